This is an optimization exercise on Yosys and OpenROAD, whose aim is a short achievable clock period and few clock cycles, not a production implementation.
Only simulation tests tie the RTL to the original design; equivalence was not proved.
Runs are listed by start time; runs that overlapped did not see each other's results, and the first one shown may already differ from the original design.
The series may have gaps, and a smaller design here may also do less where the tests do not look.
Power and IR drop assume default switching activity.

<file path="flow/config.mk">
export PLATFORM = sky130hd
export DESIGN_NAME = cpu
export DESIGN_NICKNAME = cpu
export VERILOG_FILES = /design/flow/design.v
export SDC_FILE = /design/flow/constraint.sdc
export NUM_CORES = 4
export LEC_CHECK = 0
export CAP_MARGIN = 20
export CORE_MARGIN = 2
export CORE_UTILIZATION = 40
export SLEW_MARGIN = 20
</file>
<file path="flow/constraint.sdc">
create_clock -name core_clock -period 6.0 [get_ports {clock}]
set_input_delay 1.2000 -clock core_clock [delete_from_list [all_inputs] [get_ports {clock}]]
set_output_delay 1.2000 -clock core_clock [all_outputs]
set_load 0.01 [all_outputs]
</file>
<file path="flow/design.v">
`timescale 1ns / 10ps
module cpu(clock, reset, imem_addr, imem_rdata, dmem_addr, dmem_we, dmem_wdata, dmem_rdata);
	input clock;
	input reset;
	output[11:0] imem_addr;
	input[15:0] imem_rdata;
	output[10:0] dmem_addr;
	output dmem_we;
	output[15:0] dmem_wdata;
	input[15:0] dmem_rdata;
	wire[17:0] brbus;
	wire[15:0] inst;
	wire[2:0] ex_dest, mem_dest, wb_dest;
	wire[19:0] wbbus;
	wire[55:0] idbus;
	wire[39:0] exbus;
	wire[39:0] membus;
	fetch_module fetch(.clock(clock), .reset(reset), .brbus(brbus), .inst(inst),
		.imem_addr(imem_addr), .imem_rdata(imem_rdata));
	decode_module decode(.clock(clock), .reset(reset), .inst(inst),
		.ex_dest(ex_dest), .mem_dest(mem_dest), .wb_dest(wb_dest),
		.wbbus(wbbus), .brbus(brbus), .idbus(idbus));
	alu_module alu(.clock(clock), .reset(reset),
		.idbus(idbus), .exbus(exbus), .ex_dest(ex_dest));
	mem_module mem(.clock(clock), .reset(reset),
		.exbus(exbus), .membus(membus), .mem_dest(mem_dest),
		.dmem_addr(dmem_addr), .dmem_we(dmem_we), .dmem_wdata(dmem_wdata), .dmem_rdata(dmem_rdata));
	wb_module wb(.clock(clock), .reset(reset),
		.membus(membus), .wbbus(wbbus), .wb_dest(wb_dest));
endmodule
`timescale 1ns / 10ps
module fetch_module(clock, reset, brbus, inst, imem_addr, imem_rdata);
	input clock;
	input reset;
	input[17:0]brbus;
	output[15:0]inst;
	output[11:0]imem_addr;
	input[15:0]imem_rdata;
	reg[15:0] pc;
	wire brbus_valid;
	wire brbus_taken;
	wire[15:0] brbus_offset;
	assign brbus_valid = brbus[17];
	assign brbus_taken = brbus[16];
	assign brbus_offset = brbus[15:0];
	wire [11:0] addr;
	wire [15:0] next_pc;
	assign addr = pc[11:0];
	assign next_pc = pc + (brbus_taken?brbus_offset:16'b10);
	assign imem_addr = addr;
	assign inst = imem_rdata;
	always @(posedge clock) begin
		if (reset) begin
			pc <= 16'b0;
		end else begin 
			if (brbus_valid) begin
				pc <= next_pc;
			end
		end
	end
endmodule
`timescale 1ns / 10ps
module decode_module(clock, reset, inst, ex_dest, mem_dest, wb_dest, wbbus, brbus, idbus);
	input clock;
	input reset;
	input[15:0]inst;
	input[2:0]ex_dest, mem_dest, wb_dest;
	input[19:0]wbbus;
	output[55:0]idbus;
	output[17:0]brbus;
	reg[15:0] ir;
	wire wbbus_valid;
	wire[2:0] wbbus_dest;
	wire[15:0] wbbus_value;
	wire idbus_valid;
	wire[3:0] idbus_op;
	wire[2:0] idbus_dest;
	wire[15:0] idbus_value1;
	wire[15:0] idbus_value2;
	wire[15:0] idbus_stvalue;
	wire brbus_valid;
	wire brbus_taken;
	wire[15:0] brbus_offset;
	assign wbbus_valid = wbbus[19];
	assign wbbus_dest = wbbus[18:16];
	assign wbbus_value = wbbus[15:0];
	wire rout1_ez;
	wire rout1_lz;
	wire rout1_lez;
	wire raw;
	wire use_imm;
	wire is_branch;
	wire is_store;
	wire [3:0] op;
	wire [2:0] cond;
	wire invalid_inst;
	wire invalid_branch;
	wire [2:0] rs1;
	wire [2:0] rs2;
	wire [15:0] rout1;
	wire [15:0] rout2;
	assign raw = rs1!=3'b0 & (wb_dest==rs1 | ex_dest==rs1 | mem_dest==rs1) |
		rs2!=3'b0 & (wb_dest==rs2 | ex_dest==rs2 | mem_dest==rs2) ;
	assign use_imm = ir[15] && (ir[14] || ir[13] || ir[12]) ;
	assign op = raw?4'b0:ir[15:12];
	assign invalid_branch = is_branch & (cond[2] | cond[1] & cond[0]); 
	assign invalid_inst = ir[15:12]==4'b0
		|| (op[3] & op[2] & (op[1:0]!=2'b0))
		|| invalid_branch
		|| (~op[3] & (ir[2:0]!=3'b0))
		|| ((op==4'b1000) & (ir[2:0]!=3'b0));
	assign idbus_valid = (~op[3]&(op[2]|op[1]|op[0]))
		|(op[3]&~op[2]&~op[1])
		|(~op[2]&op[1]&~op[0]);
	assign is_branch = op==4'b1100;
	assign is_store = ir[15:12]==4'b1011;
	assign rs1 = ir[8:6];
	assign rs2 = is_store?ir[11:9]:use_imm?0:ir[5:3];
	regfile regs(.clock(clock), .raddr1(rs1), .rout1(rout1), 
		.raddr2(rs2), .rout2(rout2), 
		.wen(wbbus_valid), .waddr(wbbus_dest), .win(wbbus_value));
	assign idbus_op = op;
	assign idbus_dest = (raw|is_store|is_branch)?3'b0:ir[11:9];
	assign idbus_value1 = rout1;
	assign idbus_value2 = use_imm?{{10{ir[5]}},ir[5:0]}:rout2;
	assign idbus_stvalue = rout2;
	assign rout1_ez = rout1==16'b0;
	assign rout1_lz = rout1[15];
	assign rout1_lez = rout1_ez | rout1_lz;
	assign cond = ir[11:9];
	assign brbus_valid = ~raw & ~invalid_inst;
	assign brbus_taken = is_branch & (cond==3'b0 & rout1_ez |
		cond==3'b1 & ~rout1_lez |
		cond==3'b10 & rout1_lez);
	assign brbus_offset = {{9{ir[5]}},ir[5:0],1'b0};
	always @(posedge clock) begin
		if (reset) begin
			ir <= 16'b0;
		end else begin
			if (!raw) begin
				ir <= inst;
			end
		end
	end
	assign brbus[17] = brbus_valid;
	assign brbus[16] = brbus_taken;
	assign brbus[15:0] = brbus_offset;
	assign idbus[55] = idbus_valid;
	assign idbus[54:51] = idbus_op;
	assign idbus[50:48] = idbus_dest;
	assign idbus[47:32] = idbus_value1;
	assign idbus[31:16] = idbus_value2;
	assign idbus[15:0] = idbus_stvalue;
endmodule
`timescale 1ns / 10ps
module alu_module(clock, reset, idbus, exbus, ex_dest);
	input clock;
	input reset;
	input[55:0]idbus;
	output[39:0]exbus;
	output[2:0]ex_dest;
	wire idbus_valid;
	wire[3:0] idbus_op;
	wire[2:0] idbus_dest;
	wire[15:0] idbus_value1;
	wire[15:0] idbus_value2;
	wire[15:0] idbus_stvalue;
	wire exbus_valid;
	wire[3:0] exbus_op;
	wire[2:0] exbus_dest;
	wire[15:0] exbus_exresult;
	wire[15:0] exbus_stvalue;
	assign idbus_valid = idbus[55];
	assign idbus_op = idbus[54:51];
	assign idbus_dest = idbus[50:48];
	assign idbus_value1 = idbus[47:32];
	assign idbus_value2 = idbus[31:16];
	assign idbus_stvalue = idbus[15:0];
	reg valid;
	reg [3:0] op;
	reg [2:0] dest;
	reg [15:0] value1;
	reg [15:0] value2;
	reg [15:0] stvalue;
	wire [15:0] add_result;
	wire [15:0] sub_result;
	wire [15:0] and_result;
	wire [15:0] or_result;
	wire [15:0] not_result;
	wire [15:0] sl_result;
	wire [15:0] sr_result;
	wire [15:0] sru_result;
	assign exbus_valid = valid;
	assign exbus_op = op;
	assign exbus_dest = dest;
	assign ex_dest = dest;
	assign exbus_exresult = (op==4'b1|op==4'b1001|op[3:1]==3'b101)?add_result:
				(op==4'b10)?sub_result:
				(op==4'b11)?and_result: 
				(op==4'b100)?or_result:
				(op==4'b101)?not_result:
				(op==4'b110)?sl_result:
				(op==4'b0111)?sr_result:
				sru_result; 
	assign exbus_stvalue = stvalue;
	assign add_result = value1+value2;
	assign sub_result = value1+~value2+1;
	assign and_result = value1&value2;
	assign or_result = value1|value2;
	assign not_result = ~value1;
	assign sl_result = value1<<value2;
	assign sr_result = value1>>>value2;
	assign sru_result = value1>>value2;
	always @(posedge clock) begin
		if (reset) begin
			op <= 4'b0;
			dest <= 3'b0;
			value1 <= 16'b0;
			value2 <= 16'b0;
		end else begin
			valid <= idbus_valid;
			op <= idbus_op;
			dest <= idbus_dest;
			value1 <= idbus_value1;
			value2 <= idbus_value2;				
			stvalue <= idbus_stvalue;
		end
	end
	assign exbus[39] = exbus_valid;
	assign exbus[38:35] = exbus_op;
	assign exbus[34:32] = exbus_dest;
	assign exbus[31:16] = exbus_exresult;
	assign exbus[15:0] = exbus_stvalue;
endmodule
`timescale 1ns / 10ps
module mem_module(clock, reset, exbus, membus, mem_dest, dmem_addr, dmem_we, dmem_wdata, dmem_rdata);
	input clock;
	input reset;
	input[39:0]exbus;
	output[39:0]membus;
	output[2:0]mem_dest;
	output[10:0]dmem_addr;
	output dmem_we;
	output[15:0]dmem_wdata;
	input[15:0]dmem_rdata;
	wire exbus_valid;
	wire[3:0] exbus_op;
	wire[2:0] exbus_dest;
	wire[15:0] exbus_exresult;
	wire[15:0] exbus_stvalue;
	wire membus_valid;
	wire[3:0] membus_op;
	wire[2:0] membus_dest;
	wire[15:0] membus_exresult;
	wire[15:0] membus_memresult;
	assign exbus_valid = exbus[39];
	assign exbus_op = exbus[38:35];
	assign exbus_dest = exbus[34:32];
	assign exbus_exresult = exbus[31:16];
	assign exbus_stvalue = exbus[15:0];
	reg valid;
	reg [3:0] op;
	reg [2:0] dest;
	reg [15:0] exresult;
	reg [15:0] stvalue;
	wire [11:0] addr;
	assign dmem_addr = addr[11:1];
	assign dmem_we = op==4'b1011;
	assign dmem_wdata = stvalue;
	assign membus_memresult = dmem_rdata;
	assign addr = {exresult[10:0],1'b0};
	assign membus_valid = valid;
	assign membus_op = op;
	assign membus_dest = dest;
	assign mem_dest = dest;
	assign membus_exresult = exresult;
	always @(posedge clock) begin
		if (reset) begin
			valid <= 1'b0;
			op <= 4'b0;
			dest <= 3'b0;
		end else begin
			valid <= exbus_valid;
			op <= exbus_op;
			dest <= exbus_dest;
			exresult <= exbus_exresult;
			stvalue <= exbus_stvalue;
		end
	end
	assign membus[39] = membus_valid;
	assign membus[38:35] = membus_op;
	assign membus[34:32] = membus_dest;
	assign membus[31:16] = membus_exresult;
	assign membus[15:0] = membus_memresult;
endmodule
`timescale 1ns / 10ps
module wb_module(clock, reset, membus, wbbus, wb_dest);
	input clock;
	input reset;
	input[39:0]membus;
	output[19:0]wbbus;
	output[2:0]wb_dest;
	wire membus_valid;
	wire[3:0] membus_op;
	wire[2:0] membus_dest;
	wire[15:0] membus_exresult;
	wire[15:0] membus_memresult;
	wire wbbus_valid;
	wire[2:0] wbbus_dest;
	wire[15:0] wbbus_value;
	assign membus_valid = membus[39];
	assign membus_op = membus[38:35];
	assign membus_dest = membus[34:32];
	assign membus_exresult = membus[31:16];
	assign membus_memresult = membus[15:0];
	reg valid;
	reg [2:0] dest;
	reg [3:0] op;
	reg [15:0] exresult;
	reg [15:0] memresult;
	wire is_loadstore;
	assign is_loadstore = op[3] & op[1];
	assign wbbus_valid = valid;
	assign wbbus_dest = dest;
	assign wb_dest = dest;
	assign wbbus_value = is_loadstore?memresult:exresult;  
	always @(posedge clock) begin
		if (reset) begin
			dest <= 3'b0;
		end else begin
			valid <= membus_valid;
			dest <= membus_dest;
			op <= membus_op;
			exresult <= membus_exresult;
			memresult <= membus_memresult;
		end
	end
	assign wbbus[19] = wbbus_valid;
	assign wbbus[18:16] = wbbus_dest;
	assign wbbus[15:0] = wbbus_value;
endmodule
`timescale 1ns / 10ps
module regfile(clock, raddr1, rout1, raddr2, rout2, wen, waddr, win);
	input clock;
	input wen;
	input[15:0]win;
	input[2:0]raddr1, raddr2;
	input[2:0]waddr;
	output[15:0]rout1, rout2;
	reg[15:0] regs[7:0];
	assign rout1 = regs[raddr1];
	assign rout2 = regs[raddr2];
	always @(posedge clock)
	begin
		regs[0] <= 16'b0;
		if (wen)
		begin
			if (waddr != 0)regs[waddr] <= win;
		end
	end
endmodule
</file>
<file path="flow/run.sh">
#!/bin/bash
# synth_recipe.tcl (not shown) runs the flow's synth.tcl, then flattens the netlist and writes it again
# the make line also repeats each setting of config.mk as NAME=value (left out here)
make -C /OpenROAD-flow-scripts/flow DESIGN_CONFIG=/design/flow/config.mk WORK_HOME=/design/flow/orfs CLKGATE_MAP_FILE= SYNTH_SCRIPT=/design/flow/synth_recipe.tcl finish
</file>
==> flow_summary.ini, run 1 <==
[clock_tree]
clk_transition_reported_paths_ns = 0.06
holdBufCountCts = 0
post-cts-setup-buffer-count = 0
worst_skew_pair.late_latency_ns = 0.56
clock_tree.root_cell = sky130_fd_sc_hd__clkbuf_16
tritoncts = done
max_h_tree_level = 1
cts_max_path_buffers = 3
cts_made_buffers = 30
tritoncts_num_sinks = 292
cts-resized-gates = 0

[place]
place.detailed.hpwl_um = 30400
globalplace.congestion = 0.905
place.port_buffers = 72
postPlaceCellArea_um2 = 16900

[drt]
number_of_nets_with_antenna_violations_after_detailed_routing = 0
remaining_drc_errors = 0
routed_wire_length_per_instance_um = 21.1
drt-initial-drc-count = 1199
via_per_inst = 5.73
first_pass_iters = 5
final_routed_wirelength_um = 43800
vias = 11900

[power]
power.ir.vdd_worst_mv = 0.249
p_leak_nw = 6.57
pwr_density_cell_nw_per_um2 = 473

[finish]
post_route_cells_drive_above_1_share_pct = 9.79
finish.instance_area_um2 = 17900
finish.utilization_pct = 46.4
antenna_fix_cells = 0
num-fill-cells = 3521
multi_input_area_um2 = 7190
final_common_cell = sky130_fd_sc_hd__edfxtp_1
final_nets = 1623
mostFrequentLayoutCells = 196 x sky130_fd_sc_hd__edfxtp_1, 148 x sky130_fd_sc_hd__nand2_1, 130 x sky130_fd_sc_hd__a21oi_1, 122 x sky130_fd_sc_hd__nor2_1, 93 x sky130_fd_sc_hd__dfxtp_1
syn_to_final_growth_pct = 14.3
regArea_um2 = 7810

[worst_setup_path]
critical_path_maximum_fanout = 16
classification_of_the_worst_setup_path = register to register
critPathLaunchType = register
regToRegSetupSlack_ns = 0.61
timing.critical_path.to_type = register
worstPathRequired_ns = 6.44
timing.critical_path.arrival_ns = 5.83

[timing]
setup-violations-final = 0
grt_setup_unrepaired = false
final_min_period_over_clock_period_pct = 89.8
relSlewSlack_pct = 31.2
worst-slew-pin-transition_ns = 1.03
final-hold-violation-count = 0
final_max_slew_viol_count = 0
final_worst_path_period_need_ns = 5.39
fin_skew_ns = 0.0141
timing.setup.tns_ns = 0
fmax_mhz = 186

[die]
die_h_um = 202
die-area_um2 = 40800
fp.coreArea_um2 = 38600
num_io_pins = 74
core.rowCount = 72
initial_util_pct = 40.6
die_w_um = 202

[synth]
synth.ff_latch_count = 292
synth_instances = 1493
yosys.area.top_type = sky130_fd_sc_hd__edfxtp_1
synth_ff_type = sky130_fd_sc_hd__edfxtp_1
fraction_of_registers_with_async_set_reset_pct = 0
post_synth_instance_area_um2 = 15700
count_of_flip_flops_with_a_built_in_enable_after_synthesis = 196
synth_area_leaders = sky130_fd_sc_hd__edfxtp_1 38%, sky130_fd_sc_hd__dfxtp_1 12%, sky130_fd_sc_hd__mux2i_1 4.7%
synth_warn = 6
syn_area_per_cell_um2 = 10.5
synthDominantCellAreaShare_pct = 37.5
synth.lib_cells_used.distinct = 76
ys_seq_area_share_pct = 49.8

[hold_path]
min-delay-path-class = register to register

[global_routing]
grt_pass1_wl_um = 67700
maximum_number_of_pins_on_one_net_before_global_route_repair = 65
first_global_vias = 11600
globalRouteOverflowTotal = 0
antenna_found_initial = 1
groute.usage.overall_pct = 21.3

[flow_run]
max_cap_violations = 0

[outcome]
status = no timing/DRC/antenna violations
[routing by layer]
metal	GRT usage (%)	share of wire, %	vias to the layer above
met1	28.9	43	5793
met2	33.6	46	448
met3	3.77	6.4	86
met4	9.32	4.4	2
met5	0	0.030	-
li1	-	-	5547
[sequential cells by signal, summed over array words and instances, names as in the netlist, 2 cells and up, named ones only]
name and count:
decode.ir 16, fetch.pc 11, alu.value1 16, alu.value2 16
alu.dest 3, alu.op 4, alu.stvalue 16, wb.memresult 16
wb.op 2, wb.dest 3, mem.exresult 16, decode.regs.regs 128
mem.stvalue 16, mem.dest 3, wb.exresult 16, mem.op 4
[worst paths after layout]
kind,from,cells past startpoint,to
hold / removal,mem.exresult[11],0,wb.exresult[11]
setup reg to reg,register,18,fetch.pc[11]
hold reg to reg,mem.exresult[11],0,wb.exresult[11]
setup / recovery,register,18,fetch.pc[11]
[final cells by class]
cell class / instances / area share (%)
sequential: 292 / 43.6
multi-input combinational: 1033 / 40.1
timing repair buffer: 104 / 5.40
clock buffer: 44 / 5.17
tap: 518 / 3.62
inverter: 68 / 1.44
clock inverter: 12 / 0.670
[Yosys cell counts, types with 29 or more instances]
master	n
sky130_fd_sc_hd__a21oi_1	130
sky130_fd_sc_hd__nand2_1	148
sky130_fd_sc_hd__mux4_2	31
sky130_fd_sc_hd__a211oi_1	40
sky130_fd_sc_hd__inv_1	67
sky130_fd_sc_hd__edfxtp_1	196
sky130_fd_sc_hd__clkbuf_1	77
sky130_fd_sc_hd__nor2_1	122
sky130_fd_sc_hd__and2_1	34
sky130_fd_sc_hd__o22ai_1	29
sky130_fd_sc_hd__ha_1	57
sky130_fd_sc_hd__mux2i_1	73
sky130_fd_sc_hd__o21ai_0	52
sky130_fd_sc_hd__dfxtp_1	96
[worst max-delay path, cell delays in order (launching register included)]
cell and delay, ns:
sky130_fd_sc_hd__dfxtp_1 0.61, sky130_fd_sc_hd__nand2b_1 0.65, sky130_fd_sc_hd__o22ai_1 0.18, sky130_fd_sc_hd__a21oi_1 0.28, sky130_fd_sc_hd__nand4_1 0.18, sky130_fd_sc_hd__o41a_1 0.44, sky130_fd_sc_hd__o22a_1 0.30, sky130_fd_sc_hd__nor4b_4 0.39
sky130_fd_sc_hd__nand2_1 0.15, sky130_fd_sc_hd__fa_1 0.42, sky130_fd_sc_hd__nor2b_1 0.16, sky130_fd_sc_hd__o21ai_0 0.12, sky130_fd_sc_hd__a21boi_0 0.25, sky130_fd_sc_hd__o21ai_0 0.15, sky130_fd_sc_hd__a21oi_1 0.20, sky130_fd_sc_hd__o211ai_1 0.13
sky130_fd_sc_hd__and3b_1 0.17, sky130_fd_sc_hd__mux2i_1 0.14, sky130_fd_sc_hd__mux2_1 0.34
[through the flow]
stage          hold slack [ns]  std cells  total power, mW  setup slack, ns
2_1_floorplan            0.386       1509             5.41             1.47
3_3_place_gp             0.388       2015             6.48            0.785
3_5_place_dp             0.397       2015             6.52            0.682
4_1_cts                  0.412       2071             8.46            0.660
5_1_grt                  0.422       2071             8.96            0.319
6_report                 0.415       2071             8.47            0.614
[kinds of logic (layout without fill, tap and decap cells)]
logic type | count (synthesis) | in the layout | share of synthesized area (%)
buffers and inverters | 184 | 228 | 5.00
xor gates and xnor gates | 25 | 25 | 1.40
DFF | 292 | 292 | 49.8
AOI/OAI and AO/OA | 385 | 385 | 15.8
muxes | 123 | 123 | 10.5
other | 1 | 17 | 0.0239
and+or+nand+nor | 423 | 423 | 12.6
adders and majority gates | 60 | 60 | 4.93
[power breakdown]
group / switching [mW] / internal (mW) / leakage, nW
sequential: 0.399 / 2.63 / 2.64
clock: 0.761 / 1.15 / 0.513
combinational: 2.15 / 1.38 / 3.42
Testbench counts, summed over its fixed seeds: cycles 97,032.
==> inputs of run 2 (changes only) <==
==> flow/design.v (replaced) <==
`timescale 1ns / 10ps
module cpu(clock, reset, imem_addr, imem_rdata, dmem_addr, dmem_we, dmem_wdata, dmem_rdata);
	input clock;
	input reset;
	output[11:0] imem_addr;
	input[15:0] imem_rdata;
	output[10:0] dmem_addr;
	output dmem_we;
	output[15:0] dmem_wdata;
	input[15:0] dmem_rdata;
	reg [10:0] pc;           
	reg        s2_hold;      
	reg        s2_add, s2_sub, s2_and, s2_or, s2_not, s2_shl, s2_shr;
	reg        s2_ld, s2_st, s2_br;
	reg [1:0]  s2_cond;
	reg [2:0]  s2_rd;        
	reg        s2_fwd;       
	reg [15:0] s2_a, s2_b, s2_sd;
	reg [5:0]  s2_imm;
	reg        s3_ld, s3_st;
	reg [2:0]  s3_rd;        
	reg [15:0] s3_res, s3_sd;
	reg [15:0] rf [1:7];
	wire [15:0] inst = imem_rdata;
	wire [3:0] op  = inst[15:12];
	wire [2:0] f_rd  = inst[11:9];
	wire [2:0] f_rs1 = inst[8:6];
	wire [2:0] f_rs2 = inst[5:3];
	wire rr     = (op >= 4'd1) && (op <= 4'd8);       
	wire d_addi = op == 4'd9;
	wire d_ld   = op == 4'd10;
	wire d_st   = op == 4'd11;
	wire d_br   = op == 4'd12;
	wire d_inv  = (op == 4'd0) || (op >= 4'd13) || (d_br && (f_rd[2] || (f_rd[1] && f_rd[0])))
		|| (rr && (inst[2:0] != 3'b0));
	wire d_wr   = rr || d_addi || d_ld;             
	wire use1   = (op >= 4'd1) && (op <= 4'd12);
	wire use2   = rr && (op != 4'd5);
	wire use3   = d_st;
	wire [15:0] imm = {{10{inst[5]}}, inst[5:0]};
	wire s2_ldw = s2_ld && (s2_rd != 3'd0);
	wire stall = s2_ldw && ((use1 && f_rs1 == s2_rd) || (use2 && f_rs2 == s2_rd) || (use3 && f_rd == s2_rd));
	wire [15:0] sum  = s2_a + s2_b;
	wire [15:0] diff = s2_a - s2_b;
	wire        big  = |s2_b[15:4];
	wire [15:0] shl  = big ? 16'd0 : (s2_a << s2_b[3:0]);
	wire [15:0] shr  = big ? 16'd0 : (s2_a >> s2_b[3:0]);
	wire [15:0] alu =
		({16{s2_add}} & sum) |
		({16{s2_sub}} & diff) |
		({16{s2_and}} & (s2_a & s2_b)) |
		({16{s2_or}}  & (s2_a | s2_b)) |
		({16{s2_not}} & ~s2_a) |
		({16{s2_shl}} & shl) |
		({16{s2_shr}} & shr);
	wire a_zero = s2_a == 16'd0;
	wire taken = s2_br && (s2_cond == 2'd0 ? a_zero :
	                       s2_cond == 2'd1 ? (~s2_a[15] & ~a_zero) :
	                                         (s2_a[15] | a_zero));
	wire [10:0] pc_inc = pc + 11'd1;
	wire [10:0] pc_br  = pc + {{5{s2_imm[5]}}, s2_imm};
	wire [10:0] pc_next = (stall || s2_hold) ? pc : (taken ? pc_br : pc_inc);
	wire [15:0] wb = s3_ld ? dmem_rdata : s3_res;
	assign dmem_addr  = s3_res[10:0];
	assign dmem_we    = s3_st;
	assign dmem_wdata = s3_sd;
	assign imem_addr  = {pc, 1'b0};
	reg [15:0] v1, v2, v3;
	always @* begin
		if (f_rs1 == 3'd0) v1 = 16'd0;
		else if (s2_fwd && f_rs1 == s2_rd) v1 = alu;
		else if (f_rs1 == s3_rd) v1 = wb;
		else v1 = rf[f_rs1];
	end
	always @* begin
		if (f_rs2 == 3'd0) v2 = 16'd0;
		else if (s2_fwd && f_rs2 == s2_rd) v2 = alu;
		else if (f_rs2 == s3_rd) v2 = wb;
		else v2 = rf[f_rs2];
	end
	always @* begin
		if (f_rd == 3'd0) v3 = 16'd0;
		else if (s2_fwd && f_rd == s2_rd) v3 = alu;
		else if (f_rd == s3_rd) v3 = wb;
		else v3 = rf[f_rd];
	end
	always @(posedge clock) begin
		if (reset) begin
			pc <= 11'd0;
			s2_hold <= 1'b1;
			s2_add <= 1'b0; s2_sub <= 1'b0; s2_and <= 1'b0; s2_or <= 1'b0;
			s2_not <= 1'b0; s2_shl <= 1'b0; s2_shr <= 1'b0;
			s2_ld <= 1'b0; s2_st <= 1'b0; s2_br <= 1'b0;
			s2_rd <= 3'd0; s2_fwd <= 1'b0;
			s3_ld <= 1'b0; s3_st <= 1'b0; s3_rd <= 3'd0;
		end else begin
			pc <= pc_next;
			if (stall) begin
				s2_hold <= 1'b0;
				s2_add <= 1'b0; s2_sub <= 1'b0; s2_and <= 1'b0; s2_or <= 1'b0;
				s2_not <= 1'b0; s2_shl <= 1'b0; s2_shr <= 1'b0;
				s2_ld <= 1'b0; s2_st <= 1'b0; s2_br <= 1'b0;
				s2_rd <= 3'd0; s2_fwd <= 1'b0;
			end else begin
				s2_hold <= d_inv;
				s2_add <= op == 4'd1 || d_addi || d_ld || d_st;
				s2_sub <= op == 4'd2;
				s2_and <= op == 4'd3;
				s2_or  <= op == 4'd4;
				s2_not <= op == 4'd5;
				s2_shl <= op == 4'd6;
				s2_shr <= op == 4'd7 || op == 4'd8;
				s2_ld  <= d_ld;
				s2_st  <= d_st;
				s2_br  <= d_br;
				s2_rd  <= d_wr ? f_rd : 3'd0;
				s2_fwd <= d_wr && !d_ld && f_rd != 3'd0;
			end
			s3_ld <= s2_ld;
			s3_st <= s2_st;
			s3_rd <= s2_rd;
			if (s3_rd != 3'd0)
				rf[s3_rd] <= wb;
		end
		s2_cond <= inst[10:9];
		s2_imm  <= inst[5:0];
		s2_a  <= v1;
		s2_b  <= (rr ? v2 : imm);
		s2_sd <= v3;
		s3_res <= alu;
		s3_sd  <= s2_sd;
	end
endmodule
==> run 2 against run 1 <==
  * Clock power decreased by about 20%
  * Maximum frequency increased by 36%
  * First-iteration DRC count decreased by 11%
  * Register-to-register slack improved by 1.4 ns
  * Highest routed layer is now met4
  * Largest cell class is now multi-input combinational cells
  * Worst setup slack improved by 1.4 ns
  * Critical path depth decreased by 9
  * Flip-flop and latch count decreased by 61
  * Final cell count decreased by 5.6%
  * Non-clock buffer count decreased by 7
  * Synthesized area decreased by 6.5%
==> flow_summary.ini, run 2 <==
[synth]
synth_instances = 1458
synth_ff_type = sky130_fd_sc_hd__dfxtp_1
synth.lib_cells_used.distinct = 82
yosys.area.top_type = sky130_fd_sc_hd__edfxtp_1
synth_warn = 1
fraction_of_registers_with_async_set_reset_pct = 0
syn_area_per_cell_um2 = 10.1
synth_common_cells = 140 x sky130_fd_sc_hd__nor2_1, 119 x sky130_fd_sc_hd__dfxtp_1, 114 x sky130_fd_sc_hd__a21oi_1
yosysMostFrequentCell = sky130_fd_sc_hd__nor2_1
post_synth_instance_area_um2 = 14700
synth_area_leaders = sky130_fd_sc_hd__edfxtp_1 23%, sky130_fd_sc_hd__dfxtp_1 16%, sky130_fd_sc_hd__mux4_2 9.4%
synth.ff_latch_count = 231
synthDominantCellAreaShare_pct = 22.9
ys_seq_area_share_pct = 39.2
count_of_flip_flops_with_a_built_in_enable_after_synthesis = 112

[die]
die_w_um = 195
die_h_um = 195
num_io_pins = 74
core.rowCount = 70
die-area_um2 = 38200
fp.coreArea_um2 = 36300
initial_util_pct = 40.3

[worst_setup_path]
worstRegToRegCells = 9
critPathLaunchType = register
regToRegEndpoint = s2_a[7]
timing.critical_path.to_type = register
worstPathRequired_ns = 6.38
timing.critical_path.arrival_ns = 4.32
critical_path_maximum_fanout = 39
regToRegSetupSlack_ns = 2.05
r2r-start = s2_b[2]
classification_of_the_worst_setup_path = register to register

[drt]
vias = 11700
drt-initial-drc-count = 1062
remaining_drc_errors = 0
final_routed_wirelength_um = 44500
routed_wire_length_per_instance_um = 22.8
number_of_nets_with_antenna_violations_after_detailed_routing = 0
via_per_inst = 5.98
first_pass_iters = 5

[finish]
syn_to_final_growth_pct = 12.0
finish.instance_area_um2 = 16400
num-fill-cells = 3346
antenna_fix_cells = 0
mostFrequentLayoutCells = 140 x sky130_fd_sc_hd__nor2_1, 118 x sky130_fd_sc_hd__dfxtp_1, 114 x sky130_fd_sc_hd__a21oi_1, 112 x sky130_fd_sc_hd__edfxtp_1, 78 x sky130_fd_sc_hd__mux2i_1
max_ffs_per_register = 112
post_route_cells_drive_above_1_share_pct = 12.5
final_common_cell = sky130_fd_sc_hd__nor2_1
final_nets = 1562
registers.top_by_ff_count = rf
finish.utilization_pct = 45.2
post_layout_nonfiller_instances = 1955

[clock_tree]
cts_max_path_buffers = 3
clock_tree.root_cell = sky130_fd_sc_hd__clkbuf_16
max_h_tree_level = 1
tritoncts = done
worst_skew_pair.late_latency_ns = 0.53
clk_transition_reported_paths_ns = 0.06
post-cts-setup-buffer-count = 0
cts_made_buffers = 26
tritoncts_num_sinks = 231
holdBufCountCts = 0
cts-resized-gates = 0

[power]
seqPwrFrac_pct = 40.5
pwr_density_cell_nw_per_um2 = 288
power.total_mw = 4.73
power.net_switching_mw = 1.54
p_leak_nw = 6.20
pwr-share-clk_pct = 32.4
share_of_total_power_consumed_by_net_switching_pct = 32.6
power.ir.vdd_worst_mv = 0.199
comb_power_share_pct = 27.1
cell_internal_pwr_mw = 3.18

[timing]
final_max_slew_viol_count = 0
final_worst_path_period_need_ns = 3.95
layout_setup_ws_ns = 2.05
fmax_mhz = 253
fin_skew_ns = 0.00890
setup-violations-final = 0
final_min_period_over_clock_period_pct = 65.8
relSlewSlack_pct = 28.4
worst-slew-pin-transition_ns = 1.07
timing.setup.tns_ns = 0
final-hold-violation-count = 0
hold-worst-slack_ns = 0.320
grt_setup_unrepaired = false

[global_routing]
antenna_found_initial = 0
maximum_number_of_pins_on_one_net_before_global_route_repair = 51
first_global_vias = 11400
grt_pass1_wl_um = 68200
globalRouteOverflowTotal = 0
groute.usage.overall_pct = 23.0

[hold_path]
worst_hold_startpoint = s2_sd[4]
min-delay-path-class = register to register
holdPathStages = 0
hold_end = s3_sd[4]

[place]
postPlaceCellArea_um2 = 15600
place.detailed.hpwl_um = 31800
place.port_buffers = 72
dpl_worst_slack_ns = 1.96
placed_cells = 1907
globalplace.congestion = 0.946

[flow_run]
max_cap_violations = 0

[outcome]
status = no timing/DRC/antenna violations
## run 2: changes by cell type after synthesis, sizes merged, moves of 21 or more
cell / change
a211oi: +32
a31oi: -21
dfxtp: +23
edfxtp: -84
mux4: +31
nand2: -75
## run 2: kinds of logic after synthesis
group	count (synthesis)	synth area share, %
mux	167	17.0
xor+xnor	40	2.39
other cells	1	0.0256
buf+inv	184	5.61
simple gates	357	11.5
fa+ha+maj	62	5.43
compound gates	416	18.9
flops	231	39.2
## run 2: power groups by stage
stage | Combinational (mW) | Sequential, mW | Clock, mW
after global placement | 1.25 | 1.94 | 0
after global routing | 1.39 | 1.92 | 1.63
after detailed placement | 1.25 | 1.94 | 0
after CTS | 1.26 | 1.91 | 1.57
after floorplan | 0.929 | 1.88 | 0
final | 1.28 | 1.91 | 1.53
## run 2: area by class of cell
cell class	instances	area (µm²)	area share, %
Clock buffer	32	704	4.29
Inverter	68	255	1.55
Clock inverter	16	133	0.808
Timing Repair Buffer	97	878	5.35
Multi-Input combinational cell	1043	8110	49.4
Sequential cell	231	5750	35.0
Tap cell	468	586	3.57
## run 2: worst max path at each step
stage,start,end,slack [ns]
after floorplan,s2_a[11],pc[10],2.79
after global placement,imem_rdata[10],s2_sd[7],2.04
after detailed placement,imem_rdata[10],s2_sd[10],1.96
after CTS,s2_b[2],s2_a[7],2.13
after global routing,s2_b[2],s2_sd[10],1.78
final,s2_b[2],s2_a[7],2.05
## run 2: layer usage
layer	up-vias	GRT usage, %	share of wire [%]
met4	0	7.24	2.8
li1	5514	-	-
met2	456	38.3	47
met1	5631	30.9	43
met3	81	3.28	6.4
met5	-	0	0
## run 2: critical path, cell delays in order, from the launching register on
cell	delay (ns)
sky130_fd_sc_hd__dfxtp_1	0.31
sky130_fd_sc_hd__buf_4	0.35
sky130_fd_sc_hd__clkinv_1	0.59
sky130_fd_sc_hd__ha_1	0.66
sky130_fd_sc_hd__o21ai_0	0.13
sky130_fd_sc_hd__o21bai_1	0.26
sky130_fd_sc_hd__o21ai_0	0.24
sky130_fd_sc_hd__a221o_1	0.40
sky130_fd_sc_hd__a221oi_1	0.66
sky130_fd_sc_hd__o22ai_1	0.19
Testbench counts for the RTL of run 2, summed over its fixed seeds: cycles 60,430.
==> inputs of run 3 (changes only) <==
--- a/flow/config.mk
+++ b/flow/config.mk
@@ -5,7 +5,9 @@
 export SDC_FILE = /design/flow/constraint.sdc
 export NUM_CORES = 4
 export LEC_CHECK = 0
+export ABC_CLOCK_PERIOD_IN_PS = 2000
 export CAP_MARGIN = 20
 export CORE_MARGIN = 2
 export CORE_UTILIZATION = 40
+export SETUP_SLACK_MARGIN = 4
 export SLEW_MARGIN = 20
==> run 3 against run 2 <==
  * Combinational power grew 58%
  * Still clean
  * Largest cell class unchanged
  * Critical path depth grew 6
  * Clock skew grew 0.0073 ns
  * Clock-buffer cell count grew 5
  * Flip-flop and latch count is the same
  * Largest power group is now combinational cells
  * Final cell count grew 8.6%
  * Synthesized cell count is the same
  * Non-clock buffer count grew 169
==> flow_summary.ini, run 3 <==
[outcome]
status = no timing/DRC/antenna violations

[synth]
synthDominantCellAreaShare_pct = 22.9
ys_seq_area_share_pct = 39.2
synth_common_cells = 140 x sky130_fd_sc_hd__nor2_1, 119 x sky130_fd_sc_hd__dfxtp_1, 114 x sky130_fd_sc_hd__a21oi_1
synth.lib_cells_used.distinct = 82
syn_area_per_cell_um2 = 10.1
count_of_flip_flops_with_a_built_in_enable_after_synthesis = 112
synth_instances = 1458
synth_warn = 1
fraction_of_registers_with_async_set_reset_pct = 0
synth.ff_latch_count = 231
yosysMostFrequentCell = sky130_fd_sc_hd__nor2_1
yosys.area.top_type = sky130_fd_sc_hd__edfxtp_1
post_synth_instance_area_um2 = 14700
synth_ff_type = sky130_fd_sc_hd__dfxtp_1
synth_area_leaders = sky130_fd_sc_hd__edfxtp_1 23%, sky130_fd_sc_hd__dfxtp_1 16%, sky130_fd_sc_hd__mux4_2 9.4%

[timing]
layout_setup_ws_ns = 2.74
relSlewSlack_pct = 29.5
fmax_mhz = 307
final-hold-violation-count = 0
final_min_period_over_clock_period_pct = 54.3
setup-violations-final = 0
final_max_slew_viol_count = 0
hold-worst-slack_ns = 0.327
final_worst_path_period_need_ns = 3.26
worst-slew-pin-transition_ns = 1.06
fin_skew_ns = 0.0162
timing.setup.tns_ns = 0
grt_setup_unrepaired = true

[place]
postPlaceCellArea_um2 = 16000
place.detailed.hpwl_um = 31600
place.port_buffers = 72
dpl_worst_slack_ns = 2.08
globalplace.congestion = 0.923
placed_cells = 1900

[finish]
finish.instance_area_um2 = 20500
registers.top_by_ff_count = rf
mostFrequentLayoutCells = 125 x sky130_fd_sc_hd__nor2_1, 121 x sky130_fd_sc_hd__buf_4, 112 x sky130_fd_sc_hd__edfxtp_1, 89 x sky130_fd_sc_hd__a21oi_1, 72 x sky130_fd_sc_hd__mux2i_1
num-fill-cells = 2916
finish.utilization_pct = 56.4
max_ffs_per_register = 112
final_nets = 1732
final_common_cell = sky130_fd_sc_hd__nor2_1
antenna_fix_cells = 0
post_layout_nonfiller_instances = 2123
post_route_cells_drive_above_1_share_pct = 40.9
syn_to_final_growth_pct = 39.8

[power]
p_leak_nw = 7.80
power.total_mw = 5.44
power.ir.vdd_worst_mv = 0.169
pwr_density_cell_nw_per_um2 = 266

[clock_tree]
tritoncts_num_sinks = 231
clock_tree.root_cell = sky130_fd_sc_hd__clkbuf_16
clk_transition_reported_paths_ns = 0.07
worst_skew_pair.late_latency_ns = 0.54
cts_max_path_buffers = 3
tritoncts = done
max_h_tree_level = 1
cts_made_buffers = 25

[drt]
remaining_drc_errors = 0
vias = 13200
routed_wire_length_per_instance_um = 25.0
number_of_nets_with_antenna_violations_after_detailed_routing = 0
drt-initial-drc-count = 1214
via_per_inst = 6.20
first_pass_iters = 6
final_routed_wirelength_um = 53100

[worst_setup_path]
critPathLaunchType = register
timing.critical_path.arrival_ns = 3.70
critical_path_maximum_fanout = 7
classification_of_the_worst_setup_path = register to register
worstPathRequired_ns = 6.44
timing.critical_path.to_type = register

[die]
num_io_pins = 74
die_h_um = 195
die_w_um = 195
initial_util_pct = 40.3
core.rowCount = 70
fp.coreArea_um2 = 36300
die-area_um2 = 38200

[global_routing]
grt_pass1_wl_um = 79700
antenna_found_initial = 0
maximum_number_of_pins_on_one_net_before_global_route_repair = 51
globalRouteOverflowTotal = 0
groute.usage.overall_pct = 27.2
first_global_vias = 13000

[hold_path]
min-delay-path-class = register to register

[flow_run]
max_cap_violations = 0
-- run 3: cell counts after synthesis --
No cell type changed its count.
-- run 3: critical path, stage by stage, from the launching register on --
cell and delay [ns]:
sky130_fd_sc_hd__dfxtp_2 0.40, sky130_fd_sc_hd__nor4_4 0.29, sky130_fd_sc_hd__and4_4 0.29, sky130_fd_sc_hd__nor4b_4 0.05, sky130_fd_sc_hd__o31a_1 0.34, sky130_fd_sc_hd__nand2b_1 0.11, sky130_fd_sc_hd__ha_2 0.19, sky130_fd_sc_hd__inv_2 0.04
sky130_fd_sc_hd__fa_2 0.34, sky130_fd_sc_hd__nand2b_4 0.16, sky130_fd_sc_hd__o2bb2ai_4 0.14, sky130_fd_sc_hd__a21oi_2 0.16, sky130_fd_sc_hd__a31oi_1 0.11, sky130_fd_sc_hd__xnor2_1 0.22, sky130_fd_sc_hd__a21oi_1 0.09, sky130_fd_sc_hd__a31o_2 0.21
-- run 3: metal layers --
metal / track usage [%] / wire length, µm / share of wire [%] / vias to the layer above
li1: - / - / - / 5854
met1: 34.8 / 20800 / 39 / 6480
met2: 46.7 / 25900 / 49 / 660
met3: 3.18 / 3830 / 7.2 / 164
met4: 11.1 / 2490 / 4.7 / 0
met5: 0 / 0 / 0 / -
-- run 3: path summary, 6_finish.rpt --
path | startpoint | to | slack [ns] | cells after the start
worst max-delay path | s2_a[0] | pc[10] | 2.74 | 15
worst max register to register | s2_a[0] | pc[10] | 2.74 | 15
worst min-delay path | s2_sd[5] | s3_sd[5] | 0.33 | 0
worst min register to register | s2_sd[5] | s3_sd[5] | 0.33 | 0
-- run 3: power breakdown --
group | internal, mW | total, mW | leakage [nW] | switching, mW
combinational | 0.941 | 2.02 | 5.36 | 1.08
sequential | 1.80 | 1.91 | 2.04 | 0.110
clock | 0.864 | 1.51 | 0.400 | 0.647
total | 3.60 | 5.44 | 7.80 | 1.84
-- run 3: timing repair --
action	in CTS	in global routing
resized for setup	585	80
hold endpoints to repair	0	0
setup buffers	120	42
cloned	15	1
pin swaps	90	37
hold buffers	0	0
setup endpoints to repair	241	145
-- run 3: cell type report --
class,instances,area [µm²],area share (%)
multi-input combinational,1045,9890,48.2
clock buffer,37,747,3.65
sequential,231,5860,28.6
timing repair buffer,266,3080,15.0
tap,468,586,2.86
inverter,68,284,1.39
clock inverter,8,53.8,0.263
-- run 3: cells by family after synthesis --
group                      count (synthesis)  synth area share (%)
buffers and inverters                    184                  5.61
other                                      1                0.0256
and+or+nand+nor                          357                  11.5
muxes                                    167                  17.0
DFF                                      231                  39.2
adders and majority gates                 62                  5.43
AOI/OAI and AO/OA                        416                  18.9
xor gates and xnor gates                  40                  2.39
==> inputs of run 4 (changes only) <==
--- a/flow/design.v
+++ b/flow/design.v
@@ -19,6 +19,7 @@
 	reg [5:0]  s2_imm;
 	reg        s3_ld, s3_st;
 	reg [2:0]  s3_rd;        
+	reg        s3_w;         
 	reg [15:0] s3_res, s3_sd;
 	reg [15:0] rf [1:7];
 	wire [15:0] inst = imem_rdata;
@@ -45,19 +46,24 @@
 	wire        big  = |s2_b[15:4];
 	wire [15:0] shl  = big ? 16'd0 : (s2_a << s2_b[3:0]);
 	wire [15:0] shr  = big ? 16'd0 : (s2_a >> s2_b[3:0]);
-	wire [15:0] alu =
-		({16{s2_add}} & sum) |
-		({16{s2_sub}} & diff) |
+	wire [15:0] oth =
 		({16{s2_and}} & (s2_a & s2_b)) |
 		({16{s2_or}}  & (s2_a | s2_b)) |
 		({16{s2_not}} & ~s2_a) |
 		({16{s2_shl}} & shl) |
 		({16{s2_shr}} & shr);
+	wire [15:0] alu = ({16{s2_add}} & sum) | ({16{s2_sub}} & diff) | oth;
 	wire a_zero = s2_a == 16'd0;
 	wire taken = s2_br && (s2_cond == 2'd0 ? a_zero :
 	                       s2_cond == 2'd1 ? (~s2_a[15] & ~a_zero) :
 	                                         (s2_a[15] | a_zero));
-	wire [10:0] pc_inc = pc + 11'd1;
+	reg [10:0] pc_inc;
+	integer k;
+	always @* begin
+		pc_inc[0] = ~pc[0];
+		for (k = 1; k < 11; k = k + 1)
+			pc_inc[k] = pc[k] ^ (&(pc | ~((11'd1 << k) - 11'd1)));
+	end
 	wire [10:0] pc_br  = pc + {{5{s2_imm[5]}}, s2_imm};
 	wire [10:0] pc_next = (stall || s2_hold) ? pc : (taken ? pc_br : pc_inc);
 	wire [15:0] wb = s3_ld ? dmem_rdata : s3_res;
@@ -65,25 +71,35 @@
 	assign dmem_we    = s3_st;
 	assign dmem_wdata = s3_sd;
 	assign imem_addr  = {pc, 1'b0};
-	reg [15:0] v1, v2, v3;
-	always @* begin
-		if (f_rs1 == 3'd0) v1 = 16'd0;
-		else if (s2_fwd && f_rs1 == s2_rd) v1 = alu;
-		else if (f_rs1 == s3_rd) v1 = wb;
-		else v1 = rf[f_rs1];
-	end
-	always @* begin
-		if (f_rs2 == 3'd0) v2 = 16'd0;
-		else if (s2_fwd && f_rs2 == s2_rd) v2 = alu;
-		else if (f_rs2 == s3_rd) v2 = wb;
-		else v2 = rf[f_rs2];
-	end
-	always @* begin
-		if (f_rd == 3'd0) v3 = 16'd0;
-		else if (s2_fwd && f_rd == s2_rd) v3 = alu;
-		else if (f_rd == s3_rd) v3 = wb;
-		else v3 = rf[f_rd];
-	end
+	wire [15:0] rf_r1 = f_rs1 == 3'd0 ? 16'd0 : rf[f_rs1];
+	wire [15:0] rf_r2 = f_rs2 == 3'd0 ? 16'd0 : rf[f_rs2];
+	wire [15:0] rf_r3 = f_rd  == 3'd0 ? 16'd0 : rf[f_rd];
+	wire h2_1 = s2_fwd && f_rs1 == s2_rd;
+	wire h2_2 = s2_fwd && f_rs2 == s2_rd && rr;
+	wire h2_3 = s2_fwd && f_rd  == s2_rd;
+	wire h3_1 = s3_w && f_rs1 == s3_rd;
+	wire h3_2 = s3_w && f_rs2 == s3_rd && rr;
+	wire h3_3 = s3_w && f_rd  == s3_rd;
+	wire s2_oth = ~s2_add & ~s2_sub;
+	wire [15:0] v1 =
+		({16{h2_1 & s2_add}} & sum) |
+		({16{h2_1 & s2_sub}} & diff) |
+		({16{h2_1 & s2_oth}} & oth) |
+		({16{~h2_1 & h3_1}} & wb) |
+		({16{~h2_1 & ~h3_1}} & rf_r1);
+	wire [15:0] v2 =
+		({16{h2_2 & s2_add}} & sum) |
+		({16{h2_2 & s2_sub}} & diff) |
+		({16{h2_2 & s2_oth}} & oth) |
+		({16{~h2_2 & h3_2}} & wb) |
+		({16{~h2_2 & ~h3_2 & rr}} & rf_r2) |
+		({16{~rr}} & imm);
+	wire [15:0] v3 =
+		({16{h2_3 & s2_add}} & sum) |
+		({16{h2_3 & s2_sub}} & diff) |
+		({16{h2_3 & s2_oth}} & oth) |
+		({16{~h2_3 & h3_3}} & wb) |
+		({16{~h2_3 & ~h3_3}} & rf_r3);
 	always @(posedge clock) begin
 		if (reset) begin
 			pc <= 11'd0;
@@ -92,7 +108,7 @@
 			s2_not <= 1'b0; s2_shl <= 1'b0; s2_shr <= 1'b0;
 			s2_ld <= 1'b0; s2_st <= 1'b0; s2_br <= 1'b0;
 			s2_rd <= 3'd0; s2_fwd <= 1'b0;
-			s3_ld <= 1'b0; s3_st <= 1'b0; s3_rd <= 3'd0;
+			s3_ld <= 1'b0; s3_st <= 1'b0; s3_rd <= 3'd0; s3_w <= 1'b0;
 		end else begin
 			pc <= pc_next;
 			if (stall) begin
@@ -119,13 +135,14 @@
 			s3_ld <= s2_ld;
 			s3_st <= s2_st;
 			s3_rd <= s2_rd;
-			if (s3_rd != 3'd0)
+			s3_w  <= s2_rd != 3'd0;
+			if (s3_w)
 				rf[s3_rd] <= wb;
 		end
 		s2_cond <= inst[10:9];
 		s2_imm  <= inst[5:0];
 		s2_a  <= v1;
-		s2_b  <= (rr ? v2 : imm);
+		s2_b  <= v2;
 		s2_sd <= v3;
 		s3_res <= alu;
 		s3_sd  <= s2_sd;
==> run 4 against run 3 <==
  * Wire length is 12% higher
  * Still clean on timing, DRC and antenna
  * Clock-buffer cell count is 9 lower
  * Design area is 6.5% higher
  * Die area is 3.7% higher
  * Combinational power hardly changed
  * Register-to-register slack better by 0.57 ns
  * Flip-flop and latch count is 1 higher
==> flow_summary.ini, run 4 <==
[outcome]
status = no timing/DRC/antenna violations

[finish]
final_nets = 1835
finish.instance_area_um2 = 21800
final_common_cell = sky130_fd_sc_hd__buf_4
mostFrequentLayoutCells = 157 x sky130_fd_sc_hd__buf_4, 112 x sky130_fd_sc_hd__edfxtp_1, 109 x sky130_fd_sc_hd__nand2_1, 78 x sky130_fd_sc_hd__buf_6, 68 x sky130_fd_sc_hd__nor2_1
max_ffs_per_register = 112
antenna_fix_cells = 0
num-fill-cells = 3011
registers.top_by_ff_count = rf
syn_to_final_growth_pct = 43.5
post_route_cells_drive_above_1_share_pct = 46.6

[drt]
routed_wire_length_per_instance_um = 26.3
first_pass_iters = 7
final_routed_wirelength_um = 59600
vias = 14400
via_per_inst = 6.36
number_of_nets_with_antenna_violations_after_detailed_routing = 0
remaining_drc_errors = 0
drt-initial-drc-count = 1598

[worst_setup_path]
critPathLaunchType = register
worstPathRequired_ns = 6.42
cp_slowest_stage_delay_ns = 0.38
cpLargestDelayFamily = compound AO/OA/AOI/OAI gates
crit_buf_inv = 2
timing.critical_path.slowest_stage_cell = sky130_fd_sc_hd__fa_2
timing.critical_path.arrival_ns = 3.11
classification_of_the_worst_setup_path = register to register
critical_path_maximum_fanout = 3
cp_cell_instances = buf_12 > ha_4 > fa_2 > a211oi_4 > nor2_2 > o41ai_4 > buf_4 > o31ai_2 > mux2i_2 > nand2_1 > a221o_1
timing.critical_path.to_type = register

[synth]
ys_seq_area_share_pct = 37.9
yosys.area.top_type = sky130_fd_sc_hd__edfxtp_1
syn_area_per_cell_um2 = 10.1
synthDominantCellAreaShare_pct = 22.1
fraction_of_registers_with_async_set_reset_pct = 0
synth_common_cells = 120 x sky130_fd_sc_hd__dfxtp_1, 117 x sky130_fd_sc_hd__nand2_1, 112 x sky130_fd_sc_hd__edfxtp_1
synth.lib_cells_used.distinct = 85
post_synth_instance_area_um2 = 15200
synth_instances = 1511
synth.ff_latch_count = 232
synth_warn = 1
yosysMostFrequentCell = sky130_fd_sc_hd__dfxtp_1
count_of_flip_flops_with_a_built_in_enable_after_synthesis = 112
synth_ff_type = sky130_fd_sc_hd__dfxtp_1
synth_area_leaders = sky130_fd_sc_hd__edfxtp_1 22%, sky130_fd_sc_hd__dfxtp_1 16%, sky130_fd_sc_hd__mux4_2 8.7%

[clock_tree]
cts_max_path_buffers = 3
cts_made_buffers = 26
max_h_tree_level = 1
clock_tree.root_cell = sky130_fd_sc_hd__clkbuf_16
holdBufCountCts = 0
worst_skew_pair.late_latency_ns = 0.55
tritoncts = done
clk_transition_reported_paths_ns = 0.06
tritoncts_num_sinks = 232

[timing]
final-hold-violation-count = 0
fmax_mhz = 372
relSlewSlack_pct = 42.6
worst-slew-pin-transition_ns = 0.860
fin_skew_ns = 0.0277
final_min_period_over_clock_period_pct = 44.9
setup-violations-final = 0
final_max_slew_viol_count = 0
final_worst_path_period_need_ns = 2.69
grt_setup_unrepaired = true
timing.setup.tns_ns = 0

[global_routing]
grt_pass1_wl_um = 87800
globalRouteOverflowTotal = 0
antenna_found_initial = 0
first_global_vias = 14100
maximum_number_of_pins_on_one_net_before_global_route_repair = 32
groute.usage.overall_pct = 29.5

[place]
place.port_buffers = 72
place.detailed.hpwl_um = 37100
globalplace.congestion = 0.980
postPlaceCellArea_um2 = 16400

[die]
num_io_pins = 74
initial_util_pct = 40.5
die_h_um = 199
die_w_um = 199
core.rowCount = 71
die-area_um2 = 39600
fp.coreArea_um2 = 37600

[hold_path]
min-delay-path-class = register to register

[power]
p_leak_nw = 8.09
power.ir.vdd_worst_mv = 0.204
pwr_density_cell_nw_per_um2 = 256

[flow_run]
max_cap_violations = 0
## run 4: cell types whose count changed in the layout (fill, tap and decap cells not counted), sizes merged, moves of 16 or more
cell and change:
buf +48, a222oi +17, nand3 +16, a21oi -37, mux2 +18, nand2 +45, o21ai +26, a211oi -47
nor2 -46, o221ai +34, mux2i -17
## run 4: logic make-up (layout without fill, tap and decap cells)
group                    after synthesis  count (layout)  share of synthesized area (%)
other                                  1               1                         0.0247
flip-flops                           232             232                           37.9
XOR/XNOR                              45              45                           2.59
AO/OA/AOI/OAI                        431             433                           20.3
buffers and inverters                192             433                           5.49
adder cells (fa/ha/maj)               67              67                           5.64
AND/OR/NAND/NOR                      378             379                           11.9
multiplexers                         165             165                           16.1
## run 4: power breakdown
part | switching, mW | leakage (nW) | total, mW | internal (mW)
Clock | 0.690 | 0.442 | 1.69 | 1.00
Sequential | 0.111 | 2.05 | 1.88 | 1.77
Combinational | 1.10 | 5.60 | 2.02 | 0.920
## run 4: what timing repair did
item | in CTS | in global routing
setup endpoints to repair | 256 | 154
pin swaps | 128 | 62
resized for setup | 684 | 105
buffers inserted | 183 | 30
cloned | 16 | 0
## run 4: area by class of cell
type	instances	area [µm²]	share of cell area, %
repair buffers	310	3360	15.4
clock inverters	20	225	1.03
multi-input cells	1090	10700	48.9
flip-flops and latches	232	5910	27.1
repair inverters	1	8.76	0.0401
inverters	74	329	1.51
clock buffers	28	679	3.11
well taps	511	639	2.93
## run 4: metrics by stage
step	instances	total power, mW	util [%]	setup WS (ns)	hold slack (ns)
floorplan	1511	2.78	-	3.10	0.310
global placement	1989	3.16	43.7	2.01	0.359
detailed placement	1989	3.16	43.7	1.89	0.347
CTS	2236	5.39	56.1	3.33	0.362
global route	2266	5.77	58.1	3.19	0.354
finish	2266	5.59	58.1	3.31	0.354
## run 4: per-layer routing
layer  global-route usage (%)  up-vias  part of all wire (%)
met5                        0        -                     0
met3                     4.80      232                   7.7
li1                         -     6258                     -
met2                     49.3      826                    48
met1                     36.9     7086                    39
met4                     14.9        0                   5.9
## run 4: path summary, 6_finish.rpt
path	start	end	slack [ns]	depth (start not counted)
hold reg to reg	s2_sd[13]	s3_sd[13]	0.35	0
setup reg to reg	s2_b[0]	s2_b[14]	3.31	11
setup / recovery	s2_b[0]	s2_b[14]	3.31	11
hold / removal	s2_sd[13]	s3_sd[13]	0.35	0
## run 4: worst reg2reg max path: cells and delay by family, from the launching register on
kind            cells  cell delay, ns
mux                 1            0.23
flops               1            0.35
fa+ha+maj           2            0.54
buf+inv             2            0.31
compound gates      4            0.95
simple gates        2            0.20
Testbench counts for the RTL of run 4, summed over its fixed seeds: cycles 60,430.
==> inputs of run 5 (changes only) <==
==> flow/design.v (replaced) <==
`timescale 1ns / 10ps
module cpu(clock, reset, imem_addr, imem_rdata, dmem_addr, dmem_we, dmem_wdata, dmem_rdata);
	input clock;
	input reset;
	output[11:0] imem_addr;
	input[15:0] imem_rdata;
	output[10:0] dmem_addr;
	output dmem_we;
	output[15:0] dmem_wdata;
	input[15:0] dmem_rdata;
	reg [10:0] pc;           
	reg        s2_hold;      
	reg        s2_add, s2_sub, s2_and, s2_or, s2_not, s2_shl, s2_shr;
	reg        s2_ld, s2_st, s2_br;
	reg [1:0]  s2_cond;
	reg [2:0]  s2_rd;        
	reg        s2_bf;        
	reg        s2_fsd;       
	reg [15:0] s2_a, s2_b, s2_sd;
	reg [5:0]  s2_imm;
	reg        s3_ld, s3_st;
	reg [7:1]  s3_ao;        
	reg [7:1]  s3_lo;        
	reg        s3_isum, s3_idiff, s3_ioth;  
	reg [15:0] s3_sum, s3_diff, s3_oth, s3_sd;
	reg [15:0] rf [1:7];
	wire [15:0] inst = imem_rdata;
	wire [3:0] op  = inst[15:12];
	wire [2:0] f_rd  = inst[11:9];
	wire [2:0] f_rs1 = inst[8:6];
	wire [2:0] f_rs2 = inst[5:3];
	wire rr     = (op >= 4'd1) && (op <= 4'd8);       
	wire d_addi = op == 4'd9;
	wire d_ld   = op == 4'd10;
	wire d_st   = op == 4'd11;
	wire d_br   = op == 4'd12;
	wire d_inv  = (op == 4'd0) || (op >= 4'd13) || (d_br && (f_rd[2] || (f_rd[1] && f_rd[0])))
		|| (rr && (inst[2:0] != 3'b0));
	wire d_wr   = rr || d_addi || d_ld;             
	wire use1   = (op >= 4'd1) && (op <= 4'd11);    
	wire use2   = rr && (op != 4'd5);               
	wire [15:0] imm = {{10{inst[5]}}, inst[5:0]};
	wire s2_wr = s2_rd != 3'd0;
	wire hit1 = s2_wr && f_rs1 == s2_rd;
	wire hit2 = s2_wr && f_rs2 == s2_rd;
	wire hit3 = s2_wr && f_rd  == s2_rd;
	wire stall = (hit1 && (use1 || (d_br && s2_ld))) || (hit2 && use2);
	wire [15:0] s3_res = ({16{s3_isum}} & s3_sum) | ({16{s3_idiff}} & s3_diff) |
	                     ({16{s3_ioth}} & s3_oth);
	wire [15:0] wb = s3_ld ? dmem_rdata : s3_res;
	assign dmem_addr  = s3_sum[10:0];
	assign dmem_we    = s3_st;
	assign dmem_wdata = s3_sd;
	assign imem_addr  = {pc, 1'b0};
	wire [15:0] sum  = s2_a + s2_b;
	wire [15:0] diff = s2_a - s2_b;
	wire        big  = |s2_b[15:4];
	wire [15:0] shl  = big ? 16'd0 : (s2_a << s2_b[3:0]);
	wire [15:0] shr  = big ? 16'd0 : (s2_a >> s2_b[3:0]);
	wire [15:0] oth =
		({16{s2_and}} & (s2_a & s2_b)) |
		({16{s2_or}}  & (s2_a | s2_b)) |
		({16{s2_not}} & ~s2_a) |
		({16{s2_shl}} & shl) |
		({16{s2_shr}} & shr);
	wire z_a    = s2_a == 16'd0;
	wire z_sum  = s3_sum == 16'd0;
	wire z_diff = s3_diff == 16'd0;
	wire z_oth  = s3_oth == 16'd0;
	wire a_zero = s2_bf ? ((s3_isum & z_sum) | (s3_idiff & z_diff) | (s3_ioth & z_oth)) : z_a;
	wire a_neg  = s2_bf ? s3_res[15] : s2_a[15];
	wire taken = s2_br && (s2_cond == 2'd0 ? a_zero :
	                       s2_cond == 2'd1 ? (~a_neg & ~a_zero) :
	                                         (a_neg | a_zero));
	reg [10:0] pc_inc;
	integer k;
	always @* begin
		pc_inc[0] = ~pc[0];
		for (k = 1; k < 11; k = k + 1)
			pc_inc[k] = pc[k] ^ (&(pc | ~((11'd1 << k) - 11'd1)));
	end
	wire [10:0] pc_br  = pc + {{5{s2_imm[5]}}, s2_imm};
	wire [10:0] pc_next = taken ? pc_br : (stall || s2_hold) ? pc : pc_inc;
	wire [15:0] rv [0:7];
	assign rv[0] = 16'd0;
	genvar g;
	generate for (g = 1; g < 8; g = g + 1) begin : rvg
		assign rv[g] = s3_ao[g] ? s3_res : rf[g];
	end endgenerate
	wire [7:0] lo = {s3_lo, 1'b0};
	wire [15:0] v1 = lo[f_rs1] ? dmem_rdata : rv[f_rs1];
	wire [15:0] v2 = lo[f_rs2] ? dmem_rdata : rv[f_rs2];
	wire [15:0] v3 = lo[f_rd]  ? dmem_rdata : rv[f_rd];
	always @(posedge clock) begin
		if (reset) begin
			pc <= 11'd0;
			s2_hold <= 1'b1;
			s2_add <= 1'b0; s2_sub <= 1'b0; s2_and <= 1'b0; s2_or <= 1'b0;
			s2_not <= 1'b0; s2_shl <= 1'b0; s2_shr <= 1'b0;
			s2_ld <= 1'b0; s2_st <= 1'b0; s2_br <= 1'b0;
			s2_rd <= 3'd0; s2_bf <= 1'b0; s2_fsd <= 1'b0;
			s3_ld <= 1'b0; s3_st <= 1'b0; s3_ao <= 7'd0; s3_lo <= 7'd0;
			s3_isum <= 1'b0; s3_idiff <= 1'b0; s3_ioth <= 1'b0;
		end else begin
			pc <= pc_next;
			if (stall) begin
				s2_hold <= 1'b0;
				s2_add <= 1'b0; s2_sub <= 1'b0; s2_and <= 1'b0; s2_or <= 1'b0;
				s2_not <= 1'b0; s2_shl <= 1'b0; s2_shr <= 1'b0;
				s2_ld <= 1'b0; s2_st <= 1'b0; s2_br <= 1'b0;
				s2_rd <= 3'd0; s2_bf <= 1'b0; s2_fsd <= 1'b0;
			end else begin
				s2_hold <= d_inv;
				s2_add <= op == 4'd1 || d_addi || d_ld || d_st;
				s2_sub <= op == 4'd2;
				s2_and <= op == 4'd3;
				s2_or  <= op == 4'd4;
				s2_not <= op == 4'd5;
				s2_shl <= op == 4'd6;
				s2_shr <= op == 4'd7 || op == 4'd8;
				s2_ld  <= d_ld;
				s2_st  <= d_st;
				s2_br  <= d_br && !d_inv;
				s2_rd  <= d_wr ? f_rd : 3'd0;
				s2_bf  <= hit1;
				s2_fsd <= hit3;
			end
			s3_ld <= s2_ld;
			s3_st <= s2_st;
			s3_ao <= s2_ld ? 7'd0 : (8'd1 << s2_rd) >> 1;
			s3_lo <= s2_ld ? (8'd1 << s2_rd) >> 1 : 7'd0;
			s3_isum  <= s2_add;
			s3_idiff <= s2_sub;
			s3_ioth  <= ~s2_add & ~s2_sub;
			for (k = 1; k < 8; k = k + 1)
				if (s3_ao[k] || s3_lo[k])
					rf[k] <= wb;
		end
		s2_cond <= inst[10:9];
		s2_imm  <= inst[5:0];
		s2_a  <= v1;
		s2_b  <= rr ? v2 : imm;
		s2_sd <= v3;
		s3_sum  <= sum;
		s3_diff <= diff;
		s3_oth  <= oth;
		s3_sd   <= s2_fsd ? wb : s2_sd;
	end
endmodule
==> run 5 against run 4 <==
  * Still clean on timing, DRC and antenna
  * Clock power up 28%
  * Clock-buffer cell count up 16
  * Via count up 18%
  * Sequential share of layout area up 1.2 points
  * Die area up 10%
  * Hold slack better by 0.051 ns
  * Wire length up 18%
  * Synthesized area up 10%
  * Non-clock buffer count up 38
  * Combinational power down 9.9%
  * Final cell count up 17%
  * First-iteration DRC count up 45%
==> flow_summary.ini, run 5 <==
[die]
die_h_um = 209
fp.coreArea_um2 = 41700
die_w_um = 209
initial_util_pct = 40.3
core.rowCount = 75
die-area_um2 = 43600
num_io_pins = 74

[synth]
synth_warn = 2
synth.ff_latch_count = 277
syn_area_per_cell_um2 = 9.05
post_synth_instance_area_um2 = 16800
count_of_flip_flops_with_a_built_in_enable_after_synthesis = 112
yosysMostFrequentCell = sky130_fd_sc_hd__nor2_1
synth_ff_type = sky130_fd_sc_hd__dfxtp_1
synth_common_cells = 196 x sky130_fd_sc_hd__nor2_1, 165 x sky130_fd_sc_hd__dfxtp_1, 161 x sky130_fd_sc_hd__nand2_1
synth_instances = 1855
yosys.area.top_type = sky130_fd_sc_hd__edfxtp_1
synth_area_leaders = sky130_fd_sc_hd__edfxtp_1 20%, sky130_fd_sc_hd__dfxtp_1 20%, sky130_fd_sc_hd__mux2i_1 5.1%
synthDominantCellAreaShare_pct = 20.0
ys_seq_area_share_pct = 39.7
fraction_of_registers_with_async_set_reset_pct = 0
synth.lib_cells_used.distinct = 80

[global_routing]
maximum_number_of_pins_on_one_net_before_global_route_repair = 50
groute.usage.overall_pct = 30.4
grt_pass1_wl_um = 101000
first_global_vias = 16200
globalRouteOverflowTotal = 0
antenna_found_initial = 1

[drt]
number_of_nets_with_antenna_violations_after_detailed_routing = 0
vias = 16900
via_per_inst = 6.37
remaining_drc_errors = 0
drt-initial-drc-count = 2313
routed_wire_length_per_instance_um = 26.5
first_pass_iters = 8
final_routed_wirelength_um = 70600

[timing]
final_min_period_over_clock_period_pct = 43.5
hold-worst-slack_ns = 0.405
fin_skew_ns = 0.0164
final-hold-violation-count = 0
fmax_mhz = 384
worst-slew-pin-transition_ns = 0.850
final_max_slew_viol_count = 0
grt_setup_unrepaired = true
setup-violations-final = 0
timing.setup.tns_ns = 0
relSlewSlack_pct = 43.3
final_worst_path_period_need_ns = 2.61

[worst_setup_path]
timing.critical_path.slowest_stage_cell = sky130_fd_sc_hd__mux4_2
cp_cell_instances = buf_12 > buf_12 > mux2_4 > mux4_2 > o21ba_4 > o21ai_2 > a31oi_1 > a211oi_1 > nor2_1
timing.critical_path.arrival_ns = 3.13
worstPathRequired_ns = 6.53
critPathLaunchType = input port
startpoint = imem_rdata[4]
classification_of_the_worst_setup_path = input port to register
crit_top_cell = sky130_fd_sc_hd__buf_12
r2r-start = s2_b[0]
cp_slowest_stage_delay_ns = 0.60
crit_buf_inv = 2
cpLargestDelayFamily = multiplexers
critical_path_maximum_fanout = 7
timing.critical_path.to_type = register

[finish]
multi_input_area_um2 = 11300
mostFrequentLayoutCells = 167 x sky130_fd_sc_hd__buf_4, 164 x sky130_fd_sc_hd__nor2_1, 140 x sky130_fd_sc_hd__nand2_1, 112 x sky130_fd_sc_hd__edfxtp_1, 110 x sky130_fd_sc_hd__dfxtp_1
post_layout_nonfiller_instances = 2660
num-fill-cells = 3446
max_ffs_per_register = 112
final_common_cell = sky130_fd_sc_hd__buf_4
regArea_um2 = 6820
finish.instance_area_um2 = 24100
registers.top_by_ff_count = rf
syn_to_final_growth_pct = 43.6
final_nets = 2194
post_route_cells_drive_above_1_share_pct = 39.5

[place]
placed_cells = 2359
postPlaceCellArea_um2 = 18200
globalplace.congestion = 0.997
place.detailed.hpwl_um = 42500
place.port_buffers = 72

[clock_tree]
clk_transition_reported_paths_ns = 0.06
clock_tree.root_cell = sky130_fd_sc_hd__clkbuf_16
tritoncts = done
max_h_tree_level = 1
tritoncts_num_sinks = 277
worst_skew_pair.late_latency_ns = 0.60
cts_max_path_buffers = 3
cts_made_buffers = 31
holdBufCountCts = 0

[flow_run]
max_cap_violations = 0

[hold_path]
min-delay-path-class = register to register
worst_hold_startpoint = s2_sub

[power]
pwr_density_cell_nw_per_um2 = 262
power.total_mw = 6.31
power.ir.vdd_worst_mv = 0.255
p_leak_nw = 9.32

[outcome]
status = no timing/DRC/antenna violations
-- run 5: cell types whose count changed in the layout (fill, tap and decap cells not counted), moves of 17 or more --
cell                       change
sky130_fd_sc_hd__mux4_2       -31
sky130_fd_sc_hd__a22o_1       +27
sky130_fd_sc_hd__dfxtp_1      +52
sky130_fd_sc_hd__mux2_2       -22
sky130_fd_sc_hd__o21ai_1      +23
sky130_fd_sc_hd__o221ai_2     -24
sky130_fd_sc_hd__a21oi_1      +31
sky130_fd_sc_hd__nor2_1       +96
sky130_fd_sc_hd__nand2_1      +31
sky130_fd_sc_hd__o21ai_2      +25
sky130_fd_sc_hd__a21oi_2      +17
-- run 5: final cells by class --
| type | instances | area share [%] |
|---|---|---|
| Inverter | 83 | 1.55 |
| Antenna cell | 1 | 0.0104 |
| Timing Repair inverter | 1 | 0.0311 |
| Multi-Input combinational cell | 1353 | 46.7 |
| Clock buffer | 44 | 3.75 |
| Timing Repair Buffer | 348 | 15.8 |
| Clock inverter | 14 | 1.06 |
| Tap cell | 539 | 2.80 |
| Sequential cell | 277 | 28.3 |
-- run 5: metal layers --
layer,wire (µm),global-route usage (%)
met5,0,0
met4,4690,17.0
met3,7130,6.94
met2,31700,48.0
met1,27000,38.5
-- run 5: cells by family after synthesis --
kind of cell / synth area share (%)
compound gates: 22.7
xor+xnor: 2.45
flops: 39.7
mux: 11.0
other cells: 0.0223
buf+inv: 5.77
simple gates: 13.3
fa+ha+maj: 4.98
-- run 5: per-stage QoR --
stage / utilization, % / setup WS [ns]
2_1_floorplan: - / 3.07
3_3_place_gp: 43.6 / 1.74
3_5_place_dp: 43.6 / 1.62
4_1_cts: 53.6 / 3.46
5_1_grt: 57.9 / 3.36
6_report: 57.9 / 3.39
-- run 5: path summary, 6_finish.rpt --
| path | slack [ns] | endpoint | cells after the start |
|---|---|---|---|
| max | 3.39 | s2_b[14] | 9 |
| min | 0.40 | s3_ioth | 1 |
| max reg2reg | 3.53 | s3_diff[14] | 10 |
| min reg2reg | 0.40 | s3_ioth | 1 |
-- run 5: where the power goes --
| group | internal, mW | total (mW) | switching [mW] |
|---|---|---|---|
| Combinational | 0.870 | 1.82 | 0.950 |
| Clock | 1.35 | 2.16 | 0.814 |
| Sequential | 2.15 | 2.33 | 0.186 |
-- run 5: worst register-to-register path, stage by stage (launching register included) --
cell and delay [ns]:
sky130_fd_sc_hd__dfxtp_4 0.37, sky130_fd_sc_hd__buf_6 0.13, sky130_fd_sc_hd__ha_4 0.15, sky130_fd_sc_hd__fa_2 0.39, sky130_fd_sc_hd__o21bai_4 0.18, sky130_fd_sc_hd__a211oi_4 0.10
sky130_fd_sc_hd__or4b_4 0.58, sky130_fd_sc_hd__nand3_4 0.11, sky130_fd_sc_hd__a31oi_4 0.10, sky130_fd_sc_hd__o21bai_1 0.16, sky130_fd_sc_hd__xnor2_1 0.13
-- run 5: what timing repair did --
item / in CTS / in global routing
buffers inserted: 148 / 75
gates resized for setup: 632 / 277
cloned: 15 / 4
endpoints found under the setup margin: 389 / 289
pin swaps: 114 / 133
Testbench counts for the RTL of run 5, summed over its fixed seeds: cycles 64,218.
==> inputs of run 6 (changes only) <==
==> flow/design.v (replaced) <==
`timescale 1ns / 10ps
module cpu(clock, reset, imem_addr, imem_rdata, dmem_addr, dmem_we, dmem_wdata, dmem_rdata);
	input clock;
	input reset;
	output[11:0] imem_addr;
	input[15:0] imem_rdata;
	output[10:0] dmem_addr;
	output dmem_we;
	output[15:0] dmem_wdata;
	input[15:0] dmem_rdata;
	reg [10:0] pc;           
	reg [15:0] ir;
	reg        ir_v;         
	reg        e_add, e_sub, e_and, e_or, e_not, e_shl, e_shr;
	reg        e_ld, e_st, e_br;
	reg [1:0]  e_cond;
	reg [2:0]  e_rd;         
	reg        e_fwd;        
	reg [15:0] e_a, e_b, e_sd;
	reg [5:0]  e_imm;
	reg        e_pred;       
	reg        e_late;       
	reg [10:0] e_base;       
	reg        m_ld, m_st;
	reg [7:1]  m_ao;         
	reg [7:1]  m_lo;         
	reg        m_isum, m_idiff, m_ioth;
	reg [15:0] m_sum, m_diff, m_oth, m_sd;
	reg [15:0] rf [1:7];
	integer k;
	wire [3:0] op  = ir[15:12];
	wire [2:0] f_rd  = ir[11:9];
	wire [2:0] f_rs1 = ir[8:6];
	wire [2:0] f_rs2 = ir[5:3];
	wire rr     = ir_v && (op >= 4'd1) && (op <= 4'd8);       
	wire d_addi = ir_v && op == 4'd9;
	wire d_ld   = ir_v && op == 4'd10;
	wire d_st   = ir_v && op == 4'd11;
	wire d_brop = op == 4'd12;
	wire d_inv  = ir_v && ((op == 4'd0) || (op >= 4'd13) || (d_brop && (f_rd[2] || (f_rd[1] && f_rd[0])))
		|| (((op >= 4'd1) && (op <= 4'd8)) && (ir[2:0] != 3'b0)));
	wire d_br   = ir_v && d_brop && !d_inv;
	wire d_wr   = rr || d_addi || d_ld;             
	wire use1   = ir_v && (op >= 4'd1) && (op <= 4'd12);
	wire use2   = rr && (op != 4'd5);
	wire use3   = d_st;
	wire [15:0] imm = {{10{ir[5]}}, ir[5:0]};
	wire d_pred = d_br && (ir[5] || (f_rs1 == 3'd0 && ir[10:9] != 2'd1));
	wire e_ldw = e_ld && (e_rd != 3'd0);
	wire stall = e_ldw && ((use1 && f_rs1 == e_rd) || (use2 && f_rs2 == e_rd) || (use3 && f_rd == e_rd));
	wire [15:0] sum  = e_a + e_b;
	wire [15:0] diff = e_a - e_b;
	wire        big  = |e_b[15:4];
	wire [15:0] shl  = big ? 16'd0 : (e_a << e_b[3:0]);
	wire [15:0] shr  = big ? 16'd0 : (e_a >> e_b[3:0]);
	wire [15:0] oth =
		({16{e_and}} & (e_a & e_b)) |
		({16{e_or}}  & (e_a | e_b)) |
		({16{e_not}} & ~e_a) |
		({16{e_shl}} & shl) |
		({16{e_shr}} & shr);
	wire a_zero = e_a == 16'd0;
	wire taken = e_br && (e_cond == 2'd0 ? a_zero :
	                      e_cond == 2'd1 ? (~e_a[15] & ~a_zero) :
	                                       (e_a[15] | a_zero));
	wire [10:0] e_tgt  = e_base + {{5{e_imm[5]}}, e_imm};
	reg [10:0] e_fall;
	always @* begin
		e_fall[0] = ~e_base[0];
		for (k = 1; k < 11; k = k + 1)
			e_fall[k] = e_base[k] ^ (&(e_base | ~((11'd1 << k) - 11'd1)));
	end
	wire [10:0] e_next = taken ? e_tgt : e_fall;
	wire redirect = e_br && (e_late || (taken != e_pred));
	wire squash   = redirect && !e_late;
	reg [10:0] pc_inc;
	always @* begin
		pc_inc[0] = ~pc[0];
		for (k = 1; k < 11; k = k + 1)
			pc_inc[k] = pc[k] ^ (&(pc | ~((11'd1 << k) - 11'd1)));
	end
	wire [10:0] d_tgt = pc + {{5{ir[5]}}, ir[5:0]};
	wire [10:0] pc_next = redirect ? e_next :
	                      (stall || d_inv) ? pc :
	                      d_pred ? d_tgt : pc_inc;
	wire [15:0] m_res = ({16{m_isum}} & m_sum) | ({16{m_idiff}} & m_diff) |
	                    ({16{m_ioth}} & m_oth);
	wire [15:0] wb = m_ld ? dmem_rdata : m_res;
	assign dmem_addr  = m_sum[10:0];
	assign dmem_we    = m_st;
	assign dmem_wdata = m_sd;
	assign imem_addr  = {pc, 1'b0};
	wire [15:0] rv [0:7];
	assign rv[0] = 16'd0;
	genvar g;
	generate for (g = 1; g < 8; g = g + 1) begin : rvg
		assign rv[g] = m_ao[g] ? m_res : rf[g];
	end endgenerate
	wire [7:0] lo = {m_lo, 1'b0};
	wire h2_1 = e_fwd && f_rs1 == e_rd;
	wire h2_2 = e_fwd && f_rs2 == e_rd;
	wire h2_3 = e_fwd && f_rd  == e_rd;
	wire e_oth = ~e_add & ~e_sub;
	wire [15:0] v1 =
		({16{h2_1 & e_add}} & sum) |
		({16{h2_1 & e_sub}} & diff) |
		({16{h2_1 & e_oth}} & oth) |
		({16{~h2_1 & lo[f_rs1]}} & dmem_rdata) |
		({16{~h2_1 & ~lo[f_rs1]}} & rv[f_rs1]);
	wire [15:0] v2 =
		({16{rr & h2_2 & e_add}} & sum) |
		({16{rr & h2_2 & e_sub}} & diff) |
		({16{rr & h2_2 & e_oth}} & oth) |
		({16{rr & ~h2_2 & lo[f_rs2]}} & dmem_rdata) |
		({16{rr & ~h2_2 & ~lo[f_rs2]}} & rv[f_rs2]) |
		({16{~rr}} & imm);
	wire [15:0] v3 =
		({16{h2_3 & e_add}} & sum) |
		({16{h2_3 & e_sub}} & diff) |
		({16{h2_3 & e_oth}} & oth) |
		({16{~h2_3 & lo[f_rd]}} & dmem_rdata) |
		({16{~h2_3 & ~lo[f_rd]}} & rv[f_rd]);
	always @(posedge clock) begin
		if (reset) begin
			pc <= 11'd0;
			ir <= 16'h0000;      
			ir_v <= 1'b1;
			e_add <= 1'b0; e_sub <= 1'b0; e_and <= 1'b0; e_or <= 1'b0;
			e_not <= 1'b0; e_shl <= 1'b0; e_shr <= 1'b0;
			e_ld <= 1'b0; e_st <= 1'b0; e_br <= 1'b0;
			e_rd <= 3'd0; e_fwd <= 1'b0;
			m_ld <= 1'b0; m_st <= 1'b0; m_ao <= 7'd0; m_lo <= 7'd0;
			m_isum <= 1'b0; m_idiff <= 1'b0; m_ioth <= 1'b0;
		end else begin
			pc <= pc_next;
			if (!stall) begin
				ir <= imem_rdata;
				ir_v <= !squash;
			end
			if (stall) begin
				e_add <= 1'b0; e_sub <= 1'b0; e_and <= 1'b0; e_or <= 1'b0;
				e_not <= 1'b0; e_shl <= 1'b0; e_shr <= 1'b0;
				e_ld <= 1'b0; e_st <= 1'b0; e_br <= 1'b0;
				e_rd <= 3'd0; e_fwd <= 1'b0;
			end else begin
				e_add <= (ir_v && op == 4'd1) || d_addi || d_ld || d_st;
				e_sub <= ir_v && op == 4'd2;
				e_and <= ir_v && op == 4'd3;
				e_or  <= ir_v && op == 4'd4;
				e_not <= ir_v && op == 4'd5;
				e_shl <= ir_v && op == 4'd6;
				e_shr <= ir_v && (op == 4'd7 || op == 4'd8);
				e_ld  <= d_ld;
				e_st  <= d_st;
				e_br  <= d_br;
				e_rd  <= d_wr ? f_rd : 3'd0;
				e_fwd <= d_wr && !d_ld && f_rd != 3'd0;
			end
			m_ld <= e_ld;
			m_st <= e_st;
			m_ao <= e_ld ? 7'd0 : (8'd1 << e_rd) >> 1;
			m_lo <= e_ld ? (8'd1 << e_rd) >> 1 : 7'd0;
			m_isum  <= e_add;
			m_idiff <= e_sub;
			m_ioth  <= ~e_add & ~e_sub;
			for (k = 1; k < 8; k = k + 1)
				if (m_ao[k] || m_lo[k])
					rf[k] <= wb;
		end
		e_cond <= ir[10:9];
		e_imm  <= ir[5:0];
		e_pred <= d_pred;
		e_late <= redirect;
		e_base <= redirect ? e_next : pc;
		e_a  <= v1;
		e_b  <= v2;
		e_sd <= v3;
		m_sum  <= sum;
		m_diff <= diff;
		m_oth  <= oth;
		m_sd   <= e_sd;
	end
endmodule
==> run 6 against run 5 <==
  * Clock-buffer cell count increased by 5
  * Non-clock buffer count increased by 43
  * Clock power rose by 8%
  * Design area rose by 16%
  * Still clean on timing, DRC and antenna
  * Largest power group is now combinational cells
  * Hold slack got worse by 0.075 ns
  * Final cell count grew 13%
  * Power increased by 19%
  * Clock skew up 0.0061 ns
==> flow_summary.ini, run 6 <==
[finish]
multi_input_area_um2 = 13900
num-fill-cells = 3949
post_route_cells_drive_above_1_share_pct = 41.2
mostFrequentLayoutCells = 212 x sky130_fd_sc_hd__buf_4, 196 x sky130_fd_sc_hd__nor2_1, 155 x sky130_fd_sc_hd__nand2_1, 113 x sky130_fd_sc_hd__dfxtp_1, 112 x sky130_fd_sc_hd__edfxtp_1
syn_to_final_growth_pct = 43.6
final_nets = 2486
post_layout_nonfiller_instances = 3015
registers.top_by_ff_count = rf
max_ffs_per_register = 112
antenna_fix_cells = 0
regArea_um2 = 7460
final_common_cell = sky130_fd_sc_hd__buf_4

[clock_tree]
holdBufCountCts = 0
tritoncts_num_sinks = 305
tritoncts = done
cts_max_path_buffers = 3
clock_tree.root_cell = sky130_fd_sc_hd__clkbuf_16
worst_skew_pair.late_latency_ns = 0.56
clk_transition_reported_paths_ns = 0.06
cts_made_buffers = 36
max_h_tree_level = 2

[die]
die-area_um2 = 50300
core.rowCount = 80
fp.coreArea_um2 = 47800
die_w_um = 224
num_io_pins = 74
die_h_um = 224
initial_util_pct = 40.6

[power]
power.net_switching_mw = 2.53
p_leak_nw = 10.8
power.total_mw = 7.49
comb_power_share_pct = 35.1
seqPwrFrac_pct = 33.6
pwr_density_cell_nw_per_um2 = 269
share_of_total_power_consumed_by_net_switching_pct = 33.8
pwr-share-clk_pct = 31.2
cell_internal_pwr_mw = 4.96
power.ir.vdd_worst_mv = 0.212

[drt]
number_of_nets_with_antenna_violations_after_detailed_routing = 0
via_per_inst = 6.50
vias = 19600
routed_wire_length_per_instance_um = 27.8
drt-initial-drc-count = 2623
final_routed_wirelength_um = 83800
first_pass_iters = 7
remaining_drc_errors = 0

[worst_setup_path]
classification_of_the_worst_setup_path = register to register
critical_path_maximum_fanout = 6
worstRegToRegCells = 9
timing.critical_path.to_type = register
regToRegSetupSlack_ns = 3.33
worstPathRequired_ns = 6.43
r2r-start = e_b[0]
timing.critical_path.arrival_ns = 3.10
critPathLaunchType = register
regToRegEndpoint = e_a[12]

[hold_path]
holdPathStages = 0
worst_hold_startpoint = e_sd[6]
hold_end = m_sd[6]
min-delay-path-class = register to register

[synth]
synth_area_leaders = sky130_fd_sc_hd__dfxtp_1 20%, sky130_fd_sc_hd__edfxtp_1 17%, sky130_fd_sc_hd__mux4_2 6.4%
syn_area_per_cell_um2 = 9.20
fraction_of_registers_with_async_set_reset_pct = 0
synth_ff_type = sky130_fd_sc_hd__dfxtp_1
synth_common_cells = 229 x sky130_fd_sc_hd__nor2_1, 193 x sky130_fd_sc_hd__dfxtp_1, 173 x sky130_fd_sc_hd__nand2_1
count_of_flip_flops_with_a_built_in_enable_after_synthesis = 112
ys_seq_area_share_pct = 37.2
synth.lib_cells_used.distinct = 82
yosys.area.top_type = sky130_fd_sc_hd__dfxtp_1
synth.ff_latch_count = 305
synthDominantCellAreaShare_pct = 19.9
post_synth_instance_area_um2 = 19400
yosysMostFrequentCell = sky130_fd_sc_hd__nor2_1
synth_warn = 2
synth_instances = 2111

[global_routing]
global_route.usage.met3_pct = 6.48
maximum_number_of_pins_on_one_net_before_global_route_repair = 48
globalRouteOverflowTotal = 0
groute.usage.overall_pct = 31.9
grt_pass1_wl_um = 120000
first_global_vias = 18500
grt-busiest-layer = met2
grt_use_met1_pct = 41.1
groute.layer.met2.usage_pct = 50.5
antenna_found_initial = 3

[timing]
setup-violations-final = 0
final-hold-violation-count = 0
final_worst_path_period_need_ns = 2.67
grt_setup_unrepaired = true
final_min_period_over_clock_period_pct = 44.5
timing.setup.tns_ns = 0
worst-slew-pin-transition_ns = 1.11
fmax_mhz = 374
final_max_slew_viol_count = 0
fin_skew_ns = 0.0225
relSlewSlack_pct = 26.0

[place]
place.detailed.hpwl_um = 51600
placed_cells = 2656
place.port_buffers = 72
globalplace.congestion = 0.950

[outcome]
status = no timing/DRC/antenna violations

[flow_run]
max_cap_violations = 0
run 6: critical path, stage by stage (launching register included):
cell                       delay (ns)
sky130_fd_sc_hd__dfxtp_4         0.38
sky130_fd_sc_hd__buf_12          0.15
sky130_fd_sc_hd__ha_4            0.17
sky130_fd_sc_hd__a21oi_4         0.15
sky130_fd_sc_hd__nand4b_1        0.17
sky130_fd_sc_hd__a32oi_2         0.19
sky130_fd_sc_hd__a211o_4         0.39
sky130_fd_sc_hd__a31o_4          0.28
sky130_fd_sc_hd__a221o_1         0.33
sky130_fd_sc_hd__a211o_1         0.31
run 6: power by group through the flow:
stage	combinational, mW	clock [mW]	sequential [mW]
5_1_grt	2.73	2.44	2.53
6_report	2.63	2.34	2.52
3_5_place_dp	1.57	0	2.58
3_3_place_gp	1.57	0	2.57
4_1_cts	2.23	2.35	2.51
2_1_floorplan	1.19	0	2.45
run 6: per-stage QoR:
stage               util, %  cell area, µm²  worst slack (ns)  hold slack [ns]
floorplan                 -           20100              3.38            0.310
global placement       43.6           20800              2.56            0.315
detailed placement     43.6           20900              2.47            0.314
CTS                    54.8           26200              3.39            0.330
global route           58.3           27900              3.33            0.332
finish                 58.3           27900              3.33            0.329
run 6: routing by layer:
layer | routed length (µm) | vias up
li1 | - | 8479
met1 | 31800 | 9489
met2 | 37800 | 1296
met3 | 8780 | 334
met4 | 5480 | 2
met5 | 8 | -
run 6: repair_timing:
action,in CTS,in global routing
cloned,21,0
endpoints found under the setup margin,404,249
gates resized for setup,669,245
pin swaps,121,116
setup buffers,202,70
run 6: logic make-up (layout without fill, tap and decap cells):
group | count (synthesis) | count (layout) | share of synthesized area [%]
other | 1 | 1 | 0.0193
XOR/XNOR | 52 | 52 | 2.35
adder cells (fa/ha/maj) | 80 | 80 | 5.27
AND/OR/NAND/NOR | 608 | 610 | 14.2
buffers and inverters | 278 | 562 | 5.77
multiplexers | 173 | 173 | 12.6
flip-flops | 305 | 305 | 37.2
AO/OA/AOI/OAI | 614 | 617 | 22.5
run 6: final cells by class:
cell class                 instances  share of cell area, %
tap                              615                   2.76
clock buffer                      49                   3.85
timing repair buffer             391                   14.4
multi-input combinational       1533                   50.0
inverter                         103                   1.60
sequential                       305                   26.8
timing repair inverter             2                 0.0583
clock inverter                    17                  0.668
run 6: worst max path at each step:
stage                       from      end  slack, ns
final                     e_b[0]  e_a[12]       3.33
after global routing      e_b[0]  e_a[12]       3.33
after CTS                 e_b[0]  e_b[12]       3.39
after detailed placement  e_b[0]  e_b[12]       2.47
after global placement    e_b[0]  e_a[12]       2.56
after floorplan           e_b[1]  e_b[12]       3.38
Testbench counts for the RTL of run 6, summed over its fixed seeds: cycles 61,497.
==> inputs of run 7 (changes only) <==
==> flow/design.v (replaced) <==
`timescale 1ns / 10ps
module cpu(clock, reset, imem_addr, imem_rdata, dmem_addr, dmem_we, dmem_wdata, dmem_rdata);
	input clock;
	input reset;
	output[11:0] imem_addr;
	input[15:0] imem_rdata;
	output[10:0] dmem_addr;
	output dmem_we;
	output[15:0] dmem_wdata;
	input[15:0] dmem_rdata;
	integer k;
	reg [10:0] pc;           
	reg [15:0] ir;
	reg        ir_v;         
	reg        x_add, x_sub, x_and, x_or, x_not, x_shl, x_shr;
	reg        x_ld, x_st, x_br;
	reg [1:0]  x_cond;
	reg [5:0]  x_imm;
	reg [2:0]  x_rd;         
	reg        x_alu;        
	reg        x_sh;         
	reg        x_ldw;        
	reg [7:0]  x_alo, x_blo, x_ahi, x_bhi;
	reg        x_fa1, x_fb1;  
	reg        x_fa2, x_fb2;  
	reg [15:0] x_sd;
	reg        x_sf1, x_sf2;  
	reg        x_pred;
	reg [10:0] x_base;       
	reg        x_kill;       
	reg        y_add, y_sub, y_and, y_or, y_not, y_shl, y_shr;
	reg        y_ld, y_st, y_br;
	reg        y_c0, y_c1, y_c2;  
	reg        y_zlo;        
	reg [5:0]  y_imm;
	reg [2:0]  y_rd;
	reg [7:1]  y_wo;         
	reg        y_alu, y_sh, y_ldw;
	reg [7:0]  y_lo;         
	reg        y_c, y_bc;    
	reg [7:0]  y_alo, y_blo, y_ahi, y_bhi;
	reg [10:0] y_addr;
	reg [15:0] y_sd;
	reg        y_pred;
	reg        y_late;       
	reg [10:0] y_base;
	reg [7:1]  w_wo;
	reg [15:0] w_val;
	reg [15:0] rf [1:7];
	wire [3:0] op  = ir[15:12];
	wire [2:0] f_rd  = ir[11:9];
	wire [2:0] f_rs1 = ir[8:6];
	wire [2:0] f_rs2 = ir[5:3];
	wire rr     = ir_v && (op >= 4'd1) && (op <= 4'd8);       
	wire d_addi = ir_v && op == 4'd9;
	wire d_ld   = ir_v && op == 4'd10;
	wire d_st   = ir_v && op == 4'd11;
	wire d_brop = op == 4'd12;
	wire d_inv  = ir_v && ((op == 4'd0) || (op >= 4'd13) || (d_brop && (f_rd[2] || (f_rd[1] && f_rd[0])))
		|| (((op >= 4'd1) && (op <= 4'd8)) && (ir[2:0] != 3'b0)));
	wire d_br   = ir_v && d_brop && !d_inv;
	wire d_sh   = ir_v && (op >= 4'd6) && (op <= 4'd8);
	wire d_wr   = rr || d_addi || d_ld;             
	wire use1   = ir_v && (op >= 4'd1) && (op <= 4'd12);
	wire use2   = rr && (op != 4'd5);
	wire [15:0] imm = {{10{ir[5]}}, ir[5:0]};
	wire d_pred = d_br && (ir[5] || (f_rs1 == 3'd0 && ir[10:9] != 2'd1));
	wire x_w = x_rd != 3'd0 && !x_kill;
	wire y_w = y_rd != 3'd0;
	wire p1_1 = x_w && f_rs1 == x_rd;
	wire p1_2 = x_w && f_rs2 == x_rd;
	wire p1_3 = x_w && f_rd  == x_rd;
	wire p2_1 = !p1_1 && y_w && f_rs1 == y_rd;
	wire p2_2 = !p1_2 && y_w && f_rs2 == y_rd;
	wire p2_3 = !p1_3 && y_w && f_rd  == y_rd;
	wire stall = (use1 && p1_1 && (x_sh || x_ldw || d_ld || d_st)) ||
	             (use2 && p1_2 && (x_sh || x_ldw));
	wire [8:0] sum_lo  = {1'b0, x_alo} + {1'b0, x_blo};
	wire [8:0] diff_lo = {1'b0, x_alo} + {1'b0, ~x_blo} + 9'd1;
	wire [7:0] log_lo  = ({8{x_and}} & (x_alo & x_blo)) |
	                     ({8{x_or}}  & (x_alo | x_blo)) |
	                     ({8{x_not}} & ~x_alo);
	wire [7:0] res_lo  = ({8{x_add}} & sum_lo[7:0]) | ({8{x_sub}} & diff_lo[7:0]) | log_lo;
	wire [2:0] ah0 = x_ahi[2:0] + x_bhi[2:0];
	wire [2:0] ah1 = {ah0[2] ^ (ah0[1] & ah0[0]), ah0[1] ^ ah0[0], ~ah0[0]};
	wire [2:0] addr_hi = sum_lo[8] ? ah1 : ah0;
	wire [15:0] ya = {y_ahi, y_alo};
	wire [15:0] yb = {y_bhi, y_blo};
	wire [7:0] sum_hi  = y_ahi + y_bhi + {7'b0, y_c};
	wire [7:0] diff_hi = y_ahi + ~y_bhi + {7'b0, y_bc};
	wire [7:0] log_hi  = ({8{y_and}} & (y_ahi & y_bhi)) |
	                     ({8{y_or}}  & (y_ahi | y_bhi)) |
	                     ({8{y_not}} & ~y_ahi);
	wire [7:0] res_hi  = ({8{y_add}} & sum_hi) | ({8{y_sub}} & diff_hi) | log_hi;
	wire        big = |y_bhi | |y_blo[7:4];
	wire [15:0] shl = big ? 16'd0 : (ya << y_blo[3:0]);
	wire [15:0] shr = big ? 16'd0 : (ya >> y_blo[3:0]);
	wire [15:0] shres = ({16{y_shl}} & shl) | ({16{y_shr}} & shr);
	wire [15:0] wb = ({16{y_alu}} & {res_hi, y_lo}) | ({16{y_sh}} & shres) |
	                 ({16{y_ldw}} & dmem_rdata);
	wire a_zero = y_zlo && y_ahi == 8'd0;
	wire a_neg  = y_ahi[7];
	wire tk1 = y_br && (y_c0 || y_c2);                       
	wire tk0 = y_br && ((y_c1 && !a_neg) || (y_c2 && a_neg));  
	wire [10:0] y_tgt = y_base + {{5{y_imm[5]}}, y_imm};
	reg [10:0] y_fall;
	always @* begin
		y_fall[0] = ~y_base[0];
		for (k = 1; k < 11; k = k + 1)
			y_fall[k] = y_base[k] ^ (&(y_base | ~((11'd1 << k) - 11'd1)));
	end
	wire [10:0] nx1 = tk1 ? y_tgt : y_fall;
	wire [10:0] nx0 = tk0 ? y_tgt : y_fall;
	wire rd1 = y_br && (y_late || (tk1 != y_pred));
	wire rd0 = y_br && (y_late || (tk0 != y_pred));
	wire redirect = a_zero ? rd1 : rd0;
	wire squash   = redirect && !y_late;
	assign dmem_addr  = y_addr;
	assign dmem_we    = y_st;
	assign dmem_wdata = y_sd;
	reg [10:0] pc_inc;
	always @* begin
		pc_inc[0] = ~pc[0];
		for (k = 1; k < 11; k = k + 1)
			pc_inc[k] = pc[k] ^ (&(pc | ~((11'd1 << k) - 11'd1)));
	end
	wire [10:0] d_tgt = pc + {{5{ir[5]}}, ir[5:0]};
	wire [10:0] pc_norm = (stall || d_inv) ? pc : d_pred ? d_tgt : pc_inc;
	wire [10:0] pc_next = a_zero ? (rd1 ? nx1 : pc_norm) : (rd0 ? nx0 : pc_norm);
	assign imem_addr = {pc, 1'b0};
	wire [15:0] rv [0:7];
	assign rv[0] = 16'd0;
	genvar g;
	generate for (g = 1; g < 8; g = g + 1) begin : rvg
		assign rv[g] = w_wo[g] ? w_val : rf[g];
	end endgenerate
	wire [15:0] r1 = rv[f_rs1];
	wire [15:0] r2 = rv[f_rs2];
	wire [15:0] r3 = rv[f_rd];
	wire y_alu_lo = y_alu;       
	wire [7:0] a_lo =
		({8{p1_1 & x_add}} & sum_lo[7:0]) | ({8{p1_1 & x_sub}} & diff_lo[7:0]) |
		({8{p1_1 & (x_and | x_or | x_not)}} & log_lo) |
		({8{p2_1 & y_alu_lo}} & y_lo) | ({8{p2_1 & y_sh}} & shres[7:0]) |
		({8{p2_1 & y_ldw}} & dmem_rdata[7:0]) |
		({8{~p1_1 & ~p2_1}} & r1[7:0]);
	wire [7:0] b_lo =
		({8{rr & p1_2 & x_add}} & sum_lo[7:0]) | ({8{rr & p1_2 & x_sub}} & diff_lo[7:0]) |
		({8{rr & p1_2 & (x_and | x_or | x_not)}} & log_lo) |
		({8{rr & p2_2 & y_alu_lo}} & y_lo) | ({8{rr & p2_2 & y_sh}} & shres[7:0]) |
		({8{rr & p2_2 & y_ldw}} & dmem_rdata[7:0]) |
		({8{rr & ~p1_2 & ~p2_2}} & r2[7:0]) |
		({8{~rr}} & imm[7:0]);
	wire [2:0] y_hi3 = ({3{y_alu}} & res_hi[2:0]) | ({3{y_sh}} & shres[10:8]) |
	                   ({3{y_ldw}} & dmem_rdata[10:8]);
	wire [7:0] a_hi = {r1[15:11], p2_1 ? y_hi3 : r1[10:8]};
	wire [7:0] b_hi = rr ? r2[15:8] : imm[15:8];
	wire y_log = y_and | y_or | y_not;
	always @(posedge clock) begin
		if (reset) begin
			pc <= 11'd0;
			ir <= 16'h0000;      
			ir_v <= 1'b1;
			x_add <= 1'b0; x_sub <= 1'b0; x_and <= 1'b0; x_or <= 1'b0;
			x_not <= 1'b0; x_shl <= 1'b0; x_shr <= 1'b0;
			x_ld <= 1'b0; x_st <= 1'b0; x_br <= 1'b0;
			x_rd <= 3'd0; x_alu <= 1'b0; x_sh <= 1'b0; x_ldw <= 1'b0; x_kill <= 1'b0;
			y_add <= 1'b0; y_sub <= 1'b0; y_and <= 1'b0; y_or <= 1'b0;
			y_not <= 1'b0; y_shl <= 1'b0; y_shr <= 1'b0;
			y_ld <= 1'b0; y_st <= 1'b0; y_br <= 1'b0;
			y_rd <= 3'd0; y_wo <= 7'd0; y_alu <= 1'b0; y_sh <= 1'b0; y_ldw <= 1'b0;
			w_wo <= 7'd0;
		end else begin
			pc <= pc_next;
			if (squash) begin
				ir_v <= 1'b0;
			end else if (!stall) begin
				ir <= imem_rdata;
				ir_v <= 1'b1;
			end
			x_kill <= squash;
			if (stall) begin
				x_add <= 1'b0; x_sub <= 1'b0; x_and <= 1'b0; x_or <= 1'b0;
				x_not <= 1'b0; x_shl <= 1'b0; x_shr <= 1'b0;
				x_ld <= 1'b0; x_st <= 1'b0; x_br <= 1'b0;
				x_rd <= 3'd0; x_alu <= 1'b0; x_sh <= 1'b0; x_ldw <= 1'b0;
			end else begin
				x_add <= (ir_v && op == 4'd1) || d_addi || d_ld || d_st;
				x_sub <= ir_v && op == 4'd2;
				x_and <= ir_v && op == 4'd3;
				x_or  <= ir_v && op == 4'd4;
				x_not <= ir_v && op == 4'd5;
				x_shl <= ir_v && op == 4'd6;
				x_shr <= ir_v && (op == 4'd7 || op == 4'd8);
				x_ld  <= d_ld;
				x_st  <= d_st;
				x_br  <= d_br;
				x_rd  <= d_wr ? f_rd : 3'd0;
				x_alu <= d_wr && !d_ld && !d_sh && f_rd != 3'd0;
				x_sh  <= d_sh && f_rd != 3'd0;
				x_ldw <= d_ld && f_rd != 3'd0;
			end
			y_add <= x_add; y_sub <= x_sub; y_and <= x_and; y_or <= x_or;
			y_not <= x_not; y_shl <= x_shl; y_shr <= x_shr;
			y_ld <= x_ld && !x_kill; y_st <= x_st && !x_kill; y_br <= x_br && !x_kill;
			y_rd <= x_kill ? 3'd0 : x_rd;
			y_wo <= x_kill ? 7'd0 : (8'd1 << x_rd) >> 1;
			y_alu <= x_alu && !x_kill; y_sh <= x_sh && !x_kill; y_ldw <= x_ldw && !x_kill;
			w_wo <= y_wo;
			for (k = 1; k < 8; k = k + 1)
				if (w_wo[k])
					rf[k] <= w_val;
		end
		x_cond <= ir[10:9];
		x_imm  <= ir[5:0];
		x_alo  <= a_lo;
		x_blo  <= b_lo;
		x_ahi  <= a_hi;
		x_bhi  <= b_hi;
		x_fa1  <= p1_1;
		x_fb1  <= rr && p1_2;
		x_sd   <= r3;
		x_sf1  <= p1_3;
		x_sf2  <= p2_3;
		x_fa2  <= p2_1;
		x_fb2  <= rr && p2_2;
		x_pred <= d_pred;
		x_base <= pc;
		y_c0   <= x_cond == 2'd0;
		y_c1   <= x_cond == 2'd1;
		y_c2   <= x_cond[1];
		y_zlo  <= x_alo == 8'd0;
		y_imm  <= x_imm;
		y_lo   <= res_lo;
		y_c    <= sum_lo[8];
		y_bc   <= diff_lo[8];
		y_alo  <= x_alo;
		y_blo  <= x_blo;
		y_ahi  <= ({8{x_fa1 & y_add}} & sum_hi) | ({8{x_fa1 & y_sub}} & diff_hi) |
		          ({8{x_fa1 & y_log}} & log_hi) | ({8{x_fa2}} & w_val[15:8]) |
		          ({8{~x_fa1 & ~x_fa2}} & x_ahi);
		y_bhi  <= ({8{x_fb1 & y_add}} & sum_hi) | ({8{x_fb1 & y_sub}} & diff_hi) |
		          ({8{x_fb1 & y_log}} & log_hi) | ({8{x_fb2}} & w_val[15:8]) |
		          ({8{~x_fb1 & ~x_fb2}} & x_bhi);
		y_addr <= {addr_hi, sum_lo[7:0]};
		y_sd   <= x_sf1 ? wb : x_sf2 ? w_val : x_sd;
		y_pred <= x_pred;
		y_late <= redirect;
		y_base <= a_zero ? (rd1 ? nx1 : x_base) : (rd0 ? nx0 : x_base);
		w_val  <= wb;
	end
endmodule
==> run 7 against run 6 <==
  * Flip-flop and latch count rose by 62
  * Synthesized area up 5.5%
  * Final cell count is 0.46% lower
  * First-iteration DRC count down 3.3%
  * Critical path depth grew 2
  * Die area is 5.4% higher
  * Sequential power rose by about 20%
  * Clock-buffer cell count grew 6
  * Design area is 1.4% lower
  * Wire length is 12% lower
  * Synthesized cell count down 0.99%
  * Critical path type unchanged
==> flow_summary.ini, run 7 <==
[outcome]
status = no timing/DRC/antenna violations

[timing]
final_max_slew_viol_count = 0
hold-worst-slack_ns = 0.327
setup-violations-final = 0
relSlewSlack_pct = 43.5
final_worst_path_period_need_ns = 2.43
final_min_period_over_clock_period_pct = 40.5
fin_skew_ns = 0.0172
timing.setup.tns_ns = 0
final-hold-violation-count = 0
grt_setup_unrepaired = true
fmax_mhz = 411
worst-slew-pin-transition_ns = 0.847

[place]
globalplace.congestion = 0.919
place.detailed.hpwl_um = 44100
postPlaceCellArea_um2 = 22000
place.port_buffers = 72

[synth]
xor_xnor_share_of_the_synthesized_area_pct = 2.27
syn_area_per_cell_um2 = 9.80
compound_gate_portion_of_the_synthesized_area_pct = 18.3
synth_instances = 2090
yosys.area.top_type = sky130_fd_sc_hd__dfxtp_1
synth_common_cells = 255 x sky130_fd_sc_hd__dfxtp_1, 169 x sky130_fd_sc_hd__nor2_1, 163 x sky130_fd_sc_hd__nand2_1
combinational_family_with_the_most_area_after_synthesis = compound AO/OA/AOI/OAI gates
proportion_of_synthesized_area_in_mux_cells_pct = 14.8
count_of_flip_flops_with_a_built_in_enable_after_synthesis = 112
post_synth_and_or_nand_nor_area_fraction_pct = 11.9
synthAdderAreaFrac_pct = 5.70
post_synth_instance_area_um2 = 20500
synth_area_leaders = sky130_fd_sc_hd__dfxtp_1 25%, sky130_fd_sc_hd__edfxtp_1 16%, sky130_fd_sc_hd__mux4_2 5.2%
fraction_of_registers_with_async_set_reset_pct = 0
synth.lib_cells_used.distinct = 89
synth.ff_latch_count = 367
synth_ff_type = sky130_fd_sc_hd__dfxtp_1
ys_seq_area_share_pct = 41.3
synthDominantCellAreaShare_pct = 24.9
yosysMostFrequentCell = sky130_fd_sc_hd__dfxtp_1
synth_warn = 2

[die]
initial_util_pct = 40.7
die_w_um = 230
die-area_um2 = 53100
fp.coreArea_um2 = 50400
core.rowCount = 82
die_h_um = 230
num_io_pins = 74

[drt]
final_routed_wirelength_um = 74100
number_of_nets_with_antenna_violations_after_detailed_routing = 0
first_pass_iters = 10
drt-initial-drc-count = 2536
vias = 18300
via_per_inst = 6.10
routed_wire_length_per_instance_um = 24.7
remaining_drc_errors = 0

[clock_tree]
tritoncts_num_sinks = 367
worst_skew_pair.late_latency_ns = 0.57
tritoncts = done
cts_max_path_buffers = 3
clk_transition_reported_paths_ns = 0.07
cts_made_buffers = 40
max_h_tree_level = 2
clock_tree.root_cell = sky130_fd_sc_hd__clkbuf_16

[finish]
finish.utilization_pct = 54.6
mostFrequentLayoutCells = 165 x sky130_fd_sc_hd__dfxtp_1, 151 x sky130_fd_sc_hd__nor2_1, 150 x sky130_fd_sc_hd__nand2_1, 148 x sky130_fd_sc_hd__buf_4
syn_to_final_growth_pct = 34.2
final_common_cell = sky130_fd_sc_hd__dfxtp_1
post_route_cells_drive_above_1_share_pct = 35.9
num-fill-cells = 4138
regArea_um2 = 8690
final_nets = 2423
finish.instance_area_um2 = 27500
max_ffs_per_register = 112
antenna_fix_cells = 0
registers.top_by_ff_count = rf
multi_input_area_um2 = 12500

[global_routing]
first_global_vias = 17700
grt_pass1_wl_um = 110000
globalRouteOverflowTotal = 0
maximum_number_of_pins_on_one_net_before_global_route_repair = 61
antenna_found_initial = 0
groute.usage.overall_pct = 26.8

[flow_run]
max_cap_violations = 0

[power]
p_leak_nw = 10.7
pwr_density_cell_nw_per_um2 = 268
power.total_mw = 7.36
power.ir.vdd_worst_mv = 0.163

[worst_setup_path]
classification_of_the_worst_setup_path = register to register
critPathLaunchType = register
timing.critical_path.to_type = register
critical_path_maximum_fanout = 2
worstPathRequired_ns = 6.47
timing.critical_path.arrival_ns = 2.90

[hold_path]
min-delay-path-class = register to register
==> run 7: changes by cell type after synthesis, sizes merged, moves of 11 or more <==
cell	before	now
dfxtp	193	255
clkbuf	129	94
mux2	28	84
a211o	22	5
a22oi	16	40
a222oi	33	9
nor2	229	169
inv	101	135
a21o	31	15
nor2b	23	34
==> run 7: layout make-up <==
class | instances | share of cell area [%]
timing repair inverter | 2 | 0.0546
multi-input combinational | 1436 | 45.6
timing repair buffer | 316 | 13.0
clock buffer | 55 | 4.14
inverter | 138 | 1.99
clock inverter | 15 | 0.578
tap | 672 | 3.06
sequential | 367 | 31.6
==> run 7: cells by family after synthesis <==
family,after synthesis
other cells,1
buf+inv,288
flops,367
xor+xnor,53
fa+ha+maj,88
mux,225
simple gates,523
compound gates,545
==> run 7: final timing paths <==
check	from	to	slack [ns]	cells past startpoint
hold / removal	x_imm[2]	y_imm[2]	0.33	0
setup reg to reg	y_base[0]	pc[10]	3.57	11
setup / recovery	y_base[0]	pc[10]	3.57	11
hold reg to reg	x_imm[2]	y_imm[2]	0.33	0
==> run 7: layer usage <==
layer	wire [µm]	global-route usage, %
met1	30200	35.6
met2	34000	42.8
met3	6680	5.03
met4	3240	11.4
met5	0	0
==> run 7: through the flow <==
step | std cells | worst slack [ns]
6_report | 3001 | 3.57
5_1_grt | 3001 | 3.48
4_1_cts | 2951 | 3.61
3_5_place_dp | 2713 | 2.42
3_3_place_gp | 2713 | 2.48
2_1_floorplan | 2090 | 2.59
==> run 7: critical path, stage by stage, from the launching register on <==
cell and delay, ns:
sky130_fd_sc_hd__dfxtp_2 0.34, sky130_fd_sc_hd__ha_4 0.17, sky130_fd_sc_hd__inv_2 0.06, sky130_fd_sc_hd__fa_2 0.23, sky130_fd_sc_hd__nor2b_4 0.06, sky130_fd_sc_hd__o31ai_4 0.27, sky130_fd_sc_hd__a21oi_4 0.12, sky130_fd_sc_hd__a2111oi_4 0.46
sky130_fd_sc_hd__buf_4 0.19, sky130_fd_sc_hd__nand3b_1 0.08, sky130_fd_sc_hd__o2111a_1 0.15, sky130_fd_sc_hd__o32ai_1 0.22
==> run 7: report_power, final <==
group | switching [mW] | internal [mW] | leakage, nW | total (mW)
combinational | 0.972 | 0.889 | 6.81 | 1.86
clock | 1.03 | 1.45 | 0.635 | 2.48
sequential | 0.227 | 2.79 | 3.24 | 3.02
==> run 7: repair_timing <==
item	CTS	global route
buffers inserted	148	46
endpoints found under the hold margin	0	0
gates resized for setup	533	166
pin swaps	98	89
setup endpoints to repair	318	212
hold buffers	0	0
cloned	20	4
Testbench counts for the RTL of run 7, summed over its fixed seeds: cycles 63,595.
==> inputs of run 8 (changes only) <==
--- a/flow/design.v
+++ b/flow/design.v
@@ -27,6 +27,7 @@
 	reg        x_sf1, x_sf2;  
 	reg        x_pred;
 	reg [10:0] x_base;       
+	reg [10:0] x_tgt;        
 	reg        x_kill;       
 	reg        y_add, y_sub, y_and, y_or, y_not, y_shl, y_shr;
 	reg        y_ld, y_st, y_br;
@@ -44,6 +45,7 @@
 	reg        y_pred;
 	reg        y_late;       
 	reg [10:0] y_base;
+	reg [10:0] y_tgt;        
 	reg [7:1]  w_wo;
 	reg [15:0] w_val;
 	reg [15:0] rf [1:7];
@@ -102,13 +104,16 @@
 	wire a_neg  = y_ahi[7];
 	wire tk1 = y_br && (y_c0 || y_c2);                       
 	wire tk0 = y_br && ((y_c1 && !a_neg) || (y_c2 && a_neg));  
-	wire [10:0] y_tgt = y_base + {{5{y_imm[5]}}, y_imm};
 	reg [10:0] y_fall;
 	always @* begin
 		y_fall[0] = ~y_base[0];
 		for (k = 1; k < 11; k = k + 1)
 			y_fall[k] = y_base[k] ^ (&(y_base | ~((11'd1 << k) - 11'd1)));
 	end
+	wire [10:0] x_off = {{5{x_imm[5]}}, x_imm};
+	wire [10:0] lt_t;
+	ks_add11 lt_u(.a(y_tgt), .b(x_off), .s(lt_t));
+	wire [10:0] lt_f = y_fall + x_off;
 	wire [10:0] nx1 = tk1 ? y_tgt : y_fall;
 	wire [10:0] nx0 = tk0 ? y_tgt : y_fall;
 	wire rd1 = y_br && (y_late || (tk1 != y_pred));
@@ -172,12 +177,12 @@
 			w_wo <= 7'd0;
 		end else begin
 			pc <= pc_next;
-			if (squash) begin
+			if (!stall)
+				ir <= imem_rdata;
+			if (squash)
 				ir_v <= 1'b0;
-			end else if (!stall) begin
-				ir <= imem_rdata;
+			else if (!stall)
 				ir_v <= 1'b1;
-			end
 			x_kill <= squash;
 			if (stall) begin
 				x_add <= 1'b0; x_sub <= 1'b0; x_and <= 1'b0; x_or <= 1'b0;
@@ -226,6 +231,7 @@
 		x_fb2  <= rr && p2_2;
 		x_pred <= d_pred;
 		x_base <= pc;
+		x_tgt  <= d_tgt;
 		y_c0   <= x_cond == 2'd0;
 		y_c1   <= x_cond == 2'd1;
 		y_c2   <= x_cond[1];
@@ -243,10 +249,55 @@
 		          ({8{x_fb1 & y_log}} & log_hi) | ({8{x_fb2}} & w_val[15:8]) |
 		          ({8{~x_fb1 & ~x_fb2}} & x_bhi);
 		y_addr <= {addr_hi, sum_lo[7:0]};
-		y_sd   <= x_sf1 ? wb : x_sf2 ? w_val : x_sd;
+		y_sd[15:8] <= ({8{x_sf1 & y_alu & y_add}} & sum_hi) | ({8{x_sf1 & y_alu & y_sub}} & diff_hi) |
+		              ({8{x_sf1 & y_alu & y_log}} & log_hi) | ({8{x_sf1 & y_sh}} & shres[15:8]) |
+		              ({8{x_sf1 & y_ldw}} & dmem_rdata[15:8]) | ({8{x_sf2}} & w_val[15:8]) |
+		              ({8{~x_sf1 & ~x_sf2}} & x_sd[15:8]);
+		y_sd[7:0]  <= ({8{x_sf1 & y_alu}} & y_lo) | ({8{x_sf1 & y_sh}} & shres[7:0]) |
+		              ({8{x_sf1 & y_ldw}} & dmem_rdata[7:0]) | ({8{x_sf2}} & w_val[7:0]) |
+		              ({8{~x_sf1 & ~x_sf2}} & x_sd[7:0]);
 		y_pred <= x_pred;
 		y_late <= redirect;
 		y_base <= a_zero ? (rd1 ? nx1 : x_base) : (rd0 ? nx0 : x_base);
+		y_tgt  <= a_zero ? (rd1 ? (tk1 ? lt_t : lt_f) : x_tgt) : (rd0 ? (tk0 ? lt_t : lt_f) : x_tgt);
 		w_val  <= wb;
 	end
 endmodule
+module ks_add11(a, b, s);
+	input [10:0] a, b;
+	output [10:0] s;
+	wire [10:0] p = a ^ b;
+	wire [10:0] g0 = a & b;
+	wire [10:0] t0 = a | b;
+	wire [10:0] g1, t1, g2, t2, g3, t3, g4;
+	genvar i;
+	generate for (i = 0; i < 11; i = i + 1) begin : pre
+		if (i >= 1) begin : l1
+			assign g1[i] = g0[i] | (t0[i] & g0[i-1]);
+			assign t1[i] = t0[i] & t0[i-1];
+		end else begin : l1c
+			assign g1[i] = g0[i];
+			assign t1[i] = t0[i];
+		end
+		if (i >= 2) begin : l2
+			assign g2[i] = g1[i] | (t1[i] & g1[i-2]);
+			assign t2[i] = t1[i] & t1[i-2];
+		end else begin : l2c
+			assign g2[i] = g1[i];
+			assign t2[i] = t1[i];
+		end
+		if (i >= 4) begin : l3
+			assign g3[i] = g2[i] | (t2[i] & g2[i-4]);
+			assign t3[i] = t2[i] & t2[i-4];
+		end else begin : l3c
+			assign g3[i] = g2[i];
+			assign t3[i] = t2[i];
+		end
+		if (i >= 8) begin : l4
+			assign g4[i] = g3[i] | (t3[i] & g3[i-8]);
+		end else begin : l4c
+			assign g4[i] = g3[i];
+		end
+	end endgenerate
+	assign s = p ^ {g4[9:0], 1'b0};
+endmodule
==> run 8 against run 7 <==
  * Flip-flop and latch count is 16 higher
  * Global-route usage about the same
  * Critical endpoint is now y_sd[14]
  * Largest power group unchanged
  * Die area grew 4.9%
  * Critical path type unchanged
  * Still clean
  * Largest cell class unchanged
==> flow_summary.ini, run 8 <==
[outcome]
status = no timing/DRC/antenna violations

[place]
place.port_buffers = 72
dpl_worst_slack_ns = 2.78
place.detailed.hpwl_um = 48600
placed_cells = 2914
postPlaceCellArea_um2 = 23100
globalplace.congestion = 0.892

[worst_setup_path]
worstPathRequired_ns = 6.52
critical_path_maximum_fanout = 4
regToRegSetupSlack_ns = 3.50
worstRegToRegCells = 10
cpLargestDelayFamily = compound AO/OA/AOI/OAI gates
cp_cell_instances = fa_2 > inv_2 > fa_2 > nand2b_4 > a21oi_4 > o21ai_1 > nor3b_2 > o32a_1 > o211ai_1 > a21o_1
critPathLaunchType = register
cp_slowest_stage_delay_ns = 0.38
classification_of_the_worst_setup_path = register to register
r2r-start = y_ahi[0]
startpoint = y_ahi[0]
crit_top_cell = sky130_fd_sc_hd__fa_2
timing.critical_path.to_type = register
timing.critical_path.slowest_stage_cell = sky130_fd_sc_hd__fa_2
regToRegEndpoint = y_sd[14]
timing.critical_path.arrival_ns = 3.02
crit_buf_inv = 1

[clock_tree]
tritoncts_num_sinks = 383
clock_tree.root_cell = sky130_fd_sc_hd__clkbuf_16
cts_made_buffers = 45
holdBufCountCts = 0
cts_max_path_buffers = 3
tritoncts = done
max_h_tree_level = 2
worst_skew_pair.late_latency_ns = 0.59
clk_transition_reported_paths_ns = 0.06

[flow_run]
max_cap_violations = 0

[timing]
fin_skew_ns = 0.0277
grt_setup_unrepaired = true
final-hold-violation-count = 0
final_min_period_over_clock_period_pct = 41.6
setup-violations-final = 0
timing.setup.tns_ns = 0
worst-slew-pin-transition_ns = 1.16
layout_setup_ws_ns = 3.50
final_worst_path_period_need_ns = 2.50
final_max_slew_viol_count = 0
fmax_mhz = 400
relSlewSlack_pct = 21.5

[finish]
max_ffs_per_register = 112
mostFrequentLayoutCells = 190 x sky130_fd_sc_hd__dfxtp_1, 178 x sky130_fd_sc_hd__buf_4, 176 x sky130_fd_sc_hd__nand2_1, 152 x sky130_fd_sc_hd__nor2_1, 130 x sky130_fd_sc_hd__inv_1
finish.instance_area_um2 = 29300
post_route_cells_drive_above_1_share_pct = 36.1
final_nets = 2660
multi_input_area_um2 = 13500
num-fill-cells = 4497
final_common_cell = sky130_fd_sc_hd__dfxtp_1
regArea_um2 = 9000
post_layout_nonfiller_instances = 3251
registers.top_by_ff_count = rf
syn_to_final_growth_pct = 36.3
finish.utilization_pct = 54.8

[drt]
routed_wire_length_per_instance_um = 23.9
via_per_inst = 5.97
drt-initial-drc-count = 2104
number_of_nets_with_antenna_violations_after_detailed_routing = 0
first_pass_iters = 6
remaining_drc_errors = 0
vias = 19400
final_routed_wirelength_um = 77700

[synth]
synth_ff_type = sky130_fd_sc_hd__dfxtp_1
synth.lib_cells_used.distinct = 82
yosys.area.top_type = sky130_fd_sc_hd__dfxtp_1
post_synth_instance_area_um2 = 21500
yosysMostFrequentCell = sky130_fd_sc_hd__dfxtp_1
synth_warn = 2
synth.ff_latch_count = 383
fraction_of_registers_with_async_set_reset_pct = 0
syn_area_per_cell_um2 = 9.48
count_of_flip_flops_with_a_built_in_enable_after_synthesis = 112
synth_area_leaders = sky130_fd_sc_hd__dfxtp_1 25%, sky130_fd_sc_hd__edfxtp_1 16%, sky130_fd_sc_hd__ha_1 5.7%
synth_instances = 2271
synthDominantCellAreaShare_pct = 25.2
ys_seq_area_share_pct = 40.8
synth_common_cells = 271 x sky130_fd_sc_hd__dfxtp_1, 200 x sky130_fd_sc_hd__nand2_1, 166 x sky130_fd_sc_hd__nor2_1

[global_routing]
maximum_number_of_pins_on_one_net_before_global_route_repair = 55
grt_pass1_wl_um = 116000
first_global_vias = 19000
globalRouteOverflowTotal = 0
antenna_found_initial = 3
groute.usage.overall_pct = 26.8

[hold_path]
min-delay-path-class = register to register
hold_end = y_pred
worst_hold_startpoint = x_pred
holdPathStages = 0

[power]
pwr_density_cell_nw_per_um2 = 276
power.ir.vdd_worst_mv = 0.170
p_leak_nw = 11.6

[die]
die-area_um2 = 55700
die_w_um = 236
die_h_um = 236
core.rowCount = 85
num_io_pins = 74
fp.coreArea_um2 = 53500
initial_util_pct = 40.2
[run 8: cell types whose count changed after synthesis, sizes merged, moves of 17 or more]
cell	delta
a22oi	+21
o22ai	+26
inv	+17
ha	+19
a21o	+19
a22o	+17
a221oi	-21
nand2	+37
o21ai	+37
[run 8: cell families (layout without fill, tap and decap cells)]
group	count (synthesis)	count (layout)	synth area share, %
muxes	205	205	12.4
adders and majority gates	108	108	6.63
and+or+nand+nor	556	559	11.8
xor gates and xnor gates	64	64	2.60
DFF	383	383	40.8
AOI/OAI and AO/OA	640	640	20.0
buffers and inverters	314	594	5.75
other	1	2	0.0174
[run 8: how the worst max path moves through the flow]
stage               endpoint  slack (ns)  cells past startpoint
floorplan              pc[3]        2.51                      4
global placement    rf[2][8]        2.81                      4
detailed placement  rf[6][8]        2.78                      4
CTS                 y_sd[14]        3.56                     10
global route        y_sd[14]        3.46                     11
finish              y_sd[14]        3.50                     10
[run 8: power breakdown]
| part | leakage, nW | total, mW | internal (mW) | switching, mW |
|---|---|---|---|---|
| Combinational | 7.42 | 1.99 | 0.937 | 1.05 |
| Clock | 0.807 | 2.99 | 1.83 | 1.16 |
| Sequential | 3.37 | 3.11 | 2.90 | 0.217 |
[run 8: metal layers]
metal	vias to the layer above	global-route usage [%]	share of wire (%)	wire length, µm
met3	226	6.17	8.6	6680
met4	2	11.7	4.7	3680
met2	913	42.7	46	35600
met1	9516	34.8	41	31700
met5	-	0	0.015	12
li1	8762	-	-	-
[run 8: what timing repair did]
item / 4_1_cts / 5_1_grt
endpoints found under the setup margin: 334 / 197
pin swaps: 112 / 103
setup buffers: 184 / 54
resized for setup: 559 / 217
gates cloned: 14 / 1
[run 8: stage by stage]
stage / hold WS (ns) / power, mW
6_report: 0.327 / 8.10
5_1_grt: 0.329 / 8.39
4_1_cts: 0.328 / 7.90
3_5_place_dp: 0.314 / 4.60
3_3_place_gp: 0.315 / 4.57
2_1_floorplan: 0.310 / 4.14
[run 8: cell type report]
class / instances / share of cell area [%]
diodes: 1 / 0.00853
clock buffers: 60 / 4.56
clock inverters: 23 / 1.02
inverters: 159 / 2.16
multi-input cells: 1577 / 46.0
flip-flops and latches: 383 / 30.7
well taps: 696 / 2.97
repair buffers: 351 / 12.6
repair inverters: 1 / 0.0256
Testbench counts for the RTL of run 8, summed over its fixed seeds: cycles 63,595.
==> inputs of run 9 (changes only) <==
--- a/flow/design.v
+++ b/flow/design.v
@@ -113,7 +113,7 @@
 	wire [10:0] x_off = {{5{x_imm[5]}}, x_imm};
 	wire [10:0] lt_t;
 	ks_add11 lt_u(.a(y_tgt), .b(x_off), .s(lt_t));
-	wire [10:0] lt_f = y_fall + x_off;
+	wire [10:0] lt_f = y_base + x_off + 11'd1;
 	wire [10:0] nx1 = tk1 ? y_tgt : y_fall;
 	wire [10:0] nx0 = tk0 ? y_tgt : y_fall;
 	wire rd1 = y_br && (y_late || (tk1 != y_pred));
==> run 9 against run 8 <==
  * Highest routed layer unchanged
  * Largest cell class unchanged
  * Sequential power about the same
  * Global-route usage up 0.64 points
  * Clock power down 2%
  * Critical endpoint is now pc[9]
  * Largest power group unchanged
  * Design area up 0.15%
  * Via count up 2.4%
==> flow_summary.ini, run 9 <==
[global_routing]
maximum_number_of_pins_on_one_net_before_global_route_repair = 49
first_global_vias = 19000
globalRouteOverflowTotal = 0
groute.usage.overall_pct = 27.5
grt_pass1_wl_um = 118000
antenna_found_initial = 4

[flow_run]
max_cap_violations = 0

[clock_tree]
max_h_tree_level = 2
cts_made_buffers = 44
tritoncts_num_sinks = 383
clk_transition_reported_paths_ns = 0.06
worst_skew_pair.late_latency_ns = 0.60
clock_tree.root_cell = sky130_fd_sc_hd__clkbuf_16
tritoncts = done
cts_max_path_buffers = 3

[synth]
synth_common_cells = 271 x sky130_fd_sc_hd__dfxtp_1, 222 x sky130_fd_sc_hd__nand2_1, 157 x sky130_fd_sc_hd__nor2_1
post_synth_instance_area_um2 = 21600
yosys.area.top_type = sky130_fd_sc_hd__dfxtp_1
ys_seq_area_share_pct = 40.6
synth_warn = 2
synth.lib_cells_used.distinct = 85
yosysMostFrequentCell = sky130_fd_sc_hd__dfxtp_1
synth_ff_type = sky130_fd_sc_hd__dfxtp_1
synth_instances = 2293
synth_area_leaders = sky130_fd_sc_hd__dfxtp_1 25%, sky130_fd_sc_hd__edfxtp_1 16%, sky130_fd_sc_hd__ha_1 5.7%
syn_area_per_cell_um2 = 9.44
count_of_flip_flops_with_a_built_in_enable_after_synthesis = 112
synthDominantCellAreaShare_pct = 25.1
fraction_of_registers_with_async_set_reset_pct = 0
synth.ff_latch_count = 383

[worst_setup_path]
classification_of_the_worst_setup_path = register to register
timing.critical_path.to_type = register
critical_path_maximum_fanout = 7
worstPathRequired_ns = 6.46
timing.critical_path.arrival_ns = 2.88
critPathLaunchType = register

[drt]
routed_wire_length_per_instance_um = 24.9
number_of_nets_with_antenna_violations_after_detailed_routing = 0
first_pass_iters = 7
via_per_inst = 6.13
met3WireLength_um = 7200
final_routed_wirelength_um = 80800
route.top_layer_used = met5
m1WireLength_um = 32700
drt-initial-drc-count = 2263
vias = 19900
wl_met2_um = 36800
remaining_drc_errors = 0

[power]
seqPwrFrac_pct = 38.1
pwr_density_cell_nw_per_um2 = 280
comb_power_share_pct = 26.3
p_leak_nw = 11.5
power.net_switching_mw = 2.56
share_of_total_power_consumed_by_net_switching_pct = 31.2
power.ir.vdd_worst_mv = 0.195
cell_internal_pwr_mw = 5.66
pwr-share-clk_pct = 35.6

[die]
fp.coreArea_um2 = 53700
core.rowCount = 85
die_h_um = 237
initial_util_pct = 40.3
num_io_pins = 74
die_w_um = 237
die-area_um2 = 56000

[timing]
hold-worst-slack_ns = 0.353
setup-violations-final = 0
final-hold-violation-count = 0
timing.setup.tns_ns = 0
fmax_mhz = 413
relSlewSlack_pct = 49.0
final_worst_path_period_need_ns = 2.42
grt_setup_unrepaired = true
final_max_slew_viol_count = 0
fin_skew_ns = 0.0391
worst-slew-pin-transition_ns = 0.764
final_min_period_over_clock_period_pct = 40.4

[finish]
registers.top_by_ff_count = rf
final_nets = 2650
mostFrequentLayoutCells = 192 x sky130_fd_sc_hd__dfxtp_1, 182 x sky130_fd_sc_hd__nand2_1, 146 x sky130_fd_sc_hd__buf_4, 139 x sky130_fd_sc_hd__nor2_1, 126 x sky130_fd_sc_hd__inv_1
final_common_cell = sky130_fd_sc_hd__dfxtp_1
post_route_cells_drive_above_1_share_pct = 37.3
finish.instance_area_um2 = 29400
finish.utilization_pct = 54.7
max_ffs_per_register = 112
syn_to_final_growth_pct = 35.7

[hold_path]
min-delay-path-class = register to register

[place]
place.detailed.hpwl_um = 50000
postPlaceCellArea_um2 = 23100
globalplace.congestion = 0.951
place.port_buffers = 72

[outcome]
status = no timing/DRC/antenna violations
run 9: changes by cell type after synthesis, sizes merged, moves of 10 or more:
cell    before  now
a21o        34   21
a21oi      137  149
a221oi      28   39
mux2        75   85
mux2i       89   69
nand2      200  222
nor4         8   19
o21ai      137  118
o22ai       48   35
xor2        21   32
run 9: repair_timing:
item	in CTS	in global routing
hold buffers	0	0
setup buffers	156	45
resized for setup	647	210
setup endpoints to repair	327	227
pin swaps	121	103
gates cloned	16	5
run 9: cells by family after synthesis:
group | count (synthesis) | synth area share, %
buffers and inverters | 314 | 5.69
AO/OA/AOI/OAI | 618 | 19.3
AND/OR/NAND/NOR | 606 | 13.0
other | 1 | 0.0173
XOR/XNOR | 66 | 2.67
multiplexers | 197 | 12.1
adder cells (fa/ha/maj) | 108 | 6.59
flip-flops | 383 | 40.6
run 9: worst paths after layout:
path / depth (start not counted) / start / slack [ns] / endpoint
setup / recovery: 11 / ir[13] / 3.58 / pc[9]
hold / removal: 0 / x_pred / 0.35 / y_pred
setup reg to reg: 11 / ir[13] / 3.58 / pc[9]
hold reg to reg: 0 / x_pred / 0.35 / y_pred
run 9: power by group through the flow:
stage	clock network, mW	registers, mW	logic (mW)
floorplan	0	3.08	1.11
global placement	0	3.18	1.48
detailed placement	0	3.19	1.50
CTS	2.96	3.12	1.96
global route	3.07	3.15	2.29
finish	2.93	3.13	2.17
run 9: metrics by stage:
| stage | total power [mW] | cells | setup slack [ns] |
|---|---|---|---|
| after floorplan | 4.19 | 2293 | 2.60 |
| after global placement | 4.66 | 2936 | 2.44 |
| after detailed placement | 4.69 | 2936 | 2.40 |
| after CTS | 8.04 | 3190 | 3.60 |
| after global routing | 8.51 | 3241 | 3.49 |
| final | 8.23 | 3242 | 3.58 |
run 9: area by class of cell:
cell class / count / area (µm²)
fill: 4440 / 24300
multi-input combinational: 1600 / 13700
sequential: 383 / 9010
timing repair buffer: 320 / 3530
clock buffer: 58 / 1330
tap: 696 / 871
inverter: 159 / 658
clock inverter: 24 / 268
antenna: 2 / 5.00
run 9: critical path: stages (launching register included):
cell and delay (ns):
sky130_fd_sc_hd__dfxtp_4 0.35, sky130_fd_sc_hd__buf_4 0.15, sky130_fd_sc_hd__buf_4 0.14, sky130_fd_sc_hd__nor3_1 0.38, sky130_fd_sc_hd__a21boi_0 0.38, sky130_fd_sc_hd__o21a_2 0.26, sky130_fd_sc_hd__buf_4 0.13, sky130_fd_sc_hd__nor3_4 0.04
sky130_fd_sc_hd__buf_12 0.13, sky130_fd_sc_hd__a31oi_1 0.17, sky130_fd_sc_hd__a21o_1 0.11, sky130_fd_sc_hd__a31oi_1 0.08
run 9: layer usage:
layer / vias to the layer above / track usage, %
li1: 8825 / -
met4: 4 / 13.3
met1: 9672 / 36.2
met5: - / 0
met2: 1132 / 43.6
met3: 253 / 4.93
Testbench counts for the RTL of run 9, summed over its fixed seeds: cycles 63,595.
==> inputs of run 10 (changes only) <==
--- a/flow/design.v
+++ b/flow/design.v
@@ -49,6 +49,7 @@
 	reg [7:1]  w_wo;
 	reg [15:0] w_val;
 	reg [15:0] rf [1:7];
+	reg [7:1]  zf;           
 	wire [3:0] op  = ir[15:12];
 	wire [2:0] f_rd  = ir[11:9];
 	wire [2:0] f_rs1 = ir[8:6];
@@ -66,7 +67,6 @@
 	wire use1   = ir_v && (op >= 4'd1) && (op <= 4'd12);
 	wire use2   = rr && (op != 4'd5);
 	wire [15:0] imm = {{10{ir[5]}}, ir[5:0]};
-	wire d_pred = d_br && (ir[5] || (f_rs1 == 3'd0 && ir[10:9] != 2'd1));
 	wire x_w = x_rd != 3'd0 && !x_kill;
 	wire y_w = y_rd != 3'd0;
 	wire p1_1 = x_w && f_rs1 == x_rd;
@@ -75,6 +75,23 @@
 	wire p2_1 = !p1_1 && y_w && f_rs1 == y_rd;
 	wire p2_2 = !p1_2 && y_w && f_rs2 == y_rd;
 	wire p2_3 = !p1_3 && y_w && f_rd  == y_rd;
+	wire [7:0] zfv = {zf, 1'b1};
+	wire [7:0] sgv;
+	assign sgv[0] = 1'b0;
+	genvar gz;
+	generate for (gz = 1; gz < 8; gz = gz + 1) begin : sgg
+		assign sgv[gz] = rf[gz][15];
+	end endgenerate
+	wire [7:0] w_wo8 = {w_wo, 1'b0};
+	wire x_lz = (x_alo ^ x_blo) == {x_alo[6:0] | x_blo[6:0], 1'b0};
+	wire d_z = zfv[f_rs1];
+	wire d_n = sgv[f_rs1];
+	wire d_guess = p1_1 && x_alu && x_add;
+	wire d_known = !p1_1 && !p2_1 && !w_wo8[f_rs1];
+	wire d_tk = ir[10:9] == 2'd0 ? d_z : ir[10:9] == 2'd1 ? (!d_n && !d_z) : (d_n || d_z);
+	wire pred1 = d_br && (d_guess ? ir[10:9] != 2'd1 : d_known ? d_tk : ir[5]);
+	wire pred0 = d_br && (d_guess ? ir[10:9] == 2'd1 : d_known ? d_tk : ir[5]);
+	wire d_pred = x_lz ? pred1 : pred0;
 	wire stall = (use1 && p1_1 && (x_sh || x_ldw || d_ld || d_st)) ||
 	             (use2 && p1_2 && (x_sh || x_ldw));
 	wire [8:0] sum_lo  = {1'b0, x_alo} + {1'b0, x_blo};
@@ -130,7 +147,10 @@
 			pc_inc[k] = pc[k] ^ (&(pc | ~((11'd1 << k) - 11'd1)));
 	end
 	wire [10:0] d_tgt = pc + {{5{ir[5]}}, ir[5:0]};
-	wire [10:0] pc_norm = (stall || d_inv) ? pc : d_pred ? d_tgt : pc_inc;
+	wire [10:0] pc_hold = (stall || d_inv) ? pc : pc_inc;
+	wire [10:0] norm1 = (pred1 && !stall) ? d_tgt : pc_hold;
+	wire [10:0] norm0 = (pred0 && !stall) ? d_tgt : pc_hold;
+	wire [10:0] pc_norm = x_lz ? norm1 : norm0;
 	wire [10:0] pc_next = a_zero ? (rd1 ? nx1 : pc_norm) : (rd0 ? nx0 : pc_norm);
 	assign imem_addr = {pc, 1'b0};
 	wire [15:0] rv [0:7];
@@ -213,8 +233,10 @@
 			y_alu <= x_alu && !x_kill; y_sh <= x_sh && !x_kill; y_ldw <= x_ldw && !x_kill;
 			w_wo <= y_wo;
 			for (k = 1; k < 8; k = k + 1)
-				if (w_wo[k])
+				if (w_wo[k]) begin
 					rf[k] <= w_val;
+					zf[k] <= w_val == 16'd0;
+				end
 		end
 		x_cond <= ir[10:9];
 		x_imm  <= ir[5:0];
==> run 10 against run 9 <==
  * First-iteration DRC count fell by 6.2%
  * Clock-buffer cell count did not move
  * Power fell by 1.7%
  * Design area rose by 0.31%
  * Flip-flop and latch count rose by 7
  * Largest power group unchanged
  * Combinational power rose by 3%
  * Worst setup slack got worse by 0.24 ns
  * Global-route usage fell by 0.32 points
  * Largest cell class unchanged
  * Wire length fell by 1.6%
  * Clock skew fell by 0.012 ns
  * Clock power fell by 7.8%
  * Core utilization rose by 0.17 points
==> flow_summary.ini, run 10 <==
[die]
fp.coreArea_um2 = 53700
num_io_pins = 74
die-area_um2 = 56100
die_h_um = 237
initial_util_pct = 40.4
core.rowCount = 85
die_w_um = 237

[global_routing]
maximum_number_of_pins_on_one_net_before_global_route_repair = 85
antenna_found_initial = 3
groute.usage.overall_pct = 27.1
grt_pass1_wl_um = 116000
first_global_vias = 18700
globalRouteOverflowTotal = 0

[timing]
fmax_mhz = 375
final_max_slew_viol_count = 0
final-hold-violation-count = 0
fin_skew_ns = 0.0267
grt_setup_unrepaired = true
setup-violations-final = 0
final_worst_path_period_need_ns = 2.67
layout_setup_ws_ns = 3.33
relSlewSlack_pct = 46.8
timing.setup.tns_ns = 0
final_min_period_over_clock_period_pct = 44.4
worst-slew-pin-transition_ns = 0.796

[finish]
final_nets = 2642
registers.top_by_ff_count = rf
final_common_cell = sky130_fd_sc_hd__dfxtp_1
antenna_fix_cells = 0
mostFrequentLayoutCells = 197 x sky130_fd_sc_hd__dfxtp_1, 160 x sky130_fd_sc_hd__nand2_1, 159 x sky130_fd_sc_hd__nor2_1, 157 x sky130_fd_sc_hd__buf_4, 128 x sky130_fd_sc_hd__inv_1
syn_to_final_growth_pct = 35.9
post_layout_nonfiller_instances = 3234
max_ffs_per_register = 112
post_route_cells_drive_above_1_share_pct = 35.9

[worst_setup_path]
timing.critical_path.arrival_ns = 3.15
critical_path_maximum_fanout = 13
worstPathRequired_ns = 6.48
classification_of_the_worst_setup_path = register to register
critPathLaunchType = register
regToRegSetupSlack_ns = 3.33
timing.critical_path.slowest_stage_cell = sky130_fd_sc_hd__a2111oi_0
cp_cell_instances = buf_6 > buf_4 > a2111oi_0 > nand4_1 > a21oi_1 > nor4b_4 > buf_12 > nor3_1 > a211o_1
timing.critical_path.to_type = register
cp_slowest_stage_delay_ns = 0.52

[drt]
routed_wire_length_per_instance_um = 24.6
number_of_nets_with_antenna_violations_after_detailed_routing = 0
drt-initial-drc-count = 2122
remaining_drc_errors = 0
final_routed_wirelength_um = 79500
via_per_inst = 5.99
vias = 19400
first_pass_iters = 6

[synth]
yosys.area.top_type = sky130_fd_sc_hd__dfxtp_1
post_synth_instance_area_um2 = 21700
syn_area_per_cell_um2 = 9.63
fraction_of_registers_with_async_set_reset_pct = 0
synthDominantCellAreaShare_pct = 25.0
yosysMostFrequentCell = sky130_fd_sc_hd__dfxtp_1
synth.ff_latch_count = 390
synth_warn = 2
synth.lib_cells_used.distinct = 78
count_of_flip_flops_with_a_built_in_enable_after_synthesis = 119
synth_area_leaders = sky130_fd_sc_hd__dfxtp_1 25%, sky130_fd_sc_hd__edfxtp_1 16%, sky130_fd_sc_hd__ha_1 5.5%
synth_ff_type = sky130_fd_sc_hd__dfxtp_1
synth_common_cells = 271 x sky130_fd_sc_hd__dfxtp_1, 193 x sky130_fd_sc_hd__nand2_1, 177 x sky130_fd_sc_hd__nor2_1
ys_seq_area_share_pct = 41.5
synth_instances = 2252

[power]
p_leak_nw = 11.8
pwr_density_cell_nw_per_um2 = 274
power.ir.vdd_worst_mv = 0.191
power.total_mw = 8.09

[clock_tree]
tritoncts = done
holdBufCountCts = 0
cts_max_path_buffers = 3
worst_skew_pair.late_latency_ns = 0.60
max_h_tree_level = 2
cts_made_buffers = 44
tritoncts_num_sinks = 390
clock_tree.root_cell = sky130_fd_sc_hd__clkbuf_16
clk_transition_reported_paths_ns = 0.06

[outcome]
status = no timing/DRC/antenna violations

[place]
dpl_worst_slack_ns = 2.27
place.detailed.hpwl_um = 49600
placed_cells = 2890
place.port_buffers = 72
globalplace.congestion = 0.911

[hold_path]
min-delay-path-class = register to register

[flow_run]
max_cap_violations = 0
## run 10: layout make-up
cell class                 count  area, µm²
multi-input combinational   1538      13300
timing repair buffer         364       3910
sequential                   390       9200
inverter                     164        689
fill                        4535      24200
clock buffer                  58       1240
timing repair inverter         1       7.51
clock inverter                23        210
tap                          696        871
## run 10: power breakdown
part / internal [mW] / switching, mW / total (mW)
Combinational: 1.04 / 1.19 / 2.23
Sequential: 2.96 / 0.201 / 3.16
Clock: 1.53 / 1.17 / 2.70
Total: 5.52 / 2.56 / 8.09
## run 10: critical path: cells and delay by family, from the launching register on
kind | cells | cell delay (ns)
compound gates | 3 | 1.00
simple gates | 3 | 0.72
buf+inv | 3 | 0.48
flops | 1 | 0.35
## run 10: final timing paths
path                              from  endpoint  cells after the start
worst max-delay path            ir[13]     pc[7]                      9
worst min-delay path            x_pred    y_pred                      0
worst max register to register  ir[13]     pc[7]                      9
worst min register to register  x_pred    y_pred                      0
## run 10: through the flow
stage	cell area, µm²	util [%]	hold WS (ns)
global placement	23200	43.2	0.317
detailed placement	23200	43.2	0.312
CTS	28200	52.5	0.331
global route	29500	54.9	0.344
finish	29500	54.9	0.329
floorplan	22200	-	0.310
## run 10: cells by family (layout without fill, tap and decap cells)
kind of cell | count (synthesis) | count (layout) | share of synthesized area [%]
buffers and inverters | 324 | 610 | 5.83
and+or+nand+nor | 577 | 577 | 12.2
DFF | 390 | 390 | 41.5
xor gates and xnor gates | 80 | 80 | 3.23
AOI/OAI and AO/OA | 557 | 557 | 17.9
muxes | 218 | 218 | 13.0
other | 1 | 1 | 0.0173
adders and majority gates | 105 | 105 | 6.41
## run 10: what timing repair did
item,4_1_cts,5_1_grt
resized for setup,614,180
setup endpoints to repair,306,222
pin swaps,145,106
setup buffers,198,50
gates cloned,12,3
## run 10: metal layers
layer  routed length, µm  global-route usage (%)
met5                  25                       0
met4                3210                    9.92
met3                6530                    5.15
met2               37100                    44.2
met1               32700                    35.9
Testbench counts for the RTL of run 10, summed over its fixed seeds: cycles 61,784.
==> inputs of run 11 (changes only) <==
--- a/flow/design.v
+++ b/flow/design.v
@@ -54,18 +54,23 @@
 	wire [2:0] f_rd  = ir[11:9];
 	wire [2:0] f_rs1 = ir[8:6];
 	wire [2:0] f_rs2 = ir[5:3];
-	wire rr     = ir_v && (op >= 4'd1) && (op <= 4'd8);       
-	wire d_addi = ir_v && op == 4'd9;
-	wire d_ld   = ir_v && op == 4'd10;
-	wire d_st   = ir_v && op == 4'd11;
-	wire d_brop = op == 4'd12;
-	wire d_inv  = ir_v && ((op == 4'd0) || (op >= 4'd13) || (d_brop && (f_rd[2] || (f_rd[1] && f_rd[0])))
-		|| (((op >= 4'd1) && (op <= 4'd8)) && (ir[2:0] != 3'b0)));
-	wire d_br   = ir_v && d_brop && !d_inv;
-	wire d_sh   = ir_v && (op >= 4'd6) && (op <= 4'd8);
+	wire [3:0] f_op = imem_rdata[15:12];
+	wire f_rr  = (f_op >= 4'd1) && (f_op <= 4'd8);
+	wire f_inv = (f_op == 4'd0) || (f_op >= 4'd13) ||
+		(f_op == 4'd12 && (imem_rdata[11] || (imem_rdata[10] && imem_rdata[9]))) ||
+		(f_rr && (imem_rdata[2:0] != 3'b0));
+	reg pd_rr, pd_addi, pd_ld, pd_st, pd_br, pd_inv, pd_sh, pd_use1, pd_use2;
+	reg pd_add, pd_sub, pd_and, pd_or, pd_not, pd_shl, pd_shr;
+	wire rr     = ir_v && pd_rr;           
+	wire d_addi = ir_v && pd_addi;
+	wire d_ld   = ir_v && pd_ld;
+	wire d_st   = ir_v && pd_st;
+	wire d_inv  = ir_v && pd_inv;
+	wire d_br   = ir_v && pd_br;
+	wire d_sh   = ir_v && pd_sh;
 	wire d_wr   = rr || d_addi || d_ld;             
-	wire use1   = ir_v && (op >= 4'd1) && (op <= 4'd12);
-	wire use2   = rr && (op != 4'd5);
+	wire use1   = ir_v && pd_use1;
+	wire use2   = ir_v && pd_use2;
 	wire [15:0] imm = {{10{ir[5]}}, ir[5:0]};
 	wire x_w = x_rd != 3'd0 && !x_kill;
 	wire y_w = y_rd != 3'd0;
@@ -185,6 +190,10 @@
 		if (reset) begin
 			pc <= 11'd0;
 			ir <= 16'h0000;      
+			pd_rr <= 1'b0; pd_addi <= 1'b0; pd_ld <= 1'b0; pd_st <= 1'b0; pd_br <= 1'b0;
+			pd_inv <= 1'b1; pd_sh <= 1'b0; pd_use1 <= 1'b0; pd_use2 <= 1'b0;
+			pd_add <= 1'b0; pd_sub <= 1'b0; pd_and <= 1'b0; pd_or <= 1'b0;
+			pd_not <= 1'b0; pd_shl <= 1'b0; pd_shr <= 1'b0;
 			ir_v <= 1'b1;
 			x_add <= 1'b0; x_sub <= 1'b0; x_and <= 1'b0; x_or <= 1'b0;
 			x_not <= 1'b0; x_shl <= 1'b0; x_shr <= 1'b0;
@@ -197,8 +206,25 @@
 			w_wo <= 7'd0;
 		end else begin
 			pc <= pc_next;
-			if (!stall)
+			if (!stall) begin
 				ir <= imem_rdata;
+				pd_rr   <= f_rr;
+				pd_addi <= f_op == 4'd9;
+				pd_ld   <= f_op == 4'd10;
+				pd_st   <= f_op == 4'd11;
+				pd_br   <= f_op == 4'd12 && !f_inv;
+				pd_inv  <= f_inv;
+				pd_sh   <= (f_op >= 4'd6) && (f_op <= 4'd8);
+				pd_use1 <= (f_op >= 4'd1) && (f_op <= 4'd12);
+				pd_use2 <= f_rr && (f_op != 4'd5);
+				pd_add  <= f_op == 4'd1 || f_op == 4'd9 || f_op == 4'd10 || f_op == 4'd11;
+				pd_sub  <= f_op == 4'd2;
+				pd_and  <= f_op == 4'd3;
+				pd_or   <= f_op == 4'd4;
+				pd_not  <= f_op == 4'd5;
+				pd_shl  <= f_op == 4'd6;
+				pd_shr  <= f_op == 4'd7 || f_op == 4'd8;
+			end
 			if (squash)
 				ir_v <= 1'b0;
 			else if (!stall)
@@ -210,13 +236,13 @@
 				x_ld <= 1'b0; x_st <= 1'b0; x_br <= 1'b0;
 				x_rd <= 3'd0; x_alu <= 1'b0; x_sh <= 1'b0; x_ldw <= 1'b0;
 			end else begin
-				x_add <= (ir_v && op == 4'd1) || d_addi || d_ld || d_st;
-				x_sub <= ir_v && op == 4'd2;
-				x_and <= ir_v && op == 4'd3;
-				x_or  <= ir_v && op == 4'd4;
-				x_not <= ir_v && op == 4'd5;
-				x_shl <= ir_v && op == 4'd6;
-				x_shr <= ir_v && (op == 4'd7 || op == 4'd8);
+				x_add <= ir_v && pd_add;
+				x_sub <= ir_v && pd_sub;
+				x_and <= ir_v && pd_and;
+				x_or  <= ir_v && pd_or;
+				x_not <= ir_v && pd_not;
+				x_shl <= ir_v && pd_shl;
+				x_shr <= ir_v && pd_shr;
 				x_ld  <= d_ld;
 				x_st  <= d_st;
 				x_br  <= d_br;
==> run 11 against run 10 <==
  * Largest cell class unchanged
  * Largest power group unchanged
  * Core utilization increased by 0.32 points
  * Global-route usage grew 0.53 points
  * Die area grew 2.2%
  * Non-clock buffer count fell by 4
  * Via count up 2.4%
  * Power down 4.7%
  * Synthesized area is 2.3% higher
  * Still clean
  * Combinational power decreased by 21%
  * Clock-buffer cell count grew 12
  * Highest routed layer is now met4
==> flow_summary.ini, run 11 <==
[clock_tree]
holdBufCountCts = 0
cts_max_path_buffers = 3
tritoncts_num_sinks = 402
clock_tree.root_cell = sky130_fd_sc_hd__clkbuf_16
cts_made_buffers = 45
worst_skew_pair.late_latency_ns = 0.60
max_h_tree_level = 2
clk_transition_reported_paths_ns = 0.06
tritoncts = done

[synth]
synth_instances = 2299
fraction_of_registers_with_async_set_reset_pct = 0
yosys.area.top_type = sky130_fd_sc_hd__dfxtp_1
ys_seq_area_share_pct = 41.7
count_of_flip_flops_with_a_built_in_enable_after_synthesis = 119
synth_ff_type = sky130_fd_sc_hd__dfxtp_1
synth_warn = 2
syn_area_per_cell_um2 = 9.64
synthDominantCellAreaShare_pct = 25.6
synth_common_cells = 283 x sky130_fd_sc_hd__dfxtp_1, 199 x sky130_fd_sc_hd__nand2_1, 157 x sky130_fd_sc_hd__inv_1, 157 x sky130_fd_sc_hd__nor2_1, 133 x sky130_fd_sc_hd__a21oi_1
synth.lib_cells_used.distinct = 81
yosysMostFrequentCell = sky130_fd_sc_hd__dfxtp_1
synth_area_leaders = sky130_fd_sc_hd__dfxtp_1 26%, sky130_fd_sc_hd__edfxtp_1 16%, sky130_fd_sc_hd__ha_1 5.4%
synth.ff_latch_count = 402
post_synth_instance_area_um2 = 22200

[timing]
relSlewSlack_pct = 23.1
worst-slew-pin-transition_ns = 1.15
final-hold-violation-count = 0
timing.setup.tns_ns = 0
layout_setup_ws_ns = 3.42
grt_setup_unrepaired = true
final_worst_path_period_need_ns = 2.58
setup-violations-final = 0
final_max_slew_viol_count = 0
fin_skew_ns = 0.0246
final_min_period_over_clock_period_pct = 43.0
fmax_mhz = 387

[worst_setup_path]
worstPathRequired_ns = 6.52
timing.critical_path.arrival_ns = 3.10
classification_of_the_worst_setup_path = register to register
critPathLaunchType = register
timing.critical_path.to_type = register
critical_path_maximum_fanout = 8

[drt]
vias = 19800
routed_wire_length_per_instance_um = 24.3
via_per_inst = 5.95
met3WireLength_um = 6440
remaining_drc_errors = 0
first_pass_iters = 8
wl_met2_um = 37200
drt-initial-drc-count = 2254
number_of_nets_with_antenna_violations_after_detailed_routing = 0
final_routed_wirelength_um = 81000
route.top_layer_used = met4
m1WireLength_um = 33300

[power]
pwr_density_cell_nw_per_um2 = 254
pwr-share-clk_pct = 36.0
p_leak_nw = 11.9
seqPwrFrac_pct = 41.1
power.net_switching_mw = 2.28
power.ir.vdd_worst_mv = 0.219
share_of_total_power_consumed_by_net_switching_pct = 29.6
cell_internal_pwr_mw = 5.43
comb_power_share_pct = 22.9

[die]
die_h_um = 239
die-area_um2 = 57300
core.rowCount = 86
die_w_um = 239
initial_util_pct = 40.3
num_io_pins = 74
fp.coreArea_um2 = 55000

[place]
place.detailed.hpwl_um = 50900
postPlaceCellArea_um2 = 23800
place.port_buffers = 72
globalplace.congestion = 0.947
dpl_worst_slack_ns = 2.18

[finish]
syn_to_final_growth_pct = 36.9
multi_input_area_um2 = 14000
num-fill-cells = 4613
final_nets = 2688
post_route_cells_drive_above_1_share_pct = 38.4
final_common_cell = sky130_fd_sc_hd__dfxtp_1
max_ffs_per_register = 112
finish.utilization_pct = 55.2
finish.instance_area_um2 = 30300
registers.top_by_ff_count = rf
mostFrequentLayoutCells = 193 x sky130_fd_sc_hd__dfxtp_1, 183 x sky130_fd_sc_hd__buf_4, 182 x sky130_fd_sc_hd__nand2_1, 136 x sky130_fd_sc_hd__nor2_1
regArea_um2 = 9480
antenna_fix_cells = 0

[global_routing]
grt_pass1_wl_um = 120000
first_global_vias = 19200
antenna_found_initial = 1
maximum_number_of_pins_on_one_net_before_global_route_repair = 61
groute.usage.overall_pct = 27.7
globalRouteOverflowTotal = 0

[flow_run]
max_cap_violations = 0

[outcome]
status = no timing/DRC/antenna violations

[hold_path]
min-delay-path-class = register to register
run 11: changes by cell type after synthesis, moves of 11 or more:
cell / previous run / this run
sky130_fd_sc_hd__mux2i_1: 100 / 69
sky130_fd_sc_hd__a221oi_1: 41 / 57
sky130_fd_sc_hd__xor2_1: 42 / 30
sky130_fd_sc_hd__a221o_1: 27 / 10
sky130_fd_sc_hd__xnor2_1: 38 / 49
sky130_fd_sc_hd__nor2_1: 177 / 157
sky130_fd_sc_hd__o22ai_1: 49 / 35
sky130_fd_sc_hd__a21oi_1: 104 / 133
sky130_fd_sc_hd__mux2_2: 71 / 92
sky130_fd_sc_hd__nor3_1: 42 / 31
sky130_fd_sc_hd__dfxtp_1: 271 / 283
run 11: worst max-delay path: stages (launching register included):
cell	delay (ns)
sky130_fd_sc_hd__dfxtp_4	0.39
sky130_fd_sc_hd__inv_4	0.05
sky130_fd_sc_hd__ha_4	0.27
sky130_fd_sc_hd__xnor2_4	0.15
sky130_fd_sc_hd__nor4_4	0.31
sky130_fd_sc_hd__a21oi_1	0.12
sky130_fd_sc_hd__o21ba_4	0.25
sky130_fd_sc_hd__or4_4	0.64
sky130_fd_sc_hd__nor2_8	0.16
sky130_fd_sc_hd__a311o_1	0.18
run 11: power by group through the flow:
stage                     Combinational [mW]  Sequential [mW]  Clock [mW]
after detailed placement                1.21             3.25           0
after floorplan                        0.905             3.14           0
after global placement                  1.20             3.24           0
final                                   1.76             3.16        2.78
after global routing                    1.87             3.18        2.92
after CTS                               1.55             3.15        2.81
run 11: area by class of cell:
cell class	instances	area share, %
Clock buffer	70	4.63
Clock inverter	12	0.235
Inverter	163	2.25
Multi-Input combinational cell	1573	46.1
Sequential cell	402	31.3
Tap cell	748	3.08
Timing Repair Buffer	360	12.3
Timing Repair inverter	4	0.157
run 11: cells by family (layout without fill, tap and decap cells):
kind of cell             Yosys count  after routing  synth area share [%]
flip-flops                       402            402                  41.7
other                              1              1                0.0169
buffers and inverters            324            609                  5.79
adder cells (fa/ha/maj)          105            105                  6.27
XOR/XNOR                          79             79                  3.12
AND/OR/NAND/NOR                  580            580                  12.2
multiplexers                     207            207                  12.5
AO/OA/AOI/OAI                    601            601                  18.4
run 11: path summary, 6_finish.rpt:
path                                from     end  slack [ns]  depth (start not counted)
worst min register to register    x_pred  y_pred        0.33                          0
worst min-delay path              x_pred  y_pred        0.33                          0
worst max register to register  x_alo[3]   pc[9]        3.42                          9
worst max-delay path            x_alo[3]   pc[9]        3.42                          9
run 11: timing repair:
action,4_1_cts,5_1_grt
pin swaps,146,111
resized for setup,643,206
cloned,11,0
buffers inserted,191,66
endpoints found under the setup margin,354,213
run 11: metal layers:
metal	GRT usage [%]	up-vias
met4	12.9	0
met3	4.69	256
met5	0	-
met2	44.7	1028
li1	-	8904
met1	36.2	9650
run 11: stage by stage:
step                hold WS [ns]  std cells  total power, mW
detailed placement         0.313       2982             4.46
floorplan                  0.310       2299             4.05
global route               0.345       3332             7.97
CTS                        0.327       3266             7.50
finish                     0.329       3332             7.70
global placement           0.316       2982             4.44
Testbench counts for the RTL of run 11, summed over its fixed seeds: cycles 61,784.
==> inputs of run 12 (changes only) <==
--- a/flow/design.v
+++ b/flow/design.v
@@ -97,8 +97,18 @@
 	wire pred1 = d_br && (d_guess ? ir[10:9] != 2'd1 : d_known ? d_tk : ir[5]);
 	wire pred0 = d_br && (d_guess ? ir[10:9] == 2'd1 : d_known ? d_tk : ir[5]);
 	wire d_pred = x_lz ? pred1 : pred0;
-	wire stall = (use1 && p1_1 && (x_sh || x_ldw || d_ld || d_st)) ||
-	             (use2 && p1_2 && (x_sh || x_ldw));
+	reg stall_r;
+	wire stall = stall_r;
+	wire d_wsh = d_sh && f_rd != 3'd0;           
+	wire d_wld = d_ld && f_rd != 3'd0;           
+	wire d_wany = d_wr && f_rd != 3'd0;
+	wire f_mem  = f_op == 4'd10 || f_op == 4'd11;
+	wire f_u1   = (f_op >= 4'd1) && (f_op <= 4'd12);
+	wire f_u2   = f_rr && (f_op != 4'd5);
+	wire f_h1   = imem_rdata[8:6] == f_rd;
+	wire f_h2   = imem_rdata[5:3] == f_rd;
+	wire stall_next = (f_u1 && f_h1 && (d_wsh || d_wld || (f_mem && d_wany))) ||
+	                  (f_u2 && f_h2 && (d_wsh || d_wld));
 	wire [8:0] sum_lo  = {1'b0, x_alo} + {1'b0, x_blo};
 	wire [8:0] diff_lo = {1'b0, x_alo} + {1'b0, ~x_blo} + 9'd1;
 	wire [7:0] log_lo  = ({8{x_and}} & (x_alo & x_blo)) |
@@ -190,6 +200,7 @@
 		if (reset) begin
 			pc <= 11'd0;
 			ir <= 16'h0000;      
+			stall_r <= 1'b0;
 			pd_rr <= 1'b0; pd_addi <= 1'b0; pd_ld <= 1'b0; pd_st <= 1'b0; pd_br <= 1'b0;
 			pd_inv <= 1'b1; pd_sh <= 1'b0; pd_use1 <= 1'b0; pd_use2 <= 1'b0;
 			pd_add <= 1'b0; pd_sub <= 1'b0; pd_and <= 1'b0; pd_or <= 1'b0;
@@ -230,6 +241,7 @@
 			else if (!stall)
 				ir_v <= 1'b1;
 			x_kill <= squash;
+			stall_r <= !stall && !squash && stall_next;
 			if (stall) begin
 				x_add <= 1'b0; x_sub <= 1'b0; x_and <= 1'b0; x_or <= 1'b0;
 				x_not <= 1'b0; x_shl <= 1'b0; x_shr <= 1'b0;
==> run 12 against run 11 <==
  * Via count shrank 0.14%
  * Still clean
  * Design area fell by 2.0%
  * Synthesized cell count up 0.22%
  * First-iteration DRC count is 4.7% higher
  * Die area rose by 0.72%
  * Clock skew about the same
  * Clock-buffer cell count shrank 6
  * Clock power up 4%
  * Core utilization fell by 1.2 points
  * Power rose by 0.63%
==> flow_summary.ini, run 12 <==
[power]
power.ir.vdd_worst_mv = 0.191
pwr_density_cell_nw_per_um2 = 261
seqPwrFrac_pct = 40.7
p_leak_nw = 11.8
power.net_switching_mw = 2.24
pwr-share-clk_pct = 37.4
cell_internal_pwr_mw = 5.52
share_of_total_power_consumed_by_net_switching_pct = 28.8
comb_power_share_pct = 21.9

[drt]
vias = 19800
via_per_inst = 6.00
final_routed_wirelength_um = 79700
number_of_nets_with_antenna_violations_after_detailed_routing = 0
remaining_drc_errors = 0
routed_wire_length_per_instance_um = 24.1
first_pass_iters = 6
drt-initial-drc-count = 2359

[worst_setup_path]
timing.critical_path.to_type = register
critical_path_maximum_fanout = 5
worstPathRequired_ns = 6.52
timing.critical_path.arrival_ns = 3.18
critPathLaunchType = register
classification_of_the_worst_setup_path = register to register

[synth]
yosysMostFrequentCell = sky130_fd_sc_hd__dfxtp_1
count_of_flip_flops_with_a_built_in_enable_after_synthesis = 119
synth_area_leaders = sky130_fd_sc_hd__dfxtp_1 25%, sky130_fd_sc_hd__edfxtp_1 16%, sky130_fd_sc_hd__ha_1 5.5%
synth_warn = 2
syn_area_per_cell_um2 = 9.69
synth_common_cells = 282 x sky130_fd_sc_hd__dfxtp_1, 175 x sky130_fd_sc_hd__nand2_1, 166 x sky130_fd_sc_hd__nor2_1
fraction_of_registers_with_async_set_reset_pct = 0
ys_seq_area_share_pct = 41.3
synth.ff_latch_count = 401
synth_instances = 2304
synth.lib_cells_used.distinct = 86
post_synth_instance_area_um2 = 22300
yosys.area.top_type = sky130_fd_sc_hd__dfxtp_1
synth_ff_type = sky130_fd_sc_hd__dfxtp_1
synthDominantCellAreaShare_pct = 25.3

[flow_run]
max_cap_violations = 0

[die]
num_io_pins = 74
die_h_um = 240
fp.coreArea_um2 = 55100
die_w_um = 240
core.rowCount = 86
die-area_um2 = 57700
initial_util_pct = 40.5

[global_routing]
groute.usage.overall_pct = 26.5
maximum_number_of_pins_on_one_net_before_global_route_repair = 120
first_global_vias = 18700
globalRouteOverflowTotal = 0
grt_pass1_wl_um = 116000
antenna_found_initial = 2

[finish]
max_ffs_per_register = 112
registers.top_by_ff_count = rf
mostFrequentLayoutCells = 200 x sky130_fd_sc_hd__dfxtp_1, 158 x sky130_fd_sc_hd__nand2_1, 152 x sky130_fd_sc_hd__nor2_1, 152 x sky130_fd_sc_hd__buf_4, 136 x sky130_fd_sc_hd__inv_1
syn_to_final_growth_pct = 33.2
final_nets = 2662
post_route_cells_drive_above_1_share_pct = 34.3
final_common_cell = sky130_fd_sc_hd__dfxtp_1
num-fill-cells = 4768
antenna_fix_cells = 0
post_layout_nonfiller_instances = 3302

[clock_tree]
worst_skew_pair.late_latency_ns = 0.59
max_h_tree_level = 2
tritoncts_num_sinks = 401
holdBufCountCts = 0
clk_transition_reported_paths_ns = 0.06
clock_tree.root_cell = sky130_fd_sc_hd__clkbuf_16
cts_max_path_buffers = 3
tritoncts = done
cts_made_buffers = 45

[outcome]
status = no timing/DRC/antenna violations

[timing]
fmax_mhz = 376
final_max_slew_viol_count = 0
setup-violations-final = 0
fin_skew_ns = 0.0250
timing.setup.tns_ns = 0
grt_setup_unrepaired = true
final_min_period_over_clock_period_pct = 44.3
relSlewSlack_pct = 27.9
worst-slew-pin-transition_ns = 1.08
final-hold-violation-count = 0
final_worst_path_period_need_ns = 2.66

[place]
place.detailed.hpwl_um = 49900
place.port_buffers = 72
globalplace.congestion = 0.881
placed_cells = 2985

[hold_path]
min-delay-path-class = register to register
## run 12: kinds of logic after synthesis
| logic type | Yosys count | synth area share [%] |
|---|---|---|
| and+or+nand+nor | 551 | 11.6 |
| other | 1 | 0.0168 |
| adders and majority gates | 108 | 6.39 |
| buffers and inverters | 337 | 5.83 |
| DFF | 401 | 41.3 |
| muxes | 221 | 12.9 |
| xor gates and xnor gates | 79 | 3.10 |
| AOI/OAI and AO/OA | 606 | 18.9 |
## run 12: repair_timing
item	CTS	global route
buffers inserted	180	43
resized for setup	540	182
pin swaps	126	110
setup endpoints to repair	223	175
cloned	9	4
## run 12: stage by stage
step	hold slack (ns)	area [µm²]	total power, mW	util, %	worst slack, ns
global placement	0.354	24000	4.41	43.6	2.63
global route	0.359	29700	8.00	54.0	3.29
detailed placement	0.343	24000	4.43	43.6	2.58
finish	0.358	29700	7.75	54.0	3.34
CTS	0.357	28500	7.60	51.7	3.40
floorplan	0.310	23100	4.03	-	3.57
## run 12: worst max-delay path: stages (launching register included)
cell and delay (ns):
sky130_fd_sc_hd__dfxtp_4 0.37, sky130_fd_sc_hd__or4_4 0.60, sky130_fd_sc_hd__o32a_1 0.40, sky130_fd_sc_hd__a21oi_2 0.19, sky130_fd_sc_hd__o31ai_4 0.08, sky130_fd_sc_hd__buf_4 0.16, sky130_fd_sc_hd__buf_6 0.13, sky130_fd_sc_hd__or3_1 0.33
sky130_fd_sc_hd__mux2_2 0.26, sky130_fd_sc_hd__nand4b_1 0.09
## run 12: power groups by stage
| stage | Sequential (mW) | Clock [mW] | Combinational, mW |
|---|---|---|---|
| floorplan | 3.13 | 0 | 0.900 |
| global placement | 3.21 | 0 | 1.20 |
| detailed placement | 3.22 | 0 | 1.21 |
| CTS | 3.14 | 2.92 | 1.53 |
| global route | 3.17 | 3.03 | 1.80 |
| finish | 3.16 | 2.90 | 1.70 |
## run 12: final timing paths
check,start,to,slack [ns],depth (start not counted)
max,y_ahi[0],y_tgt[10],3.34,9
min,x_pred,y_pred,0.36,0
max reg2reg,y_ahi[0],y_tgt[10],3.34,9
min reg2reg,x_pred,y_pred,0.36,0
## run 12: layer usage
metal	part of all wire (%)	GRT usage (%)
met5	0.029	0
met4	4.5	12.3
met3	8.9	4.40
met2	44	40.1
met1	43	36.9
## run 12: cell type report
type                            count  area [µm²]  share of cell area [%]
Timing Repair inverter              1        7.51                  0.0252
Clock inverter                     17         249                   0.837
Clock buffer                       64        1270                    4.27
Sequential cell                   401        9440                    31.7
Multi-Input combinational cell   1567       13600                    45.6
Tap cell                          748         936                    3.15
Inverter                          173         726                    2.44
Timing Repair Buffer              331        3540                    11.9
Testbench counts for the RTL of run 12, summed over its fixed seeds: cycles 61,784.
==> inputs of run 13 (changes only) <==
==> flow/design.v: back to that of run 9 <==
--- a/flow/config.mk
+++ b/flow/config.mk
@@ -9,5 +9,5 @@
 export CAP_MARGIN = 20
 export CORE_MARGIN = 2
 export CORE_UTILIZATION = 40
-export SETUP_SLACK_MARGIN = 4
+export SETUP_SLACK_MARGIN = 3.5
 export SLEW_MARGIN = 20
==> run 13 against run 12 <==
  * Still clean
  * Design area fell by 15%
  * Register-to-register slack improved by 0.18 ns
  * Sequential share of layout area rose by 3.3 points
  * Critical endpoint is now x_blo[2]
  * Largest cell class unchanged
  * Highest routed layer is now met4
==> flow_summary.ini, run 13 <==
[synth]
synthDominantCellAreaShare_pct = 25.1
count_of_flip_flops_with_a_built_in_enable_after_synthesis = 112
yosys.area.top_type = sky130_fd_sc_hd__dfxtp_1
ys_seq_area_share_pct = 40.6
synth_common_cells = 271 x sky130_fd_sc_hd__dfxtp_1, 222 x sky130_fd_sc_hd__nand2_1, 157 x sky130_fd_sc_hd__nor2_1
yosysMostFrequentCell = sky130_fd_sc_hd__dfxtp_1
syn_area_per_cell_um2 = 9.44
combinational_family_with_the_most_area_after_synthesis = compound AO/OA/AOI/OAI gates
synthAdderAreaFrac_pct = 6.59
proportion_of_synthesized_area_in_mux_cells_pct = 12.1
synth.lib_cells_used.distinct = 85
synth.ff_latch_count = 383
synth_ff_type = sky130_fd_sc_hd__dfxtp_1
synth_instances = 2293
xor_xnor_share_of_the_synthesized_area_pct = 2.67
fraction_of_registers_with_async_set_reset_pct = 0
post_synth_and_or_nand_nor_area_fraction_pct = 13.0
compound_gate_portion_of_the_synthesized_area_pct = 19.3
post_synth_instance_area_um2 = 21600
synth_warn = 2
synth_area_leaders = sky130_fd_sc_hd__dfxtp_1 25%, sky130_fd_sc_hd__edfxtp_1 16%, sky130_fd_sc_hd__ha_1 5.7%

[drt]
via_per_inst = 6.02
drt-initial-drc-count = 2308
remaining_drc_errors = 0
final_routed_wirelength_um = 71800
number_of_nets_with_antenna_violations_after_detailed_routing = 0
routed_wire_length_per_instance_um = 23.4
vias = 18500
first_pass_iters = 9

[global_routing]
first_global_vias = 17400
groute.layer.met2.usage_pct = 38.1
groute.usage.overall_pct = 25.0
globalRouteOverflowTotal = 0
global_route.usage.met3_pct = 4.46
maximum_number_of_pins_on_one_net_before_global_route_repair = 68
grt_use_met1_pct = 35.5
grt_pass1_wl_um = 108000
grt-busiest-layer = met2
antenna_found_initial = 0

[finish]
final_nets = 2477
post_route_cells_drive_above_1_share_pct = 18.8
final_common_cell = sky130_fd_sc_hd__dfxtp_1
syn_to_final_growth_pct = 17.3
finish.instance_area_um2 = 25400
num-fill-cells = 4959
post_layout_nonfiller_instances = 3067
max_ffs_per_register = 112
registers.top_by_ff_count = rf
mostFrequentLayoutCells = 222 x sky130_fd_sc_hd__dfxtp_1, 218 x sky130_fd_sc_hd__nand2_1, 151 x sky130_fd_sc_hd__nor2_1, 147 x sky130_fd_sc_hd__inv_1, 139 x sky130_fd_sc_hd__a21oi_1

[place]
place.port_buffers = 72
placed_cells = 2935
dpl_worst_slack_ns = 2.43
globalplace.congestion = 0.969
postPlaceCellArea_um2 = 22800
place.detailed.hpwl_um = 50000

[hold_path]
min-delay-path-class = register to register
worst_hold_startpoint = x_pred
hold_end = y_pred
holdPathStages = 0

[timing]
layout_setup_ws_ns = 3.52
timing.setup.tns_ns = 0
relSlewSlack_pct = 31.1
final-hold-violation-count = 0
fin_skew_ns = 0.0197
grt_setup_unrepaired = true
final_min_period_over_clock_period_pct = 41.3
worst-slew-pin-transition_ns = 1.03
setup-violations-final = 0
final_max_slew_viol_count = 0
fmax_mhz = 403
final_worst_path_period_need_ns = 2.48

[power]
pwr-share-clk_pct = 36.9
pwr_density_cell_nw_per_um2 = 298
power.ir.vdd_worst_mv = 0.212
share_of_total_power_consumed_by_net_switching_pct = 30.6
power.total_mw = 7.55
cell_internal_pwr_mw = 5.24
seqPwrFrac_pct = 41.3
power.net_switching_mw = 2.31
p_leak_nw = 9.98
comb_power_share_pct = 21.8

[clock_tree]
tritoncts = done
cts_max_path_buffers = 3
max_h_tree_level = 2
worst_skew_pair.late_latency_ns = 0.59
holdBufCountCts = 0
clk_transition_reported_paths_ns = 0.06
cts_made_buffers = 44
clock_tree.root_cell = sky130_fd_sc_hd__clkbuf_16
tritoncts_num_sinks = 383

[worst_setup_path]
worstRegToRegCells = 9
worstPathRequired_ns = 6.43
timing.critical_path.arrival_ns = 2.91
regToRegSetupSlack_ns = 3.52
critPathLaunchType = register
classification_of_the_worst_setup_path = register to register
regToRegEndpoint = x_blo[2]
r2r-start = x_alo[0]
critical_path_maximum_fanout = 4
timing.critical_path.to_type = register

[die]
die_h_um = 237
die-area_um2 = 56000
initial_util_pct = 40.3
num_io_pins = 74
die_w_um = 237
core.rowCount = 85
fp.coreArea_um2 = 53700

[flow_run]
max_cap_violations = 0

[outcome]
status = no timing/DRC/antenna violations
run 13: routing by layer:
metal	part of all wire, %	wire, µm
met5	0	0
met4	3.8	2700
met2	44	31400
met3	8.7	6240
met1	44	31400
run 13: power by group through the flow:
| stage | sequential (mW) | combinational (mW) | clock, mW |
|---|---|---|---|
| final | 3.12 | 1.65 | 2.79 |
| after floorplan | 3.07 | 1.04 | 0 |
| after global placement | 3.17 | 1.44 | 0 |
| after detailed placement | 3.18 | 1.46 | 0 |
| after global routing | 3.15 | 1.78 | 2.94 |
| after CTS | 3.12 | 1.53 | 2.83 |
run 13: critical path, cell delays in order, from the launching register on:
cell and delay (ns):
sky130_fd_sc_hd__dfxtp_2 0.34, sky130_fd_sc_hd__inv_2 0.10, sky130_fd_sc_hd__ha_4 0.15, sky130_fd_sc_hd__inv_1 0.05, sky130_fd_sc_hd__fa_2 0.42, sky130_fd_sc_hd__a221oi_1 0.29
sky130_fd_sc_hd__o21ai_1 0.23, sky130_fd_sc_hd__and3_1 0.24, sky130_fd_sc_hd__a221oi_1 0.31, sky130_fd_sc_hd__o21ai_1 0.20
run 13: repair_timing:
action	4_1_cts	5_1_grt
gates resized for setup	171	95
cloned	2	0
buffers inserted	22	26
pin swaps	13	22
endpoints found under the setup margin	222	104
hold endpoints to repair	0	0
run 13: how the worst max path moves through the flow:
stage                     startpoint       end  slack, ns
after global placement        ir[13]     x_ldw       2.55
final                       x_alo[0]  x_blo[2]       3.52
after global routing           ir[4]  x_blo[6]       3.44
after detailed placement      ir[13]     x_and       2.43
after floorplan                reset     x_alu       2.60
after CTS                   y_ahi[4]  y_ahi[7]       3.48
run 13: area by class of cell:
cell class / count / area [µm²] / area share (%)
repair buffers: 149 / 1360 / 5.37
clock inverters: 18 / 235 / 0.927
inverters: 159 / 611 / 2.41
well taps: 696 / 871 / 3.43
diodes: 1 / 2.50 / 0.00986
multi-input cells: 1598 / 12100 / 47.8
flip-flops and latches: 383 / 8900 / 35.1
clock buffers: 63 / 1260 / 4.97
run 13: cell families after synthesis:
group / after synthesis
AO/OA/AOI/OAI: 618
XOR/XNOR: 66
adder cells (fa/ha/maj): 108
buffers and inverters: 314
flip-flops: 383
multiplexers: 197
other: 1
AND/OR/NAND/NOR: 606
run 13: metrics by stage:
step	hold slack (ns)	util (%)
after floorplan	0.310	-
after global routing	0.339	47.3
after global placement	0.317	42.5
after CTS	0.328	46.3
final	0.328	47.3
after detailed placement	0.315	42.5
Testbench counts for the RTL of run 13, summed over its fixed seeds: cycles 63,595.
==> inputs of run 14 (changes only) <==
--- a/flow/design.v
+++ b/flow/design.v
@@ -53,18 +53,23 @@
 	wire [2:0] f_rd  = ir[11:9];
 	wire [2:0] f_rs1 = ir[8:6];
 	wire [2:0] f_rs2 = ir[5:3];
-	wire rr     = ir_v && (op >= 4'd1) && (op <= 4'd8);       
-	wire d_addi = ir_v && op == 4'd9;
-	wire d_ld   = ir_v && op == 4'd10;
-	wire d_st   = ir_v && op == 4'd11;
-	wire d_brop = op == 4'd12;
-	wire d_inv  = ir_v && ((op == 4'd0) || (op >= 4'd13) || (d_brop && (f_rd[2] || (f_rd[1] && f_rd[0])))
-		|| (((op >= 4'd1) && (op <= 4'd8)) && (ir[2:0] != 3'b0)));
-	wire d_br   = ir_v && d_brop && !d_inv;
-	wire d_sh   = ir_v && (op >= 4'd6) && (op <= 4'd8);
+	wire [3:0] f_op = imem_rdata[15:12];
+	wire f_rr  = (f_op >= 4'd1) && (f_op <= 4'd8);
+	wire f_inv = (f_op == 4'd0) || (f_op >= 4'd13) ||
+		(f_op == 4'd12 && (imem_rdata[11] || (imem_rdata[10] && imem_rdata[9]))) ||
+		(f_rr && (imem_rdata[2:0] != 3'b0));
+	reg pd_rr, pd_addi, pd_ld, pd_st, pd_br, pd_inv, pd_sh, pd_use1, pd_use2;
+	reg pd_add, pd_sub, pd_and, pd_or, pd_not, pd_shl, pd_shr;
+	wire rr     = ir_v && pd_rr;           
+	wire d_addi = ir_v && pd_addi;
+	wire d_ld   = ir_v && pd_ld;
+	wire d_st   = ir_v && pd_st;
+	wire d_inv  = ir_v && pd_inv;
+	wire d_br   = ir_v && pd_br;
+	wire d_sh   = ir_v && pd_sh;
 	wire d_wr   = rr || d_addi || d_ld;             
-	wire use1   = ir_v && (op >= 4'd1) && (op <= 4'd12);
-	wire use2   = rr && (op != 4'd5);
+	wire use1   = ir_v && pd_use1;
+	wire use2   = ir_v && pd_use2;
 	wire [15:0] imm = {{10{ir[5]}}, ir[5:0]};
 	wire d_pred = d_br && (ir[5] || (f_rs1 == 3'd0 && ir[10:9] != 2'd1));
 	wire x_w = x_rd != 3'd0 && !x_kill;
@@ -75,8 +80,18 @@
 	wire p2_1 = !p1_1 && y_w && f_rs1 == y_rd;
 	wire p2_2 = !p1_2 && y_w && f_rs2 == y_rd;
 	wire p2_3 = !p1_3 && y_w && f_rd  == y_rd;
-	wire stall = (use1 && p1_1 && (x_sh || x_ldw || d_ld || d_st)) ||
-	             (use2 && p1_2 && (x_sh || x_ldw));
+	reg stall_r;
+	wire stall = stall_r;
+	wire d_wsh = d_sh && f_rd != 3'd0;           
+	wire d_wld = d_ld && f_rd != 3'd0;           
+	wire d_wany = d_wr && f_rd != 3'd0;
+	wire f_mem  = f_op == 4'd10 || f_op == 4'd11;
+	wire f_u1   = (f_op >= 4'd1) && (f_op <= 4'd12);
+	wire f_u2   = f_rr && (f_op != 4'd5);
+	wire f_h1   = imem_rdata[8:6] == f_rd;
+	wire f_h2   = imem_rdata[5:3] == f_rd;
+	wire stall_next = (f_u1 && f_h1 && (d_wsh || d_wld || (f_mem && d_wany))) ||
+	                  (f_u2 && f_h2 && (d_wsh || d_wld));
 	wire [8:0] sum_lo  = {1'b0, x_alo} + {1'b0, x_blo};
 	wire [8:0] diff_lo = {1'b0, x_alo} + {1'b0, ~x_blo} + 9'd1;
 	wire [7:0] log_lo  = ({8{x_and}} & (x_alo & x_blo)) |
@@ -165,6 +180,11 @@
 		if (reset) begin
 			pc <= 11'd0;
 			ir <= 16'h0000;      
+			pd_rr <= 1'b0; pd_addi <= 1'b0; pd_ld <= 1'b0; pd_st <= 1'b0; pd_br <= 1'b0;
+			pd_inv <= 1'b1; pd_sh <= 1'b0; pd_use1 <= 1'b0; pd_use2 <= 1'b0;
+			pd_add <= 1'b0; pd_sub <= 1'b0; pd_and <= 1'b0; pd_or <= 1'b0;
+			pd_not <= 1'b0; pd_shl <= 1'b0; pd_shr <= 1'b0;
+			stall_r <= 1'b0;
 			ir_v <= 1'b1;
 			x_add <= 1'b0; x_sub <= 1'b0; x_and <= 1'b0; x_or <= 1'b0;
 			x_not <= 1'b0; x_shl <= 1'b0; x_shr <= 1'b0;
@@ -177,26 +197,44 @@
 			w_wo <= 7'd0;
 		end else begin
 			pc <= pc_next;
-			if (!stall)
+			if (!stall) begin
 				ir <= imem_rdata;
+				pd_rr   <= f_rr;
+				pd_addi <= f_op == 4'd9;
+				pd_ld   <= f_op == 4'd10;
+				pd_st   <= f_op == 4'd11;
+				pd_br   <= f_op == 4'd12 && !f_inv;
+				pd_inv  <= f_inv;
+				pd_sh   <= (f_op >= 4'd6) && (f_op <= 4'd8);
+				pd_use1 <= (f_op >= 4'd1) && (f_op <= 4'd12);
+				pd_use2 <= f_rr && (f_op != 4'd5);
+				pd_add  <= f_op == 4'd1 || f_op == 4'd9 || f_op == 4'd10 || f_op == 4'd11;
+				pd_sub  <= f_op == 4'd2;
+				pd_and  <= f_op == 4'd3;
+				pd_or   <= f_op == 4'd4;
+				pd_not  <= f_op == 4'd5;
+				pd_shl  <= f_op == 4'd6;
+				pd_shr  <= f_op == 4'd7 || f_op == 4'd8;
+			end
 			if (squash)
 				ir_v <= 1'b0;
 			else if (!stall)
 				ir_v <= 1'b1;
 			x_kill <= squash;
+			stall_r <= !stall && !squash && stall_next;
 			if (stall) begin
 				x_add <= 1'b0; x_sub <= 1'b0; x_and <= 1'b0; x_or <= 1'b0;
 				x_not <= 1'b0; x_shl <= 1'b0; x_shr <= 1'b0;
 				x_ld <= 1'b0; x_st <= 1'b0; x_br <= 1'b0;
 				x_rd <= 3'd0; x_alu <= 1'b0; x_sh <= 1'b0; x_ldw <= 1'b0;
 			end else begin
-				x_add <= (ir_v && op == 4'd1) || d_addi || d_ld || d_st;
-				x_sub <= ir_v && op == 4'd2;
-				x_and <= ir_v && op == 4'd3;
-				x_or  <= ir_v && op == 4'd4;
-				x_not <= ir_v && op == 4'd5;
-				x_shl <= ir_v && op == 4'd6;
-				x_shr <= ir_v && (op == 4'd7 || op == 4'd8);
+				x_add <= ir_v && pd_add;
+				x_sub <= ir_v && pd_sub;
+				x_and <= ir_v && pd_and;
+				x_or  <= ir_v && pd_or;
+				x_not <= ir_v && pd_not;
+				x_shl <= ir_v && pd_shl;
+				x_shr <= ir_v && pd_shr;
 				x_ld  <= d_ld;
 				x_st  <= d_st;
 				x_br  <= d_br;
--- a/flow/config.mk
+++ b/flow/config.mk
@@ -9,5 +9,5 @@
 export CAP_MARGIN = 20
 export CORE_MARGIN = 2
 export CORE_UTILIZATION = 40
-export SETUP_SLACK_MARGIN = 3.5
+export SETUP_SLACK_MARGIN = 4
 export SLEW_MARGIN = 20
==> run 14 against run 13 <==
  * Clock power fell by 4%
  * Global-route usage up 1.1 points
  * Final cell count grew 3.9%
  * Flip-flop and latch count up 11
  * Synthesized area up 1.5%
  * Die area rose by 1.5%
  * Still clean
  * Worst setup slack better by 0.016 ns
==> flow_summary.ini, run 14 <==
[outcome]
status = no timing/DRC/antenna violations

[clock_tree]
cts_made_buffers = 44
cts_max_path_buffers = 3
worst_skew_pair.late_latency_ns = 0.58
clock_tree.root_cell = sky130_fd_sc_hd__clkbuf_16
tritoncts = done
max_h_tree_level = 2
clk_transition_reported_paths_ns = 0.07
tritoncts_num_sinks = 394
holdBufCountCts = 0

[global_routing]
antenna_found_initial = 3
globalRouteOverflowTotal = 0
grt_pass1_wl_um = 114000
maximum_number_of_pins_on_one_net_before_global_route_repair = 121
groute.usage.overall_pct = 26.1
first_global_vias = 18100

[finish]
syn_to_final_growth_pct = 29.3
final_common_cell = sky130_fd_sc_hd__dfxtp_1
post_route_cells_drive_above_1_share_pct = 31.7
mostFrequentLayoutCells = 201 x sky130_fd_sc_hd__dfxtp_1, 160 x sky130_fd_sc_hd__nand2_1, 142 x sky130_fd_sc_hd__inv_1, 136 x sky130_fd_sc_hd__buf_4, 135 x sky130_fd_sc_hd__nor2_1
finish.utilization_pct = 52.6
final_nets = 2592
max_ffs_per_register = 112
finish.instance_area_um2 = 28400
registers.top_by_ff_count = rf

[die]
fp.coreArea_um2 = 54000
initial_util_pct = 40.7
die_w_um = 238
die-area_um2 = 56800
die_h_um = 238
num_io_pins = 74
core.rowCount = 85

[worst_setup_path]
worstRegToRegCells = 9
r2r-start = y_ahi[0]
critical_path_maximum_fanout = 4
timing.critical_path.to_type = register
timing.critical_path.arrival_ns = 2.89
startpoint = y_ahi[0]
worstPathRequired_ns = 6.43
classification_of_the_worst_setup_path = register to register
critPathLaunchType = register

[hold_path]
holdPathStages = 0
min-delay-path-class = register to register
worst_hold_startpoint = x_pred

[timing]
final-hold-violation-count = 0
final_worst_path_period_need_ns = 2.46
setup-violations-final = 0
grt_setup_unrepaired = true
final_min_period_over_clock_period_pct = 41.1
worst-slew-pin-transition_ns = 0.675
fmax_mhz = 406
fin_skew_ns = 0.0281
hold-worst-slack_ns = 0.342
timing.setup.tns_ns = 0
relSlewSlack_pct = 54.9
final_max_slew_viol_count = 0

[drt]
first_pass_iters = 8
via_per_inst = 6.06
routed_wire_length_per_instance_um = 24.3
remaining_drc_errors = 0
vias = 19300
number_of_nets_with_antenna_violations_after_detailed_routing = 0
drt-initial-drc-count = 2196
final_routed_wirelength_um = 77500

[synth]
ys_seq_area_share_pct = 41.0
synth_common_cells = 282 x sky130_fd_sc_hd__dfxtp_1, 182 x sky130_fd_sc_hd__nand2_1, 159 x sky130_fd_sc_hd__inv_1
synth_area_leaders = sky130_fd_sc_hd__dfxtp_1 26%, sky130_fd_sc_hd__edfxtp_1 15%, sky130_fd_sc_hd__ha_1 5.5%
synth_instances = 2275
yosys.area.top_type = sky130_fd_sc_hd__dfxtp_1
syn_area_per_cell_um2 = 9.66
synth_warn = 2
synth.ff_latch_count = 394
synth_ff_type = sky130_fd_sc_hd__dfxtp_1
yosysMostFrequentCell = sky130_fd_sc_hd__dfxtp_1
synthDominantCellAreaShare_pct = 25.7
count_of_flip_flops_with_a_built_in_enable_after_synthesis = 112
fraction_of_registers_with_async_set_reset_pct = 0
post_synth_instance_area_um2 = 22000
synth.lib_cells_used.distinct = 81

[place]
postPlaceCellArea_um2 = 23600
place.port_buffers = 72
place.detailed.hpwl_um = 49900
globalplace.congestion = 0.918

[flow_run]
max_cap_violations = 0

[power]
p_leak_nw = 11.1
power.ir.vdd_worst_mv = 0.162
pwr_density_cell_nw_per_um2 = 260
run 14: area by class of cell:
cell class | count | area (µm²)
Tap cell | 696 | 871
Sequential cell | 394 | 9230
Inverter | 165 | 672
Antenna cell | 2 | 5.00
Clock buffer | 68 | 1300
Multi-Input combinational cell | 1559 | 13300
Clock inverter | 14 | 119
Timing Repair Buffer | 288 | 2890
Fill cell | 4666 | 25600
run 14: worst paths after layout:
| check | endpoint | slack [ns] |
|---|---|---|
| max reg2reg | y_sd[10] | 3.54 |
| min | y_pred | 0.34 |
| max | y_sd[10] | 3.54 |
| min reg2reg | y_pred | 0.34 |
run 14: kinds of logic after synthesis:
group / synth area share [%]
flip-flops: 41.0
XOR/XNOR: 2.75
multiplexers: 13.3
AO/OA/AOI/OAI: 19.2
AND/OR/NAND/NOR: 11.5
adder cells (fa/ha/maj): 6.38
other: 0.0171
buffers and inverters: 5.82
run 14: power by group:
group          leakage (nW)  switching (mW)  internal (mW)  total, mW
clock network         0.703            1.13           1.55       2.68
logic                  6.89           0.854          0.759       1.61
registers              3.46           0.180           2.93       3.11
total                  11.1            2.16           5.24       7.40
run 14: stage by stage:
stage / std cells / power (mW) / worst slack (ns)
after floorplan: 2275 / 3.96 / 3.68
after global placement: 2911 / 4.34 / 3.01
after detailed placement: 2911 / 4.36 / 2.93
after CTS: 3126 / 7.24 / 3.58
after global routing: 3185 / 7.66 / 3.47
final: 3186 / 7.40 / 3.54
run 14: routing by layer:
layer | GRT usage (%) | vias up | share of wire (%)
li1 | - | 8689 | -
met1 | 36.3 | 9401 | 43
met2 | 40.4 | 1021 | 45
met3 | 4.65 | 189 | 8.7
met4 | 10.1 | 2 | 4.0
met5 | 0 | - | 0.012
run 14: timing repair:
action	CTS	global route
resized for setup	516	155
setup endpoints to repair	223	167
endpoints found under the hold margin	0	0
cloned	9	2
pin swaps	124	108
setup buffers	124	56
run 14: worst max-delay path, stage by stage (launching register included):
cell and delay [ns]:
sky130_fd_sc_hd__dfxtp_4 0.37, sky130_fd_sc_hd__fa_2 0.38, sky130_fd_sc_hd__inv_2 0.07, sky130_fd_sc_hd__fa_2 0.22
sky130_fd_sc_hd__inv_2 0.04, sky130_fd_sc_hd__a221oi_2 0.23, sky130_fd_sc_hd__a21oi_1 0.08, sky130_fd_sc_hd__a211o_1 0.28
sky130_fd_sc_hd__a22o_1 0.23, sky130_fd_sc_hd__a221o_1 0.42
Testbench counts for the RTL of run 14, summed over its fixed seeds: cycles 63,595.
==> inputs of run 15 (changes only) <==
==> flow/design.v: back to that of run 9 <==
--- a/flow/config.mk
+++ b/flow/config.mk
@@ -9,5 +9,5 @@
 export CAP_MARGIN = 20
 export CORE_MARGIN = 2
 export CORE_UTILIZATION = 40
-export SETUP_SLACK_MARGIN = 4
+export SETUP_SLACK_MARGIN = 5
 export SLEW_MARGIN = 20
==> run 15 against run 14 <==
  * Maximum frequency is 0.14% lower
  * Die area is 1.4% lower
  * Flip-flop and latch count is 11 lower
  * Worst setup slack worse by 0.0035 ns
  * Still clean
  * Sequential power is 2% higher
  * Clock power is 9.0% higher
  * Design area is 23% higher
  * Register-to-register slack hardly changed
  * Global-route usage is 6.7 points higher
==> flow_summary.ini, run 15 <==
[worst_setup_path]
critical_path_maximum_fanout = 7
worstPathRequired_ns = 6.50
cp_cell_instances = buf_12 > buf_12 > mux2_4 > nor2_1 > a21oi_1 > a221oi_1 > a211oi_1 > a21o_1
crit_top_cell = sky130_fd_sc_hd__buf_12
r2r-start = w_wo[2]
regToRegSetupSlack_ns = 3.53
classification_of_the_worst_setup_path = register to register
worstRegToRegCells = 8
critPathLaunchType = register
timing.critical_path.arrival_ns = 2.96
timing.critical_path.slowest_stage_cell = sky130_fd_sc_hd__a221oi_1
timing.critical_path.to_type = register
cp_slowest_stage_delay_ns = 0.63
regToRegEndpoint = x_ahi[0]

[power]
pwr_density_cell_nw_per_um2 = 253
cell_internal_pwr_mw = 5.95
power.net_switching_mw = 2.87
seqPwrFrac_pct = 35.9
comb_power_share_pct = 31.0
p_leak_nw = 13.8
power.ir.vdd_worst_mv = 0.240
pwr-share-clk_pct = 33.1
share_of_total_power_consumed_by_net_switching_pct = 32.5

[drt]
remaining_drc_errors = 0
via_per_inst = 6.45
vias = 22600
first_pass_iters = 9
final_routed_wirelength_um = 100000
drt-initial-drc-count = 3047
routed_wire_length_per_instance_um = 28.6
number_of_nets_with_antenna_violations_after_detailed_routing = 0

[finish]
final_nets = 2909
antenna_fix_cells = 0
registers.top_by_ff_count = rf
max_ffs_per_register = 112
syn_to_final_growth_pct = 60.9
mostFrequentLayoutCells = 243 x sky130_fd_sc_hd__buf_4, 174 x sky130_fd_sc_hd__nand2_1, 171 x sky130_fd_sc_hd__buf_6, 155 x sky130_fd_sc_hd__dfxtp_1, 116 x sky130_fd_sc_hd__nor2_1
post_route_cells_drive_above_1_share_pct = 52.2
finish.utilization_pct = 64.8
final_common_cell = sky130_fd_sc_hd__buf_4

[clock_tree]
cts_made_buffers = 46
holdBufCountCts = 0
tritoncts = done
max_h_tree_level = 2
cts_max_path_buffers = 3
worst_skew_pair.late_latency_ns = 0.61
tritoncts_num_sinks = 383
clk_transition_reported_paths_ns = 0.06
clock_tree.root_cell = sky130_fd_sc_hd__clkbuf_16

[hold_path]
min-delay-path-class = register to register
worst_hold_startpoint = x_pred
hold_end = y_pred
holdPathStages = 0

[synth]
proportion_of_synthesized_area_in_mux_cells_pct = 12.1
synth_ff_type = sky130_fd_sc_hd__dfxtp_1
yosys.area.top_type = sky130_fd_sc_hd__dfxtp_1
yosysMostFrequentCell = sky130_fd_sc_hd__dfxtp_1
synth_common_cells = 271 x sky130_fd_sc_hd__dfxtp_1, 222 x sky130_fd_sc_hd__nand2_1, 157 x sky130_fd_sc_hd__nor2_1
compound_gate_portion_of_the_synthesized_area_pct = 19.3
synth.ff_latch_count = 383
syn_area_per_cell_um2 = 9.44
combinational_family_with_the_most_area_after_synthesis = compound AO/OA/AOI/OAI gates
synth_warn = 2
synth_instances = 2293
xor_xnor_share_of_the_synthesized_area_pct = 2.67
fraction_of_registers_with_async_set_reset_pct = 0
post_synth_and_or_nand_nor_area_fraction_pct = 13.0
synth_area_leaders = sky130_fd_sc_hd__dfxtp_1 25%, sky130_fd_sc_hd__edfxtp_1 16%, sky130_fd_sc_hd__ha_1 5.7%
ys_seq_area_share_pct = 40.6
post_synth_instance_area_um2 = 21600
synth.lib_cells_used.distinct = 85
synthAdderAreaFrac_pct = 6.59
synthDominantCellAreaShare_pct = 25.1
count_of_flip_flops_with_a_built_in_enable_after_synthesis = 112

[timing]
final-hold-violation-count = 0
timing.setup.tns_ns = 0
final_min_period_over_clock_period_pct = 41.1
worst-slew-pin-transition_ns = 1.00
fin_skew_ns = 0.0183
relSlewSlack_pct = 33.2
layout_setup_ws_ns = 3.53
setup-violations-final = 0
final_worst_path_period_need_ns = 2.47
final_max_slew_viol_count = 0
grt_setup_unrepaired = true
fmax_mhz = 405

[place]
dpl_worst_slack_ns = 2.86
place.detailed.hpwl_um = 50900
place.port_buffers = 72
globalplace.congestion = 0.941

[flow_run]
max_cap_violations = 0

[die]
initial_util_pct = 40.3
die_w_um = 237
fp.coreArea_um2 = 53700
core.rowCount = 85
die-area_um2 = 56000
die_h_um = 237
num_io_pins = 74

[global_routing]
first_global_vias = 21600
globalRouteOverflowTotal = 0
antenna_found_initial = 0
groute.usage.overall_pct = 32.8
maximum_number_of_pins_on_one_net_before_global_route_repair = 35
grt_pass1_wl_um = 139000

[outcome]
status = no timing/DRC/antenna violations
## run 15: cell count changes in the layout (fill, tap and decap cells not counted), moves of 51 or more
cell	previous run	this run
sky130_fd_sc_hd__buf_4	136	243
sky130_fd_sc_hd__buf_6	78	171
sky130_fd_sc_hd__mux2_4	8	81
sky130_fd_sc_hd__mux2i_1	85	17
sky130_fd_sc_hd__o21ai_0	101	38
sky130_fd_sc_hd__mux2_2	58	4
sky130_fd_sc_hd__buf_12	12	63
## run 15: cells by family after synthesis
| family | Yosys count |
|---|---|
| AOI/OAI and AO/OA | 618 |
| muxes | 197 |
| xor gates and xnor gates | 66 |
| DFF | 383 |
| and+or+nand+nor | 606 |
| buffers and inverters | 314 |
| adders and majority gates | 108 |
| other | 1 |
## run 15: layout make-up
cell class / instances / area [µm²]
fill: 3696 / 18900
timing repair buffer: 577 / 6980
tap: 696 / 871
inverter: 159 / 686
sequential: 383 / 9060
clock buffer: 65 / 1350
clock inverter: 19 / 198
multi-input combinational: 1600 / 15700
## run 15: power by group through the flow
stage,Clock [mW],Sequential [mW],Combinational (mW)
detailed placement,0,3.23,1.61
floorplan,0,3.10,1.24
finish,2.92,3.17,2.73
global placement,0,3.22,1.59
CTS,2.91,3.15,2.32
global route,3.03,3.18,2.85
## run 15: worst max-delay path by stage
stage,start,to,slack (ns),cells past startpoint
final,w_wo[2],x_ahi[0],3.53,8
after global routing,ir[5],pc[10],3.53,8
after CTS,y_bhi[0],w_val[14],3.63,11
after detailed placement,y_blo[2],x_blo[7],2.86,6
after global placement,y_blo[2],x_blo[7],2.91,6
after floorplan,reset,x_alu,2.60,4
## run 15: worst max-delay path: cells and delay by family, from the launching register on
kind | cells | cell delay [ns]
flip-flops | 1 | 0.35
AO/OA/AOI/OAI | 4 | 1.17
buffers and inverters | 2 | 0.30
multiplexers | 1 | 0.34
AND/OR/NAND/NOR | 1 | 0.19
## run 15: what timing repair did
| item | 4_1_cts | 5_1_grt |
|---|---|---|
| setup buffers | 305 | 132 |
| gates cloned | 44 | 1 |
| gates resized for setup | 857 | 318 |
| pin swaps | 178 | 147 |
| endpoints found under the setup margin | 495 | 493 |
## run 15: metrics by stage
step / instances / instance area (µm²) / hold WS [ns] / power (mW)
5_1_grt: 3499 / 34800 / 0.341 / 9.06
3_3_place_gp: 2933 / 24300 / 0.322 / 4.82
2_1_floorplan: 2293 / 23700 / 0.310 / 4.34
6_report: 3499 / 34800 / 0.345 / 8.82
4_1_cts: 3366 / 32300 / 0.336 / 8.38
3_5_place_dp: 2933 / 24300 / 0.320 / 4.84
## run 15: layer usage
| layer | wire (µm) | up-vias | part of all wire [%] | global-route usage, % |
|---|---|---|---|---|
| met5 | 0 | - | 0 | 0 |
| met2 | 44800 | 1770 | 45 | 51.5 |
| met1 | 35800 | 10800 | 36 | 39.8 |
| met4 | 8490 | 0 | 8.5 | 20.4 |
| met3 | 11000 | 590 | 11 | 9.20 |
| li1 | - | 9360 | - | - |
Testbench counts for the RTL of run 15, summed over its fixed seeds: cycles 63,595.
==> inputs of run 16 (changes only) <==
--- a/flow/config.mk
+++ b/flow/config.mk
@@ -8,6 +8,6 @@
 export ABC_CLOCK_PERIOD_IN_PS = 2000
 export CAP_MARGIN = 20
 export CORE_MARGIN = 2
-export CORE_UTILIZATION = 40
-export SETUP_SLACK_MARGIN = 5
+export CORE_UTILIZATION = 30
+export SETUP_SLACK_MARGIN = 4
 export SLEW_MARGIN = 20
==> run 16 against run 15 <==
  * Critical path type unchanged
  * Via count fell by 12%
  * Largest power group unchanged
  * First-iteration DRC count shrank 35%
  * Core utilization decreased by 23 points
  * Die area is 33% higher
==> flow_summary.ini, run 16 <==
[drt]
remaining_drc_errors = 0
route.top_layer_used = met5
number_of_nets_with_antenna_violations_after_detailed_routing = 0
wl_met2_um = 37300
via_per_inst = 5.63
m1WireLength_um = 33000
first_pass_iters = 6
final_routed_wirelength_um = 81100
routed_wire_length_per_instance_um = 23.1
vias = 19800
drt-initial-drc-count = 1978
met3WireLength_um = 6810

[clock_tree]
tritoncts = done
cts_made_buffers = 42
max_h_tree_level = 2
tritoncts_num_sinks = 383
clock_tree.root_cell = sky130_fd_sc_hd__clkbuf_16
worst_skew_pair.late_latency_ns = 0.58
cts_max_path_buffers = 3
clk_transition_reported_paths_ns = 0.06

[synth]
yosysMostFrequentCell = sky130_fd_sc_hd__dfxtp_1
synth_common_cells = 271 x sky130_fd_sc_hd__dfxtp_1, 222 x sky130_fd_sc_hd__nand2_1, 157 x sky130_fd_sc_hd__nor2_1
synth_instances = 2293
synth_ff_type = sky130_fd_sc_hd__dfxtp_1
post_synth_instance_area_um2 = 21600
synth_area_leaders = sky130_fd_sc_hd__dfxtp_1 25%, sky130_fd_sc_hd__edfxtp_1 16%, sky130_fd_sc_hd__ha_1 5.7%
yosys.area.top_type = sky130_fd_sc_hd__dfxtp_1
count_of_flip_flops_with_a_built_in_enable_after_synthesis = 112
synth_warn = 2
synth.ff_latch_count = 383
synthDominantCellAreaShare_pct = 25.1
fraction_of_registers_with_async_set_reset_pct = 0
syn_area_per_cell_um2 = 9.44
ys_seq_area_share_pct = 40.6
synth.lib_cells_used.distinct = 85

[outcome]
status = no timing/DRC/antenna violations

[place]
place.detailed.hpwl_um = 51300
place.port_buffers = 72
postPlaceCellArea_um2 = 23400
globalplace.congestion = 0.908

[global_routing]
maximum_number_of_pins_on_one_net_before_global_route_repair = 60
globalRouteOverflowTotal = 0
grt_pass1_wl_um = 117000
first_global_vias = 18800
antenna_found_initial = 1
groute.usage.overall_pct = 20.3

[finish]
post_route_cells_drive_above_1_share_pct = 38.2
final_nets = 2666
finish.instance_area_um2 = 29700
syn_to_final_growth_pct = 37.2
registers.top_by_ff_count = rf
max_ffs_per_register = 112
num-fill-cells = 6607
final_common_cell = sky130_fd_sc_hd__dfxtp_1
multi_input_area_um2 = 13900
mostFrequentLayoutCells = 187 x sky130_fd_sc_hd__dfxtp_1, 183 x sky130_fd_sc_hd__nand2_1, 157 x sky130_fd_sc_hd__buf_4, 136 x sky130_fd_sc_hd__nor2_1, 125 x sky130_fd_sc_hd__inv_1
regArea_um2 = 9020

[die]
num_io_pins = 74
initial_util_pct = 30.3
fp.coreArea_um2 = 71500
core.rowCount = 98
die_h_um = 273
die_w_um = 273
die-area_um2 = 74300

[worst_setup_path]
critPathLaunchType = register
timing.critical_path.slowest_stage_cell = sky130_fd_sc_hd__fa_2
cp_slowest_stage_delay_ns = 0.39
timing.critical_path.arrival_ns = 2.90
cp_cell_instances = ha_4 > fa_2 > a21oi_2 > o21a_1 > o21ai_2 > xnor2_2 > a2111oi_2 > mux2_1 > o21ai_1
classification_of_the_worst_setup_path = register to register
timing.critical_path.to_type = register
critical_path_maximum_fanout = 5
worstPathRequired_ns = 6.49

[flow_run]
max_cap_violations = 0

[timing]
fin_skew_ns = 0.0302
worst-slew-pin-transition_ns = 0.874
grt_setup_unrepaired = true
hold-worst-slack_ns = 0.335
relSlewSlack_pct = 41.0
final_min_period_over_clock_period_pct = 40.2
final_worst_path_period_need_ns = 2.41
fmax_mhz = 415
timing.setup.tns_ns = 0
final-hold-violation-count = 0
final_max_slew_viol_count = 0
setup-violations-final = 0

[power]
comb_power_share_pct = 28.5
cell_internal_pwr_mw = 5.51
seqPwrFrac_pct = 38.9
pwr_density_cell_nw_per_um2 = 272
share_of_total_power_consumed_by_net_switching_pct = 31.6
power.ir.vdd_worst_mv = 0.173
p_leak_nw = 11.4
power.net_switching_mw = 2.55
pwr-share-clk_pct = 32.6

[hold_path]
min-delay-path-class = register to register
run 16: cell types whose count changed in the layout (fill, tap and decap cells not counted), sizes merged:
| cell | previous run | this run |
|---|---|---|
| buf | 533 | 296 |
| bufbuf | 11 | 5 |
| clkbuf | 66 | 67 |
| clkinv | 14 | 11 |
| clkinvlp | 5 | 7 |
| diode | 0 | 1 |
| inv | 156 | 154 |
run 16: timing repair:
item                                    4_1_cts  5_1_grt
hold buffers                                  0        0
pin swaps                                   122      128
gates cloned                                 11        6
gates resized for setup                     625      271
endpoints found under the setup margin      330      282
setup buffers                               139       86
run 16: kinds of logic after synthesis:
logic type | count (synthesis) | synth area share [%]
AOI/OAI and AO/OA | 618 | 19.3
muxes | 197 | 12.1
adders and majority gates | 108 | 6.59
other | 1 | 0.0173
and+or+nand+nor | 606 | 13.0
DFF | 383 | 40.6
xor gates and xnor gates | 66 | 2.67
buffers and inverters | 314 | 5.69
run 16: area by class of cell:
| type | count | area share, % |
|---|---|---|
| Tap cell | 950 | 4.00 |
| Sequential cell | 383 | 30.4 |
| Multi-Input combinational cell | 1600 | 46.8 |
| Timing Repair Buffer | 338 | 12.0 |
| Clock inverter | 16 | 0.636 |
| Antenna cell | 1 | 0.00843 |
| Clock buffer | 62 | 4.03 |
| Inverter | 159 | 2.18 |
run 16: per-stage QoR:
| step | power, mW | setup slack (ns) | util [%] | cells |
|---|---|---|---|---|
| detailed placement | 4.71 | 2.39 | 32.7 | 3188 |
| CTS | 7.72 | 3.58 | 38.7 | 3416 |
| global route | 8.36 | 3.51 | 41.5 | 3508 |
| floorplan | 4.19 | 2.60 | - | 2293 |
| global placement | 4.67 | 2.45 | 32.7 | 3188 |
| finish | 8.07 | 3.59 | 41.5 | 3509 |
run 16: per-layer routing:
| metal | GRT usage, % | vias to the layer above |
|---|---|---|
| met5 | 0 | - |
| met4 | 9.28 | 2 |
| met3 | 3.37 | 216 |
| met2 | 32.5 | 1028 |
| met1 | 26.8 | 9654 |
| li1 | - | 8856 |
run 16: worst paths after layout:
path	startpoint	end	slack, ns	cells after the start
max	ir[0]	pc[10]	3.59	9
min	x_pred	y_pred	0.34	0
max reg2reg	ir[0]	pc[10]	3.59	9
min reg2reg	x_pred	y_pred	0.34	0
run 16: power groups by stage:
stage,sequential [mW],combinational [mW],clock (mW)
2_1_floorplan,3.08,1.11,0
3_3_place_gp,3.18,1.49,0
3_5_place_dp,3.19,1.51,0
4_1_cts,3.12,1.93,2.66
5_1_grt,3.16,2.44,2.76
6_report,3.14,2.30,2.63
run 16: critical path: cells and delay by family (launching register included):
family	cells	cell delay [ns]
AOI/OAI and AO/OA	5	0.87
adders and majority gates	2	0.58
DFF	1	0.38
muxes	1	0.35
xor gates and xnor gates	1	0.16
==> inputs of run 17 (changes only) <==
==> flow/design.v: back to that of run 14 <==
==> run 17 against run 16 <==
  * Non-clock buffer count down 26
  * Sequential power about the same
  * Die area up 1.5%
  * Synthesized cell count down 0.78%
  * Global-route usage down 0.17 points
  * Clock power up 8.4%
  * Final cell count down 1.0%
  * Power down 5.4%
  * Clock-buffer cell count up 2
  * Via count down 1.2%
  * Critical endpoint is now x_alo[6]
==> flow_summary.ini, run 17 <==
[outcome]
status = no timing/DRC/antenna violations

[timing]
final_min_period_over_clock_period_pct = 41.6
layout_setup_ws_ns = 3.50
fmax_mhz = 401
fin_skew_ns = 0.0509
worst-slew-pin-transition_ns = 1.04
final-hold-violation-count = 0
final_worst_path_period_need_ns = 2.50
setup-violations-final = 0
final_max_slew_viol_count = 0
timing.setup.tns_ns = 0
grt_setup_unrepaired = true
relSlewSlack_pct = 30.7

[synth]
proportion_of_synthesized_area_in_mux_cells_pct = 13.3
synth.ff_latch_count = 394
combinational_family_with_the_most_area_after_synthesis = compound AO/OA/AOI/OAI gates
count_of_flip_flops_with_a_built_in_enable_after_synthesis = 112
synth_common_cells = 282 x sky130_fd_sc_hd__dfxtp_1, 182 x sky130_fd_sc_hd__nand2_1, 159 x sky130_fd_sc_hd__inv_1
synthAdderAreaFrac_pct = 6.38
synthDominantCellAreaShare_pct = 25.7
syn_area_per_cell_um2 = 9.66
yosysMostFrequentCell = sky130_fd_sc_hd__dfxtp_1
post_synth_instance_area_um2 = 22000
yosys.area.top_type = sky130_fd_sc_hd__dfxtp_1
post_synth_and_or_nand_nor_area_fraction_pct = 11.5
synth_ff_type = sky130_fd_sc_hd__dfxtp_1
synth.lib_cells_used.distinct = 81
ys_seq_area_share_pct = 41.0
synth_instances = 2275
synth_warn = 2
fraction_of_registers_with_async_set_reset_pct = 0
compound_gate_portion_of_the_synthesized_area_pct = 19.2
synth_area_leaders = sky130_fd_sc_hd__dfxtp_1 26%, sky130_fd_sc_hd__edfxtp_1 15%, sky130_fd_sc_hd__ha_1 5.5%
xor_xnor_share_of_the_synthesized_area_pct = 2.75

[clock_tree]
holdBufCountCts = 0
tritoncts = done
worst_skew_pair.late_latency_ns = 0.61
cts_made_buffers = 44
cts_max_path_buffers = 3
max_h_tree_level = 2
tritoncts_num_sinks = 394
clock_tree.root_cell = sky130_fd_sc_hd__clkbuf_16
clk_transition_reported_paths_ns = 0.07

[worst_setup_path]
r2r-start = x_alo[0]
startpoint = x_alo[0]
critical_path_maximum_fanout = 4
critPathLaunchType = register
timing.critical_path.arrival_ns = 2.96
regToRegSetupSlack_ns = 3.50
classification_of_the_worst_setup_path = register to register
worstRegToRegCells = 10
timing.critical_path.to_type = register
worstPathRequired_ns = 6.47
regToRegEndpoint = x_alo[6]

[drt]
remaining_drc_errors = 0
vias = 19500
drt-initial-drc-count = 1920
final_routed_wirelength_um = 79100
via_per_inst = 5.62
number_of_nets_with_antenna_violations_after_detailed_routing = 0
first_pass_iters = 9
routed_wire_length_per_instance_um = 22.8

[global_routing]
maximum_number_of_pins_on_one_net_before_global_route_repair = 61
first_global_vias = 19000
globalRouteOverflowTotal = 0
groute.usage.overall_pct = 20.1
grt_pass1_wl_um = 118000
antenna_found_initial = 9

[power]
power.total_mw = 7.63
p_leak_nw = 11.4
pwr_density_cell_nw_per_um2 = 260
power.ir.vdd_worst_mv = 0.192

[place]
globalplace.congestion = 0.928
dpl_worst_slack_ns = 2.85
place.port_buffers = 72
place.detailed.hpwl_um = 50400

[finish]
syn_to_final_growth_pct = 33.6
final_nets = 2616
max_ffs_per_register = 112
mostFrequentLayoutCells = 198 x sky130_fd_sc_hd__dfxtp_1, 159 x sky130_fd_sc_hd__nand2_1, 142 x sky130_fd_sc_hd__buf_4, 139 x sky130_fd_sc_hd__inv_1, 134 x sky130_fd_sc_hd__nor2_1
post_route_cells_drive_above_1_share_pct = 34.1
registers.top_by_ff_count = rf
final_common_cell = sky130_fd_sc_hd__dfxtp_1

[die]
die_w_um = 275
die_h_um = 275
initial_util_pct = 30.2
core.rowCount = 99
num_io_pins = 74
fp.coreArea_um2 = 72700
die-area_um2 = 75400

[flow_run]
max_cap_violations = 0

[hold_path]
min-delay-path-class = register to register
holdPathStages = 0
hold_end = y_pred
worst_hold_startpoint = x_pred
[run 17: how the worst max path moves through the flow]
stage / to / slack [ns] / cells past startpoint
2_1_floorplan: stall_r / 3.68 / 7
3_3_place_gp: pc[10] / 2.83 / 6
3_5_place_dp: stall_r / 2.85 / 7
4_1_cts: imem_addr[5] / 3.47 / 1
5_1_grt: y_sd[11] / 3.44 / 10
6_report: x_alo[6] / 3.50 / 10
[run 17: area by class of cell]
cell class | instances | area (µm²)
Inverter | 165 | 679
Fill cell | 6725 | 43400
Tap cell | 959 | 1200
Antenna cell | 3 | 7.51
Timing Repair inverter | 1 | 16.3
Multi-Input combinational cell | 1558 | 13500
Sequential cell | 394 | 9220
Clock buffer | 64 | 1300
Clock inverter | 18 | 218
Timing Repair Buffer | 312 | 3230
[run 17: repair_timing]
item,CTS,global route
buffers inserted,148,58
resized for setup,554,175
pin swaps,108,100
gates cloned,10,1
endpoints found under the setup margin,322,173
[run 17: logic make-up (layout without fill, tap and decap cells)]
family                     Yosys count  in the layout
xor gates and xnor gates            69             69
buffers and inverters              325            560
adders and majority gates          106            106
other                                1              4
AOI/OAI and AO/OA                  624            624
and+or+nand+nor                    542            544
DFF                                394            394
muxes                              214            214
[run 17: report_power, final]
part / switching [mW] / internal (mW)
logic: 0.871 / 0.798
clock network: 1.20 / 1.65
registers: 0.190 / 2.93
total: 2.26 / 5.38
[run 17: critical path, stage by stage, from the launching register on]
cell and delay [ns]:
sky130_fd_sc_hd__dfxtp_4 0.39, sky130_fd_sc_hd__inv_4 0.05, sky130_fd_sc_hd__ha_4 0.16, sky130_fd_sc_hd__fa_2 0.38, sky130_fd_sc_hd__o21bai_4 0.16, sky130_fd_sc_hd__a21oi_4 0.09, sky130_fd_sc_hd__o311a_1 0.30, sky130_fd_sc_hd__a211oi_2 0.19
sky130_fd_sc_hd__a21o_1 0.24, sky130_fd_sc_hd__nand2_1 0.10, sky130_fd_sc_hd__a221o_1 0.30
[run 17: metal layers]
layer | global-route usage (%) | part of all wire [%] | vias to the layer above
met2 | 32.2 | 46 | 1067
met5 | 0 | 0.085 | -
met4 | 9.21 | 4.7 | 12
met3 | 3.53 | 8.2 | 230
met1 | 26.5 | 41 | 9469
li1 | - | - | 8735
[run 17: through the flow]
step	area [µm²]	hold WS, ns	cells	util [%]
3_5_place_dp	23900	0.318	3172	32.8
4_1_cts	28200	0.333	3412	38.7
5_1_grt	29400	0.344	3472	40.4
6_report	29400	0.339	3474	40.4
3_3_place_gp	23900	0.319	3172	32.8
2_1_floorplan	22600	0.310	2275	-
Testbench counts for the RTL of run 17, summed over its fixed seeds: cycles 63,595.
==> inputs of run 18 (changes only) <==
==> flow/design.v: back to that of run 9 <==
--- a/flow/config.mk
+++ b/flow/config.mk
@@ -8,6 +8,6 @@
 export ABC_CLOCK_PERIOD_IN_PS = 2000
 export CAP_MARGIN = 20
 export CORE_MARGIN = 2
-export CORE_UTILIZATION = 30
+export CORE_UTILIZATION = 25
 export SETUP_SLACK_MARGIN = 4
 export SLEW_MARGIN = 20
==> run 18 against run 17 <==
  * Clock power decreased by 5%
  * Synthesized cell count up 0.79%
  * Global-route usage is 3.8 points lower
  * Hold slack got worse by 0.012 ns
  * Final cell count up 6.2%
  * Register-to-register slack improved by 0.09 ns
  * Largest cell class unchanged
==> flow_summary.ini, run 18 <==
[place]
place.port_buffers = 72
globalplace.congestion = 0.894
placed_cells = 3384
place.detailed.hpwl_um = 49900

[finish]
mostFrequentLayoutCells = 192 x sky130_fd_sc_hd__nand2_1, 181 x sky130_fd_sc_hd__dfxtp_1, 152 x sky130_fd_sc_hd__buf_4, 135 x sky130_fd_sc_hd__nor2_1, 123 x sky130_fd_sc_hd__inv_1
registers.top_by_ff_count = rf
antenna_fix_cells = 0
final_common_cell = sky130_fd_sc_hd__nand2_1
post_route_cells_drive_above_1_share_pct = 37.9
max_ffs_per_register = 112
post_layout_nonfiller_instances = 3689
syn_to_final_growth_pct = 38.3
final_nets = 2655

[clock_tree]
cts_made_buffers = 40
cts_max_path_buffers = 3
tritoncts = done
max_h_tree_level = 2
clk_transition_reported_paths_ns = 0.06
worst_skew_pair.late_latency_ns = 0.60
tritoncts_num_sinks = 383
clock_tree.root_cell = sky130_fd_sc_hd__clkbuf_16

[worst_setup_path]
classification_of_the_worst_setup_path = register to register
cp_cell_instances = or4b_4 > a211oi_2 > and2_4 > a31oi_2 > a2111oi_4 > mux2_1 > o21ai_1
timing.critical_path.arrival_ns = 2.89
cpLargestDelayFamily = simple AND/OR/NAND/NOR gates
worstPathRequired_ns = 6.48
cp_slowest_stage_delay_ns = 0.51
timing.critical_path.to_type = register
critPathLaunchType = register
crit_buf_inv = 0
timing.critical_path.slowest_stage_cell = sky130_fd_sc_hd__or4b_4
critical_path_maximum_fanout = 12

[die]
die_h_um = 298
num_io_pins = 74
core.rowCount = 107
die-area_um2 = 89000
initial_util_pct = 25.3
die_w_um = 298
fp.coreArea_um2 = 85500

[global_routing]
maximum_number_of_pins_on_one_net_before_global_route_repair = 59
grt_pass1_wl_um = 113000
first_global_vias = 18200
globalRouteOverflowTotal = 0
antenna_found_initial = 1
groute.usage.overall_pct = 16.3

[synth]
synth_ff_type = sky130_fd_sc_hd__dfxtp_1
ys_seq_area_share_pct = 40.6
synth_area_leaders = sky130_fd_sc_hd__dfxtp_1 25%, sky130_fd_sc_hd__edfxtp_1 16%, sky130_fd_sc_hd__ha_1 5.7%
post_synth_instance_area_um2 = 21600
synth_warn = 2
count_of_flip_flops_with_a_built_in_enable_after_synthesis = 112
syn_area_per_cell_um2 = 9.44
synth.ff_latch_count = 383
synth.lib_cells_used.distinct = 85
yosysMostFrequentCell = sky130_fd_sc_hd__dfxtp_1
synth_instances = 2293
synthDominantCellAreaShare_pct = 25.1
fraction_of_registers_with_async_set_reset_pct = 0
yosys.area.top_type = sky130_fd_sc_hd__dfxtp_1
synth_common_cells = 271 x sky130_fd_sc_hd__dfxtp_1, 222 x sky130_fd_sc_hd__nand2_1, 157 x sky130_fd_sc_hd__nor2_1

[drt]
number_of_nets_with_antenna_violations_after_detailed_routing = 0
drt-initial-drc-count = 2162
remaining_drc_errors = 0
via_per_inst = 5.28
wl_met2_um = 37100
first_pass_iters = 8
routed_wire_length_per_instance_um = 21.7
vias = 19500
final_routed_wirelength_um = 80100
met3WireLength_um = 6560
route.top_layer_used = met5
m1WireLength_um = 31800

[power]
pwr_density_cell_nw_per_um2 = 270
p_leak_nw = 11.4
power.ir.vdd_worst_mv = 0.177

[timing]
final_worst_path_period_need_ns = 2.40
setup-violations-final = 0
grt_setup_unrepaired = true
final-hold-violation-count = 0
worst-slew-pin-transition_ns = 0.932
fmax_mhz = 416
final_max_slew_viol_count = 0
timing.setup.tns_ns = 0
relSlewSlack_pct = 37.8
fin_skew_ns = 0.0517
final_min_period_over_clock_period_pct = 40.0

[flow_run]
max_cap_violations = 0

[hold_path]
min-delay-path-class = register to register

[outcome]
status = no timing/DRC/antenna violations
-- run 18: worst paths after layout --
kind,slack [ns],startpoint,cells after the start,to
worst max-delay path,3.60,ir_v,7,pc[10]
worst min-delay path,0.33,x_pred,0,y_pred
worst max register to register,3.60,ir_v,7,pc[10]
worst min register to register,0.33,x_pred,0,y_pred
-- run 18: per-layer routing --
layer	global-route usage, %	up-vias
met4	7.57	2
met2	26.5	999
li1	-	8819
met1	20.9	9429
met3	3.00	245
met5	0	-
-- run 18: power breakdown --
group,switching (mW),leakage [nW],total (mW),internal [mW]
Clock,1.12,0.701,2.72,1.61
Sequential,0.238,3.37,3.15,2.91
Combinational,1.17,7.37,2.21,1.04
-- run 18: cell type report --
cell class | count | area, µm²
inverter | 159 | 639
clock buffer | 56 | 1180
timing repair inverter | 1 | 7.51
fill | 8319 | 55600
clock inverter | 18 | 243
tap | 1144 | 1430
sequential | 383 | 9030
multi-input combinational | 1600 | 13800
timing repair buffer | 328 | 3580
-- run 18: logic make-up after synthesis --
family                     synth area share [%]
xor gates and xnor gates                   2.67
other                                    0.0173
muxes                                      12.1
buffers and inverters                      5.69
and+or+nand+nor                            13.0
adders and majority gates                  6.59
DFF                                        40.6
AOI/OAI and AO/OA                          19.3
-- run 18: stage by stage --
step	area [µm²]	hold WS, ns	total power, mW	worst slack [ns]	util (%)
CTS	27900	0.327	7.76	3.53	32.6
floorplan	22000	0.310	4.19	2.60	-
global placement	23600	0.313	4.67	2.56	27.6
finish	29900	0.327	8.08	3.60	35.0
global route	29900	0.331	8.37	3.54	35.0
detailed placement	23600	0.312	4.69	2.57	27.6
-- run 18: timing repair --
action / in CTS / in global routing
hold buffers: 0 / 0
gates cloned: 11 / 10
setup buffers: 147 / 63
gates resized for setup: 587 / 312
endpoints found under the setup margin: 324 / 204
pin swaps: 104 / 134
Testbench counts for the RTL of run 18, summed over its fixed seeds: cycles 63,595.

static timing again, ports no longer ideal:
No port has a modelled driver above. Below, the same layouts with a new extraction and two added sets of constraints.
Step 1, drivers: a clkbuf_16 drives clock and a buf_2 each remaining input, both assumed.
Step 2 moves the port delays by t, midway between the first and last clock arrival at a register: inputs arrive t later, outputs are due t later. That takes back most of the time a late clock gives input paths.
a / b / c = ideal / step 1 / step 2; a / b = the first two.
run | t, ns | setup slack, ns | pins driven straight from the clock port
run 1 | 0.605 | 0.614 / 0.614 / 0.614 | 1
run 2 | 0.571 | 2.052 / 2.052 / 1.965 | 1
run 3 | 0.586 | 2.740 / 2.740 / 2.740 | 1
run 4 | 0.588 | 3.308 / 3.308 / 2.800 | 1
run 5 | 0.651 | 3.393 / 3.402 / 2.751 | 1
run 6 | 0.607 | 3.327 / 3.327 / 3.175 | 1
run 7 | 0.623 | 3.569 / 3.569 / 3.302 | 1
run 8 | 0.637 | 3.501 / 3.501 / 3.195 | 1
run 9 | 0.639 | 3.577 / 3.577 / 3.238 | 1
run 10 | 0.645 | 3.335 / 3.335 / 2.976 | 1
run 11 | 0.649 | 3.418 / 3.418 / 3.231 | 1
run 12 | 0.639 | 3.339 / 3.339 / 2.891 | 1
run 13 | 0.641 | 3.520 / 3.465 / 3.062 | 1
run 14 | 0.630 | 3.536 / 3.536 / 3.417 | 1
run 15 | 0.659 | 3.533 / 3.533 / 3.232 | 1
run 16 | 0.623 | 3.588 / 3.555 / 3.222 | 1
run 17 | 0.650 | 3.504 / 3.504 / 3.140 | 1
run 18 | 0.640 | 3.598 / 3.541 / 3.253 | 1
After both steps every run listed still meets setup and hold. The setup slack of run 5, which loses most, moves by +0.009 ns with the drivers and by -0.642 ns with both steps.
